Background: an optimization exercise with open tools, aiming at a short achievable clock period and few clock cycles. Do not read the settings as production practice. RTL that was checked went through simulation tests only; none was proved equivalent to the original. The runs stand in the order in which they began. Some may have run side by side, so a run need not build on the results above it, and the first need not be the original design. Some runs may be left out. An edit can pass the tests and still lose a function that they never use. For runs 2 to 5 and 7, only the layout was checked, not whether the RTL still works. Power figures rest on the tool's default switching activity, not on a simulated workload.

--- flow/design.v ---
`timescale 1ns / 1ps
module RV32_CPU_top(
    input CLK100,
    input rst,
    output [9:0] LED,
    input [3:0] PB,
    output [15:2] imem_addr,
    input [31:0] imem_rdata,
    output [15:2] dmem_addr,
    input [31:0] dmem_rdata,
    output dmem_we,
    output [3:0] dmem_be,
    output [31:0] dmem_wdata
);
    wire clk = CLK100;
    reg reset, reset_sync_ff1;
    always_ff @(posedge clk) begin
        reset_sync_ff1 <= rst;
        reset <= reset_sync_ff1;
    end
    wire [31:2] memif_addr;
    wire [31:0] pc_if_out, iw_if_out;
    wire halt_pipeline;
    wire [31:0] i_rdata, d_rdata, d_wdata;
    wire d_we;
    wire [3:0] d_be;
    wire [31:2] d_addr;
    wire [31:2] io_addr;
    wire [31:0] io_rdata, io_wdata;
    wire [3:0] io_be;
    wire io_we;
    wire [31:0] rs1_data_reg_out, rs2_data_reg_out;
    wire [4:0] reg_rs1_id_out, reg_rs2_id_out;
    wire jump_enable;
    wire [31:0] jump_addr;
    wire [31:0] pc_id_out, iw_id_out;
    wire [31:0] rs1_data_id_out, rs2_data_id_out;
    wire [4:0] wb_reg_id_out;
    wire wb_enable_id_out;
    wire [1:0] wb_src_id_out;
    wire we_id_out;
    wire [31:0] pc_ex_out, iw_ex_out, alu_ex_out;
    wire [4:0] wb_reg_ex_out;
    wire wb_enable_ex_out, we_ex_out;
    wire [31:0] rs2_data_ex_out;
    wire [1:0] wb_src_ex_out;
    wire [31:0] pc_mem_out, iw_mem_out, alu_mem_out;
    wire [4:0] wb_reg_mem_out;
    wire wb_enable_mem_out;
    wire [1:0] wb_src_mem_out;
    wire [31:0] mem_rdata_mem_out, io_rdata_mem_out;
    wire [31:0] wb_reg_data_out;
    wire [4:0] wb_reg_wb_out;
    wire wb_enable_wb_out;
    wire df_ex_enable;
    wire [4:0] df_ex_reg;
    wire [31:0] df_ex_data;
    wire df_mem_enable;
    wire [4:0] df_mem_reg;
    wire [31:0] df_mem_data;
    wire df_wb_enable;
    wire [4:0] df_wb_reg;
    wire [31:0] df_wb_data;
    wire wb_from_mem_id_out;
    wire wb_from_mem_ex_out;
    wire wb_from_mem_mem_out;
    wire wb_from_mem_wb_out;
    wire we_mem_out;
    wire rs1_load_fwd_id_out, rs2_load_fwd_id_out;
    RV32_IF_top if_ (
        .clk(clk),
        .reset(reset),
        .jump_enable_in(jump_enable),
        .jump_addr_in(jump_addr),
        .halt_pipeline(halt_pipeline),
        .memif_addr(memif_addr),
        .memif_data(i_rdata),
        .pc_out(pc_if_out),
        .iw_out(iw_if_out)
    );
    assign imem_addr = memif_addr[15:2];
    assign i_rdata = imem_rdata;
    assign dmem_addr = d_addr[15:2];
    assign d_rdata = dmem_rdata;
    assign dmem_we = d_we;
    assign dmem_be = d_be;
    assign dmem_wdata = d_wdata;
    RV32_IO io (
        .clk(clk),
        .reset(reset),
        .io_addr(io_addr),
        .io_wdata(io_wdata),
        .io_we(io_we),
        .io_be(io_be),
        .io_rdata(io_rdata),
        .pushbuttons(PB),
        .leds(LED)
    );
    regs regs (
        .clk(clk),
        .reset(reset),
        .rs1_reg(reg_rs1_id_out),
        .rs2_reg(reg_rs2_id_out),
        .rs1_data(rs1_data_reg_out),
        .rs2_data(rs2_data_reg_out),
        .wb_enable(wb_enable_wb_out),
        .wb_reg(wb_reg_wb_out),
        .wb_data(wb_reg_data_out)
    );
    RV32_ID_top id (
        .clk(clk),
        .reset(reset),
        .pc_in(pc_if_out),
        .iw_in(iw_if_out),
        .regif_rs1_data(rs1_data_reg_out),
        .regif_rs2_data(rs2_data_reg_out),
        .regif_rs1_reg(reg_rs1_id_out),
        .regif_rs2_reg(reg_rs2_id_out),
        .reg_rs1_data_out(rs1_data_id_out),
        .reg_rs2_data_out(rs2_data_id_out),
        .pc_out(pc_id_out),
        .iw_out(iw_id_out),
        .wb_reg_out(wb_reg_id_out),
        .wb_enable_out(wb_enable_id_out),
        .wb_src_out(wb_src_id_out),
        .we_out(we_id_out),
        .halt_pipeline(halt_pipeline),
        .jump_enable_out(jump_enable),
        .jump_addr_out(jump_addr),
        .df_ex_enable(df_ex_enable),
        .df_ex_reg(df_ex_reg),
        .df_ex_data(df_ex_data),
        .df_mem_enable(df_mem_enable),
        .df_mem_reg(df_mem_reg),
        .df_mem_data(df_mem_data),
        .df_wb_enable(df_wb_enable),
        .df_wb_reg(df_wb_reg),
        .df_wb_data(df_wb_data),
        .df_wb_from_mem_ex(wb_from_mem_ex_out),
        .df_wb_from_mem_mem(wb_from_mem_mem_out),
        .wb_from_mem_out(wb_from_mem_id_out),
        .rs1_load_fwd_out(rs1_load_fwd_id_out),
        .rs2_load_fwd_out(rs2_load_fwd_id_out)
    );
    RV32_EX_top ex (
        .clk(clk),
        .reset(reset),
        .pc_in(pc_id_out),
        .iw_in(iw_id_out),
        .rs1_data_in(rs1_data_id_out),
        .rs2_data_in(rs2_data_id_out),
        .wb_reg_in(wb_reg_id_out),
        .wb_enable_in(wb_enable_id_out),
        .we_in(we_id_out),
        .wb_src_in(wb_src_id_out),
        .wb_src_out(wb_src_ex_out),
        .we_out(we_ex_out),
        .pc_out(pc_ex_out),
        .iw_out(iw_ex_out),
        .alu_out(alu_ex_out),
        .rs2_data_out(rs2_data_ex_out),
        .wb_reg_out(wb_reg_ex_out),
        .wb_enable_out(wb_enable_ex_out),
        .df_ex_enable(df_ex_enable),
        .wb_from_mem_out(wb_from_mem_ex_out),
        .df_ex_reg(df_ex_reg),
        .df_ex_data(df_ex_data),
        .df_wb_from_mem_wb(wb_from_mem_wb_out),
        .rs1_load_fwd_in(rs1_load_fwd_id_out),
        .rs2_load_fwd_in(rs2_load_fwd_id_out),
        .df_wb_reg(df_wb_reg),
        .df_wb_data(df_wb_data)
    );
    RV32_MEM_top mem (
        .clk(clk),
        .reset(reset),
        .pc_in(pc_ex_out),
        .iw_in(iw_ex_out),
        .alu_in(alu_ex_out),
        .rs2_data_in(rs2_data_ex_out),
        .wb_reg_in(wb_reg_ex_out),
        .wb_enable_in(wb_enable_ex_out),
        .we_in(we_ex_out),
        .pc_out(pc_mem_out),
        .iw_out(iw_mem_out),
        .alu_out(alu_mem_out),
        .wb_reg_out(wb_reg_mem_out),
        .wb_enable_out(wb_enable_mem_out),
        .wb_src_in(wb_src_ex_out),
        .wb_src_out(wb_src_mem_out),
        .we_out(we_mem_out),
        .memif_addr(d_addr),
        .memif_rdata(d_rdata),
        .memif_we(d_we),
        .memif_be(d_be),
        .memif_wdata(d_wdata),
        .io_addr(io_addr),
        .io_rdata(io_rdata),
        .io_we(io_we),
        .io_be(io_be),
        .io_wdata(io_wdata),
        .mem_rdata_out(mem_rdata_mem_out),
        .io_rdata_out(io_rdata_mem_out),
        .df_mem_enable(df_mem_enable),
        .df_mem_reg(df_mem_reg),
        .df_mem_data(df_mem_data),
        .wb_from_mem_out(wb_from_mem_mem_out)
    );
    RV32_WB_top wb (
        .clk(clk),
        .reset(reset),
        .pc_in(pc_mem_out),
        .iw_in(iw_mem_out),
        .alu_in(alu_mem_out),
        .mem_rdata_in(mem_rdata_mem_out),
        .io_rdata_in(io_rdata_mem_out),
        .wb_reg_in(wb_reg_mem_out),
        .wb_enable_in(wb_enable_mem_out),
        .wb_src_in(wb_src_mem_out),
        .regif_wb_enable(wb_enable_wb_out),
        .regif_wb_reg(wb_reg_wb_out),
        .regif_wb_data(wb_reg_data_out),
        .df_wb_enable(df_wb_enable),
        .df_wb_reg(df_wb_reg),
        .df_wb_data(df_wb_data),
        .wb_from_mem_out(wb_from_mem_wb_out)
    );
endmodule
`timescale 1ns / 1ps
module RV32_IF_top(
    input clk,
    input reset,
    input halt_pipeline,
    input jump_enable_in,
    input [31:0] jump_addr_in,
    output [31:2] memif_addr,
    input [31:0] memif_data,
    output reg [31:0] pc_out,
    output [31:0] iw_out
);
    reg [31:0] pc;
    parameter PC_RESET = 32'h00000000;
    always_ff @(posedge clk) begin
        if (reset) begin
            pc     <= PC_RESET;
            pc_out <= PC_RESET;
        end
        else if (!halt_pipeline) begin
            pc_out <= pc;
            if (jump_enable_in) begin
                pc <= jump_addr_in;   
            end
            else begin
                pc <= pc + 4;         
            end
        end
    end
    assign memif_addr = pc[31:2];
    assign iw_out = memif_data;
endmodule
`timescale 1ns / 1ps
module RV32_ID_top(
    input clk,
    input reset,
    input [31:0] pc_in,
    input [31:0] iw_in,
    output [4:0] regif_rs1_reg,
    output [4:0] regif_rs2_reg,
    input [31:0] regif_rs1_data,
    input [31:0] regif_rs2_data,
    input        df_ex_enable,
    input [4:0]  df_ex_reg,
    input [31:0] df_ex_data,
    input        df_mem_enable,
    input [4:0]  df_mem_reg,
    input [31:0] df_mem_data,
    input        df_wb_enable,
    input [4:0]  df_wb_reg,
    input [31:0] df_wb_data,
    input        df_wb_from_mem_ex,
    input        df_wb_from_mem_mem,
    output logic jump_enable_out,
    output logic [31:0] jump_addr_out,
    output reg [31:0] pc_out,
    output reg [31:0] iw_out,
    output reg [31:0] reg_rs1_data_out,
    output reg [31:0] reg_rs2_data_out,
    output reg [4:0] wb_reg_out,
    output reg [1:0] wb_src_out,
    output reg we_out,
    output reg wb_enable_out,
    output reg halt_pipeline,
    output logic wb_from_mem_out,
    output reg rs1_load_fwd_out,
    output reg rs2_load_fwd_out
);
    logic save_valid;
    logic [31:0] saved_pc, saved_iw;
    assign regif_rs1_reg = (save_valid) ? saved_iw[19:15] : iw_in[19:15];
    assign regif_rs2_reg = (save_valid) ? saved_iw[24:20] : iw_in[24:20];
    wire [6:0] opcode = (save_valid) ? saved_iw[6:0] : iw_in[6:0];
    wire [2:0] funct3 = (save_valid) ? saved_iw[14:12] : iw_in[14:12];
    wire [31:0] imm_jal = (save_valid) ? {{12{saved_iw[31]}}, saved_iw[19:12], saved_iw[20], saved_iw[30:21], 1'b0}
                                        :{{12{iw_in[31]}}, iw_in[19:12], iw_in[20], iw_in[30:21], 1'b0};
    wire [31:0] imm_branch = (save_valid) ? {{20{saved_iw[31]}}, saved_iw[7], saved_iw[30:25], saved_iw[11:8], 1'b0}
                                           : {{20{iw_in[31]}}, iw_in[7], iw_in[30:25], iw_in[11:8], 1'b0};
    wire [31:0] imm_jalr = (save_valid) ? {{20{saved_iw[31]}}, saved_iw[31:20]}
                                         : {{20{iw_in[31]}}, iw_in[31:20]};
    logic flush_next;
    logic [31:0] rs1_val, rs2_val;
    logic [1:0] wb_src_next;
    logic rs1_mem_load, rs2_mem_load;
    assign wb_from_mem_out = (opcode == 7'b0000011);  
    wire stall_ex = !flush_next && df_wb_from_mem_ex &&
        ((df_ex_reg == regif_rs1_reg && regif_rs1_reg != 0) ||
         (df_ex_reg == regif_rs2_reg && regif_rs2_reg != 0));
    wire stall_mem = !flush_next && df_wb_from_mem_mem &&
        (((opcode == 7'b1100011) &&
          ((df_mem_reg == regif_rs1_reg && regif_rs1_reg != 0) ||
           (df_mem_reg == regif_rs2_reg && regif_rs2_reg != 0))) ||
         ((opcode == 7'b1100111) &&
          (df_mem_reg == regif_rs1_reg && regif_rs1_reg != 0)));
    assign halt_pipeline = stall_ex || stall_mem;
    always_ff @(posedge clk) begin
        if (reset)
            flush_next <= 1;
        else
            flush_next <= jump_enable_out;
    end
    always_ff @(posedge clk) begin
        if (reset) begin
            save_valid <= 0;
            saved_pc <= 0;
            saved_iw <= 0;
        end else if ((stall_ex || stall_mem) && !save_valid) begin
            saved_pc <= pc_in;
            saved_iw <= iw_in;
            save_valid <= 1;
        end else if (!stall_ex && !stall_mem && save_valid) begin
            save_valid <= 0;
        end
    end
    always_comb begin
        if (regif_rs1_reg != 0) begin
            if (df_ex_enable && df_ex_reg == regif_rs1_reg)
                rs1_val = df_ex_data;
            else if (df_mem_enable && df_mem_reg == regif_rs1_reg &&
                     !(df_ex_enable && df_ex_reg == regif_rs1_reg))
                rs1_val = df_mem_data;
            else if (df_wb_enable && df_wb_reg == regif_rs1_reg &&
                     !(df_ex_enable && df_ex_reg == regif_rs1_reg) &&
                     !(df_mem_enable && df_mem_reg == regif_rs1_reg))
                rs1_val = df_wb_data;
            else
                rs1_val = regif_rs1_data;
        end else rs1_val = 0;
        if (regif_rs2_reg != 0) begin
            if (df_ex_enable && df_ex_reg == regif_rs2_reg)
                rs2_val = df_ex_data;
            else if (df_mem_enable && df_mem_reg == regif_rs2_reg &&
                     !(df_ex_enable && df_ex_reg == regif_rs2_reg))
                rs2_val = df_mem_data;
            else if (df_wb_enable && df_wb_reg == regif_rs2_reg &&
                     !(df_ex_enable && df_ex_reg == regif_rs2_reg) &&
                     !(df_mem_enable && df_mem_reg == regif_rs2_reg))
                rs2_val = df_wb_data;
            else
                rs2_val = regif_rs2_data;
        end else rs2_val = 0;
        rs1_mem_load = (regif_rs1_reg != 0) && df_wb_from_mem_mem &&
                       df_mem_enable && df_mem_reg == regif_rs1_reg &&
                       !(df_ex_enable && df_ex_reg == regif_rs1_reg);
        rs2_mem_load = (regif_rs2_reg != 0) && df_wb_from_mem_mem &&
                       df_mem_enable && df_mem_reg == regif_rs2_reg &&
                       !(df_ex_enable && df_ex_reg == regif_rs2_reg);
        jump_enable_out = 0;
        jump_addr_out = 0;
        if (!flush_next && !halt_pipeline) begin
            case (opcode)
                7'b1101111: begin
                    jump_enable_out = 1;
                    jump_addr_out = pc_in + imm_jal;
                end
                7'b1100111: begin
                    jump_enable_out = 1;
                    jump_addr_out = (rs1_val + imm_jalr) & ~32'b1;
                end
                7'b1100011: begin
                    case (funct3)
                        3'b000: if (rs1_val == rs2_val) jump_enable_out = 1;
                        3'b001: if (rs1_val != rs2_val) jump_enable_out = 1;
                        3'b100: if ($signed(rs1_val) < $signed(rs2_val)) jump_enable_out = 1;
                        3'b101: if ($signed(rs1_val) >= $signed(rs2_val)) jump_enable_out = 1;
                        3'b110: if (rs1_val < rs2_val) jump_enable_out = 1;
                        3'b111: if (rs1_val >= rs2_val) jump_enable_out = 1;
                    endcase
                    if (jump_enable_out)
                        jump_addr_out = pc_in + imm_branch;
                end
            endcase
        end
        wb_src_next = 2'b00;
        if (opcode == 7'b0000011)
            wb_src_next = 2'b01;
    end
    always_ff @(posedge clk) begin
        if (reset) begin
            pc_out <= 0;
            iw_out <= 0;
            reg_rs1_data_out <= 0;
            reg_rs2_data_out <= 0;
            wb_reg_out <= 0;
            we_out <= 0;
            wb_src_out <= 0;
            wb_enable_out <= 0;
            rs1_load_fwd_out <= 0;
            rs2_load_fwd_out <= 0;
        end else if (stall_ex || stall_mem) begin
            iw_out <= 32'h00000013;
            pc_out <= 0;
            reg_rs1_data_out <= 0;
            reg_rs2_data_out <= 0;
            wb_reg_out <= 0;
            we_out <= 0;
            wb_enable_out <= 0;
            wb_src_out <= 2'b00;
            rs1_load_fwd_out <= 0;
            rs2_load_fwd_out <= 0;
        end else if (save_valid && !stall_ex && !stall_mem) begin
            iw_out <= saved_iw;
            pc_out <= saved_pc;
            reg_rs1_data_out <= rs1_val;
            reg_rs2_data_out <= rs2_val;
            wb_reg_out <= saved_iw[11:7];
            we_out <= (saved_iw[6:0] == 7'b0100011);
            wb_src_out <= wb_src_next;
            rs1_load_fwd_out <= rs1_mem_load;
            rs2_load_fwd_out <= rs2_mem_load;
            wb_enable_out <= (saved_iw[6:0] == 7'b0000011 ||
                              saved_iw[6:0] == 7'b0010011 ||
                              saved_iw[6:0] == 7'b0010111 ||
                              saved_iw[6:0] == 7'b0110011 ||
                              saved_iw[6:0] == 7'b0110111 ||
                              saved_iw[6:0] == 7'b1100111 ||
                              saved_iw[6:0] == 7'b1101111);
        end else if (flush_next) begin
            iw_out <= 32'h00000013;
            reg_rs1_data_out <= 0;
            reg_rs2_data_out <= 0;
            wb_reg_out <= 0;
            wb_enable_out <= 0;
            wb_src_out <= 2'b00;
            we_out <= 0;
            rs1_load_fwd_out <= 0;
            rs2_load_fwd_out <= 0;
        end else begin
            iw_out <= iw_in;
            pc_out <= pc_in;
            reg_rs1_data_out <= rs1_val;
            reg_rs2_data_out <= rs2_val;
            wb_reg_out <= iw_in[11:7];
            we_out <= (opcode == 7'b0100011);
            wb_src_out <= wb_src_next;
            rs1_load_fwd_out <= rs1_mem_load;
            rs2_load_fwd_out <= rs2_mem_load;
            wb_enable_out <= (opcode == 7'b0000011 ||
                              opcode == 7'b0010011 ||
                              opcode == 7'b0010111 ||
                              opcode == 7'b0110011 ||
                              opcode == 7'b0110111 ||
                              opcode == 7'b1100111 ||
                              opcode == 7'b1101111);
        end
    end
endmodule
`timescale 1ns / 1ps
module RV32_EX_top(
    input logic clk,
    input logic reset,
    input logic [31:0] pc_in,
    input logic [31:0] iw_in,
    input logic [31:0] rs1_data_in,
    input logic [31:0] rs2_data_in,
    input logic [4:0] wb_reg_in,
    input logic wb_enable_in,
    input logic we_in,
    input [1:0] wb_src_in,
    input logic df_wb_from_mem_wb,
    input logic [4:0] df_wb_reg,
    input logic [31:0] df_wb_data,
    input logic rs1_load_fwd_in,
    input logic rs2_load_fwd_in,
    output reg [31:0] pc_out,
    output reg [31:0] iw_out,
    output reg [31:0] alu_out,
    output reg [4:0] wb_reg_out,
    output reg wb_enable_out,
    output reg we_out,
    output reg [1:0] wb_src_out,
    output logic [31:0] rs2_data_out,
    output logic wb_from_mem_out,
    output logic df_ex_enable,
    output logic [4:0] df_ex_reg,
    output logic [31:0] df_ex_data
);
    logic [31:0] rs1_val, rs2_val;
    always_comb begin
        rs1_val = rs1_data_in;
        rs2_val = rs2_data_in;
        if (df_wb_from_mem_wb && df_wb_reg != 0) begin
            if (rs1_load_fwd_in && df_wb_reg == iw_in[19:15])   
                rs1_val = df_wb_data;
            if (rs2_load_fwd_in && df_wb_reg == iw_in[24:20])   
                rs2_val = df_wb_data;
        end
    end
    logic[31:0] alu_result;
    ALU alu(
        .iw_in(iw_in),
        .pc_in(pc_in),
        .rs1_data_in(rs1_val),
        .rs2_data_in(rs2_val),
        .alu_out(alu_result)
    );
    always_ff @(posedge clk) begin
        if (reset) begin
            pc_out <= 32'b0;
            iw_out <= 32'b0;
            alu_out <= 32'b0;
            we_out <= 1'b0;
            rs2_data_out <= 32'b0;
            wb_reg_out <= 5'b0;
            wb_enable_out <= 1'b0;
            wb_src_out <= 2'b00;
        end else begin  
            pc_out <= pc_in;
            iw_out <= iw_in;
            we_out <= we_in;
            alu_out <= alu_result;
            rs2_data_out <= rs2_val;
            wb_reg_out <= wb_reg_in;
            wb_enable_out <= wb_enable_in;
            wb_src_out <= wb_src_in;
        end
    end
    assign df_ex_enable = wb_enable_in;
    assign df_ex_reg = wb_reg_in;
    assign df_ex_data = alu_result;
    assign wb_from_mem_out = (wb_src_in == 2'b01 || wb_src_in == 2'b10);
endmodule
`timescale 1ns / 1ps
module ALU(
    input logic [31:0] iw_in,         
    input logic [31:0] pc_in,         
    input logic [31:0] rs1_data_in,   
    input logic [31:0] rs2_data_in,   
    output logic [31:0] alu_out       
);
    logic [6:0] opcode;      
    logic [2:0] funct3;      
    logic [6:0] funct7;      
    logic [31:0] imm;        
    logic [4:0] shamt;       
    logic [31:0] imm_s;      
    logic [31:0] imm_j;      
    always_comb begin
        opcode = iw_in[6:0];
        funct3 = iw_in[14:12];
        funct7 = iw_in[31:25];
        imm = iw_in[31:20];   
        shamt = iw_in[24:20];   
        imm = {{20{iw_in[31]}}, iw_in[31:20]};
        imm_j = {{11{iw_in[31]}}, iw_in[19:12], iw_in[20], iw_in[30:21]};
        imm_s = {{20{iw_in[31]}}, iw_in[31:25], iw_in[11:7]};
    end
    always_comb begin
        alu_out = 32'b0;
        case (opcode)
            7'b0110011: begin   
                case (funct3)
                    3'b000: begin
                        if (funct7 == 7'b0000000) begin   
                            alu_out = rs1_data_in + rs2_data_in;
                        end else if (funct7 == 7'b0100000) begin   
                            alu_out = rs1_data_in - rs2_data_in;
                        end
                    end
                    3'b001: begin   
                        alu_out = rs1_data_in << rs2_data_in[4:0];
                    end
                    3'b010: begin   
                        alu_out = $signed(rs1_data_in) < $signed(rs2_data_in) ? 1 : 0;
                    end
                    3'b011: begin   
                        alu_out = $unsigned(rs1_data_in) < $unsigned(rs2_data_in) ? 1 : 0;
                    end
                    3'b100: begin   
                        alu_out = rs1_data_in ^ rs2_data_in;
                    end
                    3'b101: begin
                        if (funct7 == 7'b0000000) begin   
                            alu_out = rs1_data_in >> rs2_data_in[4:0];
                        end else if (funct7 == 7'b0100000) begin   
                            alu_out = $signed(rs1_data_in) >>> rs2_data_in[4:0];
                        end
                    end
                    3'b110: begin   
                        alu_out = rs1_data_in | rs2_data_in;
                    end
                    3'b111: begin   
                        alu_out = rs1_data_in & rs2_data_in;
                    end
                endcase
            end
            7'b0010011: begin   
                case (funct3)
                    3'b000: begin   
                        alu_out = rs1_data_in + $signed(imm);
                    end
                    3'b001: begin   
                        alu_out = rs1_data_in << shamt;
                    end
                    3'b010: begin   
                        alu_out = $signed(rs1_data_in) < $signed(imm) ? 1 : 0;
                    end
                    3'b011: begin   
                        alu_out = $unsigned(rs1_data_in) < $unsigned(imm) ? 1 : 0;
                    end
                    3'b100: begin   
                        alu_out = rs1_data_in ^ $signed(imm);
                    end
                    3'b110: begin   
                        alu_out = rs1_data_in | $signed(imm);
                    end
                    3'b111: begin   
                        alu_out = rs1_data_in & $signed(imm);
                    end
                    3'b101: begin
                        if (funct7 == 7'b0100000) begin   
                            alu_out = $signed(rs1_data_in) >>> shamt;
                        end else begin   
                            alu_out = rs1_data_in >> shamt;
                        end
                    end
                endcase
            end
            7'b0000011: begin   
                case (funct3)
                    3'b000: begin   
                        alu_out = $signed(rs1_data_in + $signed(imm));   
                    end
                    3'b001: begin   
                        alu_out = $signed(rs1_data_in + $signed(imm));   
                    end
                    3'b010: begin   
                        alu_out = rs1_data_in + $signed(imm);   
                    end
                    3'b100: begin   
                        alu_out = {24'b0, rs1_data_in + $unsigned(imm)};   
                    end
                    3'b101: begin   
                        alu_out = {16'b0, rs1_data_in + $unsigned(imm)};   
                    end
                endcase
            end
            7'b0100011: begin   
                case (funct3)
                    3'b000: begin   
                        alu_out = rs1_data_in + $signed(imm_s);   
                    end
                    3'b001: begin   
                        alu_out = rs1_data_in + $signed(imm_s);   
                    end
                    3'b010: begin   
                        alu_out = rs1_data_in + $signed(imm_s);   
                    end
                endcase
            end
            7'b1101111: begin   
                alu_out = pc_in + 4;
            end
            7'b1100111: begin   
                alu_out = pc_in + 4;
            end
            7'b0110111: begin   
                alu_out = {iw_in[31:12], 12'b0};   
            end
            7'b0010111: begin   
                alu_out = pc_in + {iw_in[31:12], 12'b0};   
            end
            default: begin
                alu_out = 32'b0;   
            end
        endcase
    end    
endmodule
`timescale 1ns / 1ps
module RV32_MEM_top(
    input clk,
    input reset,
    input [31:0] pc_in,
    input logic [31:0] iw_in,
    input [31:0] alu_in,
    input [4:0] wb_reg_in,
    input  we_in,
    input wb_enable_in,
    input [31:0] rs2_data_in,
    output logic [31:2] memif_addr,
    input [31:0] memif_rdata,
    output logic memif_we,
    input  [1:0] wb_src_in,
    output reg [1:0] wb_src_out,
    output reg we_out,
    output logic [3:0] memif_be,
    output logic [31:0] memif_wdata,
    output logic [31:2] io_addr,
    input [31:0] io_rdata,
    output logic io_we,
    output logic [3:0] io_be,
    output logic [31:0] io_wdata,
    output reg [31:0] pc_out,
    output reg [31:0] iw_out,
    output reg [31:0] alu_out,
    output reg [4:0] wb_reg_out,
    output reg wb_enable_out,
    output logic [31:0] mem_rdata_out,
    output logic [31:0] io_rdata_out,
    output logic df_mem_enable,
    output logic [4:0] df_mem_reg,
    output logic [31:0] df_mem_data,
    output logic wb_from_mem_out
);
    always_ff @(posedge clk) begin
        if (reset) begin
            pc_out <= 0;
            iw_out <= 0;
            alu_out <= 0;
            we_out <= 0;
            wb_reg_out <= 0;
            wb_enable_out <= 0;
            wb_src_out <= 0;
        end else begin
            pc_out <= pc_in;
            iw_out <= iw_in;
            alu_out <= alu_in;
            we_out <= we_in;
            wb_reg_out <= wb_reg_in;
            wb_enable_out <= wb_enable_in;
            if (wb_src_in == 2'b01) begin  
                if (alu_in[31] == 1'b1)
                    wb_src_out <= 2'b10;  
                else
                    wb_src_out <= 2'b01;  
            end else begin
                wb_src_out <= wb_src_in;
            end
        end
    end
    assign df_mem_enable = wb_enable_in;
    assign df_mem_reg = wb_reg_in;
    assign df_mem_data = alu_in;
    logic is_store;
    assign is_store = (iw_in[6:0] == 7'b0100011);   
    logic [3:0] store_be;
    always_comb begin
        case (iw_in[14:12])
            3'b000: store_be = 4'b0001 << alu_in[1:0];               
            3'b001: store_be = (alu_in[1]) ? 4'b1100 : 4'b0011;      
            3'b010: store_be = 4'b1111;                              
            default: store_be = 4'b0000;
        endcase
    end
    logic [31:0] shifted_wdata;
    always_comb begin
        case (iw_in[14:12])
            3'b000: shifted_wdata = rs2_data_in[7:0] << (8 * alu_in[1:0]);
            3'b001: shifted_wdata = rs2_data_in[15:0] << (8 * {alu_in[1], 1'b0});
            3'b010: shifted_wdata = rs2_data_in;
            default: shifted_wdata = 32'b0;
        endcase
    end
    always_comb begin
        memif_addr = alu_in[31:2];
        io_addr    = alu_in[31:2];
        memif_wdata = shifted_wdata;
        io_wdata    = shifted_wdata;
        memif_we = 0;
        io_we    = 0;
        memif_be = 4'b0000;
        io_be    = 4'b0000;
        if (is_store && we_in) begin
            if (alu_in[31] == 0) begin
                memif_we = 1;
                memif_be = store_be;
            end else begin
                io_we = 1;
                io_be = store_be;
            end
        end
    end
    assign mem_rdata_out = memif_rdata;
    assign io_rdata_out  = io_rdata;
    assign wb_from_mem_out = (wb_src_in == 2'b01 || wb_src_in == 2'b10);
endmodule
`timescale 1ns / 1ps
module RV32_WB_top(
    input clk,
    input reset,
    input [31:0] pc_in,
    input [31:0] iw_in,
    input [31:0] alu_in,
    input [31:0] mem_rdata_in,      
    input [31:0] io_rdata_in,       
    input [4:0] wb_reg_in,
    input wb_enable_in,
    input [1:0] wb_src_in,
    output logic [4:0] regif_wb_reg,
    output logic regif_wb_enable,
    output logic [31:0] regif_wb_data,
    output logic df_wb_enable,
    output logic [4:0] df_wb_reg,
    output logic [31:0] df_wb_data,
    output logic wb_from_mem_out
);
    logic [31:0] load_data;
    logic [31:0] rdata;
    always_comb begin
        case (wb_src_in)
            2'b01: rdata = mem_rdata_in;
            2'b10: rdata = io_rdata_in;
            default: rdata = alu_in;   
        endcase
        if (iw_in[6:0] == 7'b0000011) begin   
            case (iw_in[14:12])
                3'b000: begin   
                    case (alu_in[1:0])
                        2'b00: load_data = {{24{rdata[7]}},  rdata[7:0]};
                        2'b01: load_data = {{24{rdata[15]}}, rdata[15:8]};
                        2'b10: load_data = {{24{rdata[23]}}, rdata[23:16]};
                        2'b11: load_data = {{24{rdata[31]}}, rdata[31:24]};
                    endcase
                end
                3'b001: begin   
                    case (alu_in[1])
                        1'b0: load_data = {{16{rdata[15]}}, rdata[15:0]};
                        1'b1: load_data = {{16{rdata[31]}}, rdata[31:16]};
                    endcase
                end
                3'b010: load_data = rdata;  
                3'b100: begin   
                    case (alu_in[1:0])
                        2'b00: load_data = {24'b0, rdata[7:0]};
                        2'b01: load_data = {24'b0, rdata[15:8]};
                        2'b10: load_data = {24'b0, rdata[23:16]};
                        2'b11: load_data = {24'b0, rdata[31:24]};
                    endcase
                end
                3'b101: begin   
                    case (alu_in[1])
                        1'b0: load_data = {16'b0, rdata[15:0]};
                        1'b1: load_data = {16'b0, rdata[31:16]};
                    endcase
                end
                default: load_data = 32'b0;
            endcase
        end else begin
            load_data = rdata;   
        end
    end
    assign regif_wb_enable = wb_enable_in;
    assign regif_wb_reg    = wb_reg_in;
    assign regif_wb_data   = load_data;
    assign df_wb_enable = wb_enable_in;
    assign df_wb_reg    = wb_reg_in;
    assign df_wb_data   = load_data;
    assign wb_from_mem_out = (wb_src_in == 2'b01 || wb_src_in == 2'b10);
endmodule
`timescale 1ns / 1ps
module RV32_IO(
    input clk,
    input reset,
    input [31:2] io_addr,
    input [31:0] io_wdata,
    input io_we,
    input [3:0] io_be,
    output logic [31:0] io_rdata,
    input [3:0] pushbuttons,
    output reg [9:0] leds
);
    localparam ADDR_LED  = 2'b01;   
    localparam ADDR_PB   = 2'b00;   
    always_ff @(posedge clk) begin
        if (reset) begin
            leds <= 10'b0;
            io_rdata <= 32'b0;
        end else begin
            if (io_we) begin
                case (io_addr[3:2])
                    ADDR_LED: begin
                        if (io_be[0]) leds[7:0]   <= io_wdata[7:0];
                        if (io_be[1]) leds[9:8]   <= io_wdata[9:8];
                    end
                endcase
            end
            case (io_addr[3:2])
                ADDR_PB: io_rdata <= {28'b0, pushbuttons};
                default: io_rdata <= 32'b0;
            endcase
        end
    end
endmodule
`timescale 1ns / 1ps
module regs(
    input clk,              
    input reset,           
    input [4:0] rs1_reg,    
    input [4:0] rs2_reg,    
    input wb_enable,        
    input [4:0] wb_reg,     
    input [31:0] wb_data,   
    output [31:0] rs1_data, 
    output [31:0] rs2_data  
);
    logic [31:0] registers [31:0];
    always_ff @(posedge clk) begin
        if (reset) begin
            for (int i = 0; i < 32; i = i + 1) begin
                registers[i] <= 32'b0;
            end
        end
        else if (wb_enable && wb_reg != 5'b00000) begin
            registers[wb_reg] <= wb_data;   
        end
    end
    assign rs1_data = (rs1_reg == 5'b00000) ? 32'b0 : registers[rs1_reg];
    assign rs2_data = (rs2_reg == 5'b00000) ? 32'b0 : registers[rs2_reg];
endmodule
--- flow/constraint.sdc ---
create_clock -name core_clock -period 15.0 [get_ports {CLK100}]
set_input_delay 3.0000 -clock core_clock [delete_from_list [all_inputs] [get_ports {CLK100}]]
set_output_delay 3.0000 -clock core_clock [all_outputs]
set_load 0.01 [all_outputs]
--- flow/config.mk ---
export PLATFORM = sky130hd
export DESIGN_NAME = RV32_CPU_top
export DESIGN_NICKNAME = RV32_CPU_top
export VERILOG_FILES = /design/flow/design.v
export SDC_FILE = /design/flow/constraint.sdc
export NUM_CORES = 4
export LEC_CHECK = 0
export CAP_MARGIN = 20
export CORE_MARGIN = 2
export CORE_UTILIZATION = 40
export SLEW_MARGIN = 20
--- flow/run.sh ---
#!/bin/bash
# synth_recipe.tcl (not shown) runs the flow's synth.tcl, then flattens the netlist and writes it again
# the make line also repeats each setting of config.mk as NAME=value (left out here)
make -C /OpenROAD-flow-scripts/flow DESIGN_CONFIG=/design/flow/config.mk WORK_HOME=/design/flow/orfs CLKGATE_MAP_FILE= SYNTH_SCRIPT=/design/flow/synth_recipe.tcl finish
==> results of run 1 <==
path summary, 6_finish.rpt:
check,slack (ns),end,cells past startpoint,startpoint
hold / removal,0.33,reset,0,reset_sync_ff1
setup / recovery,1.56,if_.pc[23],35,dmem_rdata[0]
setup reg to reg,2.58,if_.pc[23],37,mem.wb_src_out[0]
hold reg to reg,0.33,reset,0,reset_sync_ff1
stage by stage:
| step | std cells | power (W) | hold WS (ns) |
|---|---|---|---|
| global placement | 15000 | 0.00646 | 0.310 |
| finish | 15300 | 0.0106 | 0.327 |
| CTS | 15300 | 0.0105 | 0.332 |
| global route | 15300 | 0.0109 | 0.338 |
| floorplan | 12400 | 0.00563 | 0.310 |
| detailed placement | 15000 | 0.00647 | 0.322 |
power groups by stage:
| stage | registers [W] | logic (W) | clock network (W) |
|---|---|---|---|
| after global placement | 0.00454 | 0.00193 | 0 |
| after detailed placement | 0.00454 | 0.00193 | 0 |
| final | 0.00446 | 0.00204 | 0.00414 |
| after floorplan | 0.00450 | 0.00113 | 0 |
| after CTS | 0.00446 | 0.00194 | 0.00415 |
| after global routing | 0.00447 | 0.00210 | 0.00430 |
metal layers:
| metal | vias up | share of wire [%] |
|---|---|---|
| li1 | 42900 | - |
| met1 | 48600 | 36 |
| met2 | 7482 | 43 |
| met3 | 1810 | 12 |
| met4 | 18 | 9.0 |
| met5 | - | 0.025 |
cells in the final DEF, fill, tap and decap left out, drive strengths merged, types with 49 or more instances in the layout:
| cell type | synthesis | layout |
|---|---|---|
| nand2 | 2681 | 2681 |
| nor2 | 1691 | 1691 |
| nand3 | 1106 | 1106 |
| edfxtp | 1024 | 1024 |
| a21oi | 667 | 667 |
| o21ai | 496 | 496 |
| dfxtp | 411 | 411 |
| buf | 215 | 361 |
| ha | 330 | 330 |
| a311oi | 317 | 317 |
| mux2i | 236 | 236 |
| clkbuf | 887 | 210 |
| inv | 204 | 207 |
| and3 | 194 | 194 |
| xnor2 | 163 | 163 |
| a31oi | 154 | 154 |
| clkdlybuf4s50 | 0 | 144 |
| a21o | 103 | 103 |
| nor2b | 94 | 94 |
| and2 | 94 | 94 |
| nor3 | 91 | 91 |
| a211oi | 86 | 86 |
| a221oi | 85 | 85 |
| o221ai | 79 | 79 |
| clkinv | 7 | 74 |
| o211ai | 67 | 67 |
| o21bai | 52 | 52 |
| o21a | 50 | 50 |
| a22oi | 49 | 49 |
cell type report:
type                            count  area (µm²)  share of cell area, %
Clock buffer                      210        4390                   4.06
Sequential cell                  1435       39000                   36.1
Tap cell                         3202        4010                   3.71
Antenna cell                       12        30.0                 0.0278
Clock inverter                     86        1020                  0.944
Multi-Input combinational cell   9623       54400                   50.3
Timing Repair Buffer              505        4420                   4.09
Inverter                          211         831                  0.769
kinds of logic (layout without fill, tap and decap cells):
family,count (synthesis),in the layout
XOR/XNOR,209,209
flip-flops,1435,1435
AO/OA/AOI/OAI,2528,2528
AND/OR/NAND/NOR,6191,6191
adder cells (fa/ha/maj),338,338
other,1,44
buffers and inverters,1313,1012
multiplexers,325,325
==> impl_table.tex, run 1 <==
\begin{tabular}{lr}
\hline
Metric & Value \\
\hline
\multicolumn{2}{l}{\textbf{Layout}} \\
Max reg flops & 1024 \\
Finished layout cell area & 0.108 mm² \\
Area growth from synthesis to layout & 10.7\% \\
Fill cell instance count of the final layout & 23800 \\
Final \#Nets & 12300 \\
Share of post-route cells with drive strength above 1 & 7.46\% \\
Register with the highest flop count & regs.registers \\
Utilization after layout & 44.5\% \\
\multicolumn{2}{l}{\textbf{Timing}} \\
Number of endpoints failing setup at the final stage & 0 \\
Achievable Freq & 74.4 MHz \\
Final Hold Vio Count & 0 \\
Slew at the pin closest to its max-slew limit & 1.37 ns \\
Final WS setup & 1.56 ns \\
Shortest period the worst path allows & 13.44 ns \\
Sum Neg Setup Slack & 0 ns \\
Final worst path period share & 89.6\% \\
Worst slew slack as a fraction of its limit & 8.61\% \\
Count of pins over their slew limit & 0 \\
Final setup skew & 0.0718 ns \\
Unrepaired setup endpoints after global routing & false \\
\multicolumn{2}{l}{\textbf{Worst setup path}} \\
Arrival @ worst endpoint & 14.13 ns \\
Peak per-stage delay on the critical path & 0.73 ns \\
CP required & 15.69 ns \\
Worst Setup Start Kind & primary input \\
Worst-path fanout max & 23 \\
Count of buffering cells on the critical path with inverters included & 4 \\
Critical Path Most Common Cell & sky130\_fd\_sc\_hd\_\_a21oi\_1 \\
CP Class & in2reg \\
Family with the most delay on the worst path & compound AO/OA/AOI/OAI gates \\
Crit end category & flip-flop \\
CP max stage cell & sky130\_fd\_sc\_hd\_\_a221oi\_1 \\
\multicolumn{2}{l}{\textbf{Yosys}} \\
Number of instances in the synthesized netlist & 12300 \\
Complex-gate fraction of the synthesized area & 17.4\% \\
Average footprint of a synthesized cell & 7.91 µm² \\
Unique cell type count in the Yosys netlist & 114 \\
Area share of the largest cell type after synthesis & 31.5\% \\
Flops \& latches, synth & 1435 \\
Library cell with the largest summed area after synthesis & sky130\_fd\_sc\_hd\_\_edfxtp\_1 \\
Number of warnings reported in the yosys synthesis log & 10 \\
Synthesized cell area & 0.0976 mm² \\
XOR/XNOR share of the synthesized area & 1.88\% \\
Flip-flop cell with the highest count after synthesis & sky130\_fd\_sc\_hd\_\_edfxtp\_1 \\
Post-synthesis share of cell area spent on and, or, nand and nor gates & 27.2\% \\
Dominant combinational cell family by area after synthesis & simple AND/OR/NAND/NOR gates \\
FFs w/ async S/R, synth & 0\% \\
Multiplexer area fraction after synthesis & 3.95\% \\
List of most frequent post-synthesis cells & sky130\_fd\_sc\_hd\_\_nand2\_1 (2681), sky130\_fd\_sc\_hd\_\_nor2\_1 (1688), sky130\_fd\_sc\_hd\_\_nand3\_1 (1106) \\
Share of the yosys chip area belonging to registers & 39.9\% \\
Post-Synth Adder-Cell Area & 4.39\% \\
Dominant cells by area after synthesis & sky130\_fd\_sc\_hd\_\_edfxtp\_1 (32\%), sky130\_fd\_sc\_hd\_\_nand2\_1 (10\%), sky130\_fd\_sc\_hd\_\_dfxtp\_1 (8.4\%), sky130\_fd\_sc\_hd\_\_nor2\_1 (6.5\%), sky130\_fd\_sc\_hd\_\_nand3\_1 (5.7\%) \\
Most used standard cell by instance count after synthesis & sky130\_fd\_sc\_hd\_\_nand2\_1 \\
Post-synth EDFFs & 1024 \\
\multicolumn{2}{l}{\textbf{Place}} \\
Post-placement worst setup slack & 1.15 ns \\
Placed cell area & 0.103 mm² \\
Post-detail-place hpwl & 335 mm \\
Port Buffers & 144 \\
Weighted congestion at the end of routability-driven global placement & 1.07 \\
\multicolumn{2}{l}{\textbf{Clock network}} \\
H-tree lvl count & 4 \\
Post-CTS repair timing setup buffer count & 0 \\
Clock slew seen by the registers of the worst setup and hold paths & 0.06 ns \\
Number of buffers inserted during clock tree synthesis & 165 \\
TritonCTS clock tree & done \\
Number of hold buffers added after cts & 0 \\
\# resized after CTS & 0 \\
Clk buf depth & 3 \\
Clock network latency to the later pin of the worst-skew pair & 0.88 ns \\
Clock tree sinks & 1435 \\
Root buf cell & sky130\_fd\_sc\_hd\_\_clkbuf\_16 \\
\multicolumn{2}{l}{\textbf{Die}} \\
Die W & 498 µm \\
Die Area & 0.248 mm² \\
Num rows & 181 \\
Placeable core region & 0.243 mm² \\
Number of primary I/O pins & 145 \\
Chip Height & 498 µm \\
Starting density of the core & 40.2\% \\
\multicolumn{2}{l}{\textbf{Route}} \\
Post-route ant nets & 0 \\
Initial detailed-routing violation count & 15700 \\
DR vias/cell & 6.60 \\
DRT Wirelength & 501 mm \\
Number of DRC violations after detailed routing & 0 \\
Avg WL per Cell & 32.8 µm \\
First-pass iteration count of the detailed router & 10 \\
Via count & 101000 \\
\multicolumn{2}{l}{\textbf{Power and ir drop}} \\
Switching part of the total & 31.8\% \\
Clock Power Share & 38.9\% \\
P per Cell Area & 98.4 mW/mm² \\
Psw & 0.00338 W \\
P\_int & 0.00726 W \\
Static Leakage & 39.9 nW \\
Combinational fraction of design power & 19.2\% \\
Share of total power in sequential cells & 42.0\% \\
Worst ir drop on vdd & 0.108 mV \\
\multicolumn{2}{l}{\textbf{Flow run}} \\
Maximum Capacitance Violations & 0 \\
\multicolumn{2}{l}{\textbf{Global route}} \\
Number of global-route vias before repair & 94100 \\
Total routing resource utilization after global routing & 38.8\% \\
GR peak layer & met2 \\
Global Route met2 Usage & 59.5\% \\
Maximum number of pins on one net before global-route repair & 144 \\
Met3 layer usage reported by global route & 8.96\% \\
Met1 layer usage reported by global route & 47.6\% \\
Antenna violations before repair & 29 \\
Global-route wire length before repair & 703 mm \\
Global route total overflow & 0 \\
\multicolumn{2}{l}{\textbf{Status}} \\
Result of the run & timing/DRC/antenna clean \\
\multicolumn{2}{l}{\textbf{Min path}} \\
Worst min-delay path class & reg2reg \\
\hline
\end{tabular}
Testbench counts, summed over its fixed seeds: cycles 194,437.
==> inputs of run 2 (changes only) <==
==> flow/design.v (replaced) <==
`timescale 1ns / 1ps
module RV32_CPU_top(
    input CLK100,
    input rst,
    output [9:0] LED,
    input [3:0] PB,
    output [15:2] imem_addr,
    input [31:0] imem_rdata,
    output [15:2] dmem_addr,
    input [31:0] dmem_rdata,
    output dmem_we,
    output [3:0] dmem_be,
    output [31:0] dmem_wdata
);
    wire clk = CLK100;
    function automatic [32:0] ks_add(input [31:0] a, input [31:0] b, input cin);
        reg [31:0] g, p, gg, pp, g2, p2;
        integer i, d;
        begin
            g = a & b;
            p = a ^ b;
            gg = g;
            pp = p;
            gg[0] = g[0] | (p[0] & cin);
            for (d = 1; d < 32; d = d * 2) begin
                g2 = gg;
                p2 = pp;
                for (i = d; i < 32; i = i + 1) begin
                    g2[i] = gg[i] | (pp[i] & gg[i-d]);
                    p2[i] = pp[i] & pp[i-d];
                end
                gg = g2;
                pp = p2;
            end
            ks_add = {gg[31], p ^ {gg[30:0], cin}};
        end
    endfunction
    wire reset = rst;
    localparam OP_LUI    = 7'b0110111;
    localparam OP_AUIPC  = 7'b0010111;
    localparam OP_JAL    = 7'b1101111;
    localparam OP_JALR   = 7'b1100111;
    localparam OP_BRANCH = 7'b1100011;
    localparam OP_LOAD   = 7'b0000011;
    localparam OP_STORE  = 7'b0100011;
    localparam OP_IMM    = 7'b0010011;
    localparam OP_OP     = 7'b0110011;
    reg [31:0] pc_f;         
    reg [31:0] pc_arr;       
    reg        fv;           
    reg        hold;
    reg [31:0] ir_hold, pc_hold;
    reg        e_valid;
    reg [31:0] e_pc, e_rs1, e_rs2, e_imm;
    reg [4:0]  e_rd;
    reg        e_wen, e_load, e_store, e_branch, e_jalr, e_ft;
    reg [2:0]  e_f3;
    reg        e_op1_pc, e_op1_zero, e_op2_imm, e_op2_four;
    reg        e_sub, e_sel_add, e_sel_slt, e_sel_sltu, e_sel_xor, e_sel_or,
               e_sel_and, e_sel_sll, e_sel_srl, e_sra;
    reg [31:0] m_result;
    reg [4:0]  m_rd;
    reg        m_wen, m_load;
    reg [2:0]  m_f3;
    reg [15:2] m_daddr;
    reg        m_we, m_io_we;
    reg [3:0]  m_be;
    reg [31:0] m_wdata;
    reg [31:0] w_result;
    reg [4:0]  w_rd;
    reg        w_wen, w_load, w_io;
    reg [2:0]  w_f3;
    reg [1:0]  w_alo;
    reg [3:0]  io_rdata;
    reg [9:0]  led_r;
    assign imem_addr  = pc_f[15:2];
    assign dmem_addr  = m_daddr;
    assign dmem_we    = m_we;
    assign dmem_be    = m_be;
    assign dmem_wdata = m_wdata;
    assign LED        = led_r;
    logic [31:0] w_raw, w_data;
    always_comb begin
        w_raw = w_io ? {28'b0, io_rdata} : dmem_rdata;
        if (w_load) begin
            case (w_f3)
                3'b000: case (w_alo)
                    2'b00: w_data = {{24{w_raw[7]}},  w_raw[7:0]};
                    2'b01: w_data = {{24{w_raw[15]}}, w_raw[15:8]};
                    2'b10: w_data = {{24{w_raw[23]}}, w_raw[23:16]};
                    default: w_data = {{24{w_raw[31]}}, w_raw[31:24]};
                endcase
                3'b001: w_data = w_alo[1] ? {{16{w_raw[31]}}, w_raw[31:16]}
                                          : {{16{w_raw[15]}}, w_raw[15:0]};
                3'b100: case (w_alo)
                    2'b00: w_data = {24'b0, w_raw[7:0]};
                    2'b01: w_data = {24'b0, w_raw[15:8]};
                    2'b10: w_data = {24'b0, w_raw[23:16]};
                    default: w_data = {24'b0, w_raw[31:24]};
                endcase
                3'b101: w_data = w_alo[1] ? {16'b0, w_raw[31:16]} : {16'b0, w_raw[15:0]};
                3'b010: w_data = w_raw;
                default: w_data = 32'b0;
            endcase
        end else begin
            w_data = w_result;
        end
    end
    wire [31:0] alu_a = e_op1_pc ? e_pc : (e_op1_zero ? 32'b0 : e_rs1);
    wire [31:0] alu_b = e_op2_four ? 32'd4 : (e_op2_imm ? e_imm : e_rs2);
    wire [31:0] ex_result;
    ALU alu (
        .a(alu_a), .b(alu_b),
        .sub(e_sub), .sel_add(e_sel_add), .sel_slt(e_sel_slt), .sel_sltu(e_sel_sltu),
        .sel_xor(e_sel_xor), .sel_or(e_sel_or), .sel_and(e_sel_and),
        .sel_sll(e_sel_sll), .sel_srl(e_sel_srl), .sra(e_sra),
        .y(ex_result)
    );
    logic br_cond;
    wire br_eq  = (e_rs1 == e_rs2);
    wire br_lt  = ($signed(e_rs1) < $signed(e_rs2));
    wire br_ltu = (e_rs1 < e_rs2);
    always_comb begin
        case (e_f3)
            3'b000: br_cond = br_eq;
            3'b001: br_cond = !br_eq;
            3'b100: br_cond = br_lt;
            3'b101: br_cond = !br_lt;
            3'b110: br_cond = br_ltu;
            3'b111: br_cond = !br_ltu;
            default: br_cond = 1'b0;
        endcase
    end
    wire ex_br_t  = e_valid && e_branch && br_cond;     
    wire ex_br_nt = e_valid && e_branch && !br_cond;    
    wire ex_jalr  = e_valid && e_jalr;
    wire [32:0] jalr_sum = ks_add(e_rs1, e_imm, 1'b0);
    wire [31:0] jalr_target = {jalr_sum[31:1], 1'b0};
    wire ex_kill  = ex_br_t || ex_jalr;                  
    logic [3:0] st_be;
    logic [31:0] st_data;
    always_comb begin
        case (e_f3[1:0])
            2'b00: begin
                st_be = 4'b0001 << ex_result[1:0];
                st_data = {4{e_rs2[7:0]}};
            end
            2'b01: begin
                st_be = ex_result[1] ? 4'b1100 : 4'b0011;
                st_data = {2{e_rs2[15:0]}};
            end
            2'b10: begin
                st_be = 4'b1111;
                st_data = e_rs2;
            end
            default: begin
                st_be = 4'b0000;
                st_data = e_rs2;
            end
        endcase
    end
    wire [31:0] d_inst  = hold ? ir_hold : imem_rdata;
    wire [31:0] d_pc    = hold ? pc_hold : pc_arr;
    wire        d_valid = hold || (fv && !ex_kill);
    wire [6:0] d_op  = d_inst[6:0];
    wire [4:0] d_rd  = d_inst[11:7];
    wire [2:0] d_f3  = d_inst[14:12];
    wire [4:0] d_rs1 = d_inst[19:15];
    wire [4:0] d_rs2 = d_inst[24:20];
    wire d_lui    = (d_op == OP_LUI);
    wire d_auipc  = (d_op == OP_AUIPC);
    wire d_jal    = (d_op == OP_JAL);
    wire d_jalr   = (d_op == OP_JALR);
    wire d_branch = (d_op == OP_BRANCH);
    wire d_load   = (d_op == OP_LOAD);
    wire d_store  = (d_op == OP_STORE);
    wire d_opimm  = (d_op == OP_IMM);
    wire d_opreg  = (d_op == OP_OP);
    wire d_use1 = d_jalr || d_branch || d_load || d_store || d_opimm || d_opreg;
    wire d_use2 = d_branch || d_store || d_opreg;
    wire d_wen  = (d_lui || d_auipc || d_jal || d_jalr || d_load || d_opimm || d_opreg) && (d_rd != 5'd0);
    wire [31:0] imm_i = {{20{d_inst[31]}}, d_inst[31:20]};
    wire [31:0] imm_s = {{20{d_inst[31]}}, d_inst[31:25], d_inst[11:7]};
    wire [31:0] imm_b = {{20{d_inst[31]}}, d_inst[7], d_inst[30:25], d_inst[11:8], 1'b0};
    wire [31:0] imm_u = {d_inst[31:12], 12'b0};
    wire [31:0] imm_j = {{12{d_inst[31]}}, d_inst[19:12], d_inst[20], d_inst[30:21], 1'b0};
    logic [31:0] d_imm;
    always_comb begin
        if (d_store) d_imm = imm_s;
        else if (d_lui || d_auipc) d_imm = imm_u;
        else d_imm = imm_i;
    end
    wire e_ld = e_valid && e_load;
    wire m_ld = m_wen && m_load;
    wire haz1 = d_use1 && (d_rs1 != 5'd0) &&
                ((e_ld && e_rd == d_rs1) || (m_ld && m_rd == d_rs1));
    wire haz2 = d_use2 && (d_rs2 != 5'd0) &&
                ((e_ld && e_rd == d_rs2) || (m_ld && m_rd == d_rs2));
    wire stall_d = d_valid && (haz1 || haz2);
    wire [32:0] tgt_jal_s = ks_add(d_pc, imm_j, 1'b0);
    wire [32:0] tgt_br_s  = ks_add(d_pc, imm_b, 1'b0);
    wire [31:0] tgt_jal = tgt_jal_s[31:0];
    wire [31:0] tgt_br  = tgt_br_s[31:0];
    wire id_redirect = d_valid && !stall_d && (d_jal || d_branch);
    wire [31:0] id_target = d_jal ? tgt_jal : tgt_br;
    wire [31:0] rf1, rf2;
    regs regs (
        .clk(clk), .reset(reset),
        .rs1_a(imem_rdata[19:15]), .rs2_a(imem_rdata[24:20]),
        .rs1_h(ir_hold[19:15]), .rs2_h(ir_hold[24:20]), .sel_h(hold),
        .rs1_data(rf1), .rs2_data(rf2),
        .wb_enable(w_wen), .wb_reg(w_rd), .wb_data(w_data)
    );
    wire e_fw = e_valid && e_wen;
    logic [31:0] d_v1, d_v2;
    always_comb begin
        if (d_rs1 == 5'd0) d_v1 = 32'b0;
        else if (e_fw && e_rd == d_rs1) d_v1 = ex_result;
        else if (m_wen && m_rd == d_rs1) d_v1 = m_result;
        else if (w_wen && w_rd == d_rs1) d_v1 = w_data;
        else d_v1 = rf1;
        if (d_rs2 == 5'd0) d_v2 = 32'b0;
        else if (e_fw && e_rd == d_rs2) d_v2 = ex_result;
        else if (m_wen && m_rd == d_rs2) d_v2 = m_result;
        else if (w_wen && w_rd == d_rs2) d_v2 = w_data;
        else d_v2 = rf2;
    end
    wire d_arith = d_opimm || d_opreg;
    wire d_is_sub = d_opreg && d_inst[30] && (d_f3 == 3'b000);
    logic [31:0] pc_next;
    always_comb begin
        if (ex_jalr) pc_next = jalr_target;
        else if (ex_br_t) pc_next = pc_f + 32'd4;
        else if (ex_br_nt && !e_ft) pc_next = e_pc + 32'd4;
        else if (id_redirect) pc_next = id_target;
        else if (stall_d || ex_br_nt) pc_next = d_pc + 32'd4;
        else pc_next = pc_f + 32'd4;
    end
    wire fv_next = !(ex_jalr || ex_br_nt || (id_redirect && d_jal));
    always_ff @(posedge clk) begin
        if (reset) begin
            pc_f <= 32'b0;
            fv <= 1'b0;
            hold <= 1'b0;
        end else begin
            pc_f <= pc_next;
            fv <= fv_next;
            hold <= stall_d;
        end
        pc_arr <= pc_f;
        if (!hold) begin
            ir_hold <= imem_rdata;
            pc_hold <= pc_arr;
        end
    end
    always_ff @(posedge clk) begin
        if (reset) begin
            e_valid <= 1'b0;
        end else begin
            e_valid <= d_valid && !stall_d;
        end
        e_pc <= d_pc;
        e_rs1 <= d_v1;
        e_rs2 <= d_v2;
        e_imm <= d_imm;
        e_rd <= d_rd;
        e_wen <= d_wen;
        e_load <= d_load;
        e_store <= d_store;
        e_branch <= d_branch;
        e_jalr <= d_jalr;
        e_ft <= !ex_br_nt;
        e_f3 <= d_f3;
        e_op1_pc <= d_auipc || d_jal || d_jalr;
        e_op1_zero <= d_lui;
        e_op2_four <= d_jal || d_jalr;
        e_op2_imm <= !d_opreg;
        e_sub <= d_opreg && (d_inst[30] ? (d_f3 == 3'b000) : 1'b0) ||
                 d_arith && (d_f3 == 3'b010 || d_f3 == 3'b011);
        e_sel_add <= !d_arith || d_f3 == 3'b000;
        e_sel_slt <= d_arith && d_f3 == 3'b010;
        e_sel_sltu <= d_arith && d_f3 == 3'b011;
        e_sel_xor <= d_arith && d_f3 == 3'b100;
        e_sel_or <= d_arith && d_f3 == 3'b110;
        e_sel_and <= d_arith && d_f3 == 3'b111;
        e_sel_sll <= d_arith && d_f3 == 3'b001;
        e_sel_srl <= d_arith && d_f3 == 3'b101;
        e_sra <= d_inst[30];
    end
    wire ex_mem_op = e_valid && (e_load || e_store);
    always_ff @(posedge clk) begin
        if (reset) begin
            m_wen <= 1'b0;
            m_we <= 1'b0;
            m_io_we <= 1'b0;
        end else begin
            m_wen <= e_valid && e_wen;
            m_we <= e_valid && e_store && !ex_result[31];
            m_io_we <= e_valid && e_store && ex_result[31];
        end
        m_result <= ex_result;
        m_rd <= e_rd;
        m_load <= e_load;
        m_f3 <= e_f3;
        m_daddr <= ex_result[15:2];
        m_be <= st_be;
        m_wdata <= st_data;
    end
    always_ff @(posedge clk) begin
        if (reset) begin
            led_r <= 10'b0;
        end else if (m_io_we && m_result[3:2] == 2'b01) begin
            if (m_be[0]) led_r[7:0] <= m_wdata[7:0];
            if (m_be[1]) led_r[9:8] <= m_wdata[9:8];
        end
        io_rdata <= (m_result[3:2] == 2'b00) ? PB : 4'b0;
    end
    always_ff @(posedge clk) begin
        if (reset) begin
            w_wen <= 1'b0;
        end else begin
            w_wen <= m_wen;
        end
        w_result <= m_result;
        w_rd <= m_rd;
        w_load <= m_load;
        w_io <= m_result[31];
        w_f3 <= m_f3;
        w_alo <= m_result[1:0];
    end
endmodule
module ALU(
    input  logic [31:0] a,
    input  logic [31:0] b,
    input  logic        sub,       
    input  logic        sel_add,   
    input  logic        sel_slt,
    input  logic        sel_sltu,
    input  logic        sel_xor,
    input  logic        sel_or,
    input  logic        sel_and,
    input  logic        sel_sll,
    input  logic        sel_srl,   
    input  logic        sra,
    output logic [31:0] y
);
    logic [32:0] sum;
    always_comb begin
        logic [31:0] g, p, gg, pp, g2, p2, bb;
        bb = sub ? ~b : b;
        g = a & bb;
        p = a ^ bb;
        gg = g;
        pp = p;
        gg[0] = g[0] | (p[0] & sub);
        for (int d = 1; d < 32; d = d * 2) begin
            g2 = gg;
            p2 = pp;
            for (int i = d; i < 32; i = i + 1) begin
                g2[i] = gg[i] | (pp[i] & gg[i-d]);
                p2[i] = pp[i] & pp[i-d];
            end
            gg = g2;
            pp = p2;
        end
        sum = {gg[31], p ^ {gg[30:0], sub}};
    end
    logic lt_s, lt_u;
    assign lt_u = !sum[32];
    assign lt_s = (a[31] ^ b[31]) ? a[31] : sum[31];
    logic [31:0] shl, shr;
    assign shl = a << b[4:0];
    assign shr = $signed({sra & a[31], a}) >>> b[4:0];
    always_comb begin
        y = ({32{sel_add}}  & sum[31:0])
          | ({32{sel_slt}}  & {31'b0, lt_s})
          | ({32{sel_sltu}} & {31'b0, lt_u})
          | ({32{sel_xor}}  & (a ^ b))
          | ({32{sel_or}}   & (a | b))
          | ({32{sel_and}}  & (a & b))
          | ({32{sel_sll}}  & shl)
          | ({32{sel_srl}}  & shr);
    end
endmodule
module regs(
    input clk,
    input reset,
    input [4:0] rs1_a,
    input [4:0] rs2_a,
    input [4:0] rs1_h,
    input [4:0] rs2_h,
    input sel_h,
    input wb_enable,
    input [4:0] wb_reg,
    input [31:0] wb_data,
    output [31:0] rs1_data,
    output [31:0] rs2_data
);
    logic [31:0] registers [31:1];
    always_ff @(posedge clk) begin
        if (reset) begin
            for (int i = 1; i < 32; i = i + 1)
                registers[i] <= 32'b0;
        end else if (wb_enable && wb_reg != 5'd0) begin
            registers[wb_reg] <= wb_data;
        end
    end
    wire [31:0] r1a = (rs1_a == 5'd0) ? 32'b0 : registers[rs1_a];
    wire [31:0] r2a = (rs2_a == 5'd0) ? 32'b0 : registers[rs2_a];
    wire [31:0] r1h = (rs1_h == 5'd0) ? 32'b0 : registers[rs1_h];
    wire [31:0] r2h = (rs2_h == 5'd0) ? 32'b0 : registers[rs2_h];
    assign rs1_data = sel_h ? r1h : r1a;
    assign rs2_data = sel_h ? r2h : r2a;
endmodule
--- a/flow/config.mk
+++ b/flow/config.mk
@@ -7,2 +7,3 @@
 export LEC_CHECK = 0
+export ABC_CLOCK_PERIOD_IN_PS = 4000
 export CAP_MARGIN = 20
==> impl_table.tex, run 2 <==
\begin{tabular}{lr}
\hline
Metric & Value \\
\hline
\multicolumn{2}{l}{\textbf{Status}} \\
Result of the run & timing/DRC/antenna clean (unchanged) \\
\multicolumn{2}{l}{\textbf{Yosys}} \\
Most used standard cell by instance count after synthesis & sky130\_fd\_sc\_hd\_\_nor2\_1 (was sky130\_fd\_sc\_hd\_\_nand2\_1) \\
Number of instances in the synthesized netlist & 7922 (was 12300) \\
Flip-flop cell with the highest count after synthesis & sky130\_fd\_sc\_hd\_\_edfxtp\_1 (unchanged) \\
List of most frequent post-synthesis cells & sky130\_fd\_sc\_hd\_\_nor2\_1 (1332), sky130\_fd\_sc\_hd\_\_mux4\_2 (1262), sky130\_fd\_sc\_hd\_\_edfxtp\_1 (1024) (was sky130\_fd\_sc\_hd\_\_nand2\_1 (2681), sky130\_fd\_sc\_hd\_\_nor2\_1 (1688), sky130\_fd\_sc\_hd\_\_nand3\_1 (1106)) \\
Unique cell type count in the Yosys netlist & 94 (was 114) \\
Library cell with the largest summed area after synthesis & sky130\_fd\_sc\_hd\_\_edfxtp\_1 (unchanged) \\
Dominant cells by area after synthesis & sky130\_fd\_sc\_hd\_\_edfxtp\_1 (32\%), sky130\_fd\_sc\_hd\_\_mux4\_2 (29\%), sky130\_fd\_sc\_hd\_\_dfxtp\_1 (7.8\%), sky130\_fd\_sc\_hd\_\_nor2\_1 (5.1\%), sky130\_fd\_sc\_hd\_\_mux2i\_1 (4.0\%) (was sky130\_fd\_sc\_hd\_\_edfxtp\_1 (32\%), sky130\_fd\_sc\_hd\_\_nand2\_1 (10\%), sky130\_fd\_sc\_hd\_\_dfxtp\_1 (8.4\%), sky130\_fd\_sc\_hd\_\_nor2\_1 (6.5\%), sky130\_fd\_sc\_hd\_\_nand3\_1 (5.7\%)) \\
Flops \& latches, synth & 1405 (was 1435) \\
Number of warnings reported in the yosys synthesis log & 3 (was 10) \\
Post-synth EDFFs & 1024 (unchanged) \\
Average footprint of a synthesized cell & 12.3 µm² (was 7.91 µm²) \\
Synthesized cell area & 0.0972 mm² (was 0.0976 mm²) \\
Share of the yosys chip area belonging to registers & 39.5\% (was 39.9\%) \\
Area share of the largest cell type after synthesis & 31.6\% (was 31.5\%) \\
FFs w/ async S/R, synth & 0\% (unchanged) \\
\multicolumn{2}{l}{\textbf{Worst setup path}} \\
CP required & 15.73 ns (was 15.69 ns) \\
CP cell instances & buf\_8 > buf\_4 > buf\_4 > buf\_4 > mux4\_2 > mux4\_2 > mux2i\_1 > o221ai\_1 > o21ai\_0 > nand2\_1 > o21ai\_0 > nand2\_1 > o211a\_1 \\
Critical Path Most Common Cell & sky130\_fd\_sc\_hd\_\_buf\_4 (was sky130\_fd\_sc\_hd\_\_a21oi\_1) \\
Arrival @ worst endpoint & 8.36 ns (was 14.13 ns) \\
Peak per-stage delay on the critical path & 0.87 ns (was 0.73 ns) \\
Worst-path fanout max & 59 (was 23) \\
Worst Setup Start Kind & primary input (unchanged) \\
CP Class & in2reg (unchanged) \\
CP max stage cell & sky130\_fd\_sc\_hd\_\_buf\_4 (was sky130\_fd\_sc\_hd\_\_a221oi\_1) \\
Crit end category & flip-flop (unchanged) \\
Worst reg2reg path depth & 18 (was 37) \\
\multicolumn{2}{l}{\textbf{Clock network}} \\
Clk buf depth & 3 (unchanged) \\
Clock network latency to the later pin of the worst-skew pair & 0.84 ns (was 0.88 ns) \\
Clock slew seen by the registers of the worst setup and hold paths & 0.06 ns (about the same) \\
Number of buffers inserted during clock tree synthesis & 154 (was 165) \\
Number of hold buffers added after cts & 0 (unchanged) \\
Root buf cell & sky130\_fd\_sc\_hd\_\_clkbuf\_16 (unchanged) \\
TritonCTS clock tree & done (unchanged) \\
Clock tree sinks & 1405 (was 1435) \\
H-tree lvl count & 4 (unchanged) \\
Post-CTS repair timing setup buffer count & 0 (unchanged) \\
\# resized after CTS & 0 (unchanged) \\
\multicolumn{2}{l}{\textbf{Timing}} \\
Shortest period the worst path allows & 7.63 ns (was 13.44 ns) \\
Slew at the pin closest to its max-slew limit & 1.34 ns (was 1.37 ns) \\
Sum Neg Setup Slack & 0 ns (unchanged) \\
Final Hold Vio Count & 0 (unchanged) \\
Number of endpoints failing setup at the final stage & 0 (unchanged) \\
Count of pins over their slew limit & 0 (unchanged) \\
Unrepaired setup endpoints after global routing & false (unchanged) \\
Achievable Freq & 131 MHz (was 74.4 MHz) \\
Final setup skew & 0.0534 ns (was 0.0718 ns) \\
Worst slew slack as a fraction of its limit & 9.59\% (was 8.61\%) \\
Final worst path period share & 50.9\% (was 89.6\%) \\
\multicolumn{2}{l}{\textbf{Route}} \\
Number of DRC violations after detailed routing & 0 (unchanged) \\
Post-route ant nets & 0 (unchanged) \\
Initial detailed-routing violation count & 13900 (was 15700) \\
First-pass iteration count of the detailed router & 8 (was 10) \\
Avg WL per Cell & 39.1 µm (was 32.8 µm) \\
Via count & 79000 (was 101000) \\
DR vias/cell & 7.15 (was 6.60) \\
DRT Wirelength & 432 mm (was 501 mm) \\
\multicolumn{2}{l}{\textbf{Layout}} \\
Final \#Nets & 8005 (was 12300) \\
Max reg flops & 1024 (unchanged) \\
Register with the highest flop count & regs.registers (unchanged) \\
Area growth from synthesis to layout & 10.4\% (was 10.7\%) \\
Most common cell after layout, fill and taps aside & sky130\_fd\_sc\_hd\_\_nor2\_1 (was sky130\_fd\_sc\_hd\_\_nand2\_1) \\
Share of post-route cells with drive strength above 1 & 25.6\% (was 7.46\%) \\
Leading cell types in the layout, fill and taps excluded & sky130\_fd\_sc\_hd\_\_nor2\_1 (1326), sky130\_fd\_sc\_hd\_\_mux4\_2 (1262), sky130\_fd\_sc\_hd\_\_edfxtp\_1 (1024), sky130\_fd\_sc\_hd\_\_mux2i\_1 (391), sky130\_fd\_sc\_hd\_\_dfxtp\_1 (369) (was sky130\_fd\_sc\_hd\_\_nand2\_1 (2618), sky130\_fd\_sc\_hd\_\_nor2\_1 (1672), sky130\_fd\_sc\_hd\_\_nand3\_1 (1105), sky130\_fd\_sc\_hd\_\_edfxtp\_1 (1024), sky130\_fd\_sc\_hd\_\_a21oi\_1 (645)) \\
Utilization after layout & 44.5\% (about the same) \\
Fill cell instance count of the final layout & 21800 (was 23800) \\
\multicolumn{2}{l}{\textbf{Die}} \\
Placeable core region & 0.241 mm² (was 0.243 mm²) \\
Number of primary I/O pins & 145 (unchanged) \\
Die W & 497 µm (was 498 µm) \\
Num rows & 180 (was 181) \\
Starting density of the core & 40.3\% (was 40.2\%) \\
Chip Height & 497 µm (was 498 µm) \\
Die Area & 0.247 mm² (was 0.248 mm²) \\
\multicolumn{2}{l}{\textbf{Power and ir drop}} \\
Worst ir drop on vdd & 0.120 mV (was 0.108 mV) \\
Clock Power Share & 33.6\% (was 38.9\%) \\
P\_int & 0.00787 W (was 0.00726 W) \\
Psw & 0.00413 W (was 0.00338 W) \\
Share of total power in sequential cells & 40.2\% (was 42.0\%) \\
Static Leakage & 39.4 nW (was 39.9 nW) \\
Combinational fraction of design power & 26.2\% (was 19.2\%) \\
Switching part of the total & 34.4\% (was 31.8\%) \\
P per Cell Area & 112 mW/mm² (was 98.4 mW/mm²) \\
\multicolumn{2}{l}{\textbf{Global route}} \\
Global route total overflow & 0 (unchanged) \\
Maximum number of pins on one net before global-route repair & 132 (was 144) \\
Antenna violations before repair & 24 (was 29) \\
Total routing resource utilization after global routing & 34.1\% (was 38.8\%) \\
Global-route wire length before repair & 596 mm (was 703 mm) \\
Number of global-route vias before repair & 75700 (was 94100) \\
\multicolumn{2}{l}{\textbf{Place}} \\
Weighted congestion at the end of routability-driven global placement & 0.998 (was 1.07) \\
Post-detail-place hpwl & 268 mm (was 335 mm) \\
Port Buffers & 144 (unchanged) \\
\multicolumn{2}{l}{\textbf{Min path}} \\
Worst min-delay path class & reg2reg (unchanged) \\
Cell count of the worst hold path & 0 (unchanged) \\
\multicolumn{2}{l}{\textbf{Flow run}} \\
Maximum Capacitance Violations & 0 (unchanged) \\
\hline
\end{tabular}
==> run 2: metrics by stage <==
stage,instance area (µm²),total power [W],worst slack [ns],hold slack (ns),cells
after floorplan,97300,0.00659,9.05,0.310,7953
after detailed placement,102000,0.00790,6.54,0.344,10800
final,107000,0.0120,7.37,0.351,11000
after CTS,107000,0.0119,7.42,0.355,11000
after global routing,107000,0.0123,6.96,0.353,11000
after global placement,102000,0.00787,6.48,0.336,10800
==> run 2: logic make-up after synthesis <==
logic type                 share of synthesized area (%)
AOI/OAI and AO/OA                                   8.29
xor gates and xnor gates                            1.99
adders and majority gates                           2.71
buffers and inverters                               4.26
DFF                                                 39.5
muxes                                               34.0
other                                            0.00386
and+or+nand+nor                                     9.20
==> run 2: area by class of cell <==
type                    instances  area, µm²  area share (%)
diodes                          9       22.5          0.0210
clock buffers                 200       4380            4.08
clock inverters                83        893           0.833
inverters                     260        977           0.911
multi-input cells            5521      55300            51.5
flip-flops and latches       1405      38400            35.8
well taps                    3185       3990            3.71
repair buffers                385       3370            3.14
==> run 2: final timing paths <==
| check | from | endpoint | slack (ns) |
|---|---|---|---|
| hold / removal | m_f3[0] | w_f3[0] | 0.35 |
| setup reg to reg | e_op2_imm | e_rs2[23] | 7.50 |
| setup / recovery | imem_rdata[15] | e_rs1[28] | 7.37 |
| hold reg to reg | m_f3[0] | w_f3[0] | 0.35 |
==> run 2: power groups by stage <==
stage	clock, W	combinational, W	sequential [W]
after floorplan	0	0.00194	0.00465
after global placement	0	0.00301	0.00486
after detailed placement	0	0.00303	0.00487
after CTS	0.00404	0.00304	0.00479
after global routing	0.00419	0.00325	0.00483
final	0.00404	0.00314	0.00482
==> run 2: per-layer routing <==
metal	routed length, µm	share of wire, %	GRT usage, %
met2	185000	43	50.0
met3	69100	16	14.2
met5	148	0.034	0
met4	35000	8.1	22.4
met1	143000	33	41.2
==> run 2: critical path, delay by kind of cell <==
| kind | cells | cell delay, ns |
|---|---|---|
| compound gates | 4 | 0.60 |
| buf+inv | 4 | 2.98 |
| mux | 3 | 1.28 |
| simple gates | 2 | 0.20 |
==> inputs of run 3 (changes only) <==
==> flow/flow/run.sh (new file) <==
#!/bin/bash
# Own layout flow: the standard synthesis and standard ORFS layout
# (standard.sh), with ORFS's timing repair asked to leave more setup slack
# than the design's 15 ns clock needs. With the 15 ns clock every path has
# slack, so repair_timing would otherwise leave the critical paths as they
# are. The constraints (SDC) are the design's, unchanged.
set -euo pipefail
MARGIN=$(cat flow/setup_margin.txt 2>/dev/null || echo 10)
bash standard.sh synth > flow_synth.log 2>&1
bash standard.sh SETUP_SLACK_MARGIN=$MARGIN finish > flow_layout.log 2>&1
==> flow/flow/setup_margin.txt (new file) <==
10
==> flow/standard.sh (new file) <==
#!/bin/bash
# synth_recipe.tcl (not shown) runs the flow's synth.tcl, then flattens the netlist and writes it again
# the make line also repeats each setting of config.mk as NAME=value (left out here)
make -C /OpenROAD-flow-scripts/flow DESIGN_CONFIG=/design/flow/config.mk WORK_HOME=/design/flow/orfs CLKGATE_MAP_FILE= SYNTH_SCRIPT=/design/flow/synth_recipe.tcl "${@:-finish}"
removed: flow/run.sh
==> impl_table.tex, run 3 <==
\begin{tabular}{lr}
\hline
Metric & Value \\
\hline
\multicolumn{2}{l}{\textbf{Yosys}} \\
FFs w/ async S/R, synth & 0\% (unchanged) \\
Share of the yosys chip area belonging to registers & 39.5\% (unchanged) \\
Synthesized cell area & 0.0972 mm² (unchanged) \\
Post-synth EDFFs & 1024 (unchanged) \\
Flops \& latches, synth & 1405 (unchanged) \\
Number of warnings reported in the yosys synthesis log & 3 (unchanged) \\
Unique cell type count in the Yosys netlist & 94 (unchanged) \\
Area share of the largest cell type after synthesis & 31.6\% (unchanged) \\
Number of instances in the synthesized netlist & 7922 (unchanged) \\
Dominant cells by area after synthesis & sky130\_fd\_sc\_hd\_\_edfxtp\_1 (32\%), sky130\_fd\_sc\_hd\_\_mux4\_2 (29\%), sky130\_fd\_sc\_hd\_\_dfxtp\_1 (7.8\%), sky130\_fd\_sc\_hd\_\_nor2\_1 (5.1\%), sky130\_fd\_sc\_hd\_\_mux2i\_1 (4.0\%) (unchanged) \\
Library cell with the largest summed area after synthesis & sky130\_fd\_sc\_hd\_\_edfxtp\_1 (unchanged) \\
Average footprint of a synthesized cell & 12.3 µm² (unchanged) \\
List of most frequent post-synthesis cells & sky130\_fd\_sc\_hd\_\_nor2\_1 (1332), sky130\_fd\_sc\_hd\_\_mux4\_2 (1262), sky130\_fd\_sc\_hd\_\_edfxtp\_1 (1024) (unchanged) \\
Flip-flop cell with the highest count after synthesis & sky130\_fd\_sc\_hd\_\_edfxtp\_1 (unchanged) \\
Most used standard cell by instance count after synthesis & sky130\_fd\_sc\_hd\_\_nor2\_1 (unchanged) \\
\multicolumn{2}{l}{\textbf{Min path}} \\
Worst min-delay path class & reg2reg (unchanged) \\
Sink of the worst hold path & w\_f3[1] (was w\_f3[0]) \\
Cell count of the worst hold path & 0 (unchanged) \\
Startpoint of the worst hold path & m\_f3[1] (was m\_f3[0]) \\
\multicolumn{2}{l}{\textbf{Route}} \\
Post-route ant nets & 0 (unchanged) \\
Number of DRC violations after detailed routing & 0 (unchanged) \\
DRT Wirelength & 456 mm (was 432 mm) \\
Initial detailed-routing violation count & 14200 (was 13900) \\
First-pass iteration count of the detailed router & 7 (was 8) \\
DR vias/cell & 7.22 (was 7.15) \\
Via count & 81800 (was 79000) \\
Avg WL per Cell & 40.2 µm (was 39.1 µm) \\
\multicolumn{2}{l}{\textbf{Worst setup path}} \\
CP max stage cell & sky130\_fd\_sc\_hd\_\_o211ai\_1 (was sky130\_fd\_sc\_hd\_\_buf\_4) \\
CP Class & in2reg (unchanged) \\
Worst-path fanout max & 3 (was 59) \\
Origin of the critical flop-to-flop path & e\_op1\_pc (was e\_op2\_imm) \\
CP cell instances & buf\_6 > mux2i\_4 > inv\_2 > ha\_4 > a211o\_1 > a211o\_1 > a22oi\_2 > buf\_4 > a21boi\_4 > o41ai\_4 > xor2\_1 > o211ai\_1 > o211ai\_1 > a31oi\_1 (was buf\_8 > buf\_4 > buf\_4 > buf\_4 > mux4\_2 > mux4\_2 > mux2i\_1 > o221ai\_1 > o21ai\_0 > nand2\_1 > o21ai\_0 > nand2\_1 > o211a\_1) \\
Setup slack of the worst register-to-register path & 9.99 ns (was 7.50 ns) \\
Capture point of the worst reg-to-reg path & e\_rs1[2] (was e\_rs2[23]) \\
Worst reg2reg path depth & 11 (was 18) \\
Crit end category & flip-flop (unchanged) \\
Peak per-stage delay on the critical path & 0.37 ns (was 0.87 ns) \\
Arrival @ worst endpoint & 5.94 ns (was 8.36 ns) \\
CP required & 15.75 ns (was 15.73 ns) \\
Worst Setup Start Kind & primary input (unchanged) \\
\multicolumn{2}{l}{\textbf{Power and ir drop}} \\
Combinational fraction of design power & 29.0\% (was 26.2\%) \\
Final Power & 0.0125 W (was 0.0120 W) \\
Psw & 0.00437 W (was 0.00413 W) \\
Static Leakage & 42.3 nW (was 39.4 nW) \\
Worst ir drop on vdd & 0.131 mV (was 0.120 mV) \\
P per Cell Area & 110 mW/mm² (was 112 mW/mm²) \\
Clock Power Share & 32.1\% (was 33.6\%) \\
Switching part of the total & 34.9\% (was 34.4\%) \\
P\_int & 0.00815 W (was 0.00787 W) \\
Share of total power in sequential cells & 38.8\% (was 40.2\%) \\
\multicolumn{2}{l}{\textbf{Global route}} \\
Global-route wire length before repair & 618 mm (was 596 mm) \\
Global route total overflow & 0 (unchanged) \\
Total routing resource utilization after global routing & 35.5\% (was 34.1\%) \\
Antenna violations before repair & 22 (was 24) \\
Maximum number of pins on one net before global-route repair & 123 (was 132) \\
Number of global-route vias before repair & 78000 (was 75700) \\
\multicolumn{2}{l}{\textbf{Timing}} \\
Final Hold Vio Count & 0 (unchanged) \\
Shortest period the worst path allows & 5.19 ns (was 7.63 ns) \\
Unrepaired setup endpoints after global routing & true (was false) \\
Worst slew slack as a fraction of its limit & 14.0\% (was 9.59\%) \\
Achievable Freq & 193 MHz (was 131 MHz) \\
Number of endpoints failing setup at the final stage & 0 (unchanged) \\
Final WS setup & 9.81 ns (was 7.37 ns) \\
Final setup skew & 0.0605 ns (was 0.0534 ns) \\
Final worst path period share & 34.6\% (was 50.9\%) \\
Slew at the pin closest to its max-slew limit & 1.29 ns (was 1.34 ns) \\
Sum Neg Setup Slack & 0 ns (unchanged) \\
Count of pins over their slew limit & 0 (unchanged) \\
\multicolumn{2}{l}{\textbf{Clock network}} \\
Clock tree sinks & 1405 (unchanged) \\
Number of buffers inserted during clock tree synthesis & 157 (was 154) \\
H-tree lvl count & 4 (unchanged) \\
Number of hold buffers added after cts & 0 (unchanged) \\
Clock network latency to the later pin of the worst-skew pair & 0.88 ns (was 0.84 ns) \\
TritonCTS clock tree & done (unchanged) \\
Clock slew seen by the registers of the worst setup and hold paths & 0.06 ns (about the same) \\
Clk buf depth & 3 (unchanged) \\
Root buf cell & sky130\_fd\_sc\_hd\_\_clkbuf\_16 (unchanged) \\
\multicolumn{2}{l}{\textbf{Layout}} \\
Register with the highest flop count & regs.registers (unchanged) \\
Finished layout cell area & 0.114 mm² (was 0.107 mm²) \\
Most common cell after layout, fill and taps aside & sky130\_fd\_sc\_hd\_\_nor2\_1 (unchanged) \\
Share of post-route cells with drive strength above 1 & 31.3\% (was 25.6\%) \\
Final \#Nets & 8280 (was 8005) \\
Leading cell types in the layout, fill and taps excluded & sky130\_fd\_sc\_hd\_\_nor2\_1 (1313), sky130\_fd\_sc\_hd\_\_mux4\_2 (1262), sky130\_fd\_sc\_hd\_\_edfxtp\_1 (1024), sky130\_fd\_sc\_hd\_\_mux2i\_1 (365), sky130\_fd\_sc\_hd\_\_dfxtp\_1 (349) (was sky130\_fd\_sc\_hd\_\_nor2\_1 (1326), sky130\_fd\_sc\_hd\_\_mux4\_2 (1262), sky130\_fd\_sc\_hd\_\_edfxtp\_1 (1024), sky130\_fd\_sc\_hd\_\_mux2i\_1 (391), sky130\_fd\_sc\_hd\_\_dfxtp\_1 (369)) \\
Max reg flops & 1024 (unchanged) \\
Area growth from synthesis to layout & 17.4\% (was 10.4\%) \\
Non-filler cells in the finished layout & 11300 (was 11000) \\
\multicolumn{2}{l}{\textbf{Place}} \\
Post-detail-place hpwl & 274 mm (was 268 mm) \\
Placed Cells incl. Taps & 10800 (about the same) \\
Port Buffers & 144 (unchanged) \\
Post-placement worst setup slack & 7.38 ns (was 6.54 ns) \\
Placed cell area & 0.103 mm² (was 0.102 mm²) \\
Weighted congestion at the end of routability-driven global placement & 1.01 (was 0.998) \\
\multicolumn{2}{l}{\textbf{Status}} \\
Result of the run & timing/DRC/antenna clean (unchanged) \\
\multicolumn{2}{l}{\textbf{Die}} \\
Die Area & 0.247 mm² (unchanged) \\
Die W & 497 µm (unchanged) \\
Num rows & 180 (unchanged) \\
Starting density of the core & 40.3\% (unchanged) \\
Number of primary I/O pins & 145 (unchanged) \\
Placeable core region & 0.241 mm² (unchanged) \\
Chip Height & 497 µm (unchanged) \\
\multicolumn{2}{l}{\textbf{Flow run}} \\
Maximum Capacitance Violations & 0 (unchanged) \\
\hline
\end{tabular}
-- run 3: timing repair --
action / CTS / global route
pin swaps: 97 / 82
cloned: 41 / 17
setup endpoints to repair: 1206 / 291
resized for setup: 523 / 175
setup buffers: 115 / 92
-- run 3: logic make-up after synthesis --
family | synth area share (%)
other | 0.00386
adder cells (fa/ha/maj) | 2.71
buffers and inverters | 4.26
flip-flops | 39.5
AO/OA/AOI/OAI | 8.29
XOR/XNOR | 1.99
AND/OR/NAND/NOR | 9.20
multiplexers | 34.0
-- run 3: how the worst max path moves through the flow --
stage / start / end / cells after the start / slack [ns]
after floorplan: imem_rdata[21] / pc_f[25] / 16 / 9.43
after global placement: imem_rdata[21] / e_rs2[14] / 13 / 7.34
after detailed placement: imem_rdata[21] / e_rs2[14] / 13 / 7.38
after CTS: imem_rdata[28] / pc_f[31] / 15 / 9.78
after global routing: imem_rdata[21] / pc_f[27] / 17 / 9.80
final: imem_rdata[9] / pc_f[16] / 14 / 9.81
-- run 3: routing by layer --
metal | vias up | global-route usage, % | wire length, µm
li1 | 31100 | - | -
met1 | 40600 | 42.1 | 147000
met2 | 7988 | 50.5 | 189000
met3 | 2118 | 16.7 | 77800
met4 | 36 | 25.5 | 41000
met5 | - | 0.174 | 505
-- run 3: power groups by stage --
stage,sequential (W),combinational (W),clock [W]
after CTS,0.00481,0.00334,0.00401
after global routing,0.00486,0.00371,0.00416
after global placement,0.00488,0.00299,0
after detailed placement,0.00489,0.00302,0
after floorplan,0.00465,0.00199,0
final,0.00486,0.00363,0.00402
-- run 3: per-stage QoR --
step / util, % / hold slack, ns
after floorplan: - / 0.310
after global routing: 47.3 / 0.342
final: 47.3 / 0.335
after global placement: 42.6 / 0.320
after CTS: 46.6 / 0.340
after detailed placement: 42.6 / 0.317
-- run 3: layout make-up --
class	instances	area [µm²]
fillers	21200	127000
clock buffers	209	4320
diodes	13	32.5
clock inverters	83	926
well taps	3185	3990
flip-flops and latches	1405	38400
multi-input cells	5533	57700
inverters	260	1010
repair buffers	645	7680
-- run 3: worst max-delay path, delay by kind of cell --
kind	cells	cell delay, ns
AOI/OAI and AO/OA	8	2.08
xor gates and xnor gates	1	0.12
adders and majority gates	1	0.21
buffers and inverters	3	0.37
muxes	1	0.16
==> inputs of run 4 (changes only) <==
--- a/flow/design.v
+++ b/flow/design.v
@@ -15,24 +15,2 @@
     wire clk = CLK100;
-    function automatic [32:0] ks_add(input [31:0] a, input [31:0] b, input cin);
-        reg [31:0] g, p, gg, pp, g2, p2;
-        integer i, d;
-        begin
-            g = a & b;
-            p = a ^ b;
-            gg = g;
-            pp = p;
-            gg[0] = g[0] | (p[0] & cin);
-            for (d = 1; d < 32; d = d * 2) begin
-                g2 = gg;
-                p2 = pp;
-                for (i = d; i < 32; i = i + 1) begin
-                    g2[i] = gg[i] | (pp[i] & gg[i-d]);
-                    p2[i] = pp[i] & pp[i-d];
-                end
-                gg = g2;
-                pp = p2;
-            end
-            ks_add = {gg[31], p ^ {gg[30:0], cin}};
-        end
-    endfunction
     wire reset = rst;
@@ -47,5 +25,9 @@
     localparam OP_OP     = 7'b0110011;
-    reg [31:0] pc_f;         
-    reg [31:0] pc_arr;       
-    reg        fv;           
+    reg [15:2]  pc_lo;        
+    reg [31:16] pc_hi;        
+    reg         hi_pend;      
+    reg [31:16] hi_a, hi_b;
+    reg         hi_c;
+    reg [31:0]  pc_arr;       
+    reg         fv;           
     reg        hold;
@@ -53,3 +35,6 @@
     reg        e_valid;
-    reg [31:0] e_pc, e_rs1, e_rs2, e_imm;
+    reg [31:0] e_pc, e_imm;
+    reg [127:0] e_c1, e_c2;     
+    reg [1:0]  e_g1, e_g2;
+    reg        e_f1m, e_f1w, e_f1x, e_f2m, e_f2w, e_f2x;   
     reg [4:0]  e_rd;
@@ -74,4 +59,5 @@
     reg [3:0]  io_rdata;
+    reg [31:0] w2_data;
     reg [9:0]  led_r;
-    assign imem_addr  = pc_f[15:2];
+    assign imem_addr  = pc_lo;
     assign dmem_addr  = m_daddr;
@@ -108,2 +94,6 @@
     end
+    wire [31:0] rf1 = e_c1[32*e_g1 +: 32];
+    wire [31:0] rf2 = e_c2[32*e_g2 +: 32];
+    wire [31:0] e_rs1 = e_f1m ? m_result : e_f1w ? w_result : e_f1x ? w2_data : rf1;
+    wire [31:0] e_rs2 = e_f2m ? m_result : e_f2w ? w_result : e_f2x ? w2_data : rf2;
     wire [31:0] alu_a = e_op1_pc ? e_pc : (e_op1_zero ? 32'b0 : e_rs1);
@@ -136,3 +126,3 @@
     wire ex_jalr  = e_valid && e_jalr;
-    wire [32:0] jalr_sum = ks_add(e_rs1, e_imm, 1'b0);
+    wire [31:0] jalr_sum = e_rs1 + e_imm;
     wire [31:0] jalr_target = {jalr_sum[31:1], 1'b0};
@@ -163,3 +153,4 @@
     wire [31:0] d_pc    = hold ? pc_hold : pc_arr;
-    wire        d_valid = hold || (fv && !ex_kill);
+    wire        d_valid_u = hold || fv;
+    wire        d_valid   = hold || (fv && !ex_kill);
     wire [6:0] d_op  = d_inst[6:0];
@@ -198,15 +189,15 @@
                 ((e_ld && e_rd == d_rs2) || (m_ld && m_rd == d_rs2));
+    wire stall_u = d_valid_u && (haz1 || haz2);
     wire stall_d = d_valid && (haz1 || haz2);
-    wire [32:0] tgt_jal_s = ks_add(d_pc, imm_j, 1'b0);
-    wire [32:0] tgt_br_s  = ks_add(d_pc, imm_b, 1'b0);
-    wire [31:0] tgt_jal = tgt_jal_s[31:0];
-    wire [31:0] tgt_br  = tgt_br_s[31:0];
-    wire id_redirect = d_valid && !stall_d && (d_jal || d_branch);
-    wire [31:0] id_target = d_jal ? tgt_jal : tgt_br;
-    wire [31:0] rf1, rf2;
+    wire [14:0] tlo_j = {1'b0, d_pc[15:2]} + {1'b0, imm_j[15:2]};
+    wire [14:0] tlo_b = {1'b0, d_pc[15:2]} + {1'b0, imm_b[15:2]};
+    wire [14:0] tlo   = d_inst[3] ? tlo_j : tlo_b;      
+    wire [31:16] thi_b = d_inst[3] ? imm_j[31:16] : imm_b[31:16];
+    wire id_redirect_u = d_valid_u && !stall_u && (d_jal || d_branch);
+    wire id_redirect   = d_valid && !stall_d && (d_jal || d_branch);
+    wire [127:0] d_c1, d_c2;
     regs regs (
         .clk(clk), .reset(reset),
-        .rs1_a(imem_rdata[19:15]), .rs2_a(imem_rdata[24:20]),
-        .rs1_h(ir_hold[19:15]), .rs2_h(ir_hold[24:20]), .sel_h(hold),
-        .rs1_data(rf1), .rs2_data(rf2),
+        .rs1_lo(d_rs1[2:0]), .rs2_lo(d_rs2[2:0]),
+        .rs1_cand(d_c1), .rs2_cand(d_c2),
         .wb_enable(w_wen), .wb_reg(w_rd), .wb_data(w_data)
@@ -214,25 +205,25 @@
     wire e_fw = e_valid && e_wen;
-    logic [31:0] d_v1, d_v2;
-    always_comb begin
-        if (d_rs1 == 5'd0) d_v1 = 32'b0;
-        else if (e_fw && e_rd == d_rs1) d_v1 = ex_result;
-        else if (m_wen && m_rd == d_rs1) d_v1 = m_result;
-        else if (w_wen && w_rd == d_rs1) d_v1 = w_data;
-        else d_v1 = rf1;
-        if (d_rs2 == 5'd0) d_v2 = 32'b0;
-        else if (e_fw && e_rd == d_rs2) d_v2 = ex_result;
-        else if (m_wen && m_rd == d_rs2) d_v2 = m_result;
-        else if (w_wen && w_rd == d_rs2) d_v2 = w_data;
-        else d_v2 = rf2;
-    end
+    wire d_f1m = (d_rs1 != 5'd0) && e_fw && e_rd == d_rs1;
+    wire d_f1w = (d_rs1 != 5'd0) && m_wen && m_rd == d_rs1;
+    wire d_f1x = (d_rs1 != 5'd0) && w_wen && w_rd == d_rs1;
+    wire d_f2m = (d_rs2 != 5'd0) && e_fw && e_rd == d_rs2;
+    wire d_f2w = (d_rs2 != 5'd0) && m_wen && m_rd == d_rs2;
+    wire d_f2x = (d_rs2 != 5'd0) && w_wen && w_rd == d_rs2;
     wire d_arith = d_opimm || d_opreg;
-    wire d_is_sub = d_opreg && d_inst[30] && (d_f3 == 3'b000);
+    wire [31:16] pc_hi_cur = hi_pend ? (hi_a + hi_b + {15'b0, hi_c}) : pc_hi;
+    wire [31:0]  pc_cur = {pc_hi_cur, pc_lo, 2'b00};
+    wire [31:0]  pc_cur4 = pc_cur + 32'd4;
     logic [31:0] pc_next;
+    logic        take_id;
     always_comb begin
+        take_id = 1'b0;
         if (ex_jalr) pc_next = jalr_target;
-        else if (ex_br_t) pc_next = pc_f + 32'd4;
+        else if (ex_br_t) pc_next = pc_cur4;
         else if (ex_br_nt && !e_ft) pc_next = e_pc + 32'd4;
-        else if (id_redirect) pc_next = id_target;
-        else if (stall_d || ex_br_nt) pc_next = d_pc + 32'd4;
-        else pc_next = pc_f + 32'd4;
+        else if (id_redirect_u) begin
+            pc_next = pc_cur4;
+            take_id = 1'b1;
+        end
+        else if (stall_u || ex_br_nt) pc_next = d_pc + 32'd4;
+        else pc_next = pc_cur4;
     end
@@ -241,3 +232,5 @@
         if (reset) begin
-            pc_f <= 32'b0;
+            pc_lo <= 14'b0;
+            pc_hi <= 16'b0;
+            hi_pend <= 1'b0;
             fv <= 1'b0;
@@ -245,3 +238,10 @@
         end else begin
-            pc_f <= pc_next;
+            if (take_id) begin
+                pc_lo <= tlo[13:0];
+                hi_pend <= 1'b1;
+            end else begin
+                pc_lo <= pc_next[15:2];
+                pc_hi <= pc_next[31:16];
+                hi_pend <= 1'b0;
+            end
             fv <= fv_next;
@@ -249,3 +249,6 @@
         end
-        pc_arr <= pc_f;
+        hi_a <= d_pc[31:16];
+        hi_b <= thi_b;
+        hi_c <= tlo[14];
+        pc_arr <= pc_cur;
         if (!hold) begin
@@ -262,5 +265,13 @@
         e_pc <= d_pc;
-        e_rs1 <= d_v1;
-        e_rs2 <= d_v2;
         e_imm <= d_imm;
+        e_c1 <= d_c1;
+        e_c2 <= d_c2;
+        e_g1 <= d_rs1[4:3];
+        e_g2 <= d_rs2[4:3];
+        e_f1m <= d_f1m;
+        e_f1w <= d_f1w;
+        e_f1x <= d_f1x;
+        e_f2m <= d_f2m;
+        e_f2w <= d_f2w;
+        e_f2x <= d_f2x;
         e_rd <= d_rd;
@@ -289,3 +300,2 @@
     end
-    wire ex_mem_op = e_valid && (e_load || e_store);
     always_ff @(posedge clk) begin
@@ -329,2 +339,3 @@
         w_alo <= m_result[1:0];
+        w2_data <= w_data;
     end
@@ -387,7 +398,4 @@
     input reset,
-    input [4:0] rs1_a,
-    input [4:0] rs2_a,
-    input [4:0] rs1_h,
-    input [4:0] rs2_h,
-    input sel_h,
+    input [2:0] rs1_lo,
+    input [2:0] rs2_lo,
     input wb_enable,
@@ -395,4 +403,4 @@
     input [31:0] wb_data,
-    output [31:0] rs1_data,
-    output [31:0] rs2_data
+    output [127:0] rs1_cand,
+    output [127:0] rs2_cand
 );
@@ -407,8 +415,14 @@
     end
-    wire [31:0] r1a = (rs1_a == 5'd0) ? 32'b0 : registers[rs1_a];
-    wire [31:0] r2a = (rs2_a == 5'd0) ? 32'b0 : registers[rs2_a];
-    wire [31:0] r1h = (rs1_h == 5'd0) ? 32'b0 : registers[rs1_h];
-    wire [31:0] r2h = (rs2_h == 5'd0) ? 32'b0 : registers[rs2_h];
-    assign rs1_data = sel_h ? r1h : r1a;
-    assign rs2_data = sel_h ? r2h : r2a;
+    wire [31:0] rd [0:31];
+    assign rd[0] = 32'b0;
+    genvar i, g;
+    generate
+        for (i = 1; i < 32; i = i + 1) begin : rd_g
+            assign rd[i] = registers[i];
+        end
+        for (g = 0; g < 4; g = g + 1) begin : cand_g
+            assign rs1_cand[32*g +: 32] = rd[{g[1:0], rs1_lo}];
+            assign rs2_cand[32*g +: 32] = rd[{g[1:0], rs2_lo}];
+        end
+    endgenerate
 endmodule
==> impl_table.tex, run 4 <==
\begin{tabular}{lr}
\hline
Metric & Value \\
\hline
\multicolumn{2}{l}{\textbf{Status}} \\
Result of the run & timing/DRC/antenna clean (unchanged) \\
\multicolumn{2}{l}{\textbf{Timing}} \\
Slew at the pin closest to its max-slew limit & 1.23 ns (was 1.29 ns) \\
Count of pins over their slew limit & 0 (unchanged) \\
Shortest period the worst path allows & 5.26 ns (was 5.19 ns) \\
Achievable Freq & 190 MHz (was 193 MHz) \\
Final Hold Vio Count & 0 (unchanged) \\
Sum Neg Setup Slack & 0 ns (unchanged) \\
Final worst path period share & 35.1\% (was 34.6\%) \\
Worst slew slack as a fraction of its limit & 17.8\% (was 14.0\%) \\
Unrepaired setup endpoints after global routing & true (unchanged) \\
Final setup skew & 0.104 ns (was 0.0605 ns) \\
Number of endpoints failing setup at the final stage & 0 (unchanged) \\
\multicolumn{2}{l}{\textbf{Layout}} \\
Largest registers & regs.registers (992), e\_c1 (128), e\_c2 (128) \\
Register with the highest flop count & regs.registers (unchanged) \\
Max reg flops & 992 (was 1024) \\
Fill cell instance count of the final layout & 18000 (was 21200) \\
Area growth from synthesis to layout & 19.9\% (was 17.4\%) \\
Share of post-route cells with drive strength above 1 & 15.7\% (was 31.3\%) \\
Final \#Nets & 8426 (was 8280) \\
Leading cell types in the layout, fill and taps excluded & sky130\_fd\_sc\_hd\_\_nor2\_1 (1255), sky130\_fd\_sc\_hd\_\_edfxtp\_1 (992), sky130\_fd\_sc\_hd\_\_a22oi\_1 (834), sky130\_fd\_sc\_hd\_\_nand2\_1 (613), sky130\_fd\_sc\_hd\_\_dfxtp\_1 (597) (was sky130\_fd\_sc\_hd\_\_nor2\_1 (1313), sky130\_fd\_sc\_hd\_\_mux4\_2 (1262), sky130\_fd\_sc\_hd\_\_edfxtp\_1 (1024), sky130\_fd\_sc\_hd\_\_mux2i\_1 (365), sky130\_fd\_sc\_hd\_\_dfxtp\_1 (349)) \\
Most common cell after layout, fill and taps aside & sky130\_fd\_sc\_hd\_\_nor2\_1 (unchanged) \\
\multicolumn{2}{l}{\textbf{Min path}} \\
Worst min-delay path class & reg2reg (unchanged) \\
\multicolumn{2}{l}{\textbf{Place}} \\
Weighted congestion at the end of routability-driven global placement & 1.01 (about the same) \\
Port Buffers & 144 (unchanged) \\
Post-detail-place hpwl & 227 mm (was 274 mm) \\
\multicolumn{2}{l}{\textbf{Yosys}} \\
Unique cell type count in the Yosys netlist & 98 (was 94) \\
Area share of the largest cell type after synthesis & 37.3\% (was 31.6\%) \\
FFs w/ async S/R, synth & 0\% (unchanged) \\
Dominant combinational cell family by area after synthesis & compound AO/OA/AOI/OAI gates (was multiplexers) \\
Synthesized cell area & 0.0799 mm² (was 0.0972 mm²) \\
XOR/XNOR share of the synthesized area & 2.25\% (was 1.99\%) \\
Dominant cells by area after synthesis & sky130\_fd\_sc\_hd\_\_edfxtp\_1 (37\%), sky130\_fd\_sc\_hd\_\_dfxtp\_1 (15\%), sky130\_fd\_sc\_hd\_\_a22oi\_1 (7.9\%), sky130\_fd\_sc\_hd\_\_nor2\_1 (6.0\%), sky130\_fd\_sc\_hd\_\_nand2\_1 (3.0\%) (was sky130\_fd\_sc\_hd\_\_edfxtp\_1 (32\%), sky130\_fd\_sc\_hd\_\_mux4\_2 (29\%), sky130\_fd\_sc\_hd\_\_dfxtp\_1 (7.8\%), sky130\_fd\_sc\_hd\_\_nor2\_1 (5.1\%), sky130\_fd\_sc\_hd\_\_mux2i\_1 (4.0\%)) \\
Average footprint of a synthesized cell & 9.99 µm² (was 12.3 µm²) \\
Post-synthesis share of cell area spent on and, or, nand and nor gates & 14.6\% (was 9.20\%) \\
Number of warnings reported in the yosys synthesis log & 3 (unchanged) \\
Multiplexer area fraction after synthesis & 4.72\% (was 34.0\%) \\
Post-synth EDFFs & 992 (was 1024) \\
Flops \& latches, synth & 1605 (was 1405) \\
List of most frequent post-synthesis cells & sky130\_fd\_sc\_hd\_\_nor2\_1 (1275), sky130\_fd\_sc\_hd\_\_edfxtp\_1 (992), sky130\_fd\_sc\_hd\_\_a22oi\_1 (836) (was sky130\_fd\_sc\_hd\_\_nor2\_1 (1332), sky130\_fd\_sc\_hd\_\_mux4\_2 (1262), sky130\_fd\_sc\_hd\_\_edfxtp\_1 (1024)) \\
Complex-gate fraction of the synthesized area & 18.2\% (was 8.29\%) \\
Library cell with the largest summed area after synthesis & sky130\_fd\_sc\_hd\_\_edfxtp\_1 (unchanged) \\
Most used standard cell by instance count after synthesis & sky130\_fd\_sc\_hd\_\_nor2\_1 (unchanged) \\
Flip-flop cell with the highest count after synthesis & sky130\_fd\_sc\_hd\_\_edfxtp\_1 (unchanged) \\
Number of instances in the synthesized netlist & 8002 (was 7922) \\
Post-Synth Adder-Cell Area & 3.06\% (was 2.71\%) \\
Share of the yosys chip area belonging to registers & 52.6\% (was 39.5\%) \\
\multicolumn{2}{l}{\textbf{Route}} \\
Via count & 72000 (was 81800) \\
Initial detailed-routing violation count & 13100 (was 14200) \\
DRT Wirelength & 371 mm (was 456 mm) \\
DR vias/cell & 6.56 (was 7.22) \\
Post-route ant nets & 0 (unchanged) \\
First-pass iteration count of the detailed router & 9 (was 7) \\
Avg WL per Cell & 33.8 µm (was 40.2 µm) \\
Number of DRC violations after detailed routing & 0 (unchanged) \\
\multicolumn{2}{l}{\textbf{Worst setup path}} \\
CP required & 15.71 ns (was 15.75 ns) \\
Worst Setup Start Kind & flip-flop (was primary input) \\
Capture point of the worst reg-to-reg path & m\_be[0] (was e\_rs1[2]) \\
Origin of the worst setup path & ir\_hold[23] (was imem\_rdata[9]) \\
Arrival @ worst endpoint & 5.98 ns (was 5.94 ns) \\
Worst reg2reg path depth & 24 (was 11) \\
CP Class & reg2reg (was in2reg) \\
Setup slack of the worst register-to-register path & 9.74 ns (was 9.99 ns) \\
Critical Path End & m\_be[0] (was pc\_f[16]) \\
Origin of the critical flop-to-flop path & ir\_hold[23] (was e\_op1\_pc) \\
Worst-path fanout max & 7 (was 3) \\
Crit end category & flip-flop (unchanged) \\
\multicolumn{2}{l}{\textbf{Power and ir drop}} \\
Final Power & 0.0125 W (about the same) \\
Worst ir drop on vdd & 0.137 mV (was 0.131 mV) \\
Static Leakage & 36.2 nW (was 42.3 nW) \\
P per Cell Area & 130 mW/mm² (was 110 mW/mm²) \\
\multicolumn{2}{l}{\textbf{Clock network}} \\
Clk buf depth & 3 (unchanged) \\
Number of buffers inserted during clock tree synthesis & 172 (was 157) \\
H-tree lvl count & 4 (unchanged) \\
Number of hold buffers added after cts & 0 (unchanged) \\
Root buf cell & sky130\_fd\_sc\_hd\_\_clkbuf\_16 (unchanged) \\
Clock slew seen by the registers of the worst setup and hold paths & 0.07 ns (was 0.06 ns) \\
Clock network latency to the later pin of the worst-skew pair & 0.87 ns (was 0.88 ns) \\
TritonCTS clock tree & done (unchanged) \\
Clock tree sinks & 1605 (was 1405) \\
\multicolumn{2}{l}{\textbf{Flow run}} \\
Maximum Capacitance Violations & 0 (unchanged) \\
\multicolumn{2}{l}{\textbf{Global route}} \\
Maximum number of pins on one net before global-route repair & 117 (was 123) \\
Total routing resource utilization after global routing & 34.9\% (was 35.5\%) \\
Antenna violations before repair & 30 (was 22) \\
Number of global-route vias before repair & 66900 (was 78000) \\
Global-route wire length before repair & 510 mm (was 618 mm) \\
Global route total overflow & 0 (unchanged) \\
\multicolumn{2}{l}{\textbf{Die}} \\
Starting density of the core & 40.1\% (was 40.3\%) \\
Chip Height & 451 µm (was 497 µm) \\
Num rows & 164 (was 180) \\
Die Area & 0.203 mm² (was 0.247 mm²) \\
Placeable core region & 0.199 mm² (was 0.241 mm²) \\
Number of primary I/O pins & 145 (unchanged) \\
Die W & 451 µm (was 497 µm) \\
\hline
\end{tabular}
-- run 4: worst min-delay path by stage --
stage	to	from	slack, ns	cells after the start
after global routing	w_f3[2]	m_f3[2]	0.37	0
final	w_f3[2]	m_f3[2]	0.34	0
after detailed placement	w_f3[2]	m_f3[2]	0.32	0
after global placement	w_f3[2]	m_f3[2]	0.33	0
after CTS	w_f3[2]	m_f3[2]	0.35	0
after floorplan	w_f3[0]	m_f3[0]	0.31	0
-- run 4: repair_timing --
action / in CTS / in global routing
pin swaps: 114 / 65
gates resized for setup: 443 / 177
buffers inserted: 193 / 69
cloned: 25 / 8
endpoints found under the setup margin: 1219 / 1016
-- run 4: area by class of cell --
cell class,count,area (µm²),area share [%]
Timing Repair inverter,2,15.0,0.0157
Clock buffer,238,4820,5.03
Timing Repair Buffer,656,6860,7.16
Inverter,235,911,0.951
Clock inverter,85,1180,1.23
Antenna cell,13,32.5,0.0339
Tap cell,2656,3320,3.47
Multi-Input combinational cell,5491,36600,38.2
Sequential cell,1605,42100,43.9
-- run 4: per-layer routing --
metal | part of all wire [%] | track usage [%]
met5 | 0.039 | 0
met4 | 8.2 | 22.3
met3 | 14 | 10.4
met2 | 43 | 52.0
met1 | 36 | 44.0
-- run 4: power breakdown --
part           switching, W  internal, W
clock network       0.00193      0.00262
logic               0.00176     0.000791
registers          0.000403      0.00498
-- run 4: worst max-delay path, cell delays in order, from the launching register on --
cell,delay (ns)
sky130_fd_sc_hd__dfxtp_4,0.45
sky130_fd_sc_hd__buf_12,0.18
sky130_fd_sc_hd__mux4_2,0.56
sky130_fd_sc_hd__nand2_2,0.11
sky130_fd_sc_hd__a21oi_4,0.08
sky130_fd_sc_hd__a21oi_2,0.24
sky130_fd_sc_hd__o21ai_1,0.08
sky130_fd_sc_hd__buf_4,0.16
sky130_fd_sc_hd__o211ai_1,0.15
sky130_fd_sc_hd__buf_4,0.18
sky130_fd_sc_hd__xnor2_2,0.08
sky130_fd_sc_hd__ha_4,0.33
sky130_fd_sc_hd__nand2_4,0.06
sky130_fd_sc_hd__nor2_4,0.12
sky130_fd_sc_hd__nand3_4,0.10
sky130_fd_sc_hd__buf_4,0.16
sky130_fd_sc_hd__o22ai_2,0.19
sky130_fd_sc_hd__a2111oi_4,0.07
sky130_fd_sc_hd__buf_4,0.17
sky130_fd_sc_hd__o31ai_4,0.33
sky130_fd_sc_hd__a31oi_4,0.20
sky130_fd_sc_hd__o31ai_4,0.23
sky130_fd_sc_hd__xor2_1,0.13
sky130_fd_sc_hd__a311o_2,0.43
sky130_fd_sc_hd__a221oi_2,0.30
-- run 4: cell families (layout without fill, tap and decap cells) --
logic type | after synthesis | count (layout)
mux | 307 | 307
fa+ha+maj | 193 | 193
xor+xnor | 205 | 205
flops | 1605 | 1605
compound gates | 2122 | 2122
buf+inv | 910 | 1216
other cells | 0 | 13
simple gates | 2660 | 2664
-- run 4: per-stage QoR --
| stage | std cells | instance area, µm² | util [%] | hold WS (ns) | setup WS (ns) |
|---|---|---|---|---|---|
| floorplan | 8002 | 80300 | - | 0.310 | 9.27 |
| global placement | 10300 | 84500 | 42.4 | 0.330 | 7.07 |
| detailed placement | 10300 | 84500 | 42.4 | 0.325 | 7.03 |
| CTS | 10900 | 94400 | 47.4 | 0.345 | 9.88 |
| global route | 11000 | 95800 | 48.1 | 0.365 | 9.66 |
| finish | 11000 | 95800 | 48.1 | 0.343 | 9.74 |
==> inputs of run 5 (changes only) <==
--- a/flow/design.v
+++ b/flow/design.v
@@ -32,4 +32,12 @@
     reg         fv;           
+    reg         arr_bp;       
+    reg [31:0]  arr_succ;     
+    localparam NBTB = 8;
+    reg [NBTB-1:0] btb_v;
+    reg [31:2]  btb_pc  [0:NBTB-1];
+    reg [31:2]  btb_tgt [0:NBTB-1];
+    reg [2:0]   btb_ptr;
     reg        hold;
-    reg [31:0] ir_hold, pc_hold;
+    reg [31:0] ir_hold, pc_hold, succ_hold;
+    reg        bp_hold;
     reg        e_valid;
@@ -37,8 +45,9 @@
     reg [127:0] e_c1, e_c2;     
-    reg [1:0]  e_g1, e_g2;
-    reg        e_f1m, e_f1w, e_f1x, e_f2m, e_f2w, e_f2x;   
+    reg [31:0] e_fv1, e_fv2;    
+    reg [6:0]  e_r1, e_r2, e_a, e_b;
+    reg [31:0] e_immx;          
+    reg        e_sf2;       
     reg [4:0]  e_rd;
-    reg        e_wen, e_load, e_store, e_branch, e_jalr, e_ft;
+    reg        e_wen, e_load, e_store, e_branch, e_jalr, e_ft, e_bp;
     reg [2:0]  e_f3;
-    reg        e_op1_pc, e_op1_zero, e_op2_imm, e_op2_four;
     reg        e_sub, e_sel_add, e_sel_slt, e_sel_sltu, e_sel_xor, e_sel_or,
@@ -46,2 +55,3 @@
     reg [31:0] m_result;
+    reg [31:0] m_addr;          
     reg [4:0]  m_rd;
@@ -59,3 +69,2 @@
     reg [3:0]  io_rdata;
-    reg [31:0] w2_data;
     reg [9:0]  led_r;
@@ -94,8 +103,13 @@
     end
-    wire [31:0] rf1 = e_c1[32*e_g1 +: 32];
-    wire [31:0] rf2 = e_c2[32*e_g2 +: 32];
-    wire [31:0] e_rs1 = e_f1m ? m_result : e_f1w ? w_result : e_f1x ? w2_data : rf1;
-    wire [31:0] e_rs2 = e_f2m ? m_result : e_f2w ? w_result : e_f2x ? w2_data : rf2;
-    wire [31:0] alu_a = e_op1_pc ? e_pc : (e_op1_zero ? 32'b0 : e_rs1);
-    wire [31:0] alu_b = e_op2_four ? 32'd4 : (e_op2_imm ? e_imm : e_rs2);
+    function automatic [31:0] pick(input [6:0] sel, input [31:0] m, input [31:0] v,
+                                   input [127:0] c, input [31:0] x);
+        pick = ({32{sel[0]}} & m) | ({32{sel[1]}} & v) |
+               ({32{sel[2]}} & c[31:0]) | ({32{sel[3]}} & c[63:32]) |
+               ({32{sel[4]}} & c[95:64]) | ({32{sel[5]}} & c[127:96]) |
+               ({32{sel[6]}} & x);
+    endfunction
+    wire [31:0] e_rs1 = pick(e_r1, m_result, e_fv1, e_c1, 32'b0);
+    wire [31:0] e_rs2 = pick(e_r2, m_result, e_fv2, e_c2, 32'b0);
+    wire [31:0] alu_a = pick(e_a, m_result, e_fv1, e_c1, e_pc);
+    wire [31:0] alu_b = pick(e_b, m_result, e_fv2, e_c2, e_immx);
     wire [31:0] ex_result;
@@ -123,8 +137,10 @@
     end
-    wire ex_br_t  = e_valid && e_branch && br_cond;     
-    wire ex_br_nt = e_valid && e_branch && !br_cond;    
+    wire ex_br_t  = e_valid && e_branch && !e_bp && br_cond;     
+    wire ex_br_nt = e_valid && e_branch && !e_bp && !br_cond;    
+    wire ex_bp_nt = e_valid && e_branch && e_bp && !br_cond;     
     wire ex_jalr  = e_valid && e_jalr;
-    wire [31:0] jalr_sum = e_rs1 + e_imm;
-    wire [31:0] jalr_target = {jalr_sum[31:1], 1'b0};
-    wire ex_kill  = ex_br_t || ex_jalr;                  
+    wire [31:0] agu = e_rs1 + e_imm;
+    wire [31:0] jalr_target = {agu[31:1], 1'b0};
+    wire ex_kill  = ex_br_t || ex_jalr || ex_bp_nt;      
+    wire [31:0] st_src = e_sf2 ? w_data : e_rs2;
     logic [3:0] st_be;
@@ -134,8 +150,8 @@
             2'b00: begin
-                st_be = 4'b0001 << ex_result[1:0];
-                st_data = {4{e_rs2[7:0]}};
+                st_be = 4'b0001 << agu[1:0];
+                st_data = {4{st_src[7:0]}};
             end
             2'b01: begin
-                st_be = ex_result[1] ? 4'b1100 : 4'b0011;
-                st_data = {2{e_rs2[15:0]}};
+                st_be = agu[1] ? 4'b1100 : 4'b0011;
+                st_data = {2{st_src[15:0]}};
             end
@@ -143,3 +159,3 @@
                 st_be = 4'b1111;
-                st_data = e_rs2;
+                st_data = st_src;
             end
@@ -147,3 +163,3 @@
                 st_be = 4'b0000;
-                st_data = e_rs2;
+                st_data = st_src;
             end
@@ -153,2 +169,4 @@
     wire [31:0] d_pc    = hold ? pc_hold : pc_arr;
+    wire        d_bp    = hold ? bp_hold : arr_bp;
+    wire [31:0] d_succ  = hold ? succ_hold : arr_succ;
     wire        d_valid_u = hold || fv;
@@ -185,14 +203,26 @@
     wire m_ld = m_wen && m_load;
-    wire haz1 = d_use1 && (d_rs1 != 5'd0) &&
-                ((e_ld && e_rd == d_rs1) || (m_ld && m_rd == d_rs1));
-    wire haz2 = d_use2 && (d_rs2 != 5'd0) &&
-                ((e_ld && e_rd == d_rs2) || (m_ld && m_rd == d_rs2));
-    wire stall_u = d_valid_u && (haz1 || haz2);
-    wire stall_d = d_valid && (haz1 || haz2);
-    wire [14:0] tlo_j = {1'b0, d_pc[15:2]} + {1'b0, imm_j[15:2]};
-    wire [14:0] tlo_b = {1'b0, d_pc[15:2]} + {1'b0, imm_b[15:2]};
-    wire [14:0] tlo   = d_inst[3] ? tlo_j : tlo_b;      
-    wire [31:16] thi_b = d_inst[3] ? imm_j[31:16] : imm_b[31:16];
-    wire id_redirect_u = d_valid_u && !stall_u && (d_jal || d_branch);
-    wire id_redirect   = d_valid && !stall_d && (d_jal || d_branch);
+    wire fa_haz, fa_jal, fa_branch, fh_haz, fh_jal, fh_branch;
+    wire [14:0] fa_tlo, fh_tlo;
+    wire [31:16] fa_thi, fh_thi;
+    id_fast id_arr (
+        .inst(imem_rdata), .pc(pc_arr),
+        .e_ld(e_ld), .e_rd(e_rd), .m_ld(m_ld), .m_rd(m_rd),
+        .haz(fa_haz), .jal(fa_jal), .branch(fa_branch), .tlo(fa_tlo), .thi_b(fa_thi)
+    );
+    id_fast id_hold (
+        .inst(ir_hold), .pc(pc_hold),
+        .e_ld(e_ld), .e_rd(e_rd), .m_ld(m_ld), .m_rd(m_rd),
+        .haz(fh_haz), .jal(fh_jal), .branch(fh_branch), .tlo(fh_tlo), .thi_b(fh_thi)
+    );
+    wire f_haz = hold ? fh_haz : fa_haz;
+    wire f_jal = hold ? fh_jal : fa_jal;
+    wire f_branch = hold ? fh_branch : fa_branch;
+    wire [14:0] tlo = hold ? fh_tlo : fa_tlo;      
+    wire [31:16] thi_b = hold ? fh_thi : fa_thi;
+    wire d_sf2 = d_store && (d_rs2 != 5'd0) && m_ld && m_rd == d_rs2 &&
+                 !(e_valid && e_wen && e_rd == d_rs2);
+    wire stall_u = d_valid_u && f_haz;
+    wire stall_d = d_valid && f_haz;
+    wire id_redirect_u = d_valid_u && !stall_u && (f_jal || (f_branch && !d_bp));
+    wire id_redirect   = d_valid && !stall_d && (f_jal || (f_branch && !d_bp));
     wire [127:0] d_c1, d_c2;
@@ -211,2 +241,11 @@
     wire d_f2x = (d_rs2 != 5'd0) && w_wen && w_rd == d_rs2;
+    wire d_v1 = d_f1w || d_f1x;
+    wire d_v2 = d_f2w || d_f2x;
+    wire [31:0] d_fv1 = d_f1w ? m_result : w_data;
+    wire [31:0] d_fv2 = d_f2w ? m_result : w_data;
+    wire [6:0] d_r1 = d_f1m ? 7'b0000001 : d_v1 ? 7'b0000010 : {1'b0, 4'b0001 << d_rs1[4:3], 2'b00};
+    wire [6:0] d_r2 = d_f2m ? 7'b0000001 : d_v2 ? 7'b0000010 : {1'b0, 4'b0001 << d_rs2[4:3], 2'b00};
+    wire d_a_pc = d_auipc || d_jal || d_jalr;
+    wire [6:0] d_a = d_a_pc ? 7'b1000000 : d_lui ? 7'b0000000 : d_r1;
+    wire [6:0] d_b = d_opreg ? d_r2 : 7'b1000000;
     wire d_arith = d_opimm || d_opreg;
@@ -215,8 +254,24 @@
     wire [31:0]  pc_cur4 = pc_cur + 32'd4;
+    logic [NBTB-1:0] btb_hit;
+    logic [31:2] btb_t;
+    always_comb begin
+        btb_t = 30'b0;
+        for (int k = 0; k < NBTB; k = k + 1) begin
+            btb_hit[k] = btb_v[k] && btb_pc[k] == pc_cur[31:2];
+            btb_t = btb_t | ({30{btb_hit[k]}} & btb_tgt[k]);
+        end
+    end
+    wire bp_hit = |btb_hit;
+    wire [31:0] pc_seq = bp_hit ? {btb_t, 2'b00} : pc_cur4;    
     logic [31:0] pc_next;
-    logic        take_id;
+    logic        take_id, use_bp;
     always_comb begin
         take_id = 1'b0;
+        use_bp = 1'b0;
         if (ex_jalr) pc_next = jalr_target;
-        else if (ex_br_t) pc_next = pc_cur4;
+        else if (ex_bp_nt) pc_next = e_pc + 32'd4;
+        else if (ex_br_t) begin
+            pc_next = pc_seq;
+            use_bp = bp_hit;
+        end
         else if (ex_br_nt && !e_ft) pc_next = e_pc + 32'd4;
@@ -226,6 +281,9 @@
         end
-        else if (stall_u || ex_br_nt) pc_next = d_pc + 32'd4;
-        else pc_next = pc_cur4;
+        else if (stall_u || ex_br_nt) pc_next = d_succ;
+        else begin
+            pc_next = pc_seq;
+            use_bp = bp_hit;
+        end
     end
-    wire fv_next = !(ex_jalr || ex_br_nt || (id_redirect && d_jal));
+    wire fv_next = !(ex_jalr || ex_bp_nt || ex_br_nt || (id_redirect && f_jal));
     always_ff @(posedge clk) begin
@@ -253,2 +311,4 @@
         pc_arr <= pc_cur;
+        arr_bp <= bp_hit;
+        arr_succ <= pc_seq;
         if (!hold) begin
@@ -256,2 +316,4 @@
             pc_hold <= pc_arr;
+            bp_hold <= arr_bp;
+            succ_hold <= arr_succ;
         end
@@ -268,10 +330,10 @@
         e_c2 <= d_c2;
-        e_g1 <= d_rs1[4:3];
-        e_g2 <= d_rs2[4:3];
-        e_f1m <= d_f1m;
-        e_f1w <= d_f1w;
-        e_f1x <= d_f1x;
-        e_f2m <= d_f2m;
-        e_f2w <= d_f2w;
-        e_f2x <= d_f2x;
+        e_fv1 <= d_fv1;
+        e_fv2 <= d_fv2;
+        e_r1 <= d_r1;
+        e_r2 <= d_r2;
+        e_a <= d_a;
+        e_b <= d_b;
+        e_immx <= (d_jal || d_jalr) ? 32'd4 : d_imm;
+        e_sf2 <= d_sf2;
         e_rd <= d_rd;
@@ -282,8 +344,5 @@
         e_jalr <= d_jalr;
+        e_bp <= d_bp;
         e_ft <= !ex_br_nt;
         e_f3 <= d_f3;
-        e_op1_pc <= d_auipc || d_jal || d_jalr;
-        e_op1_zero <= d_lui;
-        e_op2_four <= d_jal || d_jalr;
-        e_op2_imm <= !d_opreg;
         e_sub <= d_opreg && (d_inst[30] ? (d_f3 == 3'b000) : 1'b0) ||
@@ -300,2 +359,29 @@
     end
+    reg        bu_add, bu_del;
+    reg [31:2] bu_pc, bu_tgt;
+    always_ff @(posedge clk) begin
+        if (reset) begin
+            bu_add <= 1'b0;
+            bu_del <= 1'b0;
+        end else begin
+            bu_add <= ex_br_t;
+            bu_del <= ex_bp_nt;
+        end
+        bu_pc <= e_pc[31:2];
+        bu_tgt <= pc_cur[31:2];
+    end
+    always_ff @(posedge clk) begin
+        if (reset) begin
+            btb_v <= {NBTB{1'b0}};
+            btb_ptr <= 3'd0;
+        end else if (bu_add) begin
+            btb_v[btb_ptr] <= 1'b1;
+            btb_pc[btb_ptr] <= bu_pc;
+            btb_tgt[btb_ptr] <= bu_tgt;
+            btb_ptr <= btb_ptr + 3'd1;
+        end else if (bu_del) begin
+            for (int k = 0; k < NBTB; k = k + 1)
+                if (btb_pc[k] == bu_pc) btb_v[k] <= 1'b0;
+        end
+    end
     always_ff @(posedge clk) begin
@@ -307,4 +393,4 @@
             m_wen <= e_valid && e_wen;
-            m_we <= e_valid && e_store && !ex_result[31];
-            m_io_we <= e_valid && e_store && ex_result[31];
+            m_we <= e_valid && e_store && !agu[31];
+            m_io_we <= e_valid && e_store && agu[31];
         end
@@ -314,3 +400,4 @@
         m_f3 <= e_f3;
-        m_daddr <= ex_result[15:2];
+        m_daddr <= agu[15:2];
+        m_addr <= agu;
         m_be <= st_be;
@@ -321,3 +408,3 @@
             led_r <= 10'b0;
-        end else if (m_io_we && m_result[3:2] == 2'b01) begin
+        end else if (m_io_we && m_addr[3:2] == 2'b01) begin
             if (m_be[0]) led_r[7:0] <= m_wdata[7:0];
@@ -325,3 +412,3 @@
         end
-        io_rdata <= (m_result[3:2] == 2'b00) ? PB : 4'b0;
+        io_rdata <= (m_addr[3:2] == 2'b00) ? PB : 4'b0;
     end
@@ -336,8 +423,65 @@
         w_load <= m_load;
-        w_io <= m_result[31];
+        w_io <= m_addr[31];
         w_f3 <= m_f3;
-        w_alo <= m_result[1:0];
-        w2_data <= w_data;
+        w_alo <= m_addr[1:0];
     end
 endmodule
+module id_fast(
+    input  [31:0] inst,
+    input  [31:0] pc,
+    input         e_ld,         
+    input  [4:0]  e_rd,         
+    input         m_ld,         
+    input  [4:0]  m_rd,
+    output        haz,          
+    output        jal,
+    output        branch,
+    output [14:0] tlo,          
+    output [31:16] thi_b        
+);
+    function automatic [14:0] add14(input [13:0] a, input [13:0] b);
+        reg [13:0] g, p, gg, pp, g2, p2;
+        integer i, d;
+        begin
+            g = a & b;
+            p = a ^ b;
+            gg = g;
+            pp = p;
+            for (d = 1; d < 14; d = d * 2) begin
+                g2 = gg;
+                p2 = pp;
+                for (i = d; i < 14; i = i + 1) begin
+                    g2[i] = gg[i] | (pp[i] & gg[i-d]);
+                    p2[i] = pp[i] & pp[i-d];
+                end
+                gg = g2;
+                pp = p2;
+            end
+            add14 = {gg[13], p ^ {gg[12:0], 1'b0}};
+        end
+    endfunction
+    wire [6:0] op  = inst[6:0];
+    wire [4:0] rs1 = inst[19:15];
+    wire [4:0] rs2 = inst[24:20];
+    assign jal    = (op == 7'b1101111);
+    assign branch = (op == 7'b1100011);
+    wire jalr   = (op == 7'b1100111);
+    wire load   = (op == 7'b0000011);
+    wire store  = (op == 7'b0100011);
+    wire opimm  = (op == 7'b0010011);
+    wire opreg  = (op == 7'b0110011);
+    wire use1 = jalr || branch || load || store || opimm || opreg;
+    wire use2 = branch || store || opreg;
+    wire haz1 = use1 && (rs1 != 5'd0) &&
+                ((e_ld && e_rd == rs1) || (m_ld && m_rd == rs1));
+    wire haz2 = use2 && (rs2 != 5'd0) &&
+                ((e_ld && e_rd == rs2) || (!store && m_ld && m_rd == rs2));
+    assign haz = haz1 || haz2;
+    wire [31:0] imm_b = {{20{inst[31]}}, inst[7], inst[30:25], inst[11:8], 1'b0};
+    wire [31:0] imm_j = {{12{inst[31]}}, inst[19:12], inst[20], inst[30:21], 1'b0};
+    wire [14:0] tlo_j = add14(pc[15:2], imm_j[15:2]);
+    wire [14:0] tlo_b = add14(pc[15:2], imm_b[15:2]);
+    assign tlo   = inst[3] ? tlo_j : tlo_b;
+    assign thi_b = inst[3] ? imm_j[31:16] : imm_b[31:16];
+endmodule
 module ALU(
@@ -407,9 +551,12 @@
     logic [31:0] registers [31:1];
+    logic [31:1] written;
     always_ff @(posedge clk) begin
-        if (reset) begin
-            for (int i = 1; i < 32; i = i + 1)
-                registers[i] <= 32'b0;
-        end else if (wb_enable && wb_reg != 5'd0) begin
+        if (reset)
+            written <= 31'b0;
+        else if (wb_enable && wb_reg != 5'd0)
+            written[wb_reg] <= 1'b1;
+    end
+    always_ff @(posedge clk) begin
+        if (wb_enable && wb_reg != 5'd0)
             registers[wb_reg] <= wb_data;
-        end
     end
@@ -420,3 +567,3 @@
         for (i = 1; i < 32; i = i + 1) begin : rd_g
-            assign rd[i] = registers[i];
+            assign rd[i] = written[i] ? registers[i] : 32'b0;
         end
==> impl_table.tex, run 5 <==
\begin{tabular}{lr}
\hline
Metric & Value \\
\hline
\multicolumn{2}{l}{\textbf{Status}} \\
Result of the run & timing/DRC/antenna clean (unchanged) \\
\multicolumn{2}{l}{\textbf{Global route}} \\
Antenna violations before repair & 74 (was 30) \\
Maximum number of pins on one net before global-route repair & 66 (was 117) \\
Number of global-route vias before repair & 95000 (was 66900) \\
Total routing resource utilization after global routing & 42.3\% (was 34.9\%) \\
Global route total overflow & 0 (unchanged) \\
Global-route wire length before repair & 837 mm (was 510 mm) \\
\multicolumn{2}{l}{\textbf{Yosys}} \\
Post-synthesis share of cell area spent on and, or, nand and nor gates & 14.6\% (about the same) \\
FFs w/ async S/R, synth & 0\% (unchanged) \\
Flip-flop cell with the highest count after synthesis & sky130\_fd\_sc\_hd\_\_edfxtp\_1 (unchanged) \\
Most used standard cell by instance count after synthesis & sky130\_fd\_sc\_hd\_\_edfxtp\_1 (was sky130\_fd\_sc\_hd\_\_nor2\_1) \\
Number of instances in the synthesized netlist & 10900 (was 8002) \\
Synthesized cell area & 0.114 mm² (was 0.0799 mm²) \\
Average footprint of a synthesized cell & 10.5 µm² (was 9.99 µm²) \\
Dominant cells by area after synthesis & sky130\_fd\_sc\_hd\_\_edfxtp\_1 (40\%), sky130\_fd\_sc\_hd\_\_dfxtp\_1 (14\%), sky130\_fd\_sc\_hd\_\_xnor2\_1 (4.7\%), sky130\_fd\_sc\_hd\_\_o22ai\_1 (4.7\%), sky130\_fd\_sc\_hd\_\_nand2\_1 (4.4\%) (was sky130\_fd\_sc\_hd\_\_edfxtp\_1 (37\%), sky130\_fd\_sc\_hd\_\_dfxtp\_1 (15\%), sky130\_fd\_sc\_hd\_\_a22oi\_1 (7.9\%), sky130\_fd\_sc\_hd\_\_nor2\_1 (6.0\%), sky130\_fd\_sc\_hd\_\_nand2\_1 (3.0\%)) \\
Flops \& latches, synth & 2320 (was 1605) \\
Post-synth EDFFs & 1502 (was 992) \\
Library cell with the largest summed area after synthesis & sky130\_fd\_sc\_hd\_\_edfxtp\_1 (unchanged) \\
Number of warnings reported in the yosys synthesis log & 4 (was 3) \\
Complex-gate fraction of the synthesized area & 16.9\% (was 18.2\%) \\
Post-Synth Adder-Cell Area & 2.74\% (was 3.06\%) \\
Unique cell type count in the Yosys netlist & 119 (was 98) \\
List of most frequent post-synthesis cells & sky130\_fd\_sc\_hd\_\_edfxtp\_1 (1502), sky130\_fd\_sc\_hd\_\_nand2\_1 (1345), sky130\_fd\_sc\_hd\_\_o22ai\_1 (857) (was sky130\_fd\_sc\_hd\_\_nor2\_1 (1275), sky130\_fd\_sc\_hd\_\_edfxtp\_1 (992), sky130\_fd\_sc\_hd\_\_a22oi\_1 (836)) \\
XOR/XNOR share of the synthesized area & 5.94\% (was 2.25\%) \\
Share of the yosys chip area belonging to registers & 54.0\% (was 52.6\%) \\
Multiplexer area fraction after synthesis & 1.95\% (was 4.72\%) \\
Dominant combinational cell family by area after synthesis & compound AO/OA/AOI/OAI gates (unchanged) \\
Area share of the largest cell type after synthesis & 39.6\% (was 37.3\%) \\
\multicolumn{2}{l}{\textbf{Layout}} \\
Leading cell types in the layout, fill and taps excluded & sky130\_fd\_sc\_hd\_\_edfxtp\_1 (1502), sky130\_fd\_sc\_hd\_\_nand2\_1 (1318), sky130\_fd\_sc\_hd\_\_o22ai\_1 (851), sky130\_fd\_sc\_hd\_\_dfxtp\_1 (754), sky130\_fd\_sc\_hd\_\_xnor2\_1 (600) (was sky130\_fd\_sc\_hd\_\_nor2\_1 (1255), sky130\_fd\_sc\_hd\_\_edfxtp\_1 (992), sky130\_fd\_sc\_hd\_\_a22oi\_1 (834), sky130\_fd\_sc\_hd\_\_nand2\_1 (613), sky130\_fd\_sc\_hd\_\_dfxtp\_1 (597)) \\
Area growth from synthesis to layout & 18.3\% (was 19.9\%) \\
Max reg flops & 992 (unchanged) \\
Register with the highest flop count & regs.registers (unchanged) \\
Share of post-route cells with drive strength above 1 & 14.6\% (was 15.7\%) \\
Non-filler cells in the finished layout & 15100 (was 11000) \\
Largest registers & regs.registers (992), btb\_pc (240), btb\_tgt (240) (was regs.registers (992), e\_c1 (128), e\_c2 (128)) \\
Most common cell after layout, fill and taps aside & sky130\_fd\_sc\_hd\_\_edfxtp\_1 (was sky130\_fd\_sc\_hd\_\_nor2\_1) \\
Final \#Nets & 11400 (was 8426) \\
Utilization after layout & 47.6\% (was 48.1\%) \\
\multicolumn{2}{l}{\textbf{Timing}} \\
Final Hold Vio Count & 0 (unchanged) \\
Achievable Freq & 180 MHz (was 190 MHz) \\
Slew at the pin closest to its max-slew limit & 1.21 ns (was 1.23 ns) \\
Count of pins over their slew limit & 0 (unchanged) \\
Worst slew slack as a fraction of its limit & 18.5\% (was 17.8\%) \\
Unrepaired setup endpoints after global routing & true (unchanged) \\
Sum Neg Setup Slack & 0 ns (unchanged) \\
Worst hold slack & 0.327 ns (was 0.343 ns) \\
Number of endpoints failing setup at the final stage & 0 (unchanged) \\
Final setup skew & 0.0711 ns (was 0.104 ns) \\
Final worst path period share & 37.0\% (was 35.1\%) \\
Shortest period the worst path allows & 5.56 ns (was 5.26 ns) \\
\multicolumn{2}{l}{\textbf{Min path}} \\
Sink of the worst hold path & w\_alo[0] (was w\_f3[2]) \\
Cell count of the worst hold path & 0 (unchanged) \\
Worst min-delay path class & reg2reg (unchanged) \\
Startpoint of the worst hold path & m\_addr[0] (was m\_f3[2]) \\
\multicolumn{2}{l}{\textbf{Route}} \\
DR vias/cell & 6.93 (was 6.56) \\
Post-route ant nets & 0 (unchanged) \\
Via count & 104000 (was 72000) \\
Number of DRC violations after detailed routing & 0 (unchanged) \\
Initial detailed-routing violation count & 18900 (was 13100) \\
First-pass iteration count of the detailed router & 9 (unchanged) \\
DRT Wirelength & 633 mm (was 371 mm) \\
Avg WL per Cell & 42.0 µm (was 33.8 µm) \\
\multicolumn{2}{l}{\textbf{Clock network}} \\
Clk buf depth & 4 (was 3) \\
TritonCTS clock tree & done (unchanged) \\
Clock tree sinks & 2320 (was 1605) \\
H-tree lvl count & 5 (was 4) \\
Number of buffers inserted during clock tree synthesis & 268 (was 172) \\
Root buf cell & sky130\_fd\_sc\_hd\_\_clkbuf\_16 (unchanged) \\
Number of hold buffers added after cts & 0 (unchanged) \\
Clock slew seen by the registers of the worst setup and hold paths & 0.06 ns (was 0.07 ns) \\
Clock network latency to the later pin of the worst-skew pair & 0.91 ns (was 0.87 ns) \\
\multicolumn{2}{l}{\textbf{Power and ir drop}} \\
P per Cell Area & 111 mW/mm² (was 130 mW/mm²) \\
Final Power & 0.0149 W (was 0.0125 W) \\
Share of total power in sequential cells & 47.0\% (was 43.1\%) \\
Clock Power Share & 45.5\% (was 36.5\%) \\
Combinational fraction of design power & 7.5\% (was 20.4\%) \\
Worst ir drop on vdd & 0.0908 mV (was 0.137 mV) \\
Static Leakage & 45.6 nW (was 36.2 nW) \\
P\_int & 0.0111 W (was 0.00839 W) \\
Psw & 0.00376 W (was 0.00409 W) \\
Switching part of the total & 25.3\% (was 32.8\%) \\
\multicolumn{2}{l}{\textbf{Worst setup path}} \\
Worst Setup Start Kind & flip-flop (unchanged) \\
Arrival @ worst endpoint & 6.32 ns (was 5.98 ns) \\
Origin of the critical flop-to-flop path & hi\_a[21] (was ir\_hold[23]) \\
CP Class & reg2reg (unchanged) \\
Capture point of the worst reg-to-reg path & pc\_lo[15] (was m\_be[0]) \\
CP required & 15.76 ns (was 15.71 ns) \\
Worst-path fanout max & 17 (was 7) \\
Crit end category & flip-flop (unchanged) \\
Setup slack of the worst register-to-register path & 9.44 ns (was 9.74 ns) \\
Worst reg2reg path depth & 15 (was 24) \\
\multicolumn{2}{l}{\textbf{Place}} \\
Port Buffers & 144 (unchanged) \\
Weighted congestion at the end of routability-driven global placement & 1.06 (was 1.01) \\
Placed Cells incl. Taps & 14300 (was 10300) \\
Post-detail-place hpwl & 418 mm (was 227 mm) \\
\multicolumn{2}{l}{\textbf{Die}} \\
Chip Height & 537 µm (was 451 µm) \\
Num rows & 195 (was 164) \\
Die Area & 0.289 mm² (was 0.203 mm²) \\
Starting density of the core & 40.3\% (was 40.1\%) \\
Number of primary I/O pins & 145 (unchanged) \\
Die W & 537 µm (was 451 µm) \\
Placeable core region & 0.283 mm² (was 0.199 mm²) \\
\multicolumn{2}{l}{\textbf{Flow run}} \\
Maximum Capacitance Violations & 0 (unchanged) \\
\hline
\end{tabular}
[run 5: timing repair]
item	4_1_cts	5_1_grt
pin swaps	69	55
endpoints found under the setup margin	1155	613
gates cloned	17	4
gates resized for setup	516	243
setup buffers	126	53
[run 5: cells by family (layout without fill, tap and decap cells)]
| family | Yosys count | after routing |
|---|---|---|
| simple gates | 3416 | 3423 |
| compound gates | 2851 | 2852 |
| flops | 2320 | 2320 |
| buf+inv | 1077 | 1460 |
| xor+xnor | 764 | 764 |
| fa+ha+maj | 244 | 244 |
| mux | 201 | 201 |
| other cells | 0 | 64 |
[run 5: critical path, stage by stage, from the launching register on]
cell and delay (ns):
sky130_fd_sc_hd__edfxtp_1 0.41, sky130_fd_sc_hd__buf_6 0.21, sky130_fd_sc_hd__ha_2 0.37, sky130_fd_sc_hd__buf_12 0.21
sky130_fd_sc_hd__nand4_1 0.37, sky130_fd_sc_hd__nor2_4 0.52, sky130_fd_sc_hd__nand3_2 0.33, sky130_fd_sc_hd__o32ai_1 0.43
sky130_fd_sc_hd__nor4b_1 0.13, sky130_fd_sc_hd__and4_1 0.17, sky130_fd_sc_hd__and4_1 0.21, sky130_fd_sc_hd__buf_6 0.19
sky130_fd_sc_hd__a222oi_1 0.29, sky130_fd_sc_hd__nand4_1 0.83, sky130_fd_sc_hd__mux2_4 0.59, sky130_fd_sc_hd__o2bb2ai_1 0.12
[run 5: through the flow]
step / setup WS [ns] / instance area, µm²
global placement: 7.09 / 120000
global route: 9.51 / 134000
finish: 9.44 / 135000
floorplan: 9.39 / 114000
detailed placement: 7.10 / 121000
CTS: 9.59 / 133000
[run 5: power by group through the flow]
stage / sequential, W / clock, W / combinational [W]
floorplan: 0.00705 / 0 / 0.000491
global placement: 0.00711 / 0 / 0.000947
detailed placement: 0.00711 / 0 / 0.000952
CTS: 0.00698 / 0.00679 / 0.00103
global route: 0.00698 / 0.00704 / 0.00112
finish: 0.00699 / 0.00677 / 0.00112
[run 5: area by class of cell]
cell class | instances | area (µm²)
multi-input cells | 7484 | 51000
fillers | 25600 | 148000
well taps | 3743 | 4680
repair buffers | 706 | 7070
clock buffers | 374 | 7540
inverters | 260 | 1040
flip-flops and latches | 2320 | 61600
repair inverters | 2 | 13.8
clock inverters | 118 | 1410
diodes | 64 | 160
[run 5: how the worst max path moves through the flow]
| stage | start | endpoint | slack (ns) | depth (start not counted) |
|---|---|---|---|---|
| 2_1_floorplan | rst | btb_pc[0][0] | 9.39 | 3 |
| 3_3_place_gp | imem_rdata[16] | e_a[3] | 7.09 | 12 |
| 3_5_place_dp | imem_rdata[16] | e_a[5] | 7.10 | 12 |
| 4_1_cts | hi_a[16] | pc_lo[3] | 9.59 | 17 |
| 5_1_grt | hi_a[16] | pc_lo[15] | 9.51 | 18 |
| 6_report | hi_a[21] | pc_lo[15] | 9.44 | 15 |
[run 5: per-layer routing]
| layer | part of all wire [%] | GRT usage, % | up-vias | wire length (µm) |
|---|---|---|---|---|
| met4 | 6.9 | 23.2 | 44 | 43900 |
| met1 | 38 | 55.6 | 51800 | 239000 |
| met5 | 0.11 | 0.740 | - | 704 |
| met3 | 16 | 19.4 | 1900 | 104000 |
| met2 | 39 | 56.8 | 9055 | 246000 |
| li1 | - | - | 41700 | - |
==> inputs of run 6 (changes only) <==
--- a/flow/design.v
+++ b/flow/design.v
@@ -16,2 +16,23 @@
     wire reset = rst;
+    function automatic [14:0] add14(input [13:0] a, input [13:0] b);
+        reg [13:0] g, p, gg, pp, g2, p2;
+        integer i, d;
+        begin
+            g = a & b;
+            p = a ^ b;
+            gg = g;
+            pp = p;
+            for (d = 1; d < 14; d = d * 2) begin
+                g2 = gg;
+                p2 = pp;
+                for (i = d; i < 14; i = i + 1) begin
+                    g2[i] = gg[i] | (pp[i] & gg[i-d]);
+                    p2[i] = pp[i] & pp[i-d];
+                end
+                gg = g2;
+                pp = p2;
+            end
+            add14 = {gg[13], p ^ {gg[12:0], 1'b0}};
+        end
+    endfunction
     localparam OP_LUI    = 7'b0110111;
@@ -203,26 +224,16 @@
     wire m_ld = m_wen && m_load;
-    wire fa_haz, fa_jal, fa_branch, fh_haz, fh_jal, fh_branch;
-    wire [14:0] fa_tlo, fh_tlo;
-    wire [31:16] fa_thi, fh_thi;
-    id_fast id_arr (
-        .inst(imem_rdata), .pc(pc_arr),
-        .e_ld(e_ld), .e_rd(e_rd), .m_ld(m_ld), .m_rd(m_rd),
-        .haz(fa_haz), .jal(fa_jal), .branch(fa_branch), .tlo(fa_tlo), .thi_b(fa_thi)
-    );
-    id_fast id_hold (
-        .inst(ir_hold), .pc(pc_hold),
-        .e_ld(e_ld), .e_rd(e_rd), .m_ld(m_ld), .m_rd(m_rd),
-        .haz(fh_haz), .jal(fh_jal), .branch(fh_branch), .tlo(fh_tlo), .thi_b(fh_thi)
-    );
-    wire f_haz = hold ? fh_haz : fa_haz;
-    wire f_jal = hold ? fh_jal : fa_jal;
-    wire f_branch = hold ? fh_branch : fa_branch;
-    wire [14:0] tlo = hold ? fh_tlo : fa_tlo;      
-    wire [31:16] thi_b = hold ? fh_thi : fa_thi;
+    wire haz1 = d_use1 && (d_rs1 != 5'd0) &&
+                ((e_ld && e_rd == d_rs1) || (m_ld && m_rd == d_rs1));
+    wire haz2 = d_use2 && (d_rs2 != 5'd0) &&
+                ((e_ld && e_rd == d_rs2) || (!d_store && m_ld && m_rd == d_rs2));
     wire d_sf2 = d_store && (d_rs2 != 5'd0) && m_ld && m_rd == d_rs2 &&
                  !(e_valid && e_wen && e_rd == d_rs2);
-    wire stall_u = d_valid_u && f_haz;
-    wire stall_d = d_valid && f_haz;
-    wire id_redirect_u = d_valid_u && !stall_u && (f_jal || (f_branch && !d_bp));
-    wire id_redirect   = d_valid && !stall_d && (f_jal || (f_branch && !d_bp));
+    wire stall_u = d_valid_u && (haz1 || haz2);
+    wire stall_d = d_valid && (haz1 || haz2);
+    wire [14:0] tlo_j = add14(d_pc[15:2], imm_j[15:2]);
+    wire [14:0] tlo_b = add14(d_pc[15:2], imm_b[15:2]);
+    wire [14:0] tlo   = d_inst[3] ? tlo_j : tlo_b;      
+    wire [31:16] thi_b = d_inst[3] ? imm_j[31:16] : imm_b[31:16];
+    wire id_redirect_u = d_valid_u && !stall_u && (d_jal || (d_branch && !d_bp));
+    wire id_redirect   = d_valid && !stall_d && (d_jal || (d_branch && !d_bp));
     wire [127:0] d_c1, d_c2;
@@ -287,3 +298,3 @@
     end
-    wire fv_next = !(ex_jalr || ex_bp_nt || ex_br_nt || (id_redirect && f_jal));
+    wire fv_next = !(ex_jalr || ex_bp_nt || ex_br_nt || (id_redirect && d_jal));
     always_ff @(posedge clk) begin
@@ -428,60 +439,2 @@
 endmodule
-module id_fast(
-    input  [31:0] inst,
-    input  [31:0] pc,
-    input         e_ld,         
-    input  [4:0]  e_rd,         
-    input         m_ld,         
-    input  [4:0]  m_rd,
-    output        haz,          
-    output        jal,
-    output        branch,
-    output [14:0] tlo,          
-    output [31:16] thi_b        
-);
-    function automatic [14:0] add14(input [13:0] a, input [13:0] b);
-        reg [13:0] g, p, gg, pp, g2, p2;
-        integer i, d;
-        begin
-            g = a & b;
-            p = a ^ b;
-            gg = g;
-            pp = p;
-            for (d = 1; d < 14; d = d * 2) begin
-                g2 = gg;
-                p2 = pp;
-                for (i = d; i < 14; i = i + 1) begin
-                    g2[i] = gg[i] | (pp[i] & gg[i-d]);
-                    p2[i] = pp[i] & pp[i-d];
-                end
-                gg = g2;
-                pp = p2;
-            end
-            add14 = {gg[13], p ^ {gg[12:0], 1'b0}};
-        end
-    endfunction
-    wire [6:0] op  = inst[6:0];
-    wire [4:0] rs1 = inst[19:15];
-    wire [4:0] rs2 = inst[24:20];
-    assign jal    = (op == 7'b1101111);
-    assign branch = (op == 7'b1100011);
-    wire jalr   = (op == 7'b1100111);
-    wire load   = (op == 7'b0000011);
-    wire store  = (op == 7'b0100011);
-    wire opimm  = (op == 7'b0010011);
-    wire opreg  = (op == 7'b0110011);
-    wire use1 = jalr || branch || load || store || opimm || opreg;
-    wire use2 = branch || store || opreg;
-    wire haz1 = use1 && (rs1 != 5'd0) &&
-                ((e_ld && e_rd == rs1) || (m_ld && m_rd == rs1));
-    wire haz2 = use2 && (rs2 != 5'd0) &&
-                ((e_ld && e_rd == rs2) || (!store && m_ld && m_rd == rs2));
-    assign haz = haz1 || haz2;
-    wire [31:0] imm_b = {{20{inst[31]}}, inst[7], inst[30:25], inst[11:8], 1'b0};
-    wire [31:0] imm_j = {{12{inst[31]}}, inst[19:12], inst[20], inst[30:21], 1'b0};
-    wire [14:0] tlo_j = add14(pc[15:2], imm_j[15:2]);
-    wire [14:0] tlo_b = add14(pc[15:2], imm_b[15:2]);
-    assign tlo   = inst[3] ? tlo_j : tlo_b;
-    assign thi_b = inst[3] ? imm_j[31:16] : imm_b[31:16];
-endmodule
 module ALU(
@@ -551,12 +504,9 @@
     logic [31:0] registers [31:1];
-    logic [31:1] written;
-    always_ff @(posedge clk) begin
-        if (reset)
-            written <= 31'b0;
-        else if (wb_enable && wb_reg != 5'd0)
-            written[wb_reg] <= 1'b1;
-    end
     always_ff @(posedge clk) begin
-        if (wb_enable && wb_reg != 5'd0)
+        if (reset) begin
+            for (int i = 1; i < 32; i = i + 1)
+                registers[i] <= 32'b0;
+        end else if (wb_enable && wb_reg != 5'd0) begin
             registers[wb_reg] <= wb_data;
+        end
     end
@@ -567,3 +517,3 @@
         for (i = 1; i < 32; i = i + 1) begin : rd_g
-            assign rd[i] = written[i] ? registers[i] : 32'b0;
+            assign rd[i] = registers[i];
         end
==> impl_table.tex, run 6 <==
\begin{tabular}{lr}
\hline
Metric & Value \\
\hline
\multicolumn{2}{l}{\textbf{Route}} \\
Via count & 95300 (was 104000) \\
DR vias/cell & 6.73 (was 6.93) \\
First-pass iteration count of the detailed router & 11 (was 9) \\
Initial detailed-routing violation count & 17600 (was 18900) \\
Number of DRC violations after detailed routing & 0 (unchanged) \\
Avg WL per Cell & 38.8 µm (was 42.0 µm) \\
Post-route ant nets & 0 (unchanged) \\
DRT Wirelength & 550 mm (was 633 mm) \\
\multicolumn{2}{l}{\textbf{Global route}} \\
Global-route wire length before repair & 732 mm (was 837 mm) \\
Total routing resource utilization after global routing & 37.8\% (was 42.3\%) \\
Maximum number of pins on one net before global-route repair & 114 (was 66) \\
Antenna violations before repair & 50 (was 74) \\
Number of global-route vias before repair & 87300 (was 95000) \\
Global route total overflow & 0 (unchanged) \\
\multicolumn{2}{l}{\textbf{Yosys}} \\
Average footprint of a synthesized cell & 10.6 µm² (was 10.5 µm²) \\
Dominant cells by area after synthesis & sky130\_fd\_sc\_hd\_\_edfxtp\_1 (41\%), sky130\_fd\_sc\_hd\_\_dfxtp\_1 (15\%), sky130\_fd\_sc\_hd\_\_a22oi\_1 (7.9\%), sky130\_fd\_sc\_hd\_\_nor2\_1 (5.1\%), sky130\_fd\_sc\_hd\_\_xnor2\_1 (4.1\%) (was sky130\_fd\_sc\_hd\_\_edfxtp\_1 (40\%), sky130\_fd\_sc\_hd\_\_dfxtp\_1 (14\%), sky130\_fd\_sc\_hd\_\_xnor2\_1 (4.7\%), sky130\_fd\_sc\_hd\_\_o22ai\_1 (4.7\%), sky130\_fd\_sc\_hd\_\_nand2\_1 (4.4\%)) \\
Share of the yosys chip area belonging to registers & 55.8\% (was 54.0\%) \\
Synthesized cell area & 0.109 mm² (was 0.114 mm²) \\
Unique cell type count in the Yosys netlist & 104 (was 119) \\
Number of warnings reported in the yosys synthesis log & 3 (was 4) \\
Library cell with the largest summed area after synthesis & sky130\_fd\_sc\_hd\_\_edfxtp\_1 (unchanged) \\
Area share of the largest cell type after synthesis & 41.1\% (was 39.6\%) \\
List of most frequent post-synthesis cells & sky130\_fd\_sc\_hd\_\_edfxtp\_1 (1488), sky130\_fd\_sc\_hd\_\_nor2\_1 (1467), sky130\_fd\_sc\_hd\_\_a22oi\_1 (1148) (was sky130\_fd\_sc\_hd\_\_edfxtp\_1 (1502), sky130\_fd\_sc\_hd\_\_nand2\_1 (1345), sky130\_fd\_sc\_hd\_\_o22ai\_1 (857)) \\
FFs w/ async S/R, synth & 0\% (unchanged) \\
Post-synth EDFFs & 1488 (was 1502) \\
Flops \& latches, synth & 2289 (was 2320) \\
Most used standard cell by instance count after synthesis & sky130\_fd\_sc\_hd\_\_edfxtp\_1 (unchanged) \\
Flip-flop cell with the highest count after synthesis & sky130\_fd\_sc\_hd\_\_edfxtp\_1 (unchanged) \\
Number of instances in the synthesized netlist & 10300 (was 10900) \\
\multicolumn{2}{l}{\textbf{Min path}} \\
Cell count of the worst hold path & 0 (unchanged) \\
Worst min-delay path class & reg2reg (unchanged) \\
\multicolumn{2}{l}{\textbf{Die}} \\
Number of primary I/O pins & 145 (unchanged) \\
Die W & 525 µm (was 537 µm) \\
Die Area & 0.276 mm² (was 0.289 mm²) \\
Chip Height & 525 µm (was 537 µm) \\
Num rows & 191 (was 195) \\
Starting density of the core & 40.2\% (was 40.3\%) \\
Placeable core region & 0.271 mm² (was 0.283 mm²) \\
\multicolumn{2}{l}{\textbf{Clock network}} \\
TritonCTS clock tree & done (unchanged) \\
Clock slew seen by the registers of the worst setup and hold paths & 0.07 ns (was 0.06 ns) \\
H-tree lvl count & 4 (was 5) \\
Clock tree sinks & 2289 (was 2320) \\
Clk buf depth & 4 (unchanged) \\
Root buf cell & sky130\_fd\_sc\_hd\_\_clkbuf\_16 (unchanged) \\
Clock network latency to the later pin of the worst-skew pair & 0.98 ns (was 0.91 ns) \\
Number of hold buffers added after cts & 0 (unchanged) \\
Number of buffers inserted during clock tree synthesis & 243 (was 268) \\
\multicolumn{2}{l}{\textbf{Timing}} \\
Count of pins over their slew limit & 0 (unchanged) \\
Final worst path period share & 34.5\% (was 37.0\%) \\
Worst slew slack as a fraction of its limit & 18.2\% (was 18.5\%) \\
Shortest period the worst path allows & 5.17 ns (was 5.56 ns) \\
Slew at the pin closest to its max-slew limit & 1.22 ns (was 1.21 ns) \\
Worst hold slack & 0.331 ns (was 0.327 ns) \\
Achievable Freq & 193 MHz (was 180 MHz) \\
Final setup skew & 0.110 ns (was 0.0711 ns) \\
Sum Neg Setup Slack & 0 ns (unchanged) \\
Number of endpoints failing setup at the final stage & 0 (unchanged) \\
Final Hold Vio Count & 0 (unchanged) \\
Unrepaired setup endpoints after global routing & true (unchanged) \\
\multicolumn{2}{l}{\textbf{Layout}} \\
Largest registers & regs.registers (992), btb\_pc (240), btb\_tgt (240) (unchanged) \\
Area of combinational cells with multiple inputs & 0.0468 mm² (was 0.0510 mm²) \\
Utilization after layout & 47.5\% (was 47.6\%) \\
Share of post-route cells with drive strength above 1 & 14.0\% (was 14.6\%) \\
Finished layout cell area & 0.128 mm² (was 0.135 mm²) \\
Leading cell types in the layout, fill and taps excluded & sky130\_fd\_sc\_hd\_\_edfxtp\_1 (1488), sky130\_fd\_sc\_hd\_\_nor2\_1 (1429), sky130\_fd\_sc\_hd\_\_a22oi\_1 (1145), sky130\_fd\_sc\_hd\_\_dfxtp\_1 (788), sky130\_fd\_sc\_hd\_\_nand2\_1 (617) (was sky130\_fd\_sc\_hd\_\_edfxtp\_1 (1502), sky130\_fd\_sc\_hd\_\_nand2\_1 (1318), sky130\_fd\_sc\_hd\_\_o22ai\_1 (851), sky130\_fd\_sc\_hd\_\_dfxtp\_1 (754), sky130\_fd\_sc\_hd\_\_xnor2\_1 (600)) \\
Non-filler cells in the finished layout & 14200 (was 15100) \\
Area growth from synthesis to layout & 18.2\% (was 18.3\%) \\
Max reg flops & 992 (unchanged) \\
Storage element area & 0.0608 mm² (was 0.0616 mm²) \\
Fill cell instance count of the final layout & 24300 (was 25600) \\
Register with the highest flop count & regs.registers (unchanged) \\
Most common cell after layout, fill and taps aside & sky130\_fd\_sc\_hd\_\_edfxtp\_1 (unchanged) \\
Final \#Nets & 10600 (was 11400) \\
\multicolumn{2}{l}{\textbf{Power and ir drop}} \\
P per Cell Area & 129 mW/mm² (was 111 mW/mm²) \\
Static Leakage & 46.4 nW (was 45.6 nW) \\
Worst ir drop on vdd & 0.112 mV (was 0.0908 mV) \\
\multicolumn{2}{l}{\textbf{Place}} \\
Port Buffers & 144 (unchanged) \\
Weighted congestion at the end of routability-driven global placement & 1.04 (was 1.06) \\
Post-detail-place hpwl & 353 mm (was 418 mm) \\
Placed Cells incl. Taps & 13500 (was 14300) \\
Placed cell area & 0.115 mm² (was 0.121 mm²) \\
\multicolumn{2}{l}{\textbf{Worst setup path}} \\
Capture point of the worst reg-to-reg path & pc\_hi[25] (was pc\_lo[15]) \\
CP Class & in2reg (was reg2reg) \\
Worst reg2reg path depth & 17 (was 15) \\
Origin of the critical flop-to-flop path & hi\_a[16] (was hi\_a[21]) \\
Worst-path fanout max & 8 (was 17) \\
Crit end category & flip-flop (unchanged) \\
Setup slack of the worst register-to-register path & 9.88 ns (was 9.44 ns) \\
Origin of the worst setup path & imem\_rdata[6] (was hi\_a[21]) \\
Worst Setup Start Kind & primary input (was flip-flop) \\
CP required & 15.79 ns (was 15.76 ns) \\
Critical Path End & pc\_lo[4] (was pc\_lo[15]) \\
Arrival @ worst endpoint & 5.96 ns (was 6.32 ns) \\
\multicolumn{2}{l}{\textbf{Flow run}} \\
Maximum Capacitance Violations & 0 (unchanged) \\
\multicolumn{2}{l}{\textbf{Status}} \\
Result of the run & timing/DRC/antenna clean (unchanged) \\
\hline
\end{tabular}
[run 6: cell types whose count changed in the layout (fill, tap and decap cells not counted), moves of 54 or more]
cell                      previous run  this run
sky130_fd_sc_hd__nand4_1           228       292
sky130_fd_sc_hd__a31oi_1           111        33
sky130_fd_sc_hd__or4_1             221         9
sky130_fd_sc_hd__buf_12             48       102
sky130_fd_sc_hd__a21oi_1           380       434
sky130_fd_sc_hd__nor2_1            486      1429
sky130_fd_sc_hd__a22oi_1           380      1145
sky130_fd_sc_hd__inv_1             225       165
sky130_fd_sc_hd__nand2_1          1318       617
sky130_fd_sc_hd__buf_4             414       343
sky130_fd_sc_hd__nand3_1           378       316
sky130_fd_sc_hd__xnor2_1           600       506
sky130_fd_sc_hd__o22ai_1           851        18
[run 6: how the worst min path moves through the flow]
stage | endpoint | slack (ns) | from
finish | w_f3[1] | 0.33 | m_f3[1]
global route | w_f3[1] | 0.34 | m_f3[1]
CTS | w_f3[1] | 0.33 | m_f3[1]
detailed placement | w_f3[1] | 0.32 | m_f3[1]
global placement | w_f3[1] | 0.32 | m_f3[1]
floorplan | w_alo[0] | 0.31 | m_addr[0]
[run 6: area by class of cell]
cell class,count,share of cell area (%)
Sequential cell,2289,47.3
Multi-Input combinational cell,6963,36.4
Timing Repair Buffer,691,6.09
Clock buffer,314,5.21
Tap cell,3570,3.48
Clock inverter,136,0.949
Inverter,183,0.540
Antenna cell,19,0.0370
[run 6: routing by layer]
| layer | global-route usage (%) | wire [µm] | share of wire (%) | up-vias |
|---|---|---|---|---|
| li1 | - | - | - | 38500 |
| met1 | 48.7 | 200000 | 36 | 47200 |
| met3 | 13.1 | 81400 | 15 | 1657 |
| met2 | 54.6 | 227000 | 41 | 7883 |
| met5 | 0.208 | 531 | 0.097 | - |
| met4 | 22.1 | 40800 | 7.4 | 44 |
[run 6: power breakdown]
part | switching (W) | leakage [nW] | internal [W]
Sequential | 0.000550 | 21.5 | 0.00704
Clock | 0.00268 | 3.89 | 0.00344
Combinational | 0.00205 | 21.0 | 0.000866
[run 6: cells by family (layout without fill, tap and decap cells)]
logic type | after synthesis | after routing | synth area share [%]
fa+ha+maj | 207 | 207 | 2.42
simple gates | 3238 | 3242 | 13.4
xor+xnor | 684 | 684 | 5.52
flops | 2289 | 2289 | 55.8
compound gates | 2597 | 2597 | 16.7
other cells | 0 | 19 | 0
buf+inv | 1009 | 1324 | 3.68
mux | 233 | 233 | 2.43
[run 6: what timing repair did]
item / CTS / global route
pin swaps: 78 / 71
cloned: 20 / 15
setup buffers: 139 / 69
endpoints found under the setup margin: 1790 / 553
gates resized for setup: 549 / 186
[run 6: per-stage QoR]
stage / setup WS (ns) / power (W)
floorplan: 9.44 / 0.00857
global placement: 7.33 / 0.00996
detailed placement: 7.22 / 0.00997
CTS: 9.84 / 0.0162
global route: 9.79 / 0.0169
finish: 9.83 / 0.0166
[run 6: worst max-delay path: stages]
cell                              delay, ns
sky130_fd_sc_hd__clkdlybuf4s50_1       0.43
sky130_fd_sc_hd__mux2_4                0.33
sky130_fd_sc_hd__nor3_4                0.36
sky130_fd_sc_hd__nand4b_1              0.22
sky130_fd_sc_hd__a2111oi_4             0.12
sky130_fd_sc_hd__nor2_4                0.17
sky130_fd_sc_hd__buf_12                0.13
sky130_fd_sc_hd__nand2_8               0.08
sky130_fd_sc_hd__nor2_4                0.30
sky130_fd_sc_hd__nand2_1               0.15
sky130_fd_sc_hd__o31ai_4               0.08
sky130_fd_sc_hd__a221oi_1              0.10
sky130_fd_sc_hd__or3_1                 0.33
sky130_fd_sc_hd__a31oi_1               0.14
Testbench counts for the RTL of run 6, summed over its fixed seeds: cycles 202,279.
==> inputs of run 7 (changes only) <==
--- a/flow/design.v
+++ b/flow/design.v
@@ -16,23 +16,2 @@
     wire reset = rst;
-    function automatic [14:0] add14(input [13:0] a, input [13:0] b);
-        reg [13:0] g, p, gg, pp, g2, p2;
-        integer i, d;
-        begin
-            g = a & b;
-            p = a ^ b;
-            gg = g;
-            pp = p;
-            for (d = 1; d < 14; d = d * 2) begin
-                g2 = gg;
-                p2 = pp;
-                for (i = d; i < 14; i = i + 1) begin
-                    g2[i] = gg[i] | (pp[i] & gg[i-d]);
-                    p2[i] = pp[i] & pp[i-d];
-                end
-                gg = g2;
-                pp = p2;
-            end
-            add14 = {gg[13], p ^ {gg[12:0], 1'b0}};
-        end
-    endfunction
     localparam OP_LUI    = 7'b0110111;
@@ -46,7 +25,7 @@
     localparam OP_OP     = 7'b0110011;
-    reg [15:2]  pc_lo;        
-    reg [31:16] pc_hi;        
-    reg         hi_pend;      
+    reg [15:2]  pcm_id, pcm_r;
+    reg [31:16] pc_r_hi;
+    reg         sel_id;
     reg [31:16] hi_a, hi_b;
-    reg         hi_c;
+    reg         hi_c, hi_same;
     reg [31:0]  pc_arr;       
@@ -68,2 +47,3 @@
     reg [6:0]  e_r1, e_r2, e_a, e_b;
+    reg [6:0]  e_bsh;           
     reg [31:0] e_immx;          
@@ -91,2 +71,3 @@
     reg [9:0]  led_r;
+    wire [15:2] pc_lo = pcm_id | pcm_r;
     assign imem_addr  = pc_lo;
@@ -135,5 +116,6 @@
     wire [31:0] alu_b = pick(e_b, m_result, e_fv2, e_c2, e_immx);
+    wire [31:0] sh_b = pick(e_bsh, m_result, e_fv2, e_c2, e_immx);
     wire [31:0] ex_result;
     ALU alu (
-        .a(alu_a), .b(alu_b),
+        .a(alu_a), .b(alu_b), .shamt(sh_b[4:0]),
         .sub(e_sub), .sel_add(e_sel_add), .sel_slt(e_sel_slt), .sel_sltu(e_sel_sltu),
@@ -188,3 +170,2 @@
     end
-    wire [31:0] d_inst  = hold ? ir_hold : imem_rdata;
     wire [31:0] d_pc    = hold ? pc_hold : pc_arr;
@@ -194,72 +175,77 @@
     wire        d_valid   = hold || (fv && !ex_kill);
-    wire [6:0] d_op  = d_inst[6:0];
-    wire [4:0] d_rd  = d_inst[11:7];
-    wire [2:0] d_f3  = d_inst[14:12];
-    wire [4:0] d_rs1 = d_inst[19:15];
-    wire [4:0] d_rs2 = d_inst[24:20];
-    wire d_lui    = (d_op == OP_LUI);
-    wire d_auipc  = (d_op == OP_AUIPC);
-    wire d_jal    = (d_op == OP_JAL);
-    wire d_jalr   = (d_op == OP_JALR);
-    wire d_branch = (d_op == OP_BRANCH);
-    wire d_load   = (d_op == OP_LOAD);
-    wire d_store  = (d_op == OP_STORE);
-    wire d_opimm  = (d_op == OP_IMM);
-    wire d_opreg  = (d_op == OP_OP);
-    wire d_use1 = d_jalr || d_branch || d_load || d_store || d_opimm || d_opreg;
-    wire d_use2 = d_branch || d_store || d_opreg;
-    wire d_wen  = (d_lui || d_auipc || d_jal || d_jalr || d_load || d_opimm || d_opreg) && (d_rd != 5'd0);
-    wire [31:0] imm_i = {{20{d_inst[31]}}, d_inst[31:20]};
-    wire [31:0] imm_s = {{20{d_inst[31]}}, d_inst[31:25], d_inst[11:7]};
-    wire [31:0] imm_b = {{20{d_inst[31]}}, d_inst[7], d_inst[30:25], d_inst[11:8], 1'b0};
-    wire [31:0] imm_u = {d_inst[31:12], 12'b0};
-    wire [31:0] imm_j = {{12{d_inst[31]}}, d_inst[19:12], d_inst[20], d_inst[30:21], 1'b0};
-    logic [31:0] d_imm;
-    always_comb begin
-        if (d_store) d_imm = imm_s;
-        else if (d_lui || d_auipc) d_imm = imm_u;
-        else d_imm = imm_i;
-    end
-    wire e_ld = e_valid && e_load;
-    wire m_ld = m_wen && m_load;
-    wire haz1 = d_use1 && (d_rs1 != 5'd0) &&
-                ((e_ld && e_rd == d_rs1) || (m_ld && m_rd == d_rs1));
-    wire haz2 = d_use2 && (d_rs2 != 5'd0) &&
-                ((e_ld && e_rd == d_rs2) || (!d_store && m_ld && m_rd == d_rs2));
-    wire d_sf2 = d_store && (d_rs2 != 5'd0) && m_ld && m_rd == d_rs2 &&
-                 !(e_valid && e_wen && e_rd == d_rs2);
-    wire stall_u = d_valid_u && (haz1 || haz2);
-    wire stall_d = d_valid && (haz1 || haz2);
-    wire [14:0] tlo_j = add14(d_pc[15:2], imm_j[15:2]);
-    wire [14:0] tlo_b = add14(d_pc[15:2], imm_b[15:2]);
-    wire [14:0] tlo   = d_inst[3] ? tlo_j : tlo_b;      
-    wire [31:16] thi_b = d_inst[3] ? imm_j[31:16] : imm_b[31:16];
-    wire id_redirect_u = d_valid_u && !stall_u && (d_jal || (d_branch && !d_bp));
-    wire id_redirect   = d_valid && !stall_d && (d_jal || (d_branch && !d_bp));
-    wire [127:0] d_c1, d_c2;
+    localparam DW = 15 + 16 + 32 + 32 + 2 + 28 + 1 + 5 + 4 + 3 + 10 + 3;
+    wire [DW-1:0] dec_a, dec_h;
+    genvar gi;
+    generate
+        for (gi = 0; gi < 2; gi = gi + 1) begin : dec_g
+            wire [31:0] inst = gi ? ir_hold : imem_rdata;
+            wire [31:0] pcx  = gi ? pc_hold : pc_arr;
+            wire        haz, jal, branch, f1w, f2w, sf2, wen, load, store, jalr;
+            wire [14:0] tlo;
+            wire [31:16] thi;
+            wire [31:0] imm, immx;
+            wire [6:0]  r1, r2, a, b;
+            wire [4:0]  rd;
+            wire [2:0]  f3;
+            wire        sub, sel_add, sel_slt, sel_sltu, sel_xor, sel_or, sel_and,
+                        sel_sll, sel_srl, sra;
+            id_dec dec (
+                .inst(inst), .pc(pcx),
+                .e_valid(e_valid), .e_wen(e_wen), .e_load(e_load), .e_rd(e_rd),
+                .m_wen(m_wen), .m_load(m_load), .m_rd(m_rd),
+                .w_wen(w_wen), .w_rd(w_rd),
+                .haz(haz), .jal(jal), .branch(branch), .tlo(tlo), .thi_b(thi),
+                .imm(imm), .immx(immx), .f1w(f1w), .f2w(f2w),
+                .r1(r1), .r2(r2), .a(a), .b(b), .sf2(sf2),
+                .rd(rd), .wen(wen), .load(load), .store(store), .jalr(jalr), .f3(f3),
+                .sub(sub), .sel_add(sel_add), .sel_slt(sel_slt), .sel_sltu(sel_sltu),
+                .sel_xor(sel_xor), .sel_or(sel_or), .sel_and(sel_and),
+                .sel_sll(sel_sll), .sel_srl(sel_srl), .sra(sra)
+            );
+            wire [DW-1:0] o = {tlo, thi, imm, immx, f1w, f2w, r1, r2, a, b, sf2, rd,
+                               wen, load, store, jalr, f3,
+                               sub, sel_add, sel_slt, sel_sltu, sel_xor, sel_or, sel_and,
+                               sel_sll, sel_srl, sra, haz, jal, branch};
+            if (gi) begin : sel_h
+                assign dec_h = o;
+            end else begin : sel_a
+                assign dec_a = o;
+            end
+        end
+    endgenerate
+    wire [DW-1:0] dec = hold ? dec_h : dec_a;
+    wire [14:0]  tlo;                     
+    wire [31:16] thi_b;
+    wire [31:0]  d_imm, d_immx;
+    wire         d_f1w, d_f2w, d_sf2, d_wen, d_load, d_store, d_jalr;
+    wire [6:0]   d_r1, d_r2, d_a, d_b;
+    wire [4:0]   d_rd;
+    wire [2:0]   d_f3;
+    wire         d_sub, d_sel_add, d_sel_slt, d_sel_sltu, d_sel_xor, d_sel_or, d_sel_and,
+                 d_sel_sll, d_sel_srl, d_sra, f_haz, f_jal, f_branch;
+    assign {tlo, thi_b, d_imm, d_immx, d_f1w, d_f2w, d_r1, d_r2, d_a, d_b, d_sf2, d_rd,
+            d_wen, d_load, d_store, d_jalr, d_f3,
+            d_sub, d_sel_add, d_sel_slt, d_sel_sltu, d_sel_xor, d_sel_or, d_sel_and,
+            d_sel_sll, d_sel_srl, d_sra, f_haz, f_jal, f_branch} = dec;
+    wire d_branch = f_branch;
+    wire stall_u = d_valid_u && f_haz;
+    wire stall_d = d_valid && f_haz;
+    wire id_redirect_u = d_valid_u && !stall_u && (f_jal || (f_branch && !d_bp));
+    wire id_redirect   = d_valid && !stall_d && (f_jal || (f_branch && !d_bp));
+    wire [127:0] c1a, c2a, c1h, c2h;
     regs regs (
         .clk(clk), .reset(reset),
-        .rs1_lo(d_rs1[2:0]), .rs2_lo(d_rs2[2:0]),
-        .rs1_cand(d_c1), .rs2_cand(d_c2),
+        .rs1_a(imem_rdata[17:15]), .rs2_a(imem_rdata[22:20]),
+        .rs1_h(ir_hold[17:15]), .rs2_h(ir_hold[22:20]),
+        .rs1_cand_a(c1a), .rs2_cand_a(c2a), .rs1_cand_h(c1h), .rs2_cand_h(c2h),
         .wb_enable(w_wen), .wb_reg(w_rd), .wb_data(w_data)
     );
-    wire e_fw = e_valid && e_wen;
-    wire d_f1m = (d_rs1 != 5'd0) && e_fw && e_rd == d_rs1;
-    wire d_f1w = (d_rs1 != 5'd0) && m_wen && m_rd == d_rs1;
-    wire d_f1x = (d_rs1 != 5'd0) && w_wen && w_rd == d_rs1;
-    wire d_f2m = (d_rs2 != 5'd0) && e_fw && e_rd == d_rs2;
-    wire d_f2w = (d_rs2 != 5'd0) && m_wen && m_rd == d_rs2;
-    wire d_f2x = (d_rs2 != 5'd0) && w_wen && w_rd == d_rs2;
-    wire d_v1 = d_f1w || d_f1x;
-    wire d_v2 = d_f2w || d_f2x;
+    wire [127:0] d_c1 = hold ? c1h : c1a;
+    wire [127:0] d_c2 = hold ? c2h : c2a;
     wire [31:0] d_fv1 = d_f1w ? m_result : w_data;
     wire [31:0] d_fv2 = d_f2w ? m_result : w_data;
-    wire [6:0] d_r1 = d_f1m ? 7'b0000001 : d_v1 ? 7'b0000010 : {1'b0, 4'b0001 << d_rs1[4:3], 2'b00};
-    wire [6:0] d_r2 = d_f2m ? 7'b0000001 : d_v2 ? 7'b0000010 : {1'b0, 4'b0001 << d_rs2[4:3], 2'b00};
-    wire d_a_pc = d_auipc || d_jal || d_jalr;
-    wire [6:0] d_a = d_a_pc ? 7'b1000000 : d_lui ? 7'b0000000 : d_r1;
-    wire [6:0] d_b = d_opreg ? d_r2 : 7'b1000000;
-    wire d_arith = d_opimm || d_opreg;
-    wire [31:16] pc_hi_cur = hi_pend ? (hi_a + hi_b + {15'b0, hi_c}) : pc_hi;
-    wire [31:0]  pc_cur = {pc_hi_cur, pc_lo, 2'b00};
+    wire [31:16] pc_id_hi = hi_a + hi_b + {15'b0, hi_c};
+    wire [31:0]  pc_cur = {sel_id ? pc_id_hi : pc_r_hi, pc_lo, 2'b00};
+    wire [31:16] pc_hi_q = sel_id ? hi_a : pc_r_hi;
+    wire         btb_ok = !sel_id || hi_same;
     wire [31:0]  pc_cur4 = pc_cur + 32'd4;
@@ -270,3 +256,3 @@
         for (int k = 0; k < NBTB; k = k + 1) begin
-            btb_hit[k] = btb_v[k] && btb_pc[k] == pc_cur[31:2];
+            btb_hit[k] = btb_ok && btb_v[k] && btb_pc[k] == {pc_hi_q, pc_lo};
             btb_t = btb_t | ({30{btb_hit[k]}} & btb_tgt[k]);
@@ -276,30 +262,20 @@
     wire [31:0] pc_seq = bp_hit ? {btb_t, 2'b00} : pc_cur4;    
+    wire ex_redir = ex_jalr || ex_bp_nt || ex_br_t || (ex_br_nt && !e_ft);
+    wire take_id = !ex_redir && id_redirect_u;
     logic [31:0] pc_next;
-    logic        take_id, use_bp;
     always_comb begin
-        take_id = 1'b0;
-        use_bp = 1'b0;
         if (ex_jalr) pc_next = jalr_target;
         else if (ex_bp_nt) pc_next = e_pc + 32'd4;
-        else if (ex_br_t) begin
-            pc_next = pc_seq;
-            use_bp = bp_hit;
-        end
+        else if (ex_br_t) pc_next = pc_seq;
         else if (ex_br_nt && !e_ft) pc_next = e_pc + 32'd4;
-        else if (id_redirect_u) begin
-            pc_next = pc_cur4;
-            take_id = 1'b1;
-        end
         else if (stall_u || ex_br_nt) pc_next = d_succ;
-        else begin
-            pc_next = pc_seq;
-            use_bp = bp_hit;
-        end
+        else pc_next = pc_seq;
     end
-    wire fv_next = !(ex_jalr || ex_bp_nt || ex_br_nt || (id_redirect && d_jal));
+    wire fv_next = !(ex_jalr || ex_bp_nt || ex_br_nt || (id_redirect && f_jal));
     always_ff @(posedge clk) begin
         if (reset) begin
-            pc_lo <= 14'b0;
-            pc_hi <= 16'b0;
-            hi_pend <= 1'b0;
+            pcm_id <= 14'b0;
+            pcm_r <= 14'b0;
+            pc_r_hi <= 16'b0;
+            sel_id <= 1'b0;
             fv <= 1'b0;
@@ -307,10 +283,6 @@
         end else begin
-            if (take_id) begin
-                pc_lo <= tlo[13:0];
-                hi_pend <= 1'b1;
-            end else begin
-                pc_lo <= pc_next[15:2];
-                pc_hi <= pc_next[31:16];
-                hi_pend <= 1'b0;
-            end
+            pcm_id <= take_id ? tlo[13:0] : 14'b0;
+            pcm_r <= take_id ? 14'b0 : pc_next[15:2];
+            pc_r_hi <= pc_next[31:16];
+            sel_id <= take_id;
             fv <= fv_next;
@@ -321,2 +293,3 @@
         hi_c <= tlo[14];
+        hi_same <= tlo[14] ? (thi_b == 16'hffff) : (thi_b == 16'h0000);
         pc_arr <= pc_cur;
@@ -347,3 +320,4 @@
         e_b <= d_b;
-        e_immx <= (d_jal || d_jalr) ? 32'd4 : d_imm;
+        e_bsh <= (d_sel_sll || d_sel_srl) ? d_b : 7'b0;
+        e_immx <= d_immx;
         e_sf2 <= d_sf2;
@@ -358,15 +332,15 @@
         e_f3 <= d_f3;
-        e_sub <= d_opreg && (d_inst[30] ? (d_f3 == 3'b000) : 1'b0) ||
-                 d_arith && (d_f3 == 3'b010 || d_f3 == 3'b011);
-        e_sel_add <= !d_arith || d_f3 == 3'b000;
-        e_sel_slt <= d_arith && d_f3 == 3'b010;
-        e_sel_sltu <= d_arith && d_f3 == 3'b011;
-        e_sel_xor <= d_arith && d_f3 == 3'b100;
-        e_sel_or <= d_arith && d_f3 == 3'b110;
-        e_sel_and <= d_arith && d_f3 == 3'b111;
-        e_sel_sll <= d_arith && d_f3 == 3'b001;
-        e_sel_srl <= d_arith && d_f3 == 3'b101;
-        e_sra <= d_inst[30];
+        e_sub <= d_sub;
+        e_sel_add <= d_sel_add;
+        e_sel_slt <= d_sel_slt;
+        e_sel_sltu <= d_sel_sltu;
+        e_sel_xor <= d_sel_xor;
+        e_sel_or <= d_sel_or;
+        e_sel_and <= d_sel_and;
+        e_sel_sll <= d_sel_sll;
+        e_sel_srl <= d_sel_srl;
+        e_sra <= d_sra;
     end
-    reg        bu_add, bu_del;
+    reg [NBTB-1:0] bu_we;         
+    reg        bu_del;
     reg [31:2] bu_pc, bu_tgt;
@@ -374,6 +348,8 @@
         if (reset) begin
-            bu_add <= 1'b0;
+            bu_we <= {NBTB{1'b0}};
             bu_del <= 1'b0;
+            btb_ptr <= 3'd0;
         end else begin
-            bu_add <= ex_br_t;
+            bu_we <= ex_br_t ? (8'b1 << btb_ptr) : 8'b0;
+            if (ex_br_t) btb_ptr <= btb_ptr + 3'd1;
             bu_del <= ex_bp_nt;
@@ -384,13 +360,13 @@
     always_ff @(posedge clk) begin
-        if (reset) begin
-            btb_v <= {NBTB{1'b0}};
-            btb_ptr <= 3'd0;
-        end else if (bu_add) begin
-            btb_v[btb_ptr] <= 1'b1;
-            btb_pc[btb_ptr] <= bu_pc;
-            btb_tgt[btb_ptr] <= bu_tgt;
-            btb_ptr <= btb_ptr + 3'd1;
-        end else if (bu_del) begin
-            for (int k = 0; k < NBTB; k = k + 1)
-                if (btb_pc[k] == bu_pc) btb_v[k] <= 1'b0;
+        for (int k = 0; k < NBTB; k = k + 1) begin
+            if (reset)
+                btb_v[k] <= 1'b0;
+            else if (bu_we[k])
+                btb_v[k] <= 1'b1;
+            else if (bu_del && btb_pc[k] == bu_pc)
+                btb_v[k] <= 1'b0;
+            if (bu_we[k]) begin
+                btb_pc[k] <= bu_pc;
+                btb_tgt[k] <= bu_tgt;
+            end
         end
@@ -439,2 +415,112 @@
 endmodule
+module id_dec(
+    input  [31:0] inst,
+    input  [31:0] pc,
+    input         e_valid,      
+    input         e_wen,
+    input         e_load,
+    input  [4:0]  e_rd,
+    input         m_wen,        
+    input         m_load,
+    input  [4:0]  m_rd,
+    input         w_wen,        
+    input  [4:0]  w_rd,
+    output        haz,          
+    output        jal,
+    output        branch,
+    output [14:0] tlo,          
+    output [31:16] thi_b,       
+    output [31:0] imm,          
+    output [31:0] immx,         
+    output        f1w,          
+    output        f2w,
+    output [6:0]  r1, r2, a, b,   
+    output        sf2,          
+    output [4:0]  rd,
+    output        wen, load, store, jalr,
+    output [2:0]  f3,
+    output        sub, sel_add, sel_slt, sel_sltu, sel_xor, sel_or, sel_and,
+                  sel_sll, sel_srl, sra
+);
+    function automatic [14:0] add14(input [13:0] x, input [13:0] y);
+        reg [13:0] g, p, gg, pp, g2, p2;
+        integer i, d;
+        begin
+            g = x & y;
+            p = x ^ y;
+            gg = g;
+            pp = p;
+            for (d = 1; d < 14; d = d * 2) begin
+                g2 = gg;
+                p2 = pp;
+                for (i = d; i < 14; i = i + 1) begin
+                    g2[i] = gg[i] | (pp[i] & gg[i-d]);
+                    p2[i] = pp[i] & pp[i-d];
+                end
+                gg = g2;
+                pp = p2;
+            end
+            add14 = {gg[13], p ^ {gg[12:0], 1'b0}};
+        end
+    endfunction
+    wire [6:0] op  = inst[6:0];
+    wire [4:0] rs1 = inst[19:15];
+    wire [4:0] rs2 = inst[24:20];
+    assign rd = inst[11:7];
+    assign f3 = inst[14:12];
+    wire lui   = (op == 7'b0110111);
+    wire auipc = (op == 7'b0010111);
+    assign jal    = (op == 7'b1101111);
+    assign branch = (op == 7'b1100011);
+    assign jalr   = (op == 7'b1100111);
+    assign load   = (op == 7'b0000011);
+    assign store  = (op == 7'b0100011);
+    wire opimm  = (op == 7'b0010011);
+    wire opreg  = (op == 7'b0110011);
+    wire use1 = jalr || branch || load || store || opimm || opreg;
+    wire use2 = branch || store || opreg;
+    assign wen = (lui || auipc || jal || jalr || load || opimm || opreg) && (rd != 5'd0);
+    wire e_ld = e_valid && e_load;
+    wire m_ld = m_wen && m_load;
+    wire haz1 = use1 && (rs1 != 5'd0) &&
+                ((e_ld && e_rd == rs1) || (m_ld && m_rd == rs1));
+    wire haz2 = use2 && (rs2 != 5'd0) &&
+                ((e_ld && e_rd == rs2) || (!store && m_ld && m_rd == rs2));
+    assign haz = haz1 || haz2;
+    wire [31:0] imm_i = {{20{inst[31]}}, inst[31:20]};
+    wire [31:0] imm_s = {{20{inst[31]}}, inst[31:25], inst[11:7]};
+    wire [31:0] imm_b = {{20{inst[31]}}, inst[7], inst[30:25], inst[11:8], 1'b0};
+    wire [31:0] imm_u = {inst[31:12], 12'b0};
+    wire [31:0] imm_j = {{12{inst[31]}}, inst[19:12], inst[20], inst[30:21], 1'b0};
+    assign imm = store ? imm_s : (lui || auipc) ? imm_u : imm_i;
+    assign immx = (jal || jalr) ? 32'd4 : imm;
+    wire [14:0] tlo_j = add14(pc[15:2], imm_j[15:2]);
+    wire [14:0] tlo_b = add14(pc[15:2], imm_b[15:2]);
+    assign tlo   = inst[3] ? tlo_j : tlo_b;
+    assign thi_b = inst[3] ? imm_j[31:16] : imm_b[31:16];
+    wire e_fw = e_valid && e_wen;
+    wire f1m = (rs1 != 5'd0) && e_fw && e_rd == rs1;
+    assign f1w = (rs1 != 5'd0) && m_wen && m_rd == rs1;
+    wire f1x = (rs1 != 5'd0) && w_wen && w_rd == rs1;
+    wire f2m = (rs2 != 5'd0) && e_fw && e_rd == rs2;
+    assign f2w = (rs2 != 5'd0) && m_wen && m_rd == rs2;
+    wire f2x = (rs2 != 5'd0) && w_wen && w_rd == rs2;
+    assign sf2 = store && (rs2 != 5'd0) && m_ld && m_rd == rs2 && !f2m;
+    assign r1 = f1m ? 7'b0000001 : (f1w || f1x) ? 7'b0000010 : {1'b0, 4'b0001 << rs1[4:3], 2'b00};
+    assign r2 = f2m ? 7'b0000001 : (f2w || f2x) ? 7'b0000010 : {1'b0, 4'b0001 << rs2[4:3], 2'b00};
+    assign a = (auipc || jal || jalr) ? 7'b1000000 : lui ? 7'b0000000 : r1;
+    assign b = opreg ? r2 : 7'b1000000;
+    wire arith = opimm || opreg;
+    assign sub = opreg && (inst[30] ? (f3 == 3'b000) : 1'b0) ||
+                 arith && (f3 == 3'b010 || f3 == 3'b011);
+    assign sel_add = !arith || f3 == 3'b000;
+    assign sel_slt = arith && f3 == 3'b010;
+    assign sel_sltu = arith && f3 == 3'b011;
+    assign sel_xor = arith && f3 == 3'b100;
+    assign sel_or = arith && f3 == 3'b110;
+    assign sel_and = arith && f3 == 3'b111;
+    assign sel_sll = arith && f3 == 3'b001;
+    assign sel_srl = arith && f3 == 3'b101;
+    assign sra = inst[30];
+endmodule
 module ALU(
@@ -442,2 +528,3 @@
     input  logic [31:0] b,
+    input  logic [4:0]  shamt,     
     input  logic        sub,       
@@ -479,4 +566,4 @@
     logic [31:0] shl, shr;
-    assign shl = a << b[4:0];
-    assign shr = $signed({sra & a[31], a}) >>> b[4:0];
+    assign shl = a << shamt;
+    assign shr = $signed({sra & a[31], a}) >>> shamt;
     always_comb begin
@@ -495,4 +582,6 @@
     input reset,
-    input [2:0] rs1_lo,
-    input [2:0] rs2_lo,
+    input [2:0] rs1_a,
+    input [2:0] rs2_a,
+    input [2:0] rs1_h,
+    input [2:0] rs2_h,
     input wb_enable,
@@ -500,13 +589,18 @@
     input [31:0] wb_data,
-    output [127:0] rs1_cand,
-    output [127:0] rs2_cand
+    output [127:0] rs1_cand_a,
+    output [127:0] rs2_cand_a,
+    output [127:0] rs1_cand_h,
+    output [127:0] rs2_cand_h
 );
     logic [31:0] registers [31:1];
+    logic [31:1] written;
     always_ff @(posedge clk) begin
-        if (reset) begin
-            for (int i = 1; i < 32; i = i + 1)
-                registers[i] <= 32'b0;
-        end else if (wb_enable && wb_reg != 5'd0) begin
+        if (reset)
+            written <= 31'b0;
+        else if (wb_enable && wb_reg != 5'd0)
+            written[wb_reg] <= 1'b1;
+    end
+    always_ff @(posedge clk) begin
+        if (wb_enable && wb_reg != 5'd0)
             registers[wb_reg] <= wb_data;
-        end
     end
@@ -517,7 +611,9 @@
         for (i = 1; i < 32; i = i + 1) begin : rd_g
-            assign rd[i] = registers[i];
+            assign rd[i] = written[i] ? registers[i] : 32'b0;
         end
         for (g = 0; g < 4; g = g + 1) begin : cand_g
-            assign rs1_cand[32*g +: 32] = rd[{g[1:0], rs1_lo}];
-            assign rs2_cand[32*g +: 32] = rd[{g[1:0], rs2_lo}];
+            assign rs1_cand_a[32*g +: 32] = rd[{g[1:0], rs1_a}];
+            assign rs2_cand_a[32*g +: 32] = rd[{g[1:0], rs2_a}];
+            assign rs1_cand_h[32*g +: 32] = rd[{g[1:0], rs1_h}];
+            assign rs2_cand_h[32*g +: 32] = rd[{g[1:0], rs2_h}];
         end
==> impl_table.tex, run 7 <==
\begin{tabular}{lr}
\hline
Metric & Value \\
\hline
\multicolumn{2}{l}{\textbf{Status}} \\
Result of the run & timing/DRC/antenna clean (unchanged) \\
\multicolumn{2}{l}{\textbf{Min path}} \\
Cell count of the worst hold path & 0 (unchanged) \\
Worst min-delay path class & reg2reg (unchanged) \\
Sink of the worst hold path & w\_alo[0] (was w\_f3[1]) \\
Startpoint of the worst hold path & m\_addr[0] (was m\_f3[1]) \\
\multicolumn{2}{l}{\textbf{Worst setup path}} \\
CP Class & reg2reg (was in2reg) \\
Crit end category & flip-flop (unchanged) \\
Origin of the worst setup path & e\_c1[21] (was imem\_rdata[6]) \\
Worst Setup Start Kind & flip-flop (was primary input) \\
Arrival @ worst endpoint & 5.95 ns (was 5.96 ns) \\
Capture point of the worst reg-to-reg path & pcm\_r[4] (was pc\_hi[25]) \\
Worst-path fanout max & 12 (was 8) \\
Worst reg2reg path depth & 15 (was 17) \\
CP required & 15.83 ns (was 15.79 ns) \\
Origin of the critical flop-to-flop path & e\_c1[21] (was hi\_a[16]) \\
Setup slack of the worst register-to-register path & 9.88 ns (about the same) \\
\multicolumn{2}{l}{\textbf{Layout}} \\
Utilization after layout & 46.2\% (was 47.5\%) \\
Largest registers & regs.registers (992), btb\_pc (240), btb\_tgt (240) (unchanged) \\
Max reg flops & 992 (unchanged) \\
Most common cell after layout, fill and taps aside & sky130\_fd\_sc\_hd\_\_edfxtp\_1 (unchanged) \\
Leading cell types in the layout, fill and taps excluded & sky130\_fd\_sc\_hd\_\_edfxtp\_1 (1534), sky130\_fd\_sc\_hd\_\_o22ai\_1 (1428), sky130\_fd\_sc\_hd\_\_nand2\_1 (1382), sky130\_fd\_sc\_hd\_\_dfxtp\_1 (745), sky130\_fd\_sc\_hd\_\_nor2\_1 (621) (was sky130\_fd\_sc\_hd\_\_edfxtp\_1 (1488), sky130\_fd\_sc\_hd\_\_nor2\_1 (1429), sky130\_fd\_sc\_hd\_\_a22oi\_1 (1145), sky130\_fd\_sc\_hd\_\_dfxtp\_1 (788), sky130\_fd\_sc\_hd\_\_nand2\_1 (617)) \\
Register with the highest flop count & regs.registers (unchanged) \\
Final \#Nets & 12800 (was 10600) \\
Share of post-route cells with drive strength above 1 & 11.7\% (was 14.0\%) \\
Area growth from synthesis to layout & 15.0\% (was 18.2\%) \\
\multicolumn{2}{l}{\textbf{Global route}} \\
Antenna violations before repair & 94 (was 50) \\
Global route total overflow & 0 (unchanged) \\
Total routing resource utilization after global routing & 43.8\% (was 37.8\%) \\
Global-route wire length before repair & 967 mm (was 732 mm) \\
Number of global-route vias before repair & 116000 (was 87300) \\
Maximum number of pins on one net before global-route repair & 154 (was 114) \\
\multicolumn{2}{l}{\textbf{Route}} \\
First-pass iteration count of the detailed router & 14 (was 11) \\
DR vias/cell & 7.45 (was 6.73) \\
Initial detailed-routing violation count & 26100 (was 17600) \\
Via count & 126000 (was 95300) \\
Avg WL per Cell & 42.7 µm (was 38.8 µm) \\
Number of DRC violations after detailed routing & 0 (unchanged) \\
DRT Wirelength & 725 mm (was 550 mm) \\
Post-route ant nets & 0 (unchanged) \\
\multicolumn{2}{l}{\textbf{Timing}} \\
Final worst path period share & 34.2\% (was 34.5\%) \\
Final Hold Vio Count & 0 (unchanged) \\
Number of endpoints failing setup at the final stage & 0 (unchanged) \\
Slew at the pin closest to its max-slew limit & 1.34 ns (was 1.22 ns) \\
Achievable Freq & 195 MHz (was 193 MHz) \\
Worst hold slack & 0.331 ns (about the same) \\
Shortest period the worst path allows & 5.12 ns (was 5.17 ns) \\
Final setup skew & 0.0763 ns (was 0.110 ns) \\
Unrepaired setup endpoints after global routing & true (unchanged) \\
Count of pins over their slew limit & 0 (unchanged) \\
Sum Neg Setup Slack & 0 ns (unchanged) \\
Worst slew slack as a fraction of its limit & 10.4\% (was 18.2\%) \\
\multicolumn{2}{l}{\textbf{Clock network}} \\
Number of hold buffers added after cts & 0 (unchanged) \\
TritonCTS clock tree & done (unchanged) \\
Clock tree sinks & 2359 (was 2289) \\
Clock slew seen by the registers of the worst setup and hold paths & 0.06 ns (was 0.07 ns) \\
Root buf cell & sky130\_fd\_sc\_hd\_\_clkbuf\_16 (unchanged) \\
Clock network latency to the later pin of the worst-skew pair & 0.97 ns (was 0.98 ns) \\
Clk buf depth & 4 (unchanged) \\
H-tree lvl count & 5 (was 4) \\
Number of buffers inserted during clock tree synthesis & 279 (was 243) \\
\multicolumn{2}{l}{\textbf{Die}} \\
Number of primary I/O pins & 145 (unchanged) \\
Die W & 561 µm (was 525 µm) \\
Chip Height & 561 µm (was 525 µm) \\
Starting density of the core & 40.2\% (about the same) \\
Die Area & 0.314 mm² (was 0.276 mm²) \\
Placeable core region & 0.309 mm² (was 0.271 mm²) \\
Num rows & 204 (was 191) \\
\multicolumn{2}{l}{\textbf{Yosys}} \\
Flip-flop cell with the highest count after synthesis & sky130\_fd\_sc\_hd\_\_edfxtp\_1 (unchanged) \\
Dominant cells by area after synthesis & sky130\_fd\_sc\_hd\_\_edfxtp\_1 (37\%), sky130\_fd\_sc\_hd\_\_dfxtp\_1 (13\%), sky130\_fd\_sc\_hd\_\_o22ai\_1 (7.4\%), sky130\_fd\_sc\_hd\_\_nand2\_1 (4.3\%), sky130\_fd\_sc\_hd\_\_xnor2\_1 (3.6\%) (was sky130\_fd\_sc\_hd\_\_edfxtp\_1 (41\%), sky130\_fd\_sc\_hd\_\_dfxtp\_1 (15\%), sky130\_fd\_sc\_hd\_\_a22oi\_1 (7.9\%), sky130\_fd\_sc\_hd\_\_nor2\_1 (5.1\%), sky130\_fd\_sc\_hd\_\_xnor2\_1 (4.1\%)) \\
Flops \& latches, synth & 2359 (was 2289) \\
List of most frequent post-synthesis cells & sky130\_fd\_sc\_hd\_\_edfxtp\_1 (1534), sky130\_fd\_sc\_hd\_\_o22ai\_1 (1460), sky130\_fd\_sc\_hd\_\_nand2\_1 (1407) (was sky130\_fd\_sc\_hd\_\_edfxtp\_1 (1488), sky130\_fd\_sc\_hd\_\_nor2\_1 (1467), sky130\_fd\_sc\_hd\_\_a22oi\_1 (1148)) \\
Library cell with the largest summed area after synthesis & sky130\_fd\_sc\_hd\_\_edfxtp\_1 (unchanged) \\
Share of the yosys chip area belonging to registers & 50.5\% (was 55.8\%) \\
Synthesized cell area & 0.124 mm² (was 0.109 mm²) \\
Number of warnings reported in the yosys synthesis log & 6 (was 3) \\
Unique cell type count in the Yosys netlist & 95 (was 104) \\
FFs w/ async S/R, synth & 0\% (unchanged) \\
Area share of the largest cell type after synthesis & 37.1\% (was 41.1\%) \\
Number of instances in the synthesized netlist & 12600 (was 10300) \\
Average footprint of a synthesized cell & 9.81 µm² (was 10.6 µm²) \\
Most used standard cell by instance count after synthesis & sky130\_fd\_sc\_hd\_\_edfxtp\_1 (unchanged) \\
Post-synth EDFFs & 1534 (was 1488) \\
\multicolumn{2}{l}{\textbf{Power and ir drop}} \\
Static Leakage & 46.2 nW (was 46.4 nW) \\
P per Cell Area & 107 mW/mm² (was 129 mW/mm²) \\
Worst ir drop on vdd & 0.0901 mV (was 0.112 mV) \\
\multicolumn{2}{l}{\textbf{Place}} \\
Post-detail-place hpwl & 459 mm (was 353 mm) \\
Port Buffers & 144 (unchanged) \\
Weighted congestion at the end of routability-driven global placement & 1.06 (was 1.04) \\
\multicolumn{2}{l}{\textbf{Flow run}} \\
Maximum Capacitance Violations & 0 (unchanged) \\
\hline
\end{tabular}
[run 7: how the worst max path moves through the flow]
stage	endpoint	cells past startpoint	slack, ns
final	pcm_r[4]	15	9.88
after global routing	m_result[30]	15	9.86
after CTS	m_wdata[27]	12	9.79
after detailed placement	pc_r_hi[23]	12	8.09
after global placement	e_c2[5]	10	8.03
after floorplan	pc_r_hi[23]	10	9.63
[run 7: cells by family (layout without fill, tap and decap cells)]
family	count (synthesis)	after routing	synth area share [%]
adder cells (fa/ha/maj)	242	242	2.49
buffers and inverters	1309	1404	4.11
other	0	97	0
AO/OA/AOI/OAI	4111	4111	21.8
multiplexers	304	304	2.76
flip-flops	2359	2359	50.5
AND/OR/NAND/NOR	3635	3642	13.6
XOR/XNOR	684	684	4.83
[run 7: layout make-up]
class | count | area, µm²
Sequential cell | 2359 | 62700
Antenna cell | 97 | 243
Clock buffer | 380 | 7790
Timing Repair Buffer | 633 | 6030
Tap cell | 4120 | 5150
Multi-Input combinational cell | 8983 | 58200
Clock inverter | 129 | 1370
Inverter | 262 | 1020
Fill cell | 28500 | 166000
[run 7: metrics by stage]
stage / cell area [µm²] / instances / total power, W / setup WS [ns]
after floorplan: 124000 / 12600 / 0.00761 / 9.63
after global placement: 131000 / 16200 / 0.00817 / 8.03
after detailed placement: 131000 / 16200 / 0.00818 / 8.09
after CTS: 141000 / 16800 / 0.0151 / 9.79
after global routing: 142000 / 16900 / 0.0154 / 9.86
final: 143000 / 17000 / 0.0152 / 9.88
[run 7: where the power goes]
group | total (W) | leakage (nW) | switching [W] | internal (W)
Sequential | 0.00707 | 21.0 | 0.0000929 | 0.00698
Clock | 0.00700 | 4.48 | 0.00299 | 0.00401
Combinational | 0.00113 | 20.7 | 0.000873 | 0.000255
[run 7: repair_timing]
item,CTS,global route
gates resized for setup,251,160
gates cloned,7,6
setup endpoints to repair,481,225
buffers inserted,59,37
pin swaps,21,24
endpoints found under the hold margin,0,0
[run 7: critical path, stage by stage, from the launching register on]
cell and delay (ns):
sky130_fd_sc_hd__dfxtp_1 0.98, sky130_fd_sc_hd__a22oi_1 0.21, sky130_fd_sc_hd__nand3_1 0.40, sky130_fd_sc_hd__ha_1 0.35, sky130_fd_sc_hd__a211oi_1 0.27, sky130_fd_sc_hd__o211ai_1 0.13
sky130_fd_sc_hd__o221ai_1 0.40, sky130_fd_sc_hd__and3b_1 0.29, sky130_fd_sc_hd__a2111oi_4 0.08, sky130_fd_sc_hd__buf_4 0.19, sky130_fd_sc_hd__or3_4 0.47, sky130_fd_sc_hd__nand2_1 0.44
sky130_fd_sc_hd__nor3_4 0.09, sky130_fd_sc_hd__buf_6 0.16, sky130_fd_sc_hd__or2_4 0.33, sky130_fd_sc_hd__a211oi_1 0.21
[run 7: layer usage]
layer / track usage (%) / share of wire (%)
met3: 23.7 / 18
met4: 32.6 / 9.5
met2: 58.0 / 38
met5: 1.88 / 0.12
met1: 52.6 / 35

## port drivers added, routing unchanged
The results above use ideal ports. As a check the final layouts listed here were re-extracted and re-timed, cells and wires unchanged.
Step 1 (the two cells are an assumption about what drives the block):
set clk [get_ports {CLK100}]
set_driving_cell -lib_cell sky130_fd_sc_hd__clkbuf_16 $clk
set_driving_cell -lib_cell sky130_fd_sc_hd__buf_2 [delete_from_list [all_inputs] $clk]
Step 2 moves the port delays by t, midway between the first and last clock arrival at a register: inputs arrive t later, outputs are due t later. That takes back most of the time a late clock gives input paths.
Slacks: ideal ports / drivers / drivers and shift; pairs: ideal ports / drivers.
run	t, ns	slack for setup (ns)	hold WS [ns]	latest minus earliest clock arrival (ns)	worst register clock-pin slew, ns
run 1	0.936	1.561 / 1.590 / 0.654	0.327 / 0.327 / 0.327	0.075 / 0.076	0.08 / 0.08
run 2	0.903	7.372 / 7.369 / 6.466	0.351 / 0.351 / 0.351	0.054 / 0.054	0.08 / 0.08
run 3	0.949	9.807 / 9.479 / 8.530	0.335 / 0.335 / 0.335	0.061 / 0.061	0.07 / 0.07
run 4	0.907	9.736 / 9.736 / 8.901	0.343 / 0.343 / 0.343	0.105 / 0.104	0.07 / 0.07
run 5	0.986	9.444 / 9.444 / 8.850	0.327 / 0.327 / 0.327	0.092 / 0.092	0.07 / 0.07
run 6	1.010	9.825 / 9.878 / 8.868	0.331 / 0.331 / 0.331	0.129 / 0.129	0.08 / 0.08
run 7	1.032	9.876 / 9.876 / 8.900	0.331 / 0.331 / 0.331	0.078 / 0.078	0.07 / 0.07
After both steps setup and hold are still met in every run listed. For run 3, which loses most, drivers alone change the setup slack by -0.328 ns; drivers and shift together by -1.277 ns.
